Background: an optimization exercise with open tools, aiming at small area. Do not read the settings as production practice.
Where RTL was checked, it was by simulation tests only, not by an equivalence proof against the original.
The runs stand in the order in which they began. Some may have run side by side, so a run need not build on the results above it, and the first need not be the original design.
Some runs may be left out. An edit can pass the tests and still lose a function that they never use.
Only the layout flow was run in run 11; the RTL was not checked for function there.
No activity file was given, so power comes from the tool's default toggle rates.

[flow/config.mk]
export PLATFORM = sky130hd
export DESIGN_NAME = qos_queue
export DESIGN_NICKNAME = qos_queue
export VERILOG_FILES = /design/flow/design.v
export SDC_FILE = /design/flow/constraint.sdc
export NUM_CORES = 4
export LEC_CHECK = 0
export ABC_AREA = 1
export CAP_MARGIN = 20
export CORE_MARGIN = 2
export CORE_UTILIZATION = 40
export SLEW_MARGIN = 20
[flow/constraint.sdc]
create_clock -name core_clock -period 12.0 [get_ports {clk}]
set_input_delay 2.4000 -clock core_clock [delete_from_list [all_inputs] [get_ports {clk}]]
set_output_delay 2.4000 -clock core_clock [all_outputs]
set_load 0.01 [all_outputs]
[flow/design.v]
module switch(
	input clk,
	input rst,
	input start,
	input in_0,
	input in_1,
	output reg [3:0] write,
	output reg [3:0] p_out
);
	reg [3:0] pout;
	reg [2:0] count4;
	reg stop;
	reg [3:0] write_n;			 
	reg [3:0] p_out_n;			 
	always @(posedge clk) begin
		p_out_n = p_out;
		write_n[3:0] = 0;
		if (start == 0) begin
			count4 = 3'd0;
			stop = 0;
			p_out_n[3:0] = 4'd0;
		end
		if (stop == 0) begin
			if (in_0==1) begin
				if (count4 != 3'd4) begin
					if(count4 == 0)begin
						pout[0]=0;
					end
					if(count4 == 1)begin
						pout[1]=0;
					end
					if(count4 == 2)begin
						pout[2]=0;
					end
					if(count4 == 3)begin
						pout[3]=0;
						stop = 1;
						p_out_n[3:0] = pout[3:0];
						write_n[p_out_n[3:2]]=1;
					end
					count4 = count4 + 3'd1;
				end
			end
			if (in_1 == 1) begin
				if (count4 != 3'd4) begin
					if(count4 == 0)begin
						pout[0]=1;
					end
					if(count4 == 1)begin
						pout[1]=1;
					end
					if(count4 == 2)begin
						pout[2]=1;
					end
					if(count4 == 3)begin
						pout[3]=1;
						stop = 1;
						p_out_n[3:0] = pout[3:0];
						write_n[p_out_n[3:2]]=1;
					end
					count4 = count4 + 3'd1;
				end
			end
		end
		else begin
			count4 = 3'd4;
		end
		if (rst) begin
			write_n[3:0] = 4'd0;
			p_out_n[3:0] = 4'd0;
			count4 = 3'd0;
			stop = 1;
		end
		write <= write_n;
		p_out <= p_out_n;
	end
endmodule
module buffer(
	input clk,
	input rst,
	input [3:0] p_in,
	input read, 								 
	input write, 								 
	output reg [23:0] memory,
	output reg [2:0] fullness,				 
	output reg [15:0] time_total,			 
	output reg [9:0] input_count,		   
	output reg [7:0] drop_count         
);
	integer i;
	reg [13:0] time_reg[5:0];  			 
	reg [23:0] memory_n;				 
	reg [2:0] fullness_n;				 
	reg [15:0] time_total_n;
	reg [9:0] input_count_n;
	reg [7:0] drop_count_n;
	always @(posedge clk) begin
		memory_n = memory;
		fullness_n = fullness;
		time_total_n = time_total;
		input_count_n = input_count;
		drop_count_n = drop_count;
		if (read == 1) begin                          
			if (fullness_n != 0) begin
				memory_n[4*0+3:4*0] = memory_n[4*1+3:4*1];
				memory_n[4*1+3:4*1] = memory_n[4*2+3:4*2];
				memory_n[4*2+3:4*2] = memory_n[4*3+3:4*3];
				memory_n[4*3+3:4*3] = memory_n[4*4+3:4*4];
				memory_n[4*4+3:4*4] = memory_n[4*5+3:4*5];
			   memory_n[4*5+3:4*5] = 4'd0;                             
				time_reg[0][13:0] = time_reg[1][13:0];                 
				time_reg[1][13:0] = time_reg[2][13:0];               
				time_reg[2][13:0] = time_reg[3][13:0];               
				time_reg[3][13:0] = time_reg[4][13:0];               
				time_reg[4][13:0] = time_reg[5][13:0];               
				time_reg[5][13:0] = 14'd0; 
				fullness_n = fullness_n - 1;
			end
		end
		if (write == 1) begin                            
			input_count_n = input_count_n+1;
			if (fullness_n == 6) begin
				memory_n[4*0+3:4*0] = memory_n[4*1+3:4*1];     
				memory_n[4*1+3:4*1] = memory_n[4*2+3:4*2];
				memory_n[4*2+3:4*2] = memory_n[4*3+3:4*3];
				memory_n[4*3+3:4*3] = memory_n[4*4+3:4*4];
				memory_n[4*4+3:4*4] = memory_n[4*5+3:4*5];
				memory_n[4*5+3:4*5] = p_in[3:0];
				time_reg[0][13:0] = time_reg[1][13:0];                 
				time_reg[1][13:0] = time_reg[2][13:0];               
				time_reg[2][13:0] = time_reg[3][13:0];               
				time_reg[3][13:0] = time_reg[4][13:0];               
				time_reg[4][13:0] = time_reg[5][13:0];               
				time_reg[5][13:0] = 14'd0;                           
				drop_count_n = drop_count_n+1;
			end
			if (fullness_n < 6) begin
				for (i=0;i<4;i=i+1) begin
					memory_n[fullness_n*4+i] = p_in[i];
				end
				fullness_n = fullness_n + 1;
			end
		end
		for (i=0;i<6;i=i+1) begin
			if (i < fullness_n) begin
				time_reg[i] = time_reg[i]+1;
			end
		end
		time_total_n = 16'd0;
		for(i=0;i<6;i=i+1) begin
			time_total_n = time_total_n + time_reg[i][13:0];
		end
		if (rst) begin
			memory_n = 24'd0;
			fullness_n = 3'd0;
			time_total_n = 16'd0;
			input_count_n = 10'd0;
			drop_count_n = 8'd0;
			for (i=0;i<6;i=i+1) begin
				time_reg[i][13:0] = 14'd0;
			end
		end
		memory <= memory_n;
		fullness <= fullness_n;
		time_total <= time_total_n;
		input_count <= input_count_n;
		drop_count <= drop_count_n;
	end
endmodule
module decision(
	input  clk,
	input  rst,
	input  read_clk,							 
	input [2:0] fullness_1,  				 
	input [2:0] fullness_2,  				 
	input [2:0] fullness_3,  				 
	input [2:0] fullness_4,  				 
	input [15:0] total_time_1,  			 
	input [15:0] total_time_2,  			 
	input [15:0] total_time_3,  			 
	input [15:0] total_time_4,  			 
	output reg read_1,						 
	output reg read_2,						 
	output reg read_3,						 
	output reg read_4 						 
);
	localparam [7:0] WL_1 = 8'd56;
	localparam [7:0] WL_2 = 8'd40;
	localparam [7:0] WL_3 = 8'd19;
	localparam [7:0] WL_4 = 8'd3;
	localparam [11:0] WR_1 = 12'd15;
	localparam [11:0] WR_2 = 12'd425;
	localparam [11:0] WR_3 = 12'd759;
	localparam [11:0] WR_4 = 12'd1000;
	reg [22:0] pick_fcn_1;
	reg [22:0] pick_fcn_2;
	reg [22:0] pick_fcn_3;
	reg [22:0] pick_fcn_4;
	reg [1:0] i;
	reg [22:0] max;
	reg read_1_n, read_2_n, read_3_n, read_4_n;	 
	always @(posedge clk) begin
		read_1_n = 0;
		read_2_n = 0;
		read_3_n = 0;
		read_4_n = 0;	
		if (read_clk == 1 && !rst) begin
				pick_fcn_1 = (WL_1*total_time_1)+(WR_1*fullness_1*fullness_1);
				pick_fcn_2 = (WL_2*total_time_2)+(WR_2*fullness_2*fullness_2);
				pick_fcn_3 = (WL_3*total_time_3)+(WR_3*fullness_3*fullness_3);
				pick_fcn_4 = (WL_4*total_time_4)+(WR_4*fullness_4*fullness_4);
				i	=	0;
				max = pick_fcn_1;
				if(max<pick_fcn_2) begin
					max	=	pick_fcn_2;
					i	=	1;
				end
				if (max<pick_fcn_3) begin
					max	=	pick_fcn_3;
					i	=	2;
				end
				if (max<pick_fcn_4) begin
					max	=	pick_fcn_4;
					i	=	3;
				end
				case(i)
					2'b00 : read_1_n = 1;
					2'b01 : read_2_n = 1;
					2'b10 : read_3_n = 1;
					2'b11 : read_4_n = 1;
				endcase
			end
		read_1 <= read_1_n;
		read_2 <= read_2_n;
		read_3 <= read_3_n;
		read_4 <= read_4_n;
	end
	endmodule
module qos_queue(
	input clk,
	input rst,                  
	input start,                
	input in_0,                 
	input in_1,                 
	input read_tick,            
	output [3:0]  p_in,         
	output [3:0]  read,         
	output [11:0] fullness,     
	output [95:0] memory,       
	output [31:0] drop_count,   
	output [39:0] input_count   
);
	wire [3:0] write;
	wire [15:0] total_times[3:0];
	switch switch1(clk, rst, start, in_0, in_1, write, p_in);
	genvar b;
	generate
		for (b = 0; b < 4; b = b + 1) begin : g_buf
			buffer buffer_i(clk, rst, p_in, read[b], write[b],
				memory[24*b +: 24], fullness[3*b +: 3], total_times[b],
				input_count[10*b +: 10], drop_count[8*b +: 8]);
		end
	endgenerate
	decision decision1(clk, rst, read_tick, fullness[2:0], fullness[5:3], fullness[8:6], fullness[11:9],
		total_times[0], total_times[1], total_times[2], total_times[3], read[0], read[1], read[2], read[3]);
endmodule
[flow/run.sh]
#!/bin/bash
# synth_recipe.tcl (not shown) runs the flow's synth.tcl, then flattens the netlist and writes it again
# the make line also repeats each setting of config.mk as NAME=value (left out here)
make -C /OpenROAD-flow-scripts/flow DESIGN_CONFIG=/design/flow/config.mk WORK_HOME=/design/flow/orfs CLKGATE_MAP_FILE= SYNTH_SCRIPT=/design/flow/synth_recipe.tcl finish
==> notes.md, run 1 <==
- Total number of nets in the final design: between 8,000 and 9,000
- Path category of the worst min-delay check: flop to flop
- Vias in the first global route: 48,410
- Post-synthesis cell type count: 72
- Initial antenna violation count: 11
- End of the worst register-to-register path: decision1.read_3
- Cell with the largest stage delay on the worst path: sky130_fd_sc_hd__dfxtp_1
- Yosys reg bits: 599
- Count of flip-flops with a built-in enable after synthesis: 3
- Remaining routing DRC violations: 0
- Clock network power share: 33.8%
- Maximum clock path buffer count: 3
- Buffer count from post-CTS setup fixing: 0
- Critical Path Sink Type: flop
- Number of filler instances in the final layout: 14,260
- Summed negative setup slack over all endpoints: 0 ns
- First-pass iteration count of the detailed router: 6
- H-Tree Level Count: 3
- Met1 layer wirelength in the final routing: around 75 mm
- Leftover overflow at the end of global routing: 0
- Total track usage: 22.23%
- Worst reg-to-reg setup slack: around 1.8 ns
- Cells on worst reg2reg path: between 40 and 50
- Part of the total power dissipated in sequential elements: 28.7%
- Achievable frequency: 97.82 MHz
- Worst hold path stage count: 1
- Clock period minus final worst setup slack: 10.22 ns
- Die boundary width: 377.4 um
- Total CTS buffers: 78
- DR vias: about 50,000
- Starting Density: 40.11%
- Number of nets still failing antenna checks after routing: 0
- Post-synthesis instance area: 55,760 sq um
- Source of the worst register-to-register timing path: g_buf[1].buffer_i.fullness[0]
- Buffer type at the clock tree root: sky130_fd_sc_hd__clkbuf_16
- Status: no timing/DRC/antenna violations
- # Max-Cap Violations: 0
- Die height: 377.4 um
- RSZ-0062 raised after global routing: no
- Sequential fraction of the synthesis area: around 22%
- Combinational power share: a little under two fifths
- Worst Skew: between 0.04 and 0.05 ns
- Leading register cell type out of synthesis: sky130_fd_sc_hd__dfxtp_1
- Pin count of the biggest net entering global routing: 88
- Routed Wire Length: 159.6 mm
- Full die area: 142,400 sq um
- Detail Placement HPWL: approximately 120 mm
- Fraction of registers with async set/reset: 0%
- Switching power summed over all nets: ~3.0 mW
- Number of pins with negative max-slew slack in the final report: 0
- Metal2 WL: a little over 70 mm
- Number of diodes added for antenna fixing: 0
- Critical path class: flop to flop
- # resized after CTS: 0
- Buffers added on ports: 193
- Synth Instances: 7,918
- Count of pins on the block boundary: 194
- TritonCTS clock tree: built
- Wire length of the first global-routing pass: 256.3 mm
- Cell leakage power: 30.86 nW
- Startpoint of the lowest-slack hold path: g_buf[2].buffer_i.drop_count[7]
- Destination of the worst hold path: g_buf[2].buffer_i.drop_count[7]
- Total placed cells including tap cells: 9,770
- Fraction of layout instances using a drive strength above 1: 5.289%
- Most common library cell in the layout ignoring fill and taps: sky130_fd_sc_hd__inv_1
- Top sig layer: met5
- Number of flip-flops under the largest register name: 336
- Commonest cells after routing, fill and taps aside: 1,365 x sky130_fd_sc_hd__inv_1, 1,289 x sky130_fd_sc_hd__nand2_1, 852 x sky130_fd_sc_hd__nor2_1
- 1st-iter DRT viols: 3,332
- Final clock period utilization by the worst path: 85.19%
- Data required time at the worst endpoint: ~13 ns
- Critical path arrival: between 10 and 15 ns
- Post-route non-filler standard cell count: 9,911
- Detail Route met3 WL: 9.536 mm
- Finish-stage setup viols: 0
- Number of vias per cell: 5.057
- Switching part of the total power: 39.41%
- Biggest cell delay along the critical path: 0.67 ns
- Pin slew with the least headroom to its limit: between 1 and 1.5 ns
- Placer congestion estimate: 0.9146
- Number of warnings printed during yosys synthesis: 5
- Category of the worst setup path launch point: flop
- Largest voltage drop on the vdd net: 0.1660 mV
- Wirelength per Cell: 16.11 um
- Count of final hold-check violations: 0
- Layout area overhead: 11.15%
- Int Pwr: 4.569 mW
- Core Footprint: 139,000 sq um
- Number of hold buffers added after CTS: 0
- PD cells: approximately 120 nW/um^2
- Worst skew pair latency: 0.71 ns
- Max FO, Critical Path: 42
- Number of clock sinks seen by CTS: 599
- Cell row count: 137
- Average instance area after synthesis: 7.042 sq um
- Rel. slew slack: 28.39%
- Clock-pin slew reported for the worst setup and hold paths after clock tree synthesis: 0.06 ns
[cells in the mapped netlist, types with 8 or more instances]
library cell	instances	share of area (%)
sky130_fd_sc_hd__a21boi_0	10	0.13
sky130_fd_sc_hd__a21o_1	12	0.16
sky130_fd_sc_hd__a21oi_1	397	3.6
sky130_fd_sc_hd__a31o_2	8	0.13
sky130_fd_sc_hd__buf_1	22	0.15
sky130_fd_sc_hd__buf_4	13	0.18
sky130_fd_sc_hd__nor2_1	852	5.7
sky130_fd_sc_hd__nand2_2	13	0.15
sky130_fd_sc_hd__and2_1	17	0.19
sky130_fd_sc_hd__o21ai_2	12	0.19
sky130_fd_sc_hd__o211ai_1	16	0.22
sky130_fd_sc_hd__a31oi_1	30	0.34
sky130_fd_sc_hd__mux2i_1	182	3.3
sky130_fd_sc_hd__xor2_1	308	4.8
sky130_fd_sc_hd__a22oi_1	9	0.12
sky130_fd_sc_hd__a211oi_1	20	0.27
sky130_fd_sc_hd__nor2_4	10	0.20
sky130_fd_sc_hd__and3_1	12	0.13
sky130_fd_sc_hd__dfxtp_1	596	21
sky130_fd_sc_hd__buf_2	76	0.68
sky130_fd_sc_hd__o21bai_1	41	0.55
sky130_fd_sc_hd__inv_1	1368	9.2
sky130_fd_sc_hd__xnor2_1	106	1.7
sky130_fd_sc_hd__fa_1	261	9.4
sky130_fd_sc_hd__o31ai_1	20	0.27
sky130_fd_sc_hd__o21a_1	15	0.20
sky130_fd_sc_hd__o21ai_1	19	0.17
sky130_fd_sc_hd__o21ai_0	739	6.6
sky130_fd_sc_hd__inv_2	15	0.10
sky130_fd_sc_hd__nand3b_1	9	0.12
sky130_fd_sc_hd__clkbuf_1	143	0.96
sky130_fd_sc_hd__a221oi_1	41	0.64
sky130_fd_sc_hd__nor3_2	13	0.23
sky130_fd_sc_hd__nand3_1	215	1.9
sky130_fd_sc_hd__or2_2	138	1.5
sky130_fd_sc_hd__nand2_1	1291	8.7
sky130_fd_sc_hd__nand2_4	8	0.16
sky130_fd_sc_hd__nor4_1	21	0.24
sky130_fd_sc_hd__nor3_1	143	1.3
sky130_fd_sc_hd__ha_1	499	11
sky130_fd_sc_hd__nor2_2	9	0.10
sky130_fd_sc_hd__o221ai_1	12	0.19
sky130_fd_sc_hd__o22ai_1	22	0.25
sky130_fd_sc_hd__nand4_1	93	1.0
[logic make-up (layout without fill, tap and decap cells)]
kind of cell	after synthesis	count (layout)	share of synthesized area, %
mux	183	183	3.287
flops	599	599	21.56
buf+inv	1648	1764	11.42
fa+ha+maj	760	760	20.57
simple gates	2872	2872	22.22
other cells	1	2	0.006725
compound gates	1436	1436	14.29
xor+xnor	419	419	6.649
[routing by layer]
layer	vias to the layer above	track usage [%]
li1	25520	-
met1	23320	30.20
met2	1094	36.39
met3	174	3.660
met4	6	5.879
met5	-	0
[how the worst max path moves through the flow]
stage / endpoint / slack [ns] / start
final: decision1.read_3 / 1.78 / g_buf[1].buffer_i.fullness[0]
after global routing: decision1.read_3 / 0.57 / g_buf[1].buffer_i.fullness[0]
after CTS: decision1.read_3 / 1.33 / g_buf[1].buffer_i.fullness[0]
after detailed placement: decision1.read_3 / 1.42 / g_buf[1].buffer_i.fullness[0]
after global placement: decision1.read_3 / 1.49 / g_buf[1].buffer_i.fullness[0]
after floorplan: decision1.read_3 / 2.97 / g_buf[1].buffer_i.fullness[0]
[cell type report]
| class | instances | area (sq um) | share of cell area [%] |
|---|---|---|---|
| Clock buffer | 109 | 2228 | 3.595 |
| Clock inverter | 32 | 523.0 | 0.8438 |
| Inverter | 1390 | 5229 | 8.436 |
| Multi-Input combinational cell | 5672 | 37390 | 60.33 |
| Sequential cell | 599 | 12020 | 19.40 |
| Tap cell | 1876 | 2347 | 3.787 |
| Timing Repair Buffer | 233 | 2237 | 3.609 |
[power by group through the flow]
stage / Clock (mW) / Combinational (mW) / Sequential [mW]
global placement: 0 / 2.79 / 2.21
floorplan: 0 / 2.04 / 2.18
global route: 2.69 / 3.25 / 2.18
finish: 2.55 / 2.82 / 2.17
CTS: 2.62 / 2.84 / 2.17
detailed placement: 0 / 2.82 / 2.21
[critical path, delay by kind of cell (launching register included)]
family	cells	cell delay, ns
and+or+nand+nor	21	2.75
adders and majority gates	8	2.95
xor gates and xnor gates	1	0.24
AOI/OAI and AO/OA	12	2.74
buffers and inverters	5	0.72
DFF	1	0.67
[metrics by stage]
stage                     setup slack, ns  total power, mW  util (%)  hold WS [ns]  area [sq um]
final                               1.777            7.541     44.58        0.4532         61980
after floorplan                     2.972            4.219         -        0.4725         55760
after global placement              1.486            4.998     42.60        0.4413         59230
after global routing               0.5709            8.116     44.58        0.4812         61980
after CTS                           1.325            7.629     44.58        0.4531         61980
after detailed placement            1.417            5.032     42.60        0.4452         59230
==> run 2, diff against run 1 <==
==> flow/design.v (replaced) <==
module switch(
	input clk,
	input rst,
	input start,
	input in_0,
	input in_1,
	output reg wr,              
	output reg [3:0] p,         
	output [3:0] p_out          
);
	reg run;                    
	reg [1:0] cnt;              
	reg r, done;
	reg [1:0] c;
	reg [3:0] q;
	always @(posedge clk) begin
		r = run | ~start;
		c = start ? cnt : 2'd0;
		q = start ? p : 4'd0;
		done = 1'b0;
		if (r) begin
			if (in_0) begin
				if (c == 2'd3) done = 1'b1;
				c = c + 2'd1;
			end
			if (in_1 && !done) begin
				q[c] = 1'b1;
				if (c == 2'd3) done = 1'b1;
				c = c + 2'd1;
			end
		end
		cnt <= c;
		if (rst) begin
			run <= 1'b0;
			wr <= 1'b0;
			p <= 4'd0;
		end else begin
			run <= r & ~done;
			wr <= done;
			p <= q;
		end
	end
	assign p_out = run ? 4'd0 : p;
endmodule
module buffer(
	input clk,
	input rst,
	input [3:0] p_in,
	input read,
	input write,
	output reg [23:0] memory,
	output reg [2:0] fullness,
	output reg [15:0] time_total,
	output reg [9:0] input_count,
	output reg [7:0] drop_count
);
	reg [13:0] age [0:5];
	wire rd = read & (fullness != 3'd0);
	wire drop = write & ~rd & (fullness == 3'd6);
	wire sh = rd | drop;
	wire [2:0] f1 = fullness - {2'd0, rd};
	wire [2:0] f2 = f1 + {2'd0, write & ~drop};
	integer j, k;
	reg [13:0] x;
	reg [14:0] cc;
	reg [5:0] wrap;
	reg vld;
	reg [13:0] n [0:5];
	always @(*) begin
		for (j = 0; j < 6; j = j + 1) begin
			if (rst) x = 14'd0;
			else if (sh) x = (j < 5) ? age[(j + 1) % 6] : 14'd0;
			else x = age[j];
			vld = ~rst & (j < f2);
			cc[0] = vld;
			for (k = 0; k < 14; k = k + 1) begin
				n[j][k] = x[k] ^ cc[k];
				cc[k + 1] = x[k] & cc[k];
			end
			wrap[j] = cc[14];
		end
	end
	wire s1 = wrap[0] ^ wrap[1] ^ wrap[2];
	wire k1 = (wrap[0] & wrap[1]) | (wrap[2] & (wrap[0] ^ wrap[1]));
	wire s2 = wrap[3] ^ wrap[4] ^ wrap[5];
	wire k2 = (wrap[3] & wrap[4]) | (wrap[5] & (wrap[3] ^ wrap[4]));
	wire [1:0] wc = {k1 ^ k2 ^ (s1 & s2), s1 ^ s2};
	wire [15:0] v = ~{wc, sh ? age[0] : 14'd0};
	wire [15:0] f2x = {13'd0, f2};
	reg [15:0] ps, pc;
	reg [16:0] tc;
	reg [15:0] tn;
	always @(*) begin
		for (k = 0; k < 16; k = k + 1) begin
			ps[k] = time_total[k] ^ v[k] ^ f2x[k];
			pc[k] = (time_total[k] & v[k]) | (f2x[k] & (time_total[k] ^ v[k]));
		end
		tc[0] = 1'b1;
		for (k = 0; k < 16; k = k + 1) begin
			if (k == 0) begin
				tn[k] = ps[k] ^ tc[k];
				tc[k + 1] = ps[k] & tc[k];
			end else begin
				tn[k] = ps[k] ^ pc[k - 1] ^ tc[k];
				tc[k + 1] = (ps[k] & pc[k - 1]) | (tc[k] & (ps[k] ^ pc[k - 1]));
			end
		end
	end
	reg [10:0] ic;
	reg [8:0] dc;
	reg [9:0] icn;
	reg [7:0] dcn;
	always @(*) begin
		ic[0] = write;
		for (k = 0; k < 10; k = k + 1) begin
			icn[k] = input_count[k] ^ ic[k];
			ic[k + 1] = input_count[k] & ic[k];
		end
		dc[0] = drop;
		for (k = 0; k < 8; k = k + 1) begin
			dcn[k] = drop_count[k] ^ dc[k];
			dc[k + 1] = drop_count[k] & dc[k];
		end
	end
	reg [3:0] m;
	reg [23:0] mn;
	always @(*) begin
		for (j = 0; j < 6; j = j + 1) begin
			if (sh) m = (j < 5) ? memory[4 * ((j + 1) % 6) +: 4] : 4'd0;
			else m = memory[4 * j +: 4];
			if (write && (j == 5 ? (f1 >= 3'd5) : (f1 == j))) m = p_in;
			mn[4 * j +: 4] = m;
		end
	end
	always @(posedge clk) begin
		for (j = 0; j < 6; j = j + 1) age[j] <= n[j];
		if (rst) begin
			memory <= 24'd0;
			fullness <= 3'd0;
			time_total <= 16'd0;
			input_count <= 10'd0;
			drop_count <= 8'd0;
		end else begin
			memory <= mn;
			fullness <= f2;
			time_total <= tn;
			input_count <= icn;
			drop_count <= dcn;
		end
	end
endmodule
module rca #(parameter W = 8) (
	input [W-1:0] a,
	input [W-1:0] b,
	input ci,
	output [W-1:0] s
);
	wire [W:0] cy;
	assign cy[0] = ci;
	genvar i;
	generate
		for (i = 0; i < W; i = i + 1) begin : g
			assign s[i] = a[i] ^ b[i] ^ cy[i];
			assign cy[i + 1] = (a[i] & b[i]) | (cy[i] & (a[i] ^ b[i]));
		end
	endgenerate
endmodule
module gt #(parameter W = 8) (
	input [W-1:0] a,
	input [W-1:0] b,
	output o
);
	wire [W:0] c;
	assign c[0] = 1'b0;
	genvar i;
	generate
		for (i = 0; i < W; i = i + 1) begin : g
			assign c[i + 1] = (a[i] & ~b[i]) | (c[i] & (a[i] | ~b[i]));
		end
	endgenerate
	assign o = c[W];
endmodule
module decision(
	input  clk,
	input  rst,
	input  read_clk,
	input [2:0] fullness_1,
	input [2:0] fullness_2,
	input [2:0] fullness_3,
	input [2:0] fullness_4,
	input [15:0] total_time_1,
	input [15:0] total_time_2,
	input [15:0] total_time_3,
	input [15:0] total_time_4,
	output reg read_1,
	output reg read_2,
	output reg read_3,
	output reg read_4
);
	function [15:0] sq;
		input [2:0] f;
		input [11:0] w;
		case (f)
			3'd0: sq = 16'd0;
			3'd1: sq = w;
			3'd2: sq = w * 4;
			3'd3: sq = w * 9;
			3'd4: sq = w * 16;
			3'd5: sq = w * 25;
			3'd6: sq = w * 36;
			default: sq = w * 49;
		endcase
	endfunction
	wire [15:0] k0 = sq(fullness_1, 12'd15);
	wire [15:0] k1 = sq(fullness_2, 12'd425);
	wire [15:0] k2 = sq(fullness_3, 12'd759);
	wire [15:0] k3 = sq(fullness_4, 12'd1000);
	wire [18:0] h0, g0;
	rca #(19) a0a({total_time_1, 3'd0}, ~{3'd0, total_time_1}, 1'b1, g0);
	rca #(19) a0b(g0, {12'd0, k0[9:3]}, 1'b0, h0);
	wire [21:0] p0 = {h0, k0[2:0]};
	wire [18:0] h1, g1;
	rca #(19) a1a({1'b0, total_time_2, 2'd0}, {3'd0, total_time_2}, 1'b0, g1);
	rca #(19) a1b(g1, {8'd0, k1[13:3]}, 1'b0, h1);
	wire [21:0] p1 = {h1, k1[2:0]};
	wire [20:0] g2a, g2, p2;
	rca #(21) a2a({4'd0, total_time_3, 1'b0}, {5'd0, total_time_3}, 1'b0, g2a);
	rca #(21) a2b({1'b0, total_time_3, 4'd0}, g2a, 1'b0, g2);
	rca #(21) a2c(g2, {6'd0, k2[14:0]}, 1'b0, p2);
	wire [17:0] g3, p3;
	rca #(18) a3a({1'b0, total_time_4, 1'b0}, {2'd0, total_time_4}, 1'b0, g3);
	rca #(18) a3b(g3, {2'd0, k3}, 1'b0, p3);
	wire c01, c23, cf;
	gt #(22) g01(p1, p0, c01);
	gt #(21) g23({3'd0, p3}, p2, c23);
	wire [21:0] m01 = c01 ? p1 : p0;
	wire [20:0] m23 = c23 ? {3'd0, p3} : p2;
	gt #(22) gf({1'b0, m23}, m01, cf);
	wire go = read_clk & ~rst;
	always @(posedge clk) begin
		read_1 <= go & ~cf & ~c01;
		read_2 <= go & ~cf & c01;
		read_3 <= go & cf & ~c23;
		read_4 <= go & cf & c23;
	end
endmodule
module qos_queue(
	input clk,
	input rst,                  
	input start,                
	input in_0,                 
	input in_1,                 
	input read_tick,            
	output [3:0]  p_in,         
	output [3:0]  read,         
	output [11:0] fullness,     
	output [95:0] memory,       
	output [31:0] drop_count,   
	output [39:0] input_count   
);
	wire wr;
	wire [3:0] pk;
	wire [15:0] total_times[3:0];
	switch switch1(clk, rst, start, in_0, in_1, wr, pk, p_in);
	genvar b;
	generate
		for (b = 0; b < 4; b = b + 1) begin : g_buf
			buffer buffer_i(clk, rst, pk, read[b], wr & (pk[3:2] == b),
				memory[24*b +: 24], fullness[3*b +: 3], total_times[b],
				input_count[10*b +: 10], drop_count[8*b +: 8]);
		end
	endgenerate
	decision decision1(clk, rst, read_tick, fullness[2:0], fullness[5:3], fullness[8:6], fullness[11:9],
		total_times[0], total_times[1], total_times[2], total_times[3], read[0], read[1], read[2], read[3]);
endmodule
==> run 2 against run 1 <==
Effect of this change:
- clock power down 16%
- utilization up 2.1 points
- register-to-register slack worse by 1.1 ns
- routed wire length down 56%
- sequential share of layout area up 12 points
- worst hold slack better by 0.014 ns
- final area down 38%
- synthesized cell count down 51%
- sequential cell count down 7
- critical path type unchanged
- critical endpoint is now decision1.read_2
- largest cell class unchanged
==> notes.md, run 2 <==
- Biggest cell delay along the critical path: 0.54 ns
- Die height: slightly below 300 um
- Total number of nets in the final design: 4,722
- Buffer type at the clock tree root: sky130_fd_sc_hd__clkbuf_16
- Number of warnings printed during yosys synthesis: 6
- Largest voltage drop on the vdd net: 0.1975 mV
- RSZ-0062 raised after global routing: no
- Post-synthesis cell type count: 40
- Cell with the largest stage delay on the worst path: sky130_fd_sc_hd__fa_1
- Top-area cell type share of the netlist area: about 36%
- Cell leakage power: 18.73 nW
- Remaining routing DRC violations: 0
- Pin count of the biggest net entering global routing: 145
- Placer congestion estimate: 0.8590
- PD cells: between 150 and 200 nW/um^2
- Number of pins with negative max-slew slack in the final report: 0
- Post-synthesis instance area: 33,030 sq um
- Sequential fraction of the synthesis area: 35.88%
- Final worst slack: around 0.69 ns
- Path category of the worst min-delay check: flop to flop
- Worst hold slack: roughly 0.47 ns
- Post-synthesis cell type with the largest combined area: sky130_fd_sc_hd__dfxtp_1
- Leading register cell type out of synthesis: sky130_fd_sc_hd__dfxtp_1
- Cell row count: about 110
- Total track usage: around 17%
- Synth Instances: between 3,000 and 4,000
- # Max-Cap Violations: 0
- Average instance area after synthesis: 8.500 sq um
- Wire length of the first global-routing pass: 118.9 mm
- Worst Skew: 0.02185 ns
- Most common library cell in the layout ignoring fill and taps: sky130_fd_sc_hd__nor2_1
- Pin slew with the least headroom to its limit: 1.087 ns
- Maximum clock path buffer count: 3
- Initial antenna violation count: 1
- Count of pins on the block boundary: 194
- Dpl ws: 0.1889 ns
- Number of vias per cell: 4.707
- Count of final hold-check violations: 0
- H-Tree Level Count: 3
- Achievable frequency: between 80 and 90 MHz
- Critical path arrival: 11.79 ns
- Layout area overhead: 15.92%
- Fraction of layout instances using a drive strength above 1: 4.887%
- Max FO, Critical Path: 10
- Most frequent cell after synthesis: sky130_fd_sc_hd__nor2_1
- Commonest cells post-synth: 730 x sky130_fd_sc_hd__nor2_1, 592 x sky130_fd_sc_hd__dfxtp_1, 556 x sky130_fd_sc_hd__inv_1
- Clock period minus final worst setup slack: 11.31 ns
- Core Footprint: 81,980 sq um
- Die boundary width: just under 300 um
- Buffers added on ports: ~190
- Number of nets still failing antenna checks after routing: 0
- Cell types occupying the most area after synthesis: sky130_fd_sc_hd__dfxtp_1 36%, sky130_fd_sc_hd__ha_1 19%, sky130_fd_sc_hd__fa_1 11%
- Vias in the first global route: 23,610
- Critical path class: flop to flop
- Number of diodes added for antenna fixing: 0
- 1st-iter DRT viols: around 1,300
- Cell type with the highest occurrence count on the critical path: sky130_fd_sc_hd__nand2_1
- Starting Density: 40.29%
- Commonest cells after routing, fill and taps aside: 727 x sky130_fd_sc_hd__nor2_1, 590 x sky130_fd_sc_hd__dfxtp_1, 555 x sky130_fd_sc_hd__inv_1
- TritonCTS clock tree: built
- Number of flip-flops under the largest register name: between 300 and 400
- Status: no timing/DRC/antenna violations
- Routed Wire Length: 70.85 mm
- Number of clock sinks seen by CTS: 592
- Final clock period utilization by the worst path: 94.25%
- Clock-pin slew reported for the worst setup and hold paths after clock tree synthesis: 0.06 ns
- Yosys reg bits: 592
- Number of filler instances in the final layout: 7,990
- Data required time at the worst endpoint: 12.48 ns
- Rel. slew slack: ~27%
- Wirelength per Cell: 13.78 um
- Detail Placement HPWL: 51.49 mm
- First-pass iteration count of the detailed router: 5
- Full die area: 84,890 sq um
- Total CTS buffers: 70
- Count of flip-flops with a built-in enable after synthesis: 0
- Category of the worst setup path launch point: flop
- Fraction of registers with async set/reset: 0%
- Critical Path Sink Type: flop
- Summed negative setup slack over all endpoints: 0 ns
- Finish-stage setup viols: 0
- DR vias: 24,210
- Leftover overflow at the end of global routing: 0
- Worst skew pair latency: 0.61 ns
[run 2: cell count changes after synthesis, sizes merged, moves of 144 or more]
cell	before	now
a21oi	399	112
inv	1386	575
mux2i	182	0
nand2	1312	405
nor3	156	12
o21ai	772	349
xor2	311	8
[run 2: layout make-up]
| class | count | area, sq um | share of cell area [%] |
|---|---|---|---|
| inverter | 580 | 2190 | 5.718 |
| sequential | 592 | 11850 | 30.96 |
| clock inverter | 25 | 300.3 | 0.7842 |
| timing repair buffer | 219 | 2143 | 5.597 |
| multi-input combinational | 2556 | 18430 | 48.13 |
| tap | 1070 | 1339 | 3.496 |
| clock buffer | 100 | 2037 | 5.320 |
[run 2: through the flow]
step           cell area (sq um)  utilization [%]  power, mW  std cells
2_1_floorplan              33030                -      4.513       3886
3_3_place_gp               35900            43.80      5.078       5014
3_5_place_dp               35900            43.80      5.115       5014
4_1_cts                    38240            46.65      7.319       5139
5_1_grt                    38290            46.71      7.940       5142
6_report                   38290            46.71      7.270       5142
[run 2: logic make-up (layout without fill, tap and decap cells)]
logic type | count (synthesis) | after routing | share of synthesized area [%]
adder cells (fa/ha/maj) | 697 | 697 | 30.65
flip-flops | 592 | 592 | 35.88
AND/OR/NAND/NOR | 1281 | 1282 | 15.34
AO/OA/AOI/OAI | 545 | 545 | 8.750
XOR/XNOR | 32 | 32 | 0.8485
buffers and inverters | 739 | 924 | 8.526
[run 2: repair_timing]
action	CTS	global route
endpoints found under the setup margin	0	4
hold buffers	0	0
resized for setup	0	5
endpoints found under the hold margin	0	0
buffers inserted	0	2
[run 2: layer usage]
layer | share of wire [%] | vias to the layer above | GRT usage [%]
met1 | 47 | 11170 | 22.91
met3 | 4.1 | 91 | 2.581
met4 | 2.6 | 0 | 5.557
met2 | 46 | 337 | 28.00
met5 | 0 | - | 0
li1 | - | 12610 | -
[run 2: report_power, final]
group | internal, mW | leakage [nW] | switching [mW]
Clock | 1.29 | 1.14 | 0.854
Sequential | 2.06 | 4.78 | 0.0961
Combinational | 1.20 | 12.8 | 1.76
Total | 4.56 | 18.7 | 2.71
[run 2: critical path, delay by kind of cell, from the launching register on]
family                   cells  cell delay (ns)
AO/OA/AOI/OAI                2             0.40
adder cells (fa/ha/maj)     21             8.65
buffers and inverters        4             0.38
flip-flops                   1             0.33
AND/OR/NAND/NOR             22             1.39
[run 2: final timing paths]
kind                                                      start                          end  slack [ns]  cells past startpoint
worst max register to register  g_buf[2].buffer_i.time_total[0]             decision1.read_2        0.69                     49
worst min register to register      g_buf[0].buffer_i.memory[2]  g_buf[0].buffer_i.memory[2]        0.47                      2
worst min-delay path                g_buf[0].buffer_i.memory[2]  g_buf[0].buffer_i.memory[2]        0.47                      2
worst max-delay path            g_buf[2].buffer_i.time_total[0]             decision1.read_2        0.69                     49
==> run 3, diff against run 2 <==
--- a/flow/config.mk
+++ b/flow/config.mk
@@ -9,4 +9,6 @@
 export CAP_MARGIN = 20
 export CORE_MARGIN = 2
 export CORE_UTILIZATION = 40
+export CTS_BUF_LIST = sky130_fd_sc_hd__clkbuf_4
+export CTS_CLUSTER_SIZE = 30
 export SLEW_MARGIN = 20
==> run 3 against run 2 <==
Effect of this change:
- combinational power about the same
- sequential cell count did not move
- clock skew rose by 0.033 ns
- area after synthesis unchanged
- cell count up 3.3%
- final area shrank 0.37%
- maximum frequency is essentially flat
- die area unchanged
- power is 3.2% lower
==> notes.md, run 3 <==
- Status: no timing/DRC/antenna violations
- Average instance area after synthesis: around 8.5 sq um
- Leading register cell type out of synthesis: sky130_fd_sc_hd__dfxtp_1
- Wirelength per Cell: 13.56 um
- Count of flip-flops with a built-in enable after synthesis: 0
- Clock-pin slew reported for the worst setup and hold paths after clock tree synthesis: 0.06 ns
- Core Footprint: 81,980 sq um
- Initial antenna violation count: 1
- Cell types occupying the most area after synthesis: sky130_fd_sc_hd__dfxtp_1 36%, sky130_fd_sc_hd__ha_1 19%, sky130_fd_sc_hd__fa_1 11%
- Yosys reg bits: slightly below 600
- Number of clock sinks seen by CTS: 592
- Total CTS buffers: about 170
- Total placed cells including tap cells: 5,014
- Sequential fraction of the synthesis area: between 30% and 40%
- RSZ-0062 raised after global routing: no
- Number of nets still failing antenna checks after routing: 0
- Layout area overhead: 15.50%
- Detail Placement HPWL: 51.49 mm
- Pin slew with the least headroom to its limit: 1.085 ns
- Final worst slack: 0.6963 ns
- Worst hold slack: approximately 0.47 ns
- Total number of nets in the final design: ~4,800
- TritonCTS clock tree: built
- Total track usage: 17.36%
- Worst skew pair latency: 1.02 ns
- Data required time at the worst endpoint: between 10 and 15 ns
- Count of pins on the block boundary: 194
- Final clock period utilization by the worst path: 94.20%
- Pin count of the biggest net entering global routing: 145
- Critical Path Sink Type: flop
- Number of warnings printed during yosys synthesis: 6
- Top-area cell type share of the netlist area: 35.88%
- Cell with the largest stage delay on the worst path: sky130_fd_sc_hd__fa_1
- Leftover overflow at the end of global routing: 0
- Achievable frequency: 88.47 MHz
- Number of flip-flops under the largest register name: 336
- Worst hold path stage count: 2
- # Max-Cap Violations: 0
- Post-synthesis cell type count: 40
- Max FO, Critical Path: 4
- Category of the worst setup path launch point: flop
- Post-synthesis cell type with the largest combined area: sky130_fd_sc_hd__dfxtp_1
- Buffer type at the clock tree root: sky130_fd_sc_hd__clkbuf_4
- Vias in the first global route: 24,530
- Fraction of registers with async set/reset: 0%
- Cells on worst reg2reg path: 55
- Biggest cell delay along the critical path: 0.54 ns
- Cell row count: about 110
- H-Tree Level Count: 4
- Commonest cells post-synth: 730 x sky130_fd_sc_hd__nor2_1, 592 x sky130_fd_sc_hd__dfxtp_1, 556 x sky130_fd_sc_hd__inv_1
- Maximum clock path buffer count: 3
- Worst Skew: 0.05457 ns
- 1st-iter DRT viols: 1,164
- Critical path arrival: roughly 12 ns
- Clock period minus final worst setup slack: 11.30 ns
- Rel. slew slack: between 20% and 30%
- Synth Instances: 3,886
- Finish-stage setup viols: 0
- Most common library cell in the layout ignoring fill and taps: sky130_fd_sc_hd__nor2_1
- Wire length of the first global-routing pass: 120.6 mm
- Full die area: roughly 85,000 sq um
- Critical path class: flop to flop
- First-pass iteration count of the detailed router: 5
- Remaining routing DRC violations: 0
- Buffers added on ports: 193
- Post-route non-filler standard cell count: roughly 5,300
- Largest voltage drop on the vdd net: 0.1949 mV
- Cell type with the highest occurrence count on the critical path: sky130_fd_sc_hd__nand2_1
- Most frequent cell after synthesis: sky130_fd_sc_hd__nor2_1
- Path category of the worst min-delay check: flop to flop
- Non-Filler Cell Area, Final: 38,150 sq um
- Commonest cells after routing, fill and taps aside: 727 x sky130_fd_sc_hd__nor2_1, 590 x sky130_fd_sc_hd__dfxtp_1, 555 x sky130_fd_sc_hd__inv_1
- Summed negative setup slack over all endpoints: 0 ns
- Dpl ws: around 0.19 ns
- Routed Wire Length: roughly 70 mm
- Cell leakage power: 18.91 nW
- Area after DPL: 35,900 sq um
- Die boundary width: 291.4 um
- Starting Density: 40.29%
- DR vias: 24,860
- Count of final hold-check violations: 0
- Number of vias per cell: 4.679
- Post-synthesis instance area: between 30,000 and 40,000 sq um
- Die height: 291.4 um
- Placer congestion estimate: around 0.86
- Number of pins with negative max-slew slack in the final report: 0
- Fraction of layout instances using a drive strength above 1: 8.652%
- PD cells: around 180 nW/um^2
==> run 3: cell counts after synthesis <==
No cell type changed its count.
==> run 3: routing by layer <==
layer  routed length, um  up-vias  GRT usage [%]  part of all wire (%)
met5                   0        -              0                     0
met2               33340      394          28.41                    46
met1               33890    11440          22.47                    47
met4                1805        0          6.613                   2.5
li1                    -    12900              -                     -
met3                3014      123          3.665                   4.2
==> run 3: power breakdown <==
group	internal [mW]	switching, mW	total, mW	leakage [nW]
Clock	1.03	0.884	1.92	1.32
Combinational	1.20	1.76	2.96	12.8
Sequential	2.06	0.0968	2.16	4.78
==> run 3: path summary, 6_finish.rpt <==
path | slack (ns) | endpoint | from
max | 0.70 | decision1.read_2 | g_buf[2].buffer_i.time_total[0]
min | 0.47 | g_buf[0].buffer_i.memory[2] | g_buf[0].buffer_i.memory[2]
min reg2reg | 0.47 | g_buf[0].buffer_i.memory[2] | g_buf[0].buffer_i.memory[2]
max reg2reg | 0.70 | decision1.read_2 | g_buf[2].buffer_i.time_total[0]
==> run 3: timing repair <==
action                                  in CTS  in global routing
endpoints found under the setup margin       0                  4
hold buffers                                 0                  0
setup buffers                                0                  2
gates resized for setup                      0                  6
==> run 3: worst max-delay path, delay by kind of cell (launching register included) <==
kind | cells | cell delay (ns)
simple gates | 30 | 1.71
buf+inv | 3 | 0.30
compound gates | 1 | 0.30
fa+ha+maj | 21 | 8.60
flops | 1 | 0.33
==> run 3: kinds of logic (layout without fill, tap and decap cells) <==
group	Yosys count	after routing	share of synthesized area (%)
AND/OR/NAND/NOR	1281	1282	15.34
buffers and inverters	739	1094	8.526
adder cells (fa/ha/maj)	697	697	30.65
flip-flops	592	592	35.88
AO/OA/AOI/OAI	545	545	8.750
XOR/XNOR	32	32	0.8485
other	0	1	0
==> run 3: area by class of cell <==
type / instances / area (sq um)
antenna: 1 / 2.502
sequential: 592 / 11850
fill: 8097 / 43830
timing repair buffer: 219 / 2143
inverter: 580 / 2190
tap: 1070 / 1339
multi-input combinational: 2556 / 18430
clock inverter: 34 / 232.7
clock buffer: 261 / 1959
==> run 3: per-stage QoR <==
stage	utilization, %	power, mW
finish	46.54	7.035
global route	46.54	7.749
CTS	46.47	7.109
detailed placement	43.80	5.115
global placement	43.80	5.078
floorplan	-	4.513
==> run 4, diff against run 3 <==
--- a/flow/config.mk
+++ b/flow/config.mk
@@ -9,6 +9,5 @@
 export CAP_MARGIN = 20
 export CORE_MARGIN = 2
 export CORE_UTILIZATION = 40
-export CTS_BUF_LIST = sky130_fd_sc_hd__clkbuf_4
-export CTS_CLUSTER_SIZE = 30
+export CTS_BUF_LIST = sky130_fd_sc_hd__clkbuf_8
 export SLEW_MARGIN = 20
==> run 4 against run 3 <==
Effect of this change:
- still clean
- power is 1.7% higher
- worst setup slack better by 0.038 ns
- synthesized cell count did not move
- routed wire length is 0.74% lower
- final area increased by 0.41%
- via count is 1.4% lower
- clock-buffer cell count shrank 115
- clock power increased by 6%
- highest routed layer unchanged
==> notes.md, run 4 <==
- Cell types occupying the most area after synthesis: sky130_fd_sc_hd__dfxtp_1 36%, sky130_fd_sc_hd__ha_1 19%, sky130_fd_sc_hd__fa_1 11%
- Part of the total power dissipated in sequential elements: 30.2%
- Dpl ws: 0.1889 ns
- Count of flip-flops with a built-in enable after synthesis: 0
- Post-synthesis cell type with the largest combined area: sky130_fd_sc_hd__dfxtp_1
- Sequential fraction of the synthesis area: 35.88%
- DR vias: 24,510
- Maximum clock path buffer count: 3
- Number of pins with negative max-slew slack in the final report: 0
- H-Tree Level Count: 3
- Buffer type at the clock tree root: sky130_fd_sc_hd__clkbuf_8
- Status: no timing/DRC/antenna violations
- Post-synthesis cell type count: 40
- Initial antenna violation count: 2
- Number of nets still failing antenna checks after routing: 0
- Commonest cells after routing, fill and taps aside: 727 x sky130_fd_sc_hd__nor2_1, 590 x sky130_fd_sc_hd__dfxtp_1, 584 x sky130_fd_sc_hd__inv_1
- Peak-usage layer in the global routing report: met2
- Non-Filler Cell Area, Final: approximately 38,000 sq um
- Combinational power share: 41.3%
- Layout area overhead: 15.98%
- RSZ-0062 raised after global routing: no
- TritonCTS clock tree: built
- Worst path buffer plus inverter count: 4
- Switching power summed over all nets: roughly 2.7 mW
- Dominant combinational cell family by area after synthesis: adder cells
- Cell row count: 105
- Die boundary width: slightly below 300 um
- Simple-Gate Fraction of Synth Area: 15.34%
- 1st-iter DRT viols: 1,092
- Number of clock sinks seen by CTS: between 500 and 600
- Fraction of layout instances using a drive strength above 1: 6.226%
- Data required time at the worst endpoint: 12.57 ns
- Count of pins on the block boundary: between 150 and 200
- Destination of the worst hold path: g_buf[0].buffer_i.memory[2]
- Routed Wire Length: 71.52 mm
- Die height: 291.4 um
- Final worst slack: 0.7340 ns
- Rel. slew slack: 34.42%
- Cell type with the highest occurrence count on the critical path: sky130_fd_sc_hd__nand2_1
- PD cells: 186.8 nW/um^2
- Yosys reg bits: 592
- Critical path class: flop to flop
- Count of final hold-check violations: 0
- Area after DPL: roughly 36,000 sq um
- Startpoint of the lowest-slack hold path: g_buf[0].buffer_i.memory[2]
- Remaining routing DRC violations: 0
- Core Footprint: 81,980 sq um
- Path category of the worst min-delay check: flop to flop
- Cells on worst reg2reg path: 49
- Cell with the largest stage delay on the worst path: sky130_fd_sc_hd__fa_1
- Average instance area after synthesis: 8.500 sq um
- Leading register cell type out of synthesis: sky130_fd_sc_hd__dfxtp_1
- Wire length of the first global-routing pass: 119.5 mm
- Worst skew pair latency: approximately 0.71 ns
- Largest voltage drop on the vdd net: approximately 0.20 mV
- Placer congestion estimate: 0.8590
- Biggest cell delay along the critical path: between 0.5 and 0.6 ns
- Total track usage: 17.08%
- Clock period minus final worst setup slack: 11.27 ns
- Grt met3 use: under 10%
- Number of vias per cell: 4.699
- Starting Density: between 40% and 50%
- Final clock period utilization by the worst path: 93.88%
- Commonest cells post-synth: 730 x sky130_fd_sc_hd__nor2_1, 592 x sky130_fd_sc_hd__dfxtp_1, 556 x sky130_fd_sc_hd__inv_1
- Vias in the first global route: 23,880
- Synth Instances: 3,886
- Worst reg-to-reg setup slack: about 0.73 ns
- End of the worst register-to-register path: decision1.read_2
- Number of flip-flops under the largest register name: 336
- Fraction of the mapped netlist area in adder cells: a little under a third
- Total CTS buffers: 106
- Most common library cell in the layout ignoring fill and taps: sky130_fd_sc_hd__nor2_1
- Fraction of registers with async set/reset: 0%
- Category of the worst setup path launch point: flop
- Summed negative setup slack over all endpoints: 0 ns
- Post-synthesis instance area: around 33,000 sq um
- Critical path arrival: 11.83 ns
- Worst hold path stage count: 2
- Most frequent cell after synthesis: sky130_fd_sc_hd__nor2_1
- Xor-xnor portion of the synthesized cell area: less than 1%
- Number of hold buffers added after CTS: 0
- Pin count of the biggest net entering global routing: between 100 and 150
- Wirelength per Cell: 13.71 um
- Achievable frequency: roughly 89 MHz
- Pin slew with the least headroom to its limit: 0.9747 ns
- Multiplexer share of the synthesized area: 0%
- Number of filler instances in the final layout: about 8,000
- Global routing usage on met2: 28.24%
- Max FO, Critical Path: 10
- Switching part of the total power: 38.05%
- Finish-stage setup viols: 0
- Full die area: ~85,000 sq um
- Source of the worst register-to-register timing path: g_buf[2].buffer_i.time_total[0]
- Clock-pin slew reported for the worst setup and hold paths after clock tree synthesis: about 0.060 ns
- Area fraction in compound gates after synthesis: ~8.8%
- Critical Path Sink Type: flop
- Buffers added on ports: between 150 and 200
- # Max-Cap Violations: 0
- Global Route met1 Usage: 22.67%
- First-pass iteration count of the detailed router: 5
- Clock network power share: approximately 28%
- Leftover overflow at the end of global routing: 0
- Number of warnings printed during yosys synthesis: 6
- Int Pwr: 4.433 mW
- Detail Placement HPWL: 51.49 mm
- Total number of nets in the final design: 4,758
- Worst Skew: 0.02934 ns
- Cell leakage power: 18.92 nW
- Top-area cell type share of the netlist area: 35.88%
- Category of cells accounting for the largest share of critical-path delay: adder cells
[run 4: cell counts after synthesis]
Identical to the previous run, type by type.
[run 4: area by class of cell]
class                   instances  area (sq um)  area share (%)
diodes                          1         2.502        0.006532
clock buffers                 146          2009           5.245
clock inverters                51         340.3          0.8884
inverters                     580          2190           5.716
multi-input cells            2556         18430           48.11
flip-flops and latches        592         11850           30.94
well taps                    1070          1339           3.495
repair buffers                219          2143           5.595
[run 4: logic make-up (layout without fill, tap and decap cells)]
group | Yosys count | count (layout)
simple gates | 1281 | 1282
buf+inv | 739 | 996
fa+ha+maj | 697 | 697
flops | 592 | 592
compound gates | 545 | 545
xor+xnor | 32 | 32
other cells | 0 | 1
[run 4: worst max path at each step]
stage | from | to | slack (ns) | cells past startpoint
final | g_buf[2].buffer_i.time_total[0] | decision1.read_2 | 0.73 | 49
after global routing | g_buf[2].buffer_i.time_total[0] | decision1.read_2 | 0.04 | 52
after CTS | g_buf[2].buffer_i.time_total[0] | decision1.read_2 | 0.14 | 52
after detailed placement | g_buf[2].buffer_i.time_total[0] | decision1.read_2 | 0.19 | 52
after global placement | g_buf[2].buffer_i.time_total[0] | decision1.read_2 | 0.24 | 52
after floorplan | g_buf[2].buffer_i.time_total[1] | decision1.read_2 | 0.51 | 50
[run 4: power by group through the flow]
stage          combinational, mW  sequential, mW  clock [mW]
3_5_place_dp                2.91            2.20           0
6_report                    2.96            2.16        2.04
4_1_cts                     2.93            2.16        2.11
2_1_floorplan               2.35            2.16           0
3_3_place_gp                2.87            2.20           0
5_1_grt                     3.46            2.17        2.20
[run 4: through the flow]
| stage | power, mW | util [%] | std cells | hold WS (ns) |
|---|---|---|---|---|
| floorplan | 4.513 | - | 3886 | 0.4601 |
| global placement | 5.078 | 43.80 | 5014 | 0.4549 |
| detailed placement | 5.115 | 43.80 | 5014 | 0.4541 |
| CTS | 7.209 | 46.66 | 5211 | 0.4638 |
| global route | 7.834 | 46.73 | 5215 | 0.5003 |
| finish | 7.157 | 46.73 | 5215 | 0.4674 |
[run 4: routing by layer]
metal | vias to the layer above | share of wire (%)
li1 | 12710 | -
met1 | 11300 | 48
met2 | 382 | 46
met3 | 117 | 3.8
met4 | 0 | 2.8
met5 | - | 0
[run 4: worst min-delay path, delay by kind of cell (launching register included)]
family             cells  cell delay (ns)
DFF                    1             0.31
and+or+nand+nor        1             0.06
AOI/OAI and AO/OA      1             0.05
[run 4: timing repair]
action                     4_1_cts  5_1_grt
gates resized for setup          0        6
setup endpoints to repair        0        4
buffers inserted                 0        2
==> run 5, diff against run 4 <==
--- a/flow/config.mk
+++ b/flow/config.mk
@@ -9,5 +9,6 @@
 export CAP_MARGIN = 20
 export CORE_MARGIN = 2
 export CORE_UTILIZATION = 40
-export CTS_BUF_LIST = sky130_fd_sc_hd__clkbuf_8
+export CTS_CLUSTER_DIAMETER = 70
+export CTS_CLUSTER_SIZE = 25
 export SLEW_MARGIN = 20
==> run 5 against run 4 <==
Effect of this change:
- still clean on timing, DRC and antenna
- critical path depth is 7 higher
- non-clock buffer count stayed put
- die area stayed put
- area after synthesis stayed put
- final area is 1.9% lower
- sequential cell count stayed put
- clock skew is 0.0080 ns higher
- worst hold slack better by 0.0050 ns
- register-to-register slack hardly changed
- combinational power hardly changed
- utilization is 0.88 points lower
- cell count is 2.2% lower
- critical endpoint unchanged
- largest power group unchanged
==> notes.md, run 5 <==
- Status: no timing/DRC/antenna violations
- Layout area overhead: 13.80%
- Part of the total power dissipated in sequential elements: 31.8%
- Path category of the worst min-delay check: flop to flop
- 1st-iter DRT viols: ~1,200
- Cell with the largest stage delay on the worst path: sky130_fd_sc_hd__fa_1
- Pin slew with the least headroom to its limit: 1.060 ns
- DR vias: 24,040
- Average instance area after synthesis: 8.500 sq um
- Worst path buffer plus inverter count: 3
- Leading register cell type out of synthesis: sky130_fd_sc_hd__dfxtp_1
- Int Pwr: 4.069 mW
- Core Footprint: 81,980 sq um
- Critical Path Sink Type: flop
- Non-Filler Cell Area, Final: 37,590 sq um
- Max FO, Critical Path: 4
- Finish-stage setup viols: 0
- Critical path class: flop to flop
- Startpoint of the lowest-slack hold path: g_buf[0].buffer_i.memory[2]
- Biggest cell delay along the critical path: 0.54 ns
- First-pass iteration count of the detailed router: 5
- Data required time at the worst endpoint: roughly 12 ns
- Worst Skew: 0.03733 ns
- Fraction of registers with async set/reset: 0%
- Number of diodes added for antenna fixing: 0
- Share of the core filled with cells: 45.85%
- Synth Instances: approximately 3,900
- Switching part of the total power: approximately two fifths
- TritonCTS clock tree: built
- Fraction of layout instances using a drive strength above 1: 4.244%
- Source of the worst register-to-register timing path: g_buf[2].buffer_i.time_total[0]
- Leftover overflow at the end of global routing: 0
- Category of cells accounting for the largest share of critical-path delay: adder cells
- Multiplexer share of the synthesized area: 0%
- Fraction of the mapped netlist area in adder cells: 30.65%
- Category of the worst setup path launch point: flop
- Buffer type at the clock tree root: sky130_fd_sc_hd__clkbuf_16
- Full die area: 84,890 sq um
- Maximum clock path buffer count: 3
- Cell row count: 105
- Worst skew pair latency: between 0.6 and 0.7 ns
- PD cells: 180.5 nW/um^2
- Clock network power share: 24.6%
- Post-synthesis instance area: 33,030 sq um
- Vias in the first global route: 23,290
- Number of clock sinks seen by CTS: 592
- End of the worst register-to-register path: decision1.read_2
- Remaining routing DRC violations: 0
- Total track usage: between 10% and 20%
- Top-area cell type share of the netlist area: between 30% and 40%
- Count of final hold-check violations: 0
- Buffers added on ports: 193
- Most common library cell in the layout ignoring fill and taps: sky130_fd_sc_hd__nor2_1
- Commonest cells post-synth: 730 x sky130_fd_sc_hd__nor2_1, 592 x sky130_fd_sc_hd__dfxtp_1, 556 x sky130_fd_sc_hd__inv_1
- RSZ-0062 raised after global routing: no
- Achievable frequency: 88.77 MHz
- Count of pins on the block boundary: approximately 190
- Rel. slew slack: 28.69%
- Critical path arrival: 11.74 ns
- Cells on worst reg2reg path: 56
- Cell leakage power: 18.37 nW
- Routed Wire Length: 70.35 mm
- Worst hold path stage count: 2
- Combinational power share: a little over two fifths
- Wirelength per Cell: 13.80 um
- Number of warnings printed during yosys synthesis: 6
- Area after DPL: 35,900 sq um
- Switching power summed over all nets: about 2.7 mW
- Largest voltage drop on the vdd net: 0.1988 mV
- Cell type with the highest occurrence count on the critical path: sky130_fd_sc_hd__nand2_1
- Clock-pin slew reported for the worst setup and hold paths after clock tree synthesis: 0.09 ns
- Xor-xnor portion of the synthesized cell area: less than 1%
- Die height: 291.4 um
- Die boundary width: 291.4 um
- Number of pins with negative max-slew slack in the final report: 0
- Yosys reg bits: 592
- Number of vias per cell: 4.714
- Count of flip-flops with a built-in enable after synthesis: 0
- Pin count of the biggest net entering global routing: 145
- Summed negative setup slack over all endpoints: 0 ns
- Commonest cells after routing, fill and taps aside: 727 x sky130_fd_sc_hd__nor2_1, 590 x sky130_fd_sc_hd__dfxtp_1, 555 x sky130_fd_sc_hd__inv_1
- Post-synthesis cell type with the largest combined area: sky130_fd_sc_hd__dfxtp_1
- # Max-Cap Violations: 0
- Clock period minus final worst setup slack: ~11 ns
- Worst reg-to-reg setup slack: about 0.73 ns
- Final clock period utilization by the worst path: a little over nine tenths
- Total CTS buffers: 45
- Area fraction in compound gates after synthesis: 8.750%
- H-Tree Level Count: 2
- Sequential fraction of the synthesis area: 35.88%
- Destination of the worst hold path: g_buf[0].buffer_i.memory[2]
- Wire length of the first global-routing pass: approximately 120 mm
- Number of nets still failing antenna checks after routing: 0
- Post-synthesis cell type count: 40
- Detail Placement HPWL: 51.49 mm
- Simple-Gate Fraction of Synth Area: between 10% and 20%
- Placer congestion estimate: 0.8590
- Most frequent cell after synthesis: sky130_fd_sc_hd__nor2_1
- Initial antenna violation count: 1
- Dominant combinational cell family by area after synthesis: adder cells
- Cell types occupying the most area after synthesis: sky130_fd_sc_hd__dfxtp_1 36%, sky130_fd_sc_hd__ha_1 19%, sky130_fd_sc_hd__fa_1 11%
- Number of flip-flops under the largest register name: approximately 340
- Total number of nets in the final design: 4,697
- Starting Density: 40.29%
run 5: final cells by class:
| type | instances | area [sq um] |
|---|---|---|
| fill | 8050 | 44390 |
| multi-input combinational | 2556 | 18430 |
| sequential | 592 | 11850 |
| inverter | 580 | 2190 |
| timing repair buffer | 219 | 2143 |
| tap | 1070 | 1339 |
| clock buffer | 50 | 1197 |
| clock inverter | 32 | 434.2 |
run 5: per-layer routing:
layer | routed length [um] | global-route usage, %
met1 | 33760 | 22.88
met2 | 32420 | 27.91
met3 | 2494 | 2.314
met4 | 1675 | 4.350
met5 | 0 | 0
run 5: repair_timing:
| item | 4_1_cts | 5_1_grt |
|---|---|---|
| hold buffers | 0 | 0 |
| resized for setup | 0 | 7 |
| setup buffers | 0 | 2 |
| setup endpoints to repair | 0 | 4 |
run 5: worst max-delay path by stage:
| stage | end | slack, ns | from | cells after the start |
|---|---|---|---|---|
| finish | decision1.read_2 | 0.73 | g_buf[2].buffer_i.time_total[0] | 56 |
| global placement | decision1.read_2 | 0.24 | g_buf[2].buffer_i.time_total[0] | 52 |
| detailed placement | decision1.read_2 | 0.19 | g_buf[2].buffer_i.time_total[0] | 52 |
| floorplan | decision1.read_2 | 0.51 | g_buf[2].buffer_i.time_total[1] | 50 |
| CTS | decision1.read_2 | 0.14 | g_buf[2].buffer_i.time_total[0] | 52 |
| global route | decision1.read_2 | 0.03 | g_buf[2].buffer_i.time_total[0] | 56 |
run 5: through the flow:
| stage | instances | worst slack (ns) | power, mW | hold slack [ns] |
|---|---|---|---|---|
| 6_report | 5099 | 0.7348 | 6.787 | 0.4724 |
| 3_5_place_dp | 5014 | 0.1889 | 5.115 | 0.4541 |
| 2_1_floorplan | 3886 | 0.5099 | 4.513 | 0.4601 |
| 5_1_grt | 5099 | 0.03194 | 7.449 | 0.5058 |
| 4_1_cts | 5096 | 0.1439 | 6.832 | 0.4691 |
| 3_3_place_gp | 5014 | 0.2399 | 5.078 | 0.4549 |
run 5: power by group through the flow:
stage	clock [mW]	sequential [mW]	combinational (mW)
floorplan	0	2.16	2.35
finish	1.67	2.16	2.96
global route	1.81	2.17	3.46
global placement	0	2.20	2.87
detailed placement	0	2.20	2.91
CTS	1.74	2.16	2.93
run 5: worst reg2reg max path, delay by kind of cell (launching register included):
family / cells / cell delay [ns]
compound gates: 1 / 0.30
fa+ha+maj: 21 / 8.59
buf+inv: 3 / 0.30
flops: 1 / 0.34
simple gates: 31 / 1.59
run 5: logic make-up after synthesis:
| kind of cell | count (synthesis) |
|---|---|
| compound gates | 545 |
| simple gates | 1281 |
| buf+inv | 739 |
| fa+ha+maj | 697 |
| xor+xnor | 32 |
| flops | 592 |
==> run 6, diff against run 5 <==
--- a/flow/config.mk
+++ b/flow/config.mk
@@ -9,6 +9,6 @@
 export CAP_MARGIN = 20
 export CORE_MARGIN = 2
 export CORE_UTILIZATION = 40
-export CTS_CLUSTER_DIAMETER = 70
-export CTS_CLUSTER_SIZE = 25
+export CTS_CLUSTER_DIAMETER = 50
+export CTS_CLUSTER_SIZE = 30
 export SLEW_MARGIN = 20
==> run 6 against run 5 <==
Effect of this change:
- still clean on timing, DRC and antenna
- clock power increased by 46%
- combinational power barely moved
- largest power group unchanged
- area after synthesis stayed put
- sequential share of layout area is 0.93 points lower
- routed wire length increased by 1.5%
- via count rose by 0.83%
==> notes.md, run 6 <==
- Status: no timing/DRC/antenna violations
- Summed negative setup slack over all endpoints: 0 ns
- Most common library cell in the layout ignoring fill and taps: sky130_fd_sc_hd__nor2_1
- Grt met3 use: 2.657%
- Number of clock sinks seen by CTS: 592
- Final clock period utilization by the worst path: 93.79%
- H-Tree Level Count: 3
- DR vias: 24,240
- Post-synthesis cell type with the largest combined area: sky130_fd_sc_hd__dfxtp_1
- Cell with the largest stage delay on the worst path: sky130_fd_sc_hd__fa_1
- Post-synthesis cell type count: 40
- Final worst slack: approximately 0.74 ns
- Wirelength per Cell: 13.83 um
- Max FO, Critical Path: 4
- Clock network power share: about a third
- Number of diodes added for antenna fixing: 0
- First-pass iteration count of the detailed router: 5
- Achievable frequency: around 90 MHz
- Number of pins with negative max-slew slack in the final report: 0
- Clock-pin slew reported for the worst setup and hold paths after clock tree synthesis: 0.06 ns
- Vias in the first global route: 23,700
- Number of nets still failing antenna checks after routing: 0
- Critical path arrival: 11.75 ns
- Total number of nets in the final design: ~4,700
- Remaining routing DRC violations: 0
- Largest voltage drop on the vdd net: 0.1971 mV
- Worst reg-to-reg setup slack: 0.74 ns
- Pin count of the biggest net entering global routing: 145
- Global Route met1 Usage: 22.90%
- Wire length of the first global-routing pass: 119.3 mm
- Number of flip-flops under the largest register name: 336
- Dpl ws: about 0.19 ns
- Non-Filler Cell Area, Final: 38,730 sq um
- Critical Path Sink Type: flop
- Cell type with the highest occurrence count on the critical path: sky130_fd_sc_hd__nand2_1
- Cell row count: 105
- Peak-usage layer in the global routing report: met2
- Int Pwr: between 4 and 5 mW
- Routed Wire Length: 71.40 mm
- Placer congestion estimate: between 0.8 and 0.9
- Data required time at the worst endpoint: 12.49 ns
- Buffers added on ports: 193
- Total track usage: roughly 17%
- Core Footprint: just over 80,000 sq um
- # Max-Cap Violations: 0
- Fraction of layout instances using a drive strength above 1: 5.716%
- Number of warnings printed during yosys synthesis: 6
- Switching part of the total power: 38.21%
- 1st-iter DRT viols: 1,207
- Cell leakage power: 18.93 nW
- Commonest cells post-synth: 730 x sky130_fd_sc_hd__nor2_1, 592 x sky130_fd_sc_hd__dfxtp_1, 556 x sky130_fd_sc_hd__inv_1
- Cell types occupying the most area after synthesis: sky130_fd_sc_hd__dfxtp_1 36%, sky130_fd_sc_hd__ha_1 19%, sky130_fd_sc_hd__fa_1 11%
- Count of pins on the block boundary: between 150 and 200
- Number of vias per cell: 4.694
- Starting Density: 40.29%
- Number of hold buffers added after CTS: 0
- Path category of the worst min-delay check: flop to flop
- Number of filler instances in the final layout: 7,942
- Critical path class: flop to flop
- RSZ-0062 raised after global routing: no
- Yosys reg bits: approximately 590
- Most frequent cell after synthesis: sky130_fd_sc_hd__nor2_1
- Part of the total power dissipated in sequential elements: between 20% and 30%
- Post-route non-filler standard cell count: 5,164
- Average instance area after synthesis: 8.500 sq um
- Layout area overhead: 17.25%
- Finish-stage setup viols: 0
- Top-area cell type share of the netlist area: 35.88%
- Initial antenna violation count: 0
- Total CTS buffers: 79
- Fraction of registers with async set/reset: 0%
- Pin slew with the least headroom to its limit: approximately 1.1 ns
- Combinational power share: 39.2%
- Buffer type at the clock tree root: sky130_fd_sc_hd__clkbuf_16
- Leftover overflow at the end of global routing: 0
- Total placed cells including tap cells: 5,014
- Die boundary width: 291.4 um
- Synth Instances: 3,886
- Count of final hold-check violations: 0
- Switching power summed over all nets: 2.885 mW
- Sequential fraction of the synthesis area: 35.88%
- Leading register cell type out of synthesis: sky130_fd_sc_hd__dfxtp_1
- Post-synthesis instance area: 33,030 sq um
- TritonCTS clock tree: built
- Commonest cells after routing, fill and taps aside: 727 x sky130_fd_sc_hd__nor2_1, 590 x sky130_fd_sc_hd__dfxtp_1, 555 x sky130_fd_sc_hd__inv_1
- Clock period minus final worst setup slack: 11.26 ns
- Rel. slew slack: 29.05%
- Full die area: roughly 85,000 sq um
- Global routing usage on met2: 28.25%
- Worst Skew: 0.02560 ns
- Area after DPL: approximately 36,000 sq um
- PD cells: 195.0 nW/um^2
- Die height: 291.4 um
- Category of the worst setup path launch point: flop
- Count of flip-flops with a built-in enable after synthesis: 0
- Maximum clock path buffer count: 3
- Biggest cell delay along the critical path: between 0.5 and 0.6 ns
- Worst skew pair latency: 0.63 ns
- Detail Placement HPWL: slightly above 50 mm
## run 6: cell types whose count changed in the layout (fill, tap and decap cells not counted), moves of 2 or more
cell,previous run,this run
sky130_fd_sc_hd__clkinvlp_4,5,8
sky130_fd_sc_hd__clkbuf_1,2,4
sky130_fd_sc_hd__inv_6,3,12
sky130_fd_sc_hd__bufinv_16,1,4
sky130_fd_sc_hd__clkinv_2,4,7
sky130_fd_sc_hd__clkbuf_16,47,81
sky130_fd_sc_hd__inv_12,7,1
sky130_fd_sc_hd__clkinv_4,4,13
sky130_fd_sc_hd__inv_8,4,11
## run 6: layout make-up
type                       instances  area [sq um]  share of cell area [%]
inverter                         580          2190                   5.654
sequential                       592         11850                   30.61
clock buffer                      87          2069                   5.343
clock inverter                    60         700.7                   1.809
tap                             1070          1339                   3.457
timing repair buffer             219          2143                   5.534
multi-input combinational       2556         18430                   47.60
## run 6: power groups by stage
stage	combinational, mW	sequential, mW	clock [mW]
after floorplan	2.35	2.16	0
after global placement	2.87	2.20	0
after detailed placement	2.91	2.20	0
after CTS	2.94	2.16	2.50
after global routing	3.47	2.17	2.60
final	2.96	2.16	2.43
## run 6: per-stage QoR
stage	total power [mW]	hold slack [ns]	util, %
final	7.552	0.4673	47.24
after global routing	8.235	0.5002	47.24
after CTS	7.603	0.4639	47.18
after detailed placement	5.115	0.4541	43.80
after global placement	5.078	0.4549	43.80
after floorplan	4.513	0.4601	-
## run 6: kinds of logic after synthesis
group | synth area share, %
and+or+nand+nor | 15.34
adders and majority gates | 30.65
AOI/OAI and AO/OA | 8.750
DFF | 35.88
buffers and inverters | 8.526
xor gates and xnor gates | 0.8485
## run 6: worst paths after layout
check                                                startpoint                     endpoint  cells past startpoint
worst max-delay path            g_buf[2].buffer_i.time_total[0]             decision1.read_2                     56
worst min-delay path                g_buf[0].buffer_i.memory[2]  g_buf[0].buffer_i.memory[2]                      2
worst max register to register  g_buf[2].buffer_i.time_total[0]             decision1.read_2                     56
worst min register to register      g_buf[0].buffer_i.memory[2]  g_buf[0].buffer_i.memory[2]                      2
## run 6: worst max-delay path, delay by kind of cell (launching register included)
kind | cells | cell delay, ns
buffers and inverters | 3 | 0.30
adders and majority gates | 21 | 8.59
DFF | 1 | 0.33
AOI/OAI and AO/OA | 1 | 0.30
and+or+nand+nor | 31 | 1.58
## run 6: per-layer routing
layer / up-vias / share of wire, %
met4: 0 / 2.3
li1: 12650 / -
met1: 11160 / 47
met5: - / 0
met2: 348 / 46
met3: 87 / 4.1
## run 6: repair_timing
item | in CTS | in global routing
endpoints found under the setup margin | 0 | 4
setup buffers | 0 | 2
gates resized for setup | 0 | 7
==> run 7, diff against run 6 <==
--- a/flow/design.v
+++ b/flow/design.v
@@ -81,9 +81,9 @@
 		end
 	end
 	wire s1 = wrap[0] ^ wrap[1] ^ wrap[2];
-	wire k1 = (wrap[0] & wrap[1]) | (wrap[2] & (wrap[0] ^ wrap[1]));
+	wire k1 = (wrap[0] & wrap[1]) | (wrap[0] & wrap[2]) | (wrap[1] & wrap[2]);
 	wire s2 = wrap[3] ^ wrap[4] ^ wrap[5];
-	wire k2 = (wrap[3] & wrap[4]) | (wrap[5] & (wrap[3] ^ wrap[4]));
+	wire k2 = (wrap[3] & wrap[4]) | (wrap[3] & wrap[5]) | (wrap[4] & wrap[5]);
 	wire [1:0] wc = {k1 ^ k2 ^ (s1 & s2), s1 ^ s2};
 	wire [15:0] v = ~{wc, sh ? age[0] : 14'd0};
 	wire [15:0] f2x = {13'd0, f2};
@@ -93,7 +93,7 @@
 	always @(*) begin
 		for (k = 0; k < 16; k = k + 1) begin
 			ps[k] = time_total[k] ^ v[k] ^ f2x[k];
-			pc[k] = (time_total[k] & v[k]) | (f2x[k] & (time_total[k] ^ v[k]));
+			pc[k] = (time_total[k] & v[k]) | (time_total[k] & f2x[k]) | (v[k] & f2x[k]);
 		end
 		tc[0] = 1'b1;
 		for (k = 0; k < 16; k = k + 1) begin
@@ -102,7 +102,7 @@
 				tc[k + 1] = ps[k] & tc[k];
 			end else begin
 				tn[k] = ps[k] ^ pc[k - 1] ^ tc[k];
-				tc[k + 1] = (ps[k] & pc[k - 1]) | (tc[k] & (ps[k] ^ pc[k - 1]));
+				tc[k + 1] = (ps[k] & pc[k - 1]) | (ps[k] & tc[k]) | (pc[k - 1] & tc[k]);
 			end
 		end
 	end
@@ -161,7 +161,7 @@
 	generate
 		for (i = 0; i < W; i = i + 1) begin : g
 			assign s[i] = a[i] ^ b[i] ^ cy[i];
-			assign cy[i + 1] = (a[i] & b[i]) | (cy[i] & (a[i] ^ b[i]));
+			assign cy[i + 1] = (a[i] & b[i]) | (a[i] & cy[i]) | (b[i] & cy[i]);
 		end
 	endgenerate
 endmodule
==> flow/flow/run.sh (new file) <==
#!/bin/bash
# Layout flow: the standard ORFS flow (standard.sh) with
#  - synthesis by flow/synth.tcl (area-oriented logic mapping, same registers),
#  - port buffers of the smallest buffer cell instead of clkdlybuf4s50_1.
# The make output goes to flow.log; ORFS keeps each step's log under orfs/logs.
set -euo pipefail
W=$PWD
bash standard.sh \
  "SYNTH_SCRIPT=$W/flow/synth.tcl" \
  "BUFFER_PORTS_ARGS=-buffer_cell sky130_fd_sc_hd__buf_1" \
  finish > "$W/flow.log" 2>&1
==> flow/flow/area.abc (new file) <==
strash
dch
map -a
topo
==> flow/flow/synth.tcl (new file) <==
# The standard synthesis (synth_recipe.tcl), with two changes to the
# logic mapping only: Yosys's synth runs without its internal abc pass, so
# extract_fa sees the ripple adders as the RTL writes them, and the final
# ABC mapping uses flow/area.abc, an area-only mapping without buffering or
# upsizing (placement repairs slew, capacitance and timing). Registers and
# their names are the same as in the standard synthesis.
set flow_dir [file dirname [file normalize [info script]]]
proc synth {args} { yosys synth -nofsm -noshare -noabc {*}$args }
proc abc {args} {
  set i [lsearch -exact $args -script]
  if { $i >= 0 } { lset args [expr { $i + 1 }] $::flow_dir/area.abc }
  yosys abc {*}$args
}
source $::env(SCRIPTS_DIR)/synth.tcl
# left out here: clear keep_hierarchy, flatten, clean up, hide names made inside functions, write 1_2_yosys.v
==> flow/standard.sh (new file) <==
#!/bin/bash
# synth_recipe.tcl (not shown) runs the flow's synth.tcl, then flattens the netlist and writes it again
# the make line also repeats each setting of config.mk as NAME=value (left out here)
make -C /OpenROAD-flow-scripts/flow DESIGN_CONFIG=/design/flow/config.mk WORK_HOME=/design/flow/orfs CLKGATE_MAP_FILE= SYNTH_SCRIPT=/design/flow/synth_recipe.tcl "${@:-finish}"
--- a/flow/config.mk
+++ b/flow/config.mk
@@ -9,6 +9,4 @@
 export CAP_MARGIN = 20
 export CORE_MARGIN = 2
 export CORE_UTILIZATION = 40
-export CTS_CLUSTER_DIAMETER = 50
-export CTS_CLUSTER_SIZE = 30
 export SLEW_MARGIN = 20
removed: flow/run.sh
==> run 7 against run 6 <==
Effect of this change:
- still clean on timing, DRC and antenna
- register-to-register slack got worse by 0.19 ns
- area after synthesis fell by 4.7%
- sequential cell count did not move
- global-route usage rose by 0.13 points
- clock skew barely moved
- maximum frequency fell by 1.6%
- first-iteration DRC count rose by 2.1%
- sequential share of layout area rose by 2.2 points
- cell count fell by 6.5%
- synthesized cell count fell by 11%
- power fell by 6.1%
- largest power group unchanged
==> notes.md, run 7 <==
- Remaining routing DRC violations: 0
- Worst skew pair latency: 0.61 ns
- Clock-pin slew reported for the worst setup and hold paths after clock tree synthesis: 0.06 ns
- Number of nets still failing antenna checks after routing: 0
- Critical path arrival: 11.98 ns
- Synth Instances: roughly 3,500
- Buffer type at the clock tree root: sky130_fd_sc_hd__clkbuf_16
- Cell leakage power: 16.32 nW
- Global routing usage on met2: 28.39%
- Category of the worst setup path launch point: flop
- Average instance area after synthesis: 9.125 sq um
- Worst Skew: 0.02568 ns
- Fraction of layout instances using a drive strength above 1: approximately 5.2%
- Count of pins on the block boundary: 194
- Commonest cells post-synth: 722 x sky130_fd_sc_hd__nor2_1, 592 x sky130_fd_sc_hd__dfxtp_1, 511 x sky130_fd_sc_hd__ha_1
- Post-route non-filler standard cell count: 4,826
- Rel. slew slack: 25.68%
- Path category of the worst min-delay check: flop to flop
- Count of flip-flops with a built-in enable after synthesis: 0
- Die boundary width: 284.6 um
- Fraction of registers with async set/reset: 0%
- Placer congestion estimate: between 0.9 and 1
- Leftover overflow at the end of global routing: 0
- Status: no timing/DRC/antenna violations
- Fraction of the mapped netlist area in adder cells: between 30% and 40%
- Number of warnings printed during yosys synthesis: 6
- Total placed cells including tap cells: 4,706
- Grt met3 use: 2.737%
- Wirelength per Cell: 14.15 um
- Simple-Gate Fraction of Synth Area: 12.91%
- Number of pins with negative max-slew slack in the final report: 0
- Multiplexer share of the synthesized area: 0%
- PD cells: approximately 200 nW/um^2
- Cell types occupying the most area after synthesis: sky130_fd_sc_hd__dfxtp_1 38%, sky130_fd_sc_hd__ha_1 20%, sky130_fd_sc_hd__fa_1 12%
- Category of cells accounting for the largest share of critical-path delay: adder cells
- Switching part of the total power: 36.34%
- Number of clock sinks seen by CTS: 592
- Number of flip-flops under the largest register name: between 300 and 400
- Pin count of the biggest net entering global routing: 142
- Xor-xnor portion of the synthesized cell area: 0.6675%
- Pin slew with the least headroom to its limit: 1.105 ns
- Initial antenna violation count: 0
- Number of diodes added for antenna fixing: 0
- Biggest cell delay along the critical path: around 0.57 ns
- Buffers added on ports: ~190
- Dominant combinational cell family by area after synthesis: adder cells
- Total track usage: approximately 17%
- Peak-usage layer in the global routing report: met2
- Worst path buffer plus inverter count: 2
- Routed Wire Length: 68.28 mm
- TritonCTS clock tree: built
- 1st-iter DRT viols: about 1,200
- Full die area: between 80,000 and 90,000 sq um
- Post-synthesis cell type count: 33
- Worst hold path stage count: 2
- Commonest cells after routing, fill and taps aside: 715 x sky130_fd_sc_hd__nor2_1, 590 x sky130_fd_sc_hd__dfxtp_1, 507 x sky130_fd_sc_hd__ha_1
- Leading register cell type out of synthesis: sky130_fd_sc_hd__dfxtp_1
- Detail Placement HPWL: just over 50 mm
- Starting Density: about two fifths
- DR vias: 23,590
- Top-area cell type share of the netlist area: 37.63%
- Number of vias per cell: 4.887
- Achievable frequency: ~90 MHz
- Data required time at the worst endpoint: 12.53 ns
- Part of the total power dissipated in sequential elements: 31.0%
- Worst reg-to-reg setup slack: 0.56 ns
- Maximum clock path buffer count: 3
- Share of the core filled with cells: 46.45%
- Combinational power share: 40.8%
- Total number of nets in the final design: 4,441
- Worst hold slack: 0.4614 ns
- Max FO, Critical Path: 8
- Logic depth of the worst path, buffers included: 48
- Switching power summed over all nets: 2.577 mW
- Final clock period utilization by the worst path: roughly 95%
- Largest voltage drop on the vdd net: 0.1903 mV
- Sequential fraction of the synthesis area: 37.63%
- Clock network power share: around 28%
- Die height: about 280 um
- Number of hold buffers added after CTS: 0
- Wire length of the first global-routing pass: 115.6 mm
- Cell type with the highest occurrence count on the critical path: sky130_fd_sc_hd__fa_2
- Clock period minus final worst setup slack: approximately 11 ns
- Total CTS buffers: 67
- First-pass iteration count of the detailed router: 5
- Post-synthesis cell type with the largest combined area: sky130_fd_sc_hd__dfxtp_1
- # Max-Cap Violations: 0
- Critical Path Sink Type: flop
- Finish-stage setup viols: 0
- Layout area overhead: 14.64%
- Post-synthesis instance area: 31,490 sq um
- Cells on worst reg2reg path: 48
- Core Footprint: 77,720 sq um
- Most frequent cell after synthesis: sky130_fd_sc_hd__nor2_1
- Global Route met1 Usage: 23.11%
- Count of final hold-check violations: 0
- Int Pwr: 4.515 mW
- Critical path class: flop to flop
- H-Tree Level Count: 3
- Cell row count: 102
- Vias in the first global route: around 23,000
- Cell with the largest stage delay on the worst path: sky130_fd_sc_hd__fa_2
- Yosys reg bits: 592
- Final Total Pwr: 7.093 mW
- Area fraction in compound gates after synthesis: 11.23%
- Most common library cell in the layout ignoring fill and taps: sky130_fd_sc_hd__nor2_1
run 7: final timing paths:
check,start,endpoint
setup reg to reg,g_buf[2].buffer_i.time_total[1],decision1.read_2
hold reg to reg,g_buf[0].buffer_i.memory[22],g_buf[0].buffer_i.memory[22]
setup / recovery,g_buf[2].buffer_i.time_total[1],decision1.read_2
hold / removal,g_buf[0].buffer_i.memory[22],g_buf[0].buffer_i.memory[22]
run 7: layout make-up:
cell class              count  area (sq um)
inverters                 423          1599
flip-flops and latches    592         11850
clock inverters            16         180.2
well taps                1040          1301
fillers                  7423         41620
repair buffers            227         999.7
clock buffers             102          1971
multi-input cells        2426         18200
run 7: layer usage:
layer / vias to the layer above / part of all wire (%)
met1: 10960 / 47
li1: 12070 / -
met2: 467 / 46
met4: 0 / 2.2
met5: - / 0
met3: 91 / 4.7
run 7: power by group through the flow:
stage               combinational, mW  sequential (mW)  clock (mW)
finish                           2.90             2.20        2.00
global route                     3.36             2.22        2.14
CTS                              2.82             2.20        2.07
detailed placement               2.79             2.24           0
global placement                 2.77             2.24           0
floorplan                        2.18             2.21           0
run 7: logic make-up after synthesis:
family                     count (synthesis)
buffers and inverters                    433
adders and majority gates                703
and+or+nand+nor                         1041
xor gates and xnor gates                  24
DFF                                      592
AOI/OAI and AO/OA                        658
run 7: timing repair:
item / CTS / global route
gates resized for setup: 3 / 41
buffers inserted: 0 / 2
pin swaps: 1 / 35
endpoints found under the setup margin: 2 / 4
run 7: through the flow:
stage | area [sq um] | worst slack (ns) | TNS (ns)
2_1_floorplan | 31530 | 0.04754 | 0
3_3_place_gp | 33800 | 0.08134 | 0
3_5_place_dp | 33800 | 0.004504 | 0
4_1_cts | 35960 | 0.002899 | 0
5_1_grt | 36100 | -0.01295 | -0.01363
6_report | 36100 | 0.5569 | 0
run 7: worst min-delay path, cell delays in order, from the launching register on:
cell and delay (ns):
sky130_fd_sc_hd__dfxtp_1 0.32, sky130_fd_sc_hd__nand2_1 0.07, sky130_fd_sc_hd__nor2_1 0.03
==> run 8, diff against run 7 <==
--- a/flow/config.mk
+++ b/flow/config.mk
@@ -9,4 +9,6 @@
 export CAP_MARGIN = 20
 export CORE_MARGIN = 2
 export CORE_UTILIZATION = 40
+export CTS_CLUSTER_DIAMETER = 70
+export CTS_CLUSTER_SIZE = 25
 export SLEW_MARGIN = 20
==> run 8 against run 7 <==
Effect of this change:
- cell count decreased by 1.1%
- combinational power decreased by 2%
- maximum frequency shrank 0.28%
- largest power group unchanged
- global-route usage shrank 0.28 points
- critical endpoint is now decision1.read_1
- highest routed layer unchanged
- still clean on timing, DRC and antenna
- register-to-register slack worse by 0.03 ns
- non-clock buffer count down 1
==> notes.md, run 8 <==
- Status: no timing/DRC/antenna violations
- Wire length of the first global-routing pass: 114.2 mm
- Post-synthesis instance area: 31,490 sq um
- Buffers added on ports: 193
- Leading register cell type out of synthesis: sky130_fd_sc_hd__dfxtp_1
- Largest voltage drop on the vdd net: 0.1859 mV
- Critical Path Sink Type: flop
- Cell row count: 102
- Pin count of the biggest net entering global routing: 142
- Most frequent cell after synthesis: sky130_fd_sc_hd__nor2_1
- Max FO, Critical Path: 8
- Path category of the worst min-delay check: flop to flop
- Commonest cells post-synth: 722 x sky130_fd_sc_hd__nor2_1, 592 x sky130_fd_sc_hd__dfxtp_1, 511 x sky130_fd_sc_hd__ha_1
- Core Footprint: slightly below 80,000 sq um
- Pin slew with the least headroom to its limit: ~1.1 ns
- Final worst slack: 0.5246 ns
- Routed Wire Length: 67.45 mm
- DR vias: 23,340
- # Max-Cap Violations: 0
- Number of clock sinks seen by CTS: 592
- First-pass iteration count of the detailed router: 5
- Number of warnings printed during yosys synthesis: 6
- Clock-pin slew reported for the worst setup and hold paths after clock tree synthesis: 0.09 ns
- Critical path class: flop to flop
- Layout area overhead: 11.78%
- Total track usage: between 10% and 20%
- Number of diodes added for antenna fixing: 0
- Die height: 284.6 um
- Wirelength per Cell: 14.13 um
- 1st-iter DRT viols: 1,286
- Rel. slew slack: 27.68%
- Cell leakage power: 15.92 nW
- Global routing usage on met2: between 20% and 30%
- Most common library cell in the layout ignoring fill and taps: sky130_fd_sc_hd__nor2_1
- Sequential fraction of the synthesis area: 37.63%
- Initial antenna violation count: 0
- Number of flip-flops under the largest register name: 336
- Global Route met1 Usage: 23.13%
- Starting Density: 40.52%
- Achievable frequency: 87.14 MHz
- Placer congestion estimate: 0.9032
- Peak-usage layer in the global routing report: met2
- Detail Placement HPWL: a little over 50 mm
- Buffer type at the clock tree root: sky130_fd_sc_hd__clkbuf_16
- TritonCTS clock tree: built
- Critical path arrival: about 12 ns
- Total CTS buffers: 38
- Worst skew pair latency: slightly above 0.6 ns
- Top-area cell type share of the netlist area: 37.63%
- Synth Instances: 3,451
- Post-synthesis cell type with the largest combined area: sky130_fd_sc_hd__dfxtp_1
- Final Total Pwr: 6.506 mW
- Number of pins with negative max-slew slack in the final report: 0
- Data required time at the worst endpoint: between 10 and 15 ns
- Commonest cells after routing, fill and taps aside: 716 x sky130_fd_sc_hd__nor2_1, 590 x sky130_fd_sc_hd__dfxtp_1, 511 x sky130_fd_sc_hd__ha_1
- Worst Skew: 0.04506 ns
- Full die area: 80,990 sq um
- Number of vias per cell: 4.889
- H-Tree Level Count: 2
- Fraction of layout instances using a drive strength above 1: under 10%
- Clock period minus final worst setup slack: 11.48 ns
- Die boundary width: 284.6 um
- Vias in the first global route: 22,510
- Remaining routing DRC violations: 0
- Count of pins on the block boundary: 194
- Cells on worst reg2reg path: 48
- Fraction of registers with async set/reset: 0%
- Category of the worst setup path launch point: flop
- Count of final hold-check violations: 0
- Worst reg-to-reg setup slack: 0.52 ns
- Final clock period utilization by the worst path: 95.63%
- Cell with the largest stage delay on the worst path: sky130_fd_sc_hd__fa_2
- Finish-stage setup viols: 0
- Number of nets still failing antenna checks after routing: 0
- Dpl ws: 0.004504 ns
- Post-synthesis cell type count: 33
- Count of flip-flops with a built-in enable after synthesis: 0
- Total number of nets in the final design: 4,411
- Biggest cell delay along the critical path: 0.56 ns
- Grt met3 use: 2.512%
- Number of filler instances in the final layout: 7,531
- PD cells: between 150 and 200 nW/um^2
- Worst hold path stage count: 2
- Cell types occupying the most area after synthesis: sky130_fd_sc_hd__dfxtp_1 38%, sky130_fd_sc_hd__ha_1 20%, sky130_fd_sc_hd__fa_1 12%
- Maximum clock path buffer count: 3
- Yosys reg bits: slightly below 600
- Cell type with the highest occurrence count on the critical path: sky130_fd_sc_hd__fa_2
- Number of hold buffers added after CTS: 0
- Leftover overflow at the end of global routing: 0
- Average instance area after synthesis: 9.125 sq um
-- run 8: cell counts after synthesis --
Identical to the previous run, type by type.
-- run 8: area by class of cell --
class	instances	area, sq um	share of cell area [%]
multi-input cells	2426	18130	51.49
flip-flops and latches	592	11850	33.67
inverters	423	1598	4.539
well taps	1040	1301	3.696
repair buffers	226	988.4	2.808
clock buffers	40	979.7	2.783
clock inverters	26	355.3	1.009
-- run 8: where the power goes --
group	internal, mW	switching (mW)
clock	0.667	0.798
combinational	1.23	1.61
sequential	2.07	0.125
-- run 8: final timing paths --
check                                  start                      endpoint
max reg2reg  g_buf[2].buffer_i.time_total[1]              decision1.read_1
max          g_buf[2].buffer_i.time_total[1]              decision1.read_1
min             g_buf[0].buffer_i.memory[22]  g_buf[0].buffer_i.memory[22]
min reg2reg     g_buf[0].buffer_i.memory[22]  g_buf[0].buffer_i.memory[22]
-- run 8: timing repair --
action / in CTS / in global routing
setup endpoints to repair: 2 / 4
setup buffers: 0 / 1
resized for setup: 2 / 23
pin swaps: 1 / 18
-- run 8: metrics by stage --
stage	area [sq um]	TNS, ns	instances	utilization [%]	hold slack [ns]
detailed placement	33800	0	4706	43.49	0.4529
CTS	35140	0	4772	45.21	0.4690
finish	35200	0	4773	45.29	0.4670
global route	35200	-0.04444	4773	45.29	0.4880
global placement	33800	0	4706	43.49	0.4478
floorplan	31530	0	3451	-	0.4608
-- run 8: critical path: cells and delay by family, from the launching register on --
kind                       cells  cell delay, ns
buffers and inverters          2            0.21
DFF                            1            0.34
adders and majority gates     23            8.37
AOI/OAI and AO/OA             17            2.11
and+or+nand+nor                6            0.38
-- run 8: per-layer routing --
layer / vias to the layer above / share of wire (%)
li1: 12010 / -
met1: 10870 / 48
met2: 380 / 46
met3: 83 / 4.1
met4: 0 / 2.4
met5: - / 0
-- run 8: logic make-up after synthesis --
kind of cell / after synthesis / synth area share, %
adders and majority gates: 703 / 32.35
xor gates and xnor gates: 24 / 0.6675
DFF: 592 / 37.63
buffers and inverters: 433 / 5.209
and+or+nand+nor: 1041 / 12.91
AOI/OAI and AO/OA: 658 / 11.23
==> run 9, diff against run 8 <==
--- a/flow/config.mk
+++ b/flow/config.mk
@@ -8,7 +8,7 @@
 export ABC_AREA = 1
 export CAP_MARGIN = 20
 export CORE_MARGIN = 2
-export CORE_UTILIZATION = 40
+export CORE_UTILIZATION = 60
 export CTS_CLUSTER_DIAMETER = 70
 export CTS_CLUSTER_SIZE = 25
 export SLEW_MARGIN = 20
==> run 9 against run 8 <==
Effect of this change:
- first-iteration DRC count down 1.8%
- sequential share of layout area up 0.53 points
- sequential power about the same
- largest power group unchanged
==> notes.md, run 9 <==
- Initial antenna violation count: 1
- Pin slew with the least headroom to its limit: around 1.2 ns
- Crit path from: g_buf[2].buffer_i.time_total[0]
- Die boundary width: 233.1 um
- Placer congestion estimate: 0.8918
- Core Footprint: 51,610 sq um
- Post-synthesis cell type count: 33
- Status: no timing/DRC/antenna violations
- Clock-pin slew reported for the worst setup and hold paths after clock tree synthesis: 0.09 ns
- Clock period minus final worst setup slack: 11.36 ns
- Max FO, Critical Path: 6
- PD cells: 185.6 nW/um^2
- Number of clock sinks seen by CTS: 592
- Cell types occupying the most area after synthesis: sky130_fd_sc_hd__dfxtp_1 38%, sky130_fd_sc_hd__ha_1 20%, sky130_fd_sc_hd__fa_1 12%
- Leftover overflow at the end of global routing: 0
- Fraction of layout instances using a drive strength above 1: around 4.2%
- Buffer type at the clock tree root: sky130_fd_sc_hd__clkbuf_16
- Commonest cells after routing, fill and taps aside: 716 x sky130_fd_sc_hd__nor2_1, 590 x sky130_fd_sc_hd__dfxtp_1, 509 x sky130_fd_sc_hd__ha_1
- Synth Instances: 3,451
- Count of flip-flops with a built-in enable after synthesis: 0
- End of the worst register-to-register path: decision1.read_2
- Vias in the first global route: 23,030
- Layout area overhead: 10.04%
- Total placed cells including tap cells: between 4,000 and 5,000
- Total CTS buffers: 36
- Worst Skew: 0.01973 ns
- Leading register cell type out of synthesis: sky130_fd_sc_hd__dfxtp_1
- Most common library cell in the layout ignoring fill and taps: sky130_fd_sc_hd__nor2_1
- Worst skew pair latency: 0.58 ns
- Cell leakage power: 15.85 nW
- DR vias: 23,600
- Fraction of registers with async set/reset: 0%
- Top-area cell type share of the netlist area: 37.63%
- Most frequent cell after synthesis: sky130_fd_sc_hd__nor2_1
- Post-synthesis instance area: 31,490 sq um
- Wirelength per Cell: 15.18 um
- Number of vias per cell: 5.352
- Wire length of the first global-routing pass: 112.9 mm
- Post-route non-filler standard cell count: 4,410
- Full die area: ~54,000 sq um
- # Max-Cap Violations: 0
- Post-synthesis cell type with the largest combined area: sky130_fd_sc_hd__dfxtp_1
- Number of nets still failing antenna checks after routing: 0
- Die height: 233.1 um
- Biggest cell delay along the critical path: 0.56 ns
- Number of hold buffers added after CTS: 0
- Destination of the critical timing path: decision1.read_2
- Number of pins with negative max-slew slack in the final report: 0
- Final Total Pwr: ~6.4 mW
- Finish-stage setup viols: 0
- Category of the worst setup path launch point: flop
- Sequential fraction of the synthesis area: 37.63%
- Remaining routing DRC violations: 0
- Number of warnings printed during yosys synthesis: 6
- Pin count of the biggest net entering global routing: 96
- Average instance area after synthesis: 9.125 sq um
- Critical Path Sink Type: flop
- Critical path arrival: 11.87 ns
- Cell with the largest stage delay on the worst path: sky130_fd_sc_hd__fa_1
- Routed Wire Length: 66.92 mm
- Starting Density: 61.01%
- Rel. slew slack: 23.03%
- Data required time at the worst endpoint: 12.51 ns
- H-Tree Level Count: 2
- RSZ-0062 raised after global routing: no
- Count of final hold-check violations: 0
- Source of the worst register-to-register timing path: g_buf[2].buffer_i.time_total[0]
- Detail Placement HPWL: just over 50 mm
- Worst reg-to-reg setup slack: roughly 0.64 ns
- Number of flip-flops under the largest register name: 336
- Total track usage: 25.26%
- Cells on worst reg2reg path: 49
- Critical path class: flop to flop
- 1st-iter DRT viols: 1,263
- Worst hold path stage count: 2
- Yosys reg bits: 592
- Total number of nets in the final design: 4,410
- First-pass iteration count of the detailed router: 7
- Cell row count: 83
- Cell type with the highest occurrence count on the critical path: sky130_fd_sc_hd__fa_2
- Maximum clock path buffer count: 3
- Largest voltage drop on the vdd net: 0.1666 mV
- TritonCTS clock tree: built
- Path category of the worst min-delay check: flop to flop
- Final clock period utilization by the worst path: 94.66%
- Count of pins on the block boundary: about 190
- Buffers added on ports: 193
- Achievable frequency: just under 90 MHz
- Commonest cells post-synth: 722 x sky130_fd_sc_hd__nor2_1, 592 x sky130_fd_sc_hd__dfxtp_1, 511 x sky130_fd_sc_hd__ha_1
## run 9: worst min-delay path by stage
stage | start | to | slack [ns]
after CTS | g_buf[3].buffer_i.memory[2] | g_buf[3].buffer_i.memory[2] | 0.47
after detailed placement | g_buf[0].buffer_i.memory[2] | g_buf[0].buffer_i.memory[2] | 0.46
final | g_buf[3].buffer_i.memory[2] | g_buf[3].buffer_i.memory[2] | 0.47
after global placement | g_buf[1].buffer_i.memory[23] | g_buf[1].buffer_i.memory[23] | 0.45
after floorplan | switch1.p[3] | switch1.p[3] | 0.46
after global routing | g_buf[1].buffer_i.memory[23] | g_buf[1].buffer_i.memory[23] | 0.49
## run 9: layer usage
layer  vias up  part of all wire, %  GRT usage, %
met4         0                  2.2         5.951
met5         -                    0             0
met2       380                   47         42.47
li1      12010                    -             -
met3        91                  4.3         3.687
met1     11120                   46         34.41
## run 9: per-stage QoR
stage,setup WS (ns),utilization (%),hold slack (ns),setup TNS (ns),instance area [sq um]
4_1_cts,0.03427,66.91,0.4699,0,34530
2_1_floorplan,0.04754,-,0.4608,0,31530
6_report,0.6403,67.14,0.4669,0,34650
3_5_place_dp,-0.1152,64.53,0.4574,-0.2990,33310
3_3_place_gp,0.001266,64.53,0.4482,0,33310
5_1_grt,0.03044,67.14,0.4852,0,34650
## run 9: logic make-up (layout without fill, tap and decap cells)
logic type | Yosys count | after routing | synth area share [%]
AO/OA/AOI/OAI | 658 | 658 | 11.23
XOR/XNOR | 24 | 24 | 0.6675
adder cells (fa/ha/maj) | 703 | 703 | 32.35
buffers and inverters | 433 | 711 | 5.209
flip-flops | 592 | 592 | 37.63
other | 0 | 1 | 0
AND/OR/NAND/NOR | 1041 | 1041 | 12.91
## run 9: layout make-up
class                      instances  area [sq um]
tap                              680         850.8
multi-input combinational       2426         18170
inverter                         423          1598
fill                            4327         16960
antenna                            1         2.502
clock inverter                    18         234.0
clock buffer                      43         968.4
sequential                       592         11850
timing repair buffer             227         980.9
## run 9: power by group
group | leakage [nW] | switching, mW | internal (mW)
logic | 10.5 | 1.61 | 1.27
registers | 4.78 | 0.132 | 2.07
clock network | 0.584 | 0.722 | 0.632
## run 9: what timing repair did
item / CTS / global route
gates resized for setup: 6 / 32
pin swaps: 6 / 24
setup endpoints to repair: 4 / 4
setup buffers: 1 / 4
## run 9: worst max-delay path, delay by kind of cell (launching register included)
| family | cells | cell delay [ns] |
|---|---|---|
| fa+ha+maj | 23 | 8.11 |
| compound gates | 16 | 2.03 |
| simple gates | 6 | 0.43 |
| buf+inv | 4 | 0.39 |
| flops | 1 | 0.33 |
==> run 10, diff against run 9 <==
==> flow/flow/area.abc (replaced) <==
strash
dch
amap
strash
dch
amap
topo
==> run 10 against run 9 <==
Effect of this change:
- now fails the layout checks on setup timing
- combinational power is 7% higher
- area after synthesis is 1.6% lower
- utilization is 0.32 points higher
- clock skew is 0.013 ns higher
- worst setup slack worse by 0.98 ns
- register-to-register slack worse by 0.98 ns
- maximum frequency is 8.0% lower
- worst hold slack worse by 0.0091 ns
- critical endpoint is now decision1.read_1
- largest cell class unchanged
- largest power group unchanged
==> notes.md, run 10 <==
- Startpoint of the lowest-slack hold path: g_buf[2].buffer_i.memory[22]
- Post-synthesis instance area: about 31,000 sq um
- Number of warnings printed during yosys synthesis: 6
- Initial antenna violation count: 0
- Area after DPL: 32,970 sq um
- Achievable frequency: slightly above 80 MHz
- Critical path arrival: between 10 and 15 ns
- Die boundary width: 231.3 um
- Final worst slack: -0.3420 ns
- Detail Placement HPWL: 49.72 mm
- Switching part of the total power: 38.14%
- RSZ-0062 raised after global routing: yes
- H-Tree Level Count: 2
- Switching power summed over all nets: 2.526 mW
- Number of flip-flops under the largest register name: 336
- Placer congestion estimate: 0.8631
- Share of the core filled with cells: 67.46%
- Worst skew pair latency: roughly 0.6 ns
- Post-synthesis cell type with the largest combined area: sky130_fd_sc_hd__dfxtp_1
- Yosys reg bits: a little under 600
- Rel. slew slack: 30.61%
- Total number of nets in the final design: 4,012
- Full die area: about 53,000 sq um
- Die height: 231.3 um
- Category of the worst setup path launch point: flop
- Cell row count: between 80 and 90
- Cell type with the highest occurrence count on the critical path: sky130_fd_sc_hd__buf_4
- Number of vias per cell: roughly 5.7
- Commonest cells post-synth: 592 x sky130_fd_sc_hd__dfxtp_1, 511 x sky130_fd_sc_hd__ha_1, 469 x sky130_fd_sc_hd__nor2_1
- Fraction of layout instances using a drive strength above 1: 6.055%
- Maximum clock path buffer count: 3
- Routed Wire Length: approximately 69 mm
- Layout area overhead: 11.45%
- Pin slew with the least headroom to its limit: 1.041 ns
- Leftover overflow at the end of global routing: 0
- Non-Filler Cell Area, Final: 34,540 sq um
- Core Footprint: approximately 51,000 sq um
- PD cells: 191.7 nW/um^2
- Wirelength per Cell: 17.11 um
- Average instance area after synthesis: between 10 and 15 sq um
- Number of nets still failing antenna checks after routing: 0
- Top-area cell type share of the netlist area: 38.24%
- DR vias: 22,980
- Count of final hold-check violations: 0
- Wire length of the first global-routing pass: 114.2 mm
- Max FO, Critical Path: 3
- Final Total Pwr: 6.623 mW
- Crit path from: g_buf[2].buffer_i.time_total[1]
- Worst Skew: 0.03276 ns
- Total placed cells including tap cells: 3,921
- First-pass iteration count of the detailed router: 5
- Clock-pin slew reported for the worst setup and hold paths after clock tree synthesis: around 0.09 ns
- Cell types occupying the most area after synthesis: sky130_fd_sc_hd__dfxtp_1 38%, sky130_fd_sc_hd__ha_1 21%, sky130_fd_sc_hd__fa_1 12%
- Combinational power share: 46.4%
- Cell leakage power: between 15 and 20 nW
- Remaining routing DRC violations: 0
- Largest voltage drop on the vdd net: roughly 0.20 mV
- Part of the total power dissipated in sequential elements: between 30% and 40%
- Data required time at the worst endpoint: 12.46 ns
- Buffers added on ports: 193
- Buffer type at the clock tree root: sky130_fd_sc_hd__clkbuf_16
- Critical Path Sink Type: flop
- Fraction of registers with async set/reset: 0%
- # Max-Cap Violations: 0
- Critical path class: flop to flop
- Starting Density: 60.53%
- Total track usage: 25.94%
- TritonCTS clock tree: built
- Number of clock sinks seen by CTS: between 500 and 600
- Total CTS buffers: 36
- Post-synthesis cell type count: 39
- Number of pins with negative max-slew slack in the final report: 0
- 1st-iter DRT viols: 1,327
- Path category of the worst min-delay check: flop to flop
- Most frequent cell after synthesis: sky130_fd_sc_hd__dfxtp_1
- Most common library cell in the layout ignoring fill and taps: sky130_fd_sc_hd__dfxtp_1
- Leading register cell type out of synthesis: sky130_fd_sc_hd__dfxtp_1
- Sequential fraction of the synthesis area: between 30% and 40%
- Vias in the first global route: 23,140
- Biggest cell delay along the critical path: 0.51 ns
- Clock period minus final worst setup slack: around 12 ns
- Pin count of the biggest net entering global routing: between 100 and 150
- Post-route non-filler standard cell count: approximately 4,000
- Synth Instances: 3,016
- Count of pins on the block boundary: 194
- Summed negative setup slack over all endpoints: -1.306 ns
- Status: complete, but fails checks
- Count of flip-flops with a built-in enable after synthesis: 0
- Int Pwr: 4.097 mW
- Final clock period utilization by the worst path: 102.8%
- Source of the worst register-to-register timing path: g_buf[2].buffer_i.time_total[1]
- Clock network power share: 20.7%
- Finish-stage setup viols: 4
- Number of diodes added for antenna fixing: 0
- Layout check failures: setup timing
- Number of filler instances in the final layout: just over 4,000
- Commonest cells after routing, fill and taps aside: 589 x sky130_fd_sc_hd__dfxtp_1, 507 x sky130_fd_sc_hd__ha_1, 463 x sky130_fd_sc_hd__nor2_1
- Cell with the largest stage delay on the worst path: sky130_fd_sc_hd__fa_1
## run 10: cell count changes after synthesis, moves of 25 or more
| cell | change |
|---|---|
| sky130_fd_sc_hd__and3_1 | +60 |
| sky130_fd_sc_hd__nor2_1 | -253 |
| sky130_fd_sc_hd__nor2b_1 | +135 |
| sky130_fd_sc_hd__clkinv_1 | -212 |
| sky130_fd_sc_hd__a22oi_1 | +253 |
| sky130_fd_sc_hd__nand3_1 | -36 |
| sky130_fd_sc_hd__nor3_1 | +25 |
| sky130_fd_sc_hd__o21ai_0 | -279 |
| sky130_fd_sc_hd__o22ai_1 | +32 |
| sky130_fd_sc_hd__a21oi_1 | -172 |
| sky130_fd_sc_hd__nand2_1 | -48 |
## run 10: cells by family (layout without fill, tap and decap cells)
kind of cell             count (synthesis)  count (layout)  share of synthesized area [%]
AO/OA/AOI/OAI                          569             569                          12.82
flip-flops                             592             592                          38.24
adder cells (fa/ha/maj)                698             698                          32.71
XOR/XNOR                                 4               4                         0.1130
buffers and inverters                  221             541                          2.725
AND/OR/NAND/NOR                        932             932                          13.40
## run 10: stage by stage
stage | setup WS, ns | hold slack (ns)
floorplan | 0.01105 | 0.4377
global placement | -0.2130 | 0.4342
detailed placement | -0.3719 | 0.4452
CTS | -0.1337 | 0.4589
global route | -0.7623 | 0.4749
finish | -0.3420 | 0.4578
## run 10: area by class of cell
class	instances	area, sq um	area share, %
sequential	592	11860	34.32
multi-input combinational	2203	18530	53.65
tap	680	850.8	2.463
clock inverter	23	231.5	0.6702
timing repair buffer	264	1285	3.720
clock buffer	43	988.4	2.862
inverter	211	798.3	2.311
## run 10: per-layer routing
layer | global-route usage [%] | wire [um]
met1 | 34.04 | 30160
met2 | 44.48 | 33910
met3 | 3.346 | 2723
met4 | 8.226 | 1923
met5 | 0 | 0
## run 10: power groups by stage
| stage | logic [mW] | registers (mW) | clock network, mW |
|---|---|---|---|
| 6_report | 3.07 | 2.17 | 1.37 |
| 5_1_grt | 3.49 | 2.19 | 1.48 |
| 4_1_cts | 3.01 | 2.18 | 1.42 |
| 3_5_place_dp | 2.85 | 2.22 | 0 |
| 3_3_place_gp | 2.74 | 2.22 | 0 |
| 2_1_floorplan | 2.15 | 2.18 | 0 |
## run 10: worst max-delay path, delay by kind of cell (launching register included)
kind | cells | cell delay, ns
adder cells (fa/ha/maj) | 21 | 7.57
buffers and inverters | 28 | 3.39
AND/OR/NAND/NOR | 5 | 0.47
AO/OA/AOI/OAI | 4 | 0.38
flip-flops | 1 | 0.35
## run 10: timing repair
action	CTS	global route
setup buffers	29	0
cloned	0	0
resized for setup	22	12
hold buffers	0	0
setup endpoints to repair	4	4
pin swaps	32	6
## run 10: path summary, 6_finish.rpt
path	slack, ns	to	cells past startpoint
worst max-delay path	-0.34	decision1.read_1	58
worst max register to register	-0.34	decision1.read_1	58
worst min-delay path	0.46	g_buf[2].buffer_i.memory[22]	2
worst min register to register	0.46	g_buf[2].buffer_i.memory[22]	2
==> run 11, diff against run 10 <==
--- a/flow/design.v
+++ b/flow/design.v
@@ -60,19 +60,19 @@
 	wire sh = rd | drop;
 	wire [2:0] f1 = fullness - {2'd0, rd};
 	wire [2:0] f2 = f1 + {2'd0, write & ~drop};
+	wire nr = ~rst;
+	wire s_sh = sh & nr;           
+	wire s_hold = ~sh & nr;        
 	integer j, k;
 	reg [13:0] x;
 	reg [14:0] cc;
 	reg [5:0] wrap;
-	reg vld;
 	reg [13:0] n [0:5];
 	always @(*) begin
 		for (j = 0; j < 6; j = j + 1) begin
-			if (rst) x = 14'd0;
-			else if (sh) x = (j < 5) ? age[(j + 1) % 6] : 14'd0;
-			else x = age[j];
-			vld = ~rst & (j < f2);
-			cc[0] = vld;
+			if (j < 5) x = (age[(j + 1) % 6] & {14{s_sh}}) | (age[j] & {14{s_hold}});
+			else x = age[j] & {14{s_hold}};
+			cc[0] = nr & (j < f2);
 			for (k = 0; k < 14; k = k + 1) begin
 				n[j][k] = x[k] ^ cc[k];
 				cc[k + 1] = x[k] & cc[k];
@@ -85,15 +85,21 @@
 	wire s2 = wrap[3] ^ wrap[4] ^ wrap[5];
 	wire k2 = (wrap[3] & wrap[4]) | (wrap[3] & wrap[5]) | (wrap[4] & wrap[5]);
 	wire [1:0] wc = {k1 ^ k2 ^ (s1 & s2), s1 ^ s2};
-	wire [15:0] v = ~{wc, sh ? age[0] : 14'd0};
-	wire [15:0] f2x = {13'd0, f2};
+	wire [15:0] tt = time_total & {16{nr}};
+	wire [15:0] v = ~({wc, age[0] & {14{sh}}} & {16{nr}});
+	wire [2:0] fz = f2 & {3{nr}};
 	reg [15:0] ps, pc;
 	reg [16:0] tc;
 	reg [15:0] tn;
 	always @(*) begin
 		for (k = 0; k < 16; k = k + 1) begin
-			ps[k] = time_total[k] ^ v[k] ^ f2x[k];
-			pc[k] = (time_total[k] & v[k]) | (time_total[k] & f2x[k]) | (v[k] & f2x[k]);
+			if (k < 3) begin
+				ps[k] = tt[k] ^ v[k] ^ fz[k];
+				pc[k] = (tt[k] & v[k]) | (tt[k] & fz[k]) | (v[k] & fz[k]);
+			end else begin
+				ps[k] = tt[k] ^ v[k];
+				pc[k] = tt[k] & v[k];
+			end
 		end
 		tc[0] = 1'b1;
 		for (k = 0; k < 16; k = k + 1) begin
@@ -106,47 +112,43 @@
 			end
 		end
 	end
+	wire [9:0] icq = input_count & {10{nr}};
+	wire [7:0] dcq = drop_count & {8{nr}};
 	reg [10:0] ic;
 	reg [8:0] dc;
 	reg [9:0] icn;
 	reg [7:0] dcn;
 	always @(*) begin
-		ic[0] = write;
+		ic[0] = write & nr;
 		for (k = 0; k < 10; k = k + 1) begin
-			icn[k] = input_count[k] ^ ic[k];
-			ic[k + 1] = input_count[k] & ic[k];
-		end
-		dc[0] = drop;
+			icn[k] = icq[k] ^ ic[k];
+			ic[k + 1] = icq[k] & ic[k];
+		end
+		dc[0] = drop & nr;
 		for (k = 0; k < 8; k = k + 1) begin
-			dcn[k] = drop_count[k] ^ dc[k];
-			dc[k + 1] = drop_count[k] & dc[k];
-		end
-	end
-	reg [3:0] m;
+			dcn[k] = dcq[k] ^ dc[k];
+			dc[k + 1] = dcq[k] & dc[k];
+		end
+	end
+	reg [5:0] wsel;
 	reg [23:0] mn;
 	always @(*) begin
 		for (j = 0; j < 6; j = j + 1) begin
-			if (sh) m = (j < 5) ? memory[4 * ((j + 1) % 6) +: 4] : 4'd0;
-			else m = memory[4 * j +: 4];
-			if (write && (j == 5 ? (f1 >= 3'd5) : (f1 == j))) m = p_in;
-			mn[4 * j +: 4] = m;
+			wsel[j] = write & nr & (j == 5 ? (f1 >= 3'd5) : (f1 == j));
+			if (j < 5)
+				mn[4 * j +: 4] = (memory[4 * ((j + 1) % 6) +: 4] & {4{s_sh & ~wsel[j]}}) |
+					(memory[4 * j +: 4] & {4{s_hold & ~wsel[j]}}) | (p_in & {4{wsel[j]}});
+			else
+				mn[4 * j +: 4] = (memory[4 * j +: 4] & {4{s_hold & ~wsel[j]}}) | (p_in & {4{wsel[j]}});
 		end
 	end
 	always @(posedge clk) begin
 		for (j = 0; j < 6; j = j + 1) age[j] <= n[j];
-		if (rst) begin
-			memory <= 24'd0;
-			fullness <= 3'd0;
-			time_total <= 16'd0;
-			input_count <= 10'd0;
-			drop_count <= 8'd0;
-		end else begin
-			memory <= mn;
-			fullness <= f2;
-			time_total <= tn;
-			input_count <= icn;
-			drop_count <= dcn;
-		end
+		memory <= mn;
+		fullness <= f2 & {3{nr}};
+		time_total <= tn;
+		input_count <= icn;
+		drop_count <= dcn;
 	end
 endmodule
 module rca #(parameter W = 8) (
@@ -230,12 +232,14 @@
 	wire [17:0] g3, p3;
 	rca #(18) a3a({1'b0, total_time_4, 1'b0}, {2'd0, total_time_4}, 1'b0, g3);
 	rca #(18) a3b(g3, {2'd0, k3}, 1'b0, p3);
-	wire c01, c23, cf;
+	wire c01, c23, c02, c03, c12, c13;
 	gt #(22) g01(p1, p0, c01);
 	gt #(21) g23({3'd0, p3}, p2, c23);
-	wire [21:0] m01 = c01 ? p1 : p0;
-	wire [20:0] m23 = c23 ? {3'd0, p3} : p2;
-	gt #(22) gf({1'b0, m23}, m01, cf);
+	gt #(22) g02({1'b0, p2}, p0, c02);
+	gt #(22) g03({4'd0, p3}, p0, c03);
+	gt #(22) g12({1'b0, p2}, p1, c12);
+	gt #(22) g13({4'd0, p3}, p1, c13);
+	wire cf = c23 ? (c01 ? c13 : c03) : (c01 ? c12 : c02);
 	wire go = read_clk & ~rst;
 	always @(posedge clk) begin
 		read_1 <= go & ~cf & ~c01;
==> run 11 against run 10 <==
Effect of this change:
- now clean on timing, DRC and antenna
- critical path type unchanged
- combinational power grew 23%
- largest cell class unchanged
- sequential share of layout area is 0.42 points higher
- clock-buffer cell count shrank 2
==> notes.md, run 11 <==
- Total track usage: 24.66%
- Post-synthesis cell type with the largest combined area: sky130_fd_sc_hd__dfxtp_1
- Count of flip-flops with a built-in enable after synthesis: 0
- Pin count of the biggest net entering global routing: 95
- Cell leakage power: 15.08 nW
- Initial antenna violation count: 2
- End of the worst register-to-register path: decision1.read_2
- Part of the total power dissipated in sequential elements: 30.1%
- Post-synthesis instance area: between 30,000 and 40,000 sq um
- Clock period minus final worst setup slack: around 10 ns
- PD cells: approximately 220 nW/um^2
- Rel. slew slack: approximately 29%
- Layout area overhead: 9.344%
- Critical path arrival: 10.91 ns
- Count of pins on the block boundary: 194
- Number of flip-flops under the largest register name: roughly 340
- Clock network power share: 18.7%
- Worst skew pair latency: 0.58 ns
- Die height: 232.0 um
- Non-Filler Cell Area, Final: 34,110 sq um
- TritonCTS clock tree: built
- Worst hold slack: between 0.4 and 0.5 ns
- Buffer type at the clock tree root: sky130_fd_sc_hd__clkbuf_16
- Summed negative setup slack over all endpoints: 0 ns
- Placer congestion estimate: 0.8751
- First-pass iteration count of the detailed router: 5
- Cells on worst reg2reg path: 34
- Clock-pin slew reported for the worst setup and hold paths after clock tree synthesis: 0.09 ns
- Number of hold buffers added after CTS: 0
- Combinational power share: 51.3%
- Worst path buffer plus inverter count: 1
- Sequential fraction of the synthesis area: 37.99%
- Achievable frequency: 95.45 MHz
- Cell types occupying the most area after synthesis: sky130_fd_sc_hd__dfxtp_1 38%, sky130_fd_sc_hd__ha_1 20%, sky130_fd_sc_hd__fa_1 12%
- Category of the worst setup path launch point: flop
- Total number of nets in the final design: 4,087
- Detail Placement HPWL: 50.10 mm
- Worst hold path stage count: 2
- Top sig layer: met4
- Commonest cells post-synth: 629 x sky130_fd_sc_hd__clkinv_1, 592 x sky130_fd_sc_hd__dfxtp_1, 511 x sky130_fd_sc_hd__ha_1
- Top-area cell type share of the netlist area: 37.99%
- Largest voltage drop on the vdd net: 0.2221 mV
- Cell row count: between 80 and 90
- Pin slew with the least headroom to its limit: 1.070 ns
- Final clock period utilization by the worst path: 87.31%
- Fraction of layout instances using a drive strength above 1: 2.438%
- Vias in the first global route: 22,060
- Fraction of registers with async set/reset: 0%
- Yosys reg bits: 592
- Met1 layer wirelength in the final routing: approximately 30 mm
- Status: no timing/DRC/antenna violations
- Category of cells accounting for the largest share of critical-path delay: adder cells
- Post-synthesis cell type count: 36
- Path category of the worst min-delay check: flop to flop
- Number of nets still failing antenna checks after routing: 0
- Detail Route met3 WL: 2.306 mm
- Destination of the worst hold path: g_buf[0].buffer_i.memory[22]
- Wire length of the first global-routing pass: 108.4 mm
- Routed Wire Length: between 60 and 70 mm
- Number of pins with negative max-slew slack in the final report: 0
- Commonest cells after routing, fill and taps aside: 629 x sky130_fd_sc_hd__clkinv_1, 592 x sky130_fd_sc_hd__dfxtp_1, 511 x sky130_fd_sc_hd__ha_1
- Area after DPL: 32,890 sq um
- Maximum clock path buffer count: 3
- Most frequent cell after synthesis: sky130_fd_sc_hd__clkinv_1
- Critical Path Sink Type: flop
- # resized after CTS: 0
- Buffer count from post-CTS setup fixing: 0
- Int Pwr: roughly 4.4 mW
- Remaining routing DRC violations: 0
- Buffers added on ports: 193
- Cell with the largest stage delay on the worst path: sky130_fd_sc_hd__fa_1
- Worst Skew: between 0.015 and 0.02 ns
- Switching part of the total power: approximately 40%
- # Max-Cap Violations: 0
- Source of the worst register-to-register timing path: g_buf[2].buffer_i.time_total[1]
- Die boundary width: 232.0 um
- Cell type with the highest occurrence count on the critical path: sky130_fd_sc_hd__fa_1
- Leftover overflow at the end of global routing: 0
- Number of vias per cell: 5.397
- RSZ-0062 raised after global routing: no
- Data required time at the worst endpoint: around 12 ns
- Final Total Pwr: 7.345 mW
- Synth Instances: between 3,000 and 4,000
- Leading register cell type out of synthesis: sky130_fd_sc_hd__dfxtp_1
- Wirelength per Cell: 15.88 um
- Core Footprint: 51,410 sq um
- Full die area: approximately 54,000 sq um
- Biggest cell delay along the critical path: 0.59 ns
- Number of filler instances in the final layout: approximately 4,300
- Number of warnings printed during yosys synthesis: 6
- H-Tree Level Count: 2
- Switching power summed over all nets: 2.954 mW
- Max FO, Critical Path: 4
- Startpoint of the lowest-slack hold path: g_buf[0].buffer_i.memory[22]
- Finish-stage setup viols: 0
- 1st-iter DRT viols: 1,045
- Metal2 WL: slightly above 30 mm
- Count of final hold-check violations: 0
- Number of clock sinks seen by CTS: 592
- Total CTS buffers: 35
- Average instance area after synthesis: ~9.9 sq um
- Starting Density: 60.69%
- Worst reg-to-reg setup slack: 1.52 ns
- DR vias: 22,050
- Most common library cell in the layout ignoring fill and taps: sky130_fd_sc_hd__clkinv_1
- Critical path class: flop to flop
-- run 11: cell types whose count changed in the layout (fill, tap and decap cells not counted), moves of 50 or more --
cell                       change
sky130_fd_sc_hd__clkinv_1    +425
sky130_fd_sc_hd__a22oi_1     -284
sky130_fd_sc_hd__o22ai_1     +266
sky130_fd_sc_hd__nor2_1      -216
sky130_fd_sc_hd__nand2_1      -97
sky130_fd_sc_hd__a21oi_1      +75
sky130_fd_sc_hd__and3_1       -60
sky130_fd_sc_hd__buf_4        -50
-- run 11: power by group through the flow --
stage               Sequential (mW)  Combinational (mW)  Clock, mW
global route                   2.23                4.37       1.48
floorplan                      2.22                2.93          0
detailed placement             2.26                3.74          0
finish                         2.21                3.77       1.37
global placement               2.26                3.67          0
CTS                            2.21                3.78       1.41
-- run 11: worst max path at each step --
| stage | startpoint | slack (ns) | endpoint | cells past startpoint |
|---|---|---|---|---|
| 2_1_floorplan | rst | 0.10 | g_buf[0].buffer_i.time_total[15] | 20 |
| 3_3_place_gp | rst | 1.05 | g_buf[2].buffer_i.time_total[15] | 21 |
| 3_5_place_dp | rst | 0.89 | g_buf[0].buffer_i.time_total[15] | 21 |
| 4_1_cts | g_buf[2].buffer_i.time_total[1] | 1.47 | decision1.read_2 | 34 |
| 5_1_grt | g_buf[2].buffer_i.time_total[1] | 0.92 | decision1.read_2 | 34 |
| 6_report | g_buf[2].buffer_i.time_total[1] | 1.52 | decision1.read_2 | 34 |
-- run 11: cells by family (layout without fill, tap and decap cells) --
kind of cell | after synthesis | count (layout) | synth area share [%]
flops | 592 | 592 | 37.99
other cells | 0 | 1 | 0
compound gates | 640 | 640 | 12.80
xor+xnor | 9 | 9 | 0.2527
simple gates | 567 | 567 | 8.779
buf+inv | 635 | 899 | 7.688
fa+ha+maj | 698 | 698 | 32.49
-- run 11: final cells by class --
class,count,area [sq um],share of cell area (%)
Inverter,629,2361,6.921
Clock inverter,18,270.3,0.7922
Multi-Input combinational cell,1914,16960,49.73
Clock buffer,41,950.9,2.787
Sequential cell,592,11850,34.74
Antenna cell,1,2.502,0.007335
Tap cell,680,850.8,2.494
Timing Repair Buffer,211,863.3,2.531
-- run 11: per-stage QoR --
stage          instances  util, %  worst slack (ns)
6_report            4086    66.36             1.523
3_3_place_gp        4026    63.98             1.054
4_1_cts             4085    66.36             1.468
2_1_floorplan       3141        -            0.1036
5_1_grt             4086    66.36            0.9208
3_5_place_dp        4026    63.98            0.8926
-- run 11: metal layers --
layer | global-route usage [%] | vias to the layer above
met5 | 0 | -
met4 | 5.950 | 0
met3 | 2.849 | 69
met2 | 42.60 | 341
met1 | 33.07 | 10410
li1 | - | 11230
-- run 11: worst register-to-register path: cells and delay by family (launching register included) --
kind / cells / cell delay, ns
and+or+nand+nor: 9 / 0.66
buffers and inverters: 1 / 0.11
adders and majority gates: 21 / 8.92
DFF: 1 / 0.38
AOI/OAI and AO/OA: 3 / 0.27
==> run 12, diff against run 11 <==
--- a/flow/design.v
+++ b/flow/design.v
@@ -54,7 +54,12 @@
 	output reg [9:0] input_count,
 	output reg [7:0] drop_count
 );
-	reg [13:0] age [0:5];
+	reg [13:0] nage [0:5];         
+	wire [13:0] age [0:5];
+	genvar g;
+	generate for (g = 0; g < 6; g = g + 1) begin : g_age
+		assign age[g] = ~nage[g];
+	end endgenerate
 	wire rd = read & (fullness != 3'd0);
 	wire drop = write & ~rd & (fullness == 3'd6);
 	wire sh = rd | drop;
@@ -143,7 +148,7 @@
 		end
 	end
 	always @(posedge clk) begin
-		for (j = 0; j < 6; j = j + 1) age[j] <= n[j];
+		for (j = 0; j < 6; j = j + 1) nage[j] <= ~n[j];
 		memory <= mn;
 		fullness <= f2 & {3{nr}};
 		time_total <= tn;
==> flow/flow/run.sh (replaced) <==
#!/bin/bash
# Layout flow: the standard ORFS flow (standard.sh) with
#  - synthesis by flow/synth.tcl (area-oriented logic mapping, same registers),
#  - port buffers of the smallest buffer cell instead of clkdlybuf4s50_1,
#  - clock tree synthesis with sink clusters of at most 25 sinks and 70 um
#    and without dummy loads.
# The make output goes to flow.log; ORFS keeps each step's log under orfs/logs.
set -euo pipefail
W=$PWD
bash standard.sh \
  "SYNTH_SCRIPT=$W/flow/synth.tcl" \
  "BUFFER_PORTS_ARGS=-buffer_cell sky130_fd_sc_hd__buf_1" \
  "CTS_ARGS=-sink_clustering_enable -repair_clock_nets -sink_clustering_size 25 -sink_clustering_max_diameter 70 -dont_use_dummy_load" \
  finish > "$W/flow.log" 2>&1
==> flow/flow/area.abc (replaced) <==
strash
dch -f
amap
topo
==> flow/flow/synth.tcl (replaced) <==
# The standard synthesis (synth_recipe.tcl), with three changes to the
# logic mapping only: Yosys's synth runs without its internal abc pass, so
# extract_fa sees the ripple adders as the RTL writes them; extract_fa only
# extracts full adders (half adders are left to ABC, which can then merge
# the inversions of the inverted age registers into the increment logic);
# and the final ABC mapping uses flow/area.abc, an area-only mapping without
# buffering or upsizing (placement repairs slew, capacitance and timing).
# Registers and their names are the same as in the standard synthesis.
set flow_dir [file dirname [file normalize [info script]]]
proc synth {args} { yosys synth -nofsm -noshare -noabc {*}$args }
proc abc {args} {
  set i [lsearch -exact $args -script]
  if { $i >= 0 } { lset args [expr { $i + 1 }] $::flow_dir/area.abc }
  yosys abc {*}$args
}
proc extract_fa {args} { yosys extract_fa -fa }
source $::env(SCRIPTS_DIR)/synth.tcl
# left out here: clear keep_hierarchy, flatten, clean up, hide names made inside functions, write 1_2_yosys.v
--- a/flow/config.mk
+++ b/flow/config.mk
@@ -9,6 +9,4 @@
 export CAP_MARGIN = 20
 export CORE_MARGIN = 2
 export CORE_UTILIZATION = 60
-export CTS_CLUSTER_DIAMETER = 70
-export CTS_CLUSTER_SIZE = 25
 export SLEW_MARGIN = 20
==> run 12 against run 11 <==
Effect of this change:
- routed wire length decreased by 1.6%
- non-clock buffer count decreased by 4
- maximum frequency decreased by 0.55%
- highest routed layer unchanged
- combinational power shrank 15%
- clock-buffer cell count decreased by 5
- critical path depth grew 2
- die area decreased by 7.5%
- power is 11% lower
- sequential power barely moved
- still clean on timing, DRC and antenna
==> notes.md, run 12 <==
- Share of the core filled with cells: between 60% and 70%
- Leading register cell type out of synthesis: sky130_fd_sc_hd__dfxtp_1
- Clock network power share: 17.7%
- Cell types occupying the most area after synthesis: sky130_fd_sc_hd__dfxtp_1 41%, sky130_fd_sc_hd__fa_1 13%, sky130_fd_sc_hd__clkinv_1 7.9%
- Sequential fraction of the synthesis area: 41.14%
- Clock period minus final worst setup slack: 10.53 ns
- Buffer count from post-CTS setup fixing: 0
- Final clock period utilization by the worst path: 87.79%
- Buffer type at the clock tree root: sky130_fd_sc_hd__clkbuf_16
- H-Tree Level Count: 2
- Routed Wire Length: 63.80 mm
- Die height: 223.1 um
- Cell leakage power: 10.62 nW
- Switching part of the total power: around 40%
- Status: no timing/DRC/antenna violations
- Post-synthesis cell type with the largest combined area: sky130_fd_sc_hd__dfxtp_1
- Detail Placement HPWL: 48.26 mm
- Synth Instances: around 3,600
- Die boundary width: between 200 and 250 um
- TritonCTS clock tree: built
- Worst reg-to-reg setup slack: 1.47 ns
- # resized after CTS: 0
- Maximum clock path buffer count: 3
- Total track usage: around 26%
- Part of the total power dissipated in sequential elements: 33.4%
- Fraction of layout instances using a drive strength above 1: 1.580%
- Fraction of registers with async set/reset: 0%
- Most common library cell in the layout ignoring fill and taps: sky130_fd_sc_hd__clkinv_1
- Number of nets still failing antenna checks after routing: 0
- Total placed cells including tap cells: 4,377
- Switching power summed over all nets: 2.625 mW
- Initial antenna violation count: 0
- Rel. slew slack: 26.94%
- Buffers added on ports: between 150 and 200
- Summed negative setup slack over all endpoints: 0 ns
- Critical path arrival: 11.00 ns
- First-pass iteration count of the detailed router: 5
- Worst Skew: 0.05517 ns
- Number of vias per cell: 5.522
- Top-area cell type share of the netlist area: 41.14%
- Category of the worst setup path launch point: flop
- Count of pins on the block boundary: 194
- Number of warnings printed during yosys synthesis: 6
- Largest voltage drop on the vdd net: ~0.28 mV
- Int Pwr: 3.940 mW
- Wirelength per Cell: 14.46 um
- Total number of nets in the final design: 3,993
- Top sig layer: met4
- Clock-pin slew reported for the worst setup and hold paths after clock tree synthesis: 0.08 ns
- Core Footprint: 47,550 sq um
- Worst skew pair latency: 0.59 ns
- Most frequent cell after synthesis: sky130_fd_sc_hd__clkinv_1
- Cell with the largest stage delay on the worst path: sky130_fd_sc_hd__fa_1
- Full die area: roughly 50,000 sq um
- PD cells: 209.7 nW/um^2
- Number of flip-flops under the largest register name: 336
- Layout area overhead: 8.660%
- Data required time at the worst endpoint: 12.47 ns
- Achievable frequency: 94.93 MHz
- Number of hold buffers added after CTS: 0
- Met1 layer wirelength in the final routing: 30.17 mm
- DR vias: 24,370
- Max FO, Critical Path: 4
- Vias in the first global route: 23,140
- Metal2 WL: about 30 mm
- Number of clock sinks seen by CTS: 592
- Critical Path Sink Type: flop
- Biggest cell delay along the critical path: 0.47 ns
- Remaining routing DRC violations: 0
- Pin slew with the least headroom to its limit: 1.086 ns
- Count of final hold-check violations: 0
- 1st-iter DRT viols: 1,585
- Finish-stage setup viols: 0
- Starting Density: 60.59%
- Combinational power share: 48.9%
- Number of pins with negative max-slew slack in the final report: 0
- Path category of the worst min-delay check: flop to flop
- Leftover overflow at the end of global routing: 0
- Total CTS buffers: 36
- Cell type with the highest occurrence count on the critical path: sky130_fd_sc_hd__fa_1
- Average instance area after synthesis: 8.092 sq um
- Post-route non-filler standard cell count: roughly 4,400
- Placer congestion estimate: between 0.8 and 0.9
- Count of flip-flops with a built-in enable after synthesis: 0
- Post-synthesis cell type count: 39
- # Max-Cap Violations: 0
- Final Total Pwr: 6.565 mW
- Post-synthesis instance area: 28,810 sq um
- Cell row count: 80
- Commonest cells post-synth: 604 x sky130_fd_sc_hd__clkinv_1, 592 x sky130_fd_sc_hd__dfxtp_1, 435 x sky130_fd_sc_hd__o21ai_0
- Wire length of the first global-routing pass: ~110 mm
- Detail Route met3 WL: 2.593 mm
- Commonest cells after routing, fill and taps aside: 603 x sky130_fd_sc_hd__clkinv_1, 592 x sky130_fd_sc_hd__dfxtp_1, 435 x sky130_fd_sc_hd__o21ai_0
- RSZ-0062 raised after global routing: no
- Pin count of the biggest net entering global routing: 86
- Number of diodes added for antenna fixing: 0
- Yosys reg bits: 592
- Critical path class: flop to flop
## run 12: cell count changes in the layout (fill, tap and decap cells not counted), moves of 39 or more
cell	previous run	this run
sky130_fd_sc_hd__nand3_1	9	58
sky130_fd_sc_hd__nor2b_1	117	13
sky130_fd_sc_hd__o22a_1	0	44
sky130_fd_sc_hd__ha_1	511	0
sky130_fd_sc_hd__nand2_1	61	420
sky130_fd_sc_hd__nor2_1	247	366
sky130_fd_sc_hd__nor3_1	21	60
sky130_fd_sc_hd__o21ai_0	80	435
sky130_fd_sc_hd__a21oi_1	122	282
sky130_fd_sc_hd__or3_1	54	10
## run 12: path summary, 6_finish.rpt
kind | end | cells after the start | from
setup reg to reg | decision1.read_3 | 36 | g_buf[2].buffer_i.time_total[1]
setup / recovery | decision1.read_3 | 36 | g_buf[2].buffer_i.time_total[1]
hold reg to reg | g_buf[0].buffer_i.memory[23] | 2 | g_buf[0].buffer_i.memory[23]
hold / removal | g_buf[0].buffer_i.memory[23] | 2 | g_buf[0].buffer_i.memory[23]
## run 12: area by class of cell
class,instances,area (sq um)
Tap cell,615,769.5
Inverter,604,2270
Sequential cell,592,11850
Multi-Input combinational cell,2359,14680
Clock buffer,36,900.9
Timing Repair Buffer,207,833.3
Fill cell,4127,16240
## run 12: metal layers
| metal | up-vias | track usage [%] |
|---|---|---|
| met5 | - | 0 |
| met2 | 447 | 42.86 |
| met3 | 73 | 3.161 |
| met4 | 0 | 5.802 |
| met1 | 11140 | 36.79 |
| li1 | 12710 | - |
## run 12: logic make-up (layout without fill, tap and decap cells)
family                   after synthesis  after routing  share of synthesized area (%)
adder cells (fa/ha/maj)              187            187                          12.99
AND/OR/NAND/NOR                      968            968                          13.65
buffers and inverters                609            847                          7.987
AO/OA/AOI/OAI                       1204           1204                          24.23
flip-flops                           592            592                          41.14
## run 12: stage by stage
step	cell area (sq um)	worst slack [ns]	hold slack [ns]
floorplan	28810	-0.4841	0.4513
global placement	30400	1.166	0.4268
detailed placement	30400	1.086	0.4266
CTS	31300	1.433	0.4394
global route	31300	0.8881	0.4679
finish	31300	1.465	0.4360
## run 12: power by group through the flow
stage | clock [mW] | combinational [mW] | sequential (mW)
2_1_floorplan | 0 | 2.52 | 2.21
3_3_place_gp | 0 | 3.08 | 2.24
3_5_place_dp | 0 | 3.19 | 2.24
4_1_cts | 1.20 | 3.21 | 2.20
5_1_grt | 1.27 | 3.69 | 2.21
6_report | 1.16 | 3.21 | 2.19
## run 12: critical path, delay by kind of cell, from the launching register on
kind / cells / cell delay [ns]
AND/OR/NAND/NOR: 10 / 1.07
buffers and inverters: 2 / 0.23
adder cells (fa/ha/maj): 17 / 7.60
flip-flops: 1 / 0.36
AO/OA/AOI/OAI: 7 / 1.17
==> run 13, diff against run 12 <==
==> flow/flow/run.sh (replaced) <==
#!/bin/bash
# Layout flow: the standard ORFS flow (standard.sh) with
#  - synthesis by flow/synth.tcl (area-oriented logic mapping, same registers),
#  - port buffers of the smallest buffer cell instead of clkdlybuf4s50_1.
# The make output goes to flow.log; ORFS keeps each step's log under orfs/logs.
set -euo pipefail
W=$PWD
bash standard.sh \
  "SYNTH_SCRIPT=$W/flow/synth.tcl" \
  "BUFFER_PORTS_ARGS=-buffer_cell sky130_fd_sc_hd__buf_1" \
  finish > "$W/flow.log" 2>&1
--- a/flow/config.mk
+++ b/flow/config.mk
@@ -9,4 +9,6 @@
 export CAP_MARGIN = 20
 export CORE_MARGIN = 2
 export CORE_UTILIZATION = 60
+export CTS_CLUSTER_DIAMETER = 70
+export CTS_CLUSTER_SIZE = 25
 export SLEW_MARGIN = 20
==> run 13 against run 12 <==
Effect of this change:
- final area grew 1.1%
- worst setup slack lost 0.016 ns
- sequential power is essentially flat
- largest power group unchanged
- highest routed layer unchanged
- clock skew shrank 0.031 ns
- area after synthesis is the same
- die area is the same
- clock power grew 18%
- critical path depth is the same
- still clean on timing, DRC and antenna
==> notes.md, run 13 <==
- Number of vias per cell: 5.512
- Maximum clock path buffer count: 3
- Buffers added on ports: 193
- Initial antenna violation count: 0
- Finish-stage setup viols: 0
- Max FO, Critical Path: 4
- Area after DPL: 30,400 sq um
- Wire length of the first global-routing pass: 109.5 mm
- Total number of nets in the final design: 3,993
- Layout area overhead: 9.824%
- Post-synthesis instance area: slightly below 30,000 sq um
- Vias in the first global route: 23,220
- Clock period minus final worst setup slack: 10.55 ns
- Worst Skew: 0.02412 ns
- Biggest cell delay along the critical path: 0.47 ns
- Commonest cells after routing, fill and taps aside: 603 x sky130_fd_sc_hd__clkinv_1, 592 x sky130_fd_sc_hd__dfxtp_1, 435 x sky130_fd_sc_hd__o21ai_0
- # resized after CTS: 0
- Source of the worst register-to-register timing path: g_buf[2].buffer_i.time_total[1]
- Critical Path Sink Type: flop
- Buffer count from post-CTS setup fixing: 0
- Leading register cell type out of synthesis: sky130_fd_sc_hd__dfxtp_1
- Critical path arrival: 11.06 ns
- Die boundary width: 223.1 um
- Destination of the worst hold path: g_buf[0].buffer_i.memory[23]
- Synth Instances: 3,560
- Remaining routing DRC violations: 0
- Full die area: 49,780 sq um
- Post-route non-filler standard cell count: 4,438
- Path category of the worst min-delay check: flop to flop
- Yosys reg bits: 592
- Cells on worst reg2reg path: 36
- Critical path class: flop to flop
- # Max-Cap Violations: 0
- Buffer type at the clock tree root: sky130_fd_sc_hd__clkbuf_16
- Cell types occupying the most area after synthesis: sky130_fd_sc_hd__dfxtp_1 41%, sky130_fd_sc_hd__fa_1 13%, sky130_fd_sc_hd__clkinv_1 7.9%
- Cell leakage power: 10.76 nW
- 1st-iter DRT viols: 1,663
- TritonCTS clock tree: built
- Clock-pin slew reported for the worst setup and hold paths after clock tree synthesis: 0.09 ns
- H-Tree Level Count: 2
- Final worst slack: 1.449 ns
- Count of pins on the block boundary: around 190
- Commonest cells post-synth: 604 x sky130_fd_sc_hd__clkinv_1, 592 x sky130_fd_sc_hd__dfxtp_1, 435 x sky130_fd_sc_hd__o21ai_0
- First-pass iteration count of the detailed router: 5
- Post-synthesis cell type with the largest combined area: sky130_fd_sc_hd__dfxtp_1
- Starting Density: 60.59%
- Routed Wire Length: 64.23 mm
- Number of clock sinks seen by CTS: just under 600
- Status: no timing/DRC/antenna violations
- Total placed cells including tap cells: approximately 4,400
- Count of final hold-check violations: 0
- Non-Filler Cell Area, Final: 31,640 sq um
- Number of flip-flops under the largest register name: ~340
- PD cells: approximately 210 nW/um^2
- Total track usage: 26.12%
- Number of filler instances in the final layout: about 4,000
- Wirelength per Cell: 14.47 um
- Number of warnings printed during yosys synthesis: 6
- Rel. slew slack: 27.25%
- Fraction of registers with async set/reset: 0%
- Data required time at the worst endpoint: 12.51 ns
- Count of flip-flops with a built-in enable after synthesis: 0
- Placer congestion estimate: 0.8999
- Leftover overflow at the end of global routing: 0
- DR vias: about 24,000
- Total CTS buffers: 36
- Category of the worst setup path launch point: flop
- Sequential fraction of the synthesis area: 41.14%
- Most common library cell in the layout ignoring fill and taps: sky130_fd_sc_hd__clkinv_1
- Startpoint of the lowest-slack hold path: g_buf[0].buffer_i.memory[23]
- Achievable frequency: 94.78 MHz
- RSZ-0062 raised after global routing: no
- Cell with the largest stage delay on the worst path: sky130_fd_sc_hd__fa_1
- Dpl ws: 1.086 ns
- Worst skew pair latency: 0.60 ns
- Core Footprint: 47,550 sq um
- Most frequent cell after synthesis: sky130_fd_sc_hd__clkinv_1
- Worst hold path stage count: 2
- Fraction of layout instances using a drive strength above 1: 2.198%
- Worst reg-to-reg setup slack: 1.45 ns
- Cell row count: 80
- Cell type with the highest occurrence count on the critical path: sky130_fd_sc_hd__fa_1
- Average instance area after synthesis: 8.092 sq um
- Die height: 223.1 um
- Number of pins with negative max-slew slack in the final report: 0
- Top-area cell type share of the netlist area: 41.14%
- Detail Placement HPWL: 48.26 mm
- End of the worst register-to-register path: decision1.read_3
- Final clock period utilization by the worst path: 87.93%
- Largest voltage drop on the vdd net: between 0.2 and 0.3 mV
- Pin slew with the least headroom to its limit: 1.081 ns
- Post-synthesis cell type count: 39
- Number of nets still failing antenna checks after routing: 0
- Number of hold buffers added after CTS: 0
- Pin count of the biggest net entering global routing: 86
==> run 13: worst max-delay path, delay by kind of cell (launching register included) <==
family / cells / cell delay (ns)
buffers and inverters: 2 / 0.23
AND/OR/NAND/NOR: 10 / 1.08
flip-flops: 1 / 0.37
AO/OA/AOI/OAI: 7 / 1.18
adder cells (fa/ha/maj): 17 / 7.60
==> run 13: through the flow <==
stage                     hold slack (ns)  setup TNS [ns]  utilization (%)  power (mW)
after global routing               0.4679               0            66.54       7.379
final                              0.4375               0            66.54       6.775
after floorplan                    0.4513          -3.353                -       4.725
after global placement             0.4268               0            63.94       5.315
after CTS                          0.4406               0            66.54       6.818
after detailed placement           0.4266               0            63.94       5.431
==> run 13: power breakdown <==
part           total [mW]  switching [mW]  internal [mW]
logic                3.21            1.87           1.34
clock network        1.37           0.737          0.634
registers            2.19           0.130           2.06
==> run 13: area by class of cell <==
type                    instances  area, sq um  share of cell area (%)
repair buffers                207        833.3                   2.634
clock inverters                21        280.3                  0.8858
multi-input cells            2359        14680                   46.40
inverters                     604         2270                   7.174
flip-flops and latches        592        11850                   37.46
clock buffers                  39        953.4                   3.013
well taps                     615        769.5                   2.432
diodes                          1        2.502                0.007909
==> run 13: cells by family (layout without fill, tap and decap cells) <==
logic type | count (synthesis) | count (layout) | share of synthesized area (%)
AO/OA/AOI/OAI | 1204 | 1204 | 24.23
AND/OR/NAND/NOR | 968 | 968 | 13.65
buffers and inverters | 609 | 871 | 7.987
flip-flops | 592 | 592 | 41.14
adder cells (fa/ha/maj) | 187 | 187 | 12.99
other | 0 | 1 | 0
==> run 13: worst max-delay path by stage <==
stage	start	endpoint	slack, ns	cells after the start
detailed placement	rst	g_buf[0].buffer_i.time_total[15]	1.09	22
finish	g_buf[2].buffer_i.time_total[1]	decision1.read_3	1.45	36
CTS	g_buf[2].buffer_i.time_total[1]	decision1.read_4	1.42	36
floorplan	rst	g_buf[0].buffer_i.time_total[15]	-0.48	21
global placement	rst	g_buf[0].buffer_i.time_total[15]	1.17	22
global route	g_buf[2].buffer_i.time_total[1]	decision1.read_3	0.88	36
==> run 13: per-layer routing <==
| metal | vias to the layer above | global-route usage, % | share of wire (%) |
|---|---|---|---|
| met5 | - | 0 | 0 |
| met4 | 0 | 7.101 | 1.9 |
| met3 | 74 | 2.660 | 4.0 |
| met2 | 451 | 43.05 | 47 |
| met1 | 11200 | 36.91 | 47 |
| li1 | 12730 | - | - |
==> run 14, diff against run 13 <==
==> flow/flow/run.sh (replaced) <==
#!/bin/bash
# Layout flow: the standard ORFS flow (standard.sh) with
#  - synthesis by flow/synth.tcl (area-oriented logic mapping, same registers),
#  - port buffers of the smallest buffer cell instead of clkdlybuf4s50_1,
#  - clock tree synthesis with sink clusters of at most 25 sinks and 70 um
#    and without dummy loads.
# The make output goes to flow.log; ORFS keeps each step's log under orfs/logs.
set -euo pipefail
W=$PWD
bash standard.sh \
  "SYNTH_SCRIPT=$W/flow/synth.tcl" \
  "BUFFER_PORTS_ARGS=-buffer_cell sky130_fd_sc_hd__buf_1" \
  "CTS_ARGS=-sink_clustering_enable -repair_clock_nets -sink_clustering_size 20 -sink_clustering_max_diameter 50 -dont_use_dummy_load -buf_list sky130_fd_sc_hd__clkbuf_8" \
  finish > "$W/flow.log" 2>&1
--- a/flow/config.mk
+++ b/flow/config.mk
@@ -9,6 +9,4 @@
 export CAP_MARGIN = 20
 export CORE_MARGIN = 2
 export CORE_UTILIZATION = 60
-export CTS_CLUSTER_DIAMETER = 70
-export CTS_CLUSTER_SIZE = 25
 export SLEW_MARGIN = 20
==> run 14 against run 13 <==
Effect of this change:
- still clean
- maximum frequency is essentially flat
- global-route usage shrank 0.18 points
- critical endpoint unchanged
- non-clock buffer count is the same
- largest cell class unchanged
- first-iteration DRC count shrank 13%
==> notes.md, run 14 <==
- Status: no timing/DRC/antenna violations
- Detail Placement HPWL: about 48 mm
- Cell type with the highest occurrence count on the critical path: sky130_fd_sc_hd__fa_1
- Yosys reg bits: 592
- Max FO, Critical Path: 4
- Number of nets still failing antenna checks after routing: 0
- Total number of nets in the final design: 4,007
- Rel. slew slack: just under 30%
- Buffer type at the clock tree root: sky130_fd_sc_hd__clkbuf_8
- Cell with the largest stage delay on the worst path: sky130_fd_sc_hd__fa_1
- Achievable frequency: around 95 MHz
- Synth Instances: ~3,600
- Number of flip-flops under the largest register name: 336
- Pin slew with the least headroom to its limit: 1.052 ns
- Buffers added on ports: 193
- Category of the worst setup path launch point: flop
- Number of clock sinks seen by CTS: 592
- Number of vias per cell: around 5.5
- Maximum clock path buffer count: 3
- Commonest cells post-synth: 604 x sky130_fd_sc_hd__clkinv_1, 592 x sky130_fd_sc_hd__dfxtp_1, 435 x sky130_fd_sc_hd__o21ai_0
- Dpl ws: roughly 1.1 ns
- TritonCTS clock tree: built
- Number of warnings printed during yosys synthesis: 6
- Cell leakage power: about 11 nW
- Biggest cell delay along the critical path: between 0.4 and 0.5 ns
- Clock-pin slew reported for the worst setup and hold paths after clock tree synthesis: 0.10 ns
- Buffer count from post-CTS setup fixing: 0
- Leading register cell type out of synthesis: sky130_fd_sc_hd__dfxtp_1
- Post-synthesis cell type count: 39
- Cell types occupying the most area after synthesis: sky130_fd_sc_hd__dfxtp_1 41%, sky130_fd_sc_hd__fa_1 13%, sky130_fd_sc_hd__clkinv_1 7.9%
- Number of hold buffers added after CTS: 0
- Leftover overflow at the end of global routing: 0
- Layout area overhead: 7.922%
- Core Footprint: 47,550 sq um
- Cells on worst reg2reg path: 36
- Worst hold slack: 0.4387 ns
- Count of pins on the block boundary: 194
- Largest voltage drop on the vdd net: 0.2813 mV
- Number of diodes added for antenna fixing: 0
- Fraction of registers with async set/reset: 0%
- RSZ-0062 raised after global routing: no
- Number of pins with negative max-slew slack in the final report: 0
- # Max-Cap Violations: 0
- Post-synthesis instance area: 28,810 sq um
- DR vias: 24,490
- Top-area cell type share of the netlist area: 41.14%
- Die height: 223.1 um
- Total track usage: about a quarter
- Remaining routing DRC violations: 0
- Most common library cell in the layout ignoring fill and taps: sky130_fd_sc_hd__clkinv_1
- Worst Skew: about 0.076 ns
- Cell row count: 80
- H-Tree Level Count: 2
- Starting Density: about three fifths
- End of the worst register-to-register path: decision1.read_3
- Most frequent cell after synthesis: sky130_fd_sc_hd__clkinv_1
- Final worst slack: 1.451 ns
- Critical path class: flop to flop
- Critical Path Sink Type: flop
- First-pass iteration count of the detailed router: 5
- Pin count of the biggest net entering global routing: 86
- Post-synthesis cell type with the largest combined area: sky130_fd_sc_hd__dfxtp_1
- PD cells: 205.3 nW/um^2
- Sequential fraction of the synthesis area: approximately 40%
- Path category of the worst min-delay check: flop to flop
- Full die area: 49,780 sq um
- Worst skew pair latency: 0.68 ns
- Die boundary width: 223.1 um
- Initial antenna violation count: 0
- 1st-iter DRT viols: 1,453
- Clock period minus final worst setup slack: 10.55 ns
- # resized after CTS: 0
- Count of flip-flops with a built-in enable after synthesis: 0
- Finish-stage setup viols: 0
- Source of the worst register-to-register timing path: g_buf[2].buffer_i.time_total[1]
- Data required time at the worst endpoint: 12.56 ns
- Vias in the first global route: 23,220
- Placer congestion estimate: roughly 0.90
- Routed Wire Length: between 60 and 70 mm
- Worst reg-to-reg setup slack: 1.45 ns
- Total CTS buffers: 50
- Crit path from: g_buf[2].buffer_i.time_total[1]
- Count of final hold-check violations: 0
- Average instance area after synthesis: 8.092 sq um
- Destination of the critical timing path: decision1.read_3
- Wire length of the first global-routing pass: 108.9 mm
- Commonest cells after routing, fill and taps aside: 603 x sky130_fd_sc_hd__clkinv_1, 592 x sky130_fd_sc_hd__dfxtp_1, 435 x sky130_fd_sc_hd__o21ai_0
- Critical path arrival: 11.11 ns
- Final clock period utilization by the worst path: roughly 88%
- Fraction of layout instances using a drive strength above 1: 1.941%
- Wirelength per Cell: 14.40 um
run 14: cell counts after synthesis:
Identical to the previous run, type by type.
run 14: power by group:
group / internal, mW / switching [mW] / leakage (nW)
sequential: 2.06 / 0.130 / 4.80
combinational: 1.34 / 1.86 / 5.37
clock: 0.371 / 0.614 / 0.359
run 14: cells by family (layout without fill, tap and decap cells):
group | Yosys count | in the layout | share of synthesized area, %
buf+inv | 609 | 861 | 7.987
flops | 592 | 592 | 41.14
compound gates | 1204 | 1204 | 24.23
fa+ha+maj | 187 | 187 | 12.99
simple gates | 968 | 968 | 13.65
run 14: area by class of cell:
class	count	area, sq um
multi-input cells	2359	14680
clock buffers	50	688.2
repair buffers	207	833.3
fillers	4128	16450
well taps	615	769.5
inverters	604	2270
flip-flops and latches	592	11850
run 14: per-layer routing:
| metal | wire length (um) | GRT usage (%) |
|---|---|---|
| met1 | 30010 | 36.56 |
| met2 | 29660 | 42.64 |
| met3 | 2799 | 3.358 |
| met4 | 1297 | 6.408 |
| met5 | 0 | 0 |
run 14: stage by stage:
step	power, mW	std cells	instance area, sq um	TNS [ns]	utilization (%)
finish	6.384	4427	31090	0	65.39
global route	6.988	4427	31090	0	65.39
CTS	6.428	4427	31090	0	65.39
detailed placement	5.431	4377	30400	0	63.94
global placement	5.315	4377	30400	0	63.94
floorplan	4.725	3560	28810	-3.353	-
run 14: critical path, delay by kind of cell, from the launching register on:
| kind | cells | cell delay (ns) |
|---|---|---|
| DFF | 1 | 0.37 |
| AOI/OAI and AO/OA | 7 | 1.17 |
| and+or+nand+nor | 10 | 1.06 |
| adders and majority gates | 17 | 7.60 |
| buffers and inverters | 2 | 0.23 |
run 14: how the worst min path moves through the flow:
stage / slack [ns] / startpoint / depth (start not counted) / endpoint
final: 0.44 / g_buf[0].buffer_i.memory[23] / 2 / g_buf[0].buffer_i.memory[23]
after global routing: 0.47 / g_buf[2].buffer_i.input_count[9] / 1 / g_buf[2].buffer_i.input_count[9]
after CTS: 0.44 / g_buf[0].buffer_i.memory[23] / 2 / g_buf[0].buffer_i.memory[23]
after detailed placement: 0.43 / g_buf[0].buffer_i.memory[23] / 2 / g_buf[0].buffer_i.memory[23]
after global placement: 0.43 / g_buf[0].buffer_i.memory[23] / 2 / g_buf[0].buffer_i.memory[23]
after floorplan: 0.45 / switch1.cnt[0] / 2 / switch1.cnt[0]
==> run 15, diff against run 14 <==
--- a/flow/flow/run.sh
+++ b/flow/flow/run.sh
@@ -10,5 +10,5 @@
 bash standard.sh \
   "SYNTH_SCRIPT=$W/flow/synth.tcl" \
   "BUFFER_PORTS_ARGS=-buffer_cell sky130_fd_sc_hd__buf_1" \
-  "CTS_ARGS=-sink_clustering_enable -repair_clock_nets -sink_clustering_size 20 -sink_clustering_max_diameter 50 -dont_use_dummy_load -buf_list sky130_fd_sc_hd__clkbuf_8" \
+  "CTS_ARGS=-sink_clustering_enable -repair_clock_nets -sink_clustering_size 16 -sink_clustering_max_diameter 40 -dont_use_dummy_load -buf_list sky130_fd_sc_hd__clkbuf_8" \
   finish > "$W/flow.log" 2>&1
==> run 15 against run 14 <==
Effect of this change:
- sequential power hardly changed
- final area is 1.4% higher
- routed wire length is 0.99% higher
- via count is 0.84% higher
- global-route usage is 0.28 points higher
- worst hold slack worse by 0.0052 ns
- area after synthesis stayed put
- cell count is 0.75% higher
- critical path depth stayed put
- worst setup slack worse by 0.0016 ns
==> notes.md, run 15 <==
- Sequential fraction of the synthesis area: 41.14%
- Post-synthesis cell type count: 39
- Commonest cells after routing, fill and taps aside: 603 x sky130_fd_sc_hd__clkinv_1, 592 x sky130_fd_sc_hd__dfxtp_1, 435 x sky130_fd_sc_hd__o21ai_0
- Commonest cells post-synth: 604 x sky130_fd_sc_hd__clkinv_1, 592 x sky130_fd_sc_hd__dfxtp_1, 435 x sky130_fd_sc_hd__o21ai_0
- Peak-usage layer in the global routing report: met2
- First-pass iteration count of the detailed router: 5
- Critical path arrival: 11.09 ns
- Leftover overflow at the end of global routing: 0
- Xor-xnor portion of the synthesized cell area: 0%
- Remaining routing DRC violations: 0
- Yosys reg bits: 592
- Status: no timing/DRC/antenna violations
- Worst skew pair latency: 0.66 ns
- Core Footprint: 47,550 sq um
- Multiplexer share of the synthesized area: 0%
- Initial antenna violation count: 0
- Area after DPL: 30,400 sq um
- Switching part of the total power: 39.91%
- Dpl ws: around 1.1 ns
- Count of final hold-check violations: 0
- Post-synthesis cell type with the largest combined area: sky130_fd_sc_hd__dfxtp_1
- Cell row count: 80
- Cell types occupying the most area after synthesis: sky130_fd_sc_hd__dfxtp_1 41%, sky130_fd_sc_hd__fa_1 13%, sky130_fd_sc_hd__clkinv_1 7.9%
- Total area of multi-input combinational cells: ~15,000 sq um
- Number of pins with negative max-slew slack in the final report: 0
- Leading register cell type out of synthesis: sky130_fd_sc_hd__dfxtp_1
- Achievable frequency: 94.78 MHz
- Number of nets still failing antenna checks after routing: 0
- Flip-flop and latch area: 11,850 sq um
- Largest voltage drop on the vdd net: 0.2813 mV
- Average instance area after synthesis: 8.092 sq um
- Fraction of layout instances using a drive strength above 1: under 10%
- Post-synthesis instance area: 28,810 sq um
- Rel. slew slack: a little under a third
- Combinational power share: between 40 and 50%
- Most frequent cell after synthesis: sky130_fd_sc_hd__clkinv_1
- Top-area cell type share of the netlist area: around two fifths
- Grt met3 use: 3.477%
- Buffers added on ports: between 150 and 200
- Placer congestion estimate: 0.8999
- Number of clock sinks seen by CTS: 592
- Maximum clock path buffer count: 3
- Clock-pin slew reported for the worst setup and hold paths after clock tree synthesis: roughly 0.060 ns
- Total CTS buffers: 82
- Part of the total power dissipated in sequential elements: 32.9%
- Die boundary width: 223.1 um
- Cell with the largest stage delay on the worst path: sky130_fd_sc_hd__fa_1
- Worst hold slack: around 0.43 ns
- Cell type with the highest occurrence count on the critical path: sky130_fd_sc_hd__fa_1
- Dominant combinational cell family by area after synthesis: compound AO/OA/AOI/OAI gates
- Final worst slack: 1.449 ns
- Detail Placement HPWL: 48.26 mm
- H-Tree Level Count: 3
- Worst Skew: 0.07937 ns
- Global Route met1 Usage: 36.58%
- Starting Density: between 60% and 70%
- Full die area: 49,780 sq um
- Final clock period utilization by the worst path: 87.92%
- Total track usage: 26.23%
- Share of the core filled with cells: 66.32%
- Number of hold buffers added after CTS: 0
- Global routing usage on met2: between 40% and 50%
- Pin count of the biggest net entering global routing: 86
- Routed Wire Length: around 64 mm
- Buffer count from post-CTS setup fixing: 0
- Max FO, Critical Path: 4
- Path category of the worst min-delay check: flop to flop
- Number of vias per cell: 5.536
- # Max-Cap Violations: 0
- Biggest cell delay along the critical path: 0.47 ns
- Data required time at the worst endpoint: about 13 ns
- Clock period minus final worst setup slack: 10.55 ns
- Final Total Pwr: between 6 and 7 mW
- PD cells: between 200 and 250 nW/um^2
- Vias in the first global route: 23,540
- # resized after CTS: 0
- DR vias: 24,690
- Switching power summed over all nets: 2.664 mW
- Category of the worst setup path launch point: flop
- Fraction of registers with async set/reset: 0%
- Simple-Gate Fraction of Synth Area: between 10% and 20%
- Wirelength per Cell: 14.44 um
- Area fraction in compound gates after synthesis: 24.23%
- Critical path class: flop to flop
- Total placed cells including tap cells: 4,377
- Count of flip-flops with a built-in enable after synthesis: 0
- Category of cells accounting for the largest share of critical-path delay: adder cells
- Clock network power share: 19.0%
- Die height: 223.1 um
- Pin slew with the least headroom to its limit: 1.032 ns
- Buffer type at the clock tree root: sky130_fd_sc_hd__clkbuf_8
- Synth Instances: 3,560
- Number of flip-flops under the largest register name: 336
- Int Pwr: around 4.0 mW
- 1st-iter DRT viols: between 1,500 and 2,000
- Number of filler instances in the final layout: 4,083
- Fraction of the mapped netlist area in adder cells: about an eighth
- Finish-stage setup viols: 0
- Number of warnings printed during yosys synthesis: 6
- Cell leakage power: approximately 11 nW
- Post-route non-filler standard cell count: 4,460
- Non-Filler Cell Area, Final: 31,530 sq um
- Most common library cell in the layout ignoring fill and taps: sky130_fd_sc_hd__clkinv_1
- Critical Path Sink Type: flop
- TritonCTS clock tree: built
- Wire length of the first global-routing pass: 109.6 mm
- Worst path buffer plus inverter count: 2
- Summed negative setup slack over all endpoints: 0 ns
- Count of pins on the block boundary: roughly 190
- RSZ-0062 raised after global routing: no
- Layout area overhead: 9.459%
- Total number of nets in the final design: between 4,000 and 5,000
-- run 15: cell types whose count changed in the layout (fill, tap and decap cells not counted) --
cell,before,now
sky130_fd_sc_hd__diode_2,0,1
sky130_fd_sc_hd__clkbuf_8,50,82
-- run 15: layout make-up --
class | count | share of cell area (%)
clock buffer | 82 | 3.579
multi-input combinational | 2359 | 46.55
tap | 615 | 2.440
timing repair buffer | 207 | 2.643
antenna | 1 | 0.007936
sequential | 592 | 37.58
inverter | 604 | 7.198
-- run 15: logic make-up after synthesis --
family,count (synthesis)
simple gates,968
flops,592
compound gates,1204
fa+ha+maj,187
buf+inv,609
-- run 15: worst register-to-register path, delay by kind of cell (launching register included) --
kind                     cells  cell delay, ns
adder cells (fa/ha/maj)     17            7.59
AO/OA/AOI/OAI                7            1.18
AND/OR/NAND/NOR             10            1.06
flip-flops                   1            0.36
buffers and inverters        2            0.23
-- run 15: layer usage --
layer | vias to the layer above | share of wire (%)
li1 | 12800 | -
met3 | 97 | 4.6
met4 | 0 | 2.0
met5 | - | 0
met2 | 549 | 47
met1 | 11250 | 47
-- run 15: final timing paths --
| path | cells after the start | startpoint | slack (ns) | endpoint |
|---|---|---|---|---|
| worst min register to register | 2 | g_buf[0].buffer_i.memory[23] | 0.43 | g_buf[0].buffer_i.memory[23] |
| worst max-delay path | 36 | g_buf[2].buffer_i.time_total[1] | 1.45 | decision1.read_3 |
| worst max register to register | 36 | g_buf[2].buffer_i.time_total[1] | 1.45 | decision1.read_3 |
| worst min-delay path | 2 | g_buf[0].buffer_i.memory[23] | 0.43 | g_buf[0].buffer_i.memory[23] |
-- run 15: power by group through the flow --
stage	Sequential (mW)	Clock (mW)	Combinational (mW)
2_1_floorplan	2.21	0	2.52
3_3_place_gp	2.24	0	3.08
3_5_place_dp	2.24	0	3.19
4_1_cts	2.20	1.31	3.21
5_1_grt	2.22	1.39	3.68
6_report	2.19	1.27	3.21
==> run 16, diff against run 15 <==
--- a/flow/flow/run.sh
+++ b/flow/flow/run.sh
@@ -10,5 +10,5 @@
 bash standard.sh \
   "SYNTH_SCRIPT=$W/flow/synth.tcl" \
   "BUFFER_PORTS_ARGS=-buffer_cell sky130_fd_sc_hd__buf_1" \
-  "CTS_ARGS=-sink_clustering_enable -repair_clock_nets -sink_clustering_size 16 -sink_clustering_max_diameter 40 -dont_use_dummy_load -buf_list sky130_fd_sc_hd__clkbuf_8" \
+  "CTS_ARGS=-sink_clustering_enable -repair_clock_nets -sink_clustering_size 20 -sink_clustering_max_diameter 50 -dont_use_dummy_load -buf_list {sky130_fd_sc_hd__clkbuf_8 sky130_fd_sc_hd__clkbuf_16}" \
   finish > "$W/flow.log" 2>&1
==> run 16 against run 15 <==
Effect of this change:
- still clean
- first-iteration DRC count rose by 6.7%
- clock skew fell by 0.019 ns
- die area did not move
- worst setup slack improved by 0.017 ns
- via count fell by 0.22%
- critical path depth did not move
- area after synthesis did not move
- sequential cell count did not move
- routed wire length rose by 0.32%
- sequential share of layout area fell by 0.14 points
- critical path type unchanged
- largest power group unchanged
==> notes.md, run 16 <==
- Critical path arrival: around 11 ns
- Final clock period utilization by the worst path: 87.79%
- Synth Instances: around 3,600
- Status: no timing/DRC/antenna violations
- Detail Placement HPWL: 48.26 mm
- Top-area cell type share of the netlist area: about two fifths
- Final Total Pwr: 6.811 mW
- DR vias: 24,640
- Biggest cell delay along the critical path: 0.47 ns
- Post-synthesis cell type with the largest combined area: sky130_fd_sc_hd__dfxtp_1
- Metal2 WL: 30.16 mm
- Count of flip-flops with a built-in enable after synthesis: 0
- Post-route non-filler standard cell count: ~4,400
- Clock-pin slew reported for the worst setup and hold paths after clock tree synthesis: 0.07 ns
- Number of warnings printed during yosys synthesis: 6
- Category of the worst setup path launch point: flop
- Area after DPL: 30,400 sq um
- Fraction of registers with async set/reset: 0%
- Cell type with the highest occurrence count on the critical path: sky130_fd_sc_hd__fa_1
- Pin slew with the least headroom to its limit: 1.021 ns
- RSZ-0062 raised after global routing: no
- H-Tree Level Count: 2
- Buffers added on ports: 193
- Most frequent cell after synthesis: sky130_fd_sc_hd__clkinv_1
- 1st-iter DRT viols: 1,627
- Full die area: 49,780 sq um
- Layout area overhead: 9.876%
- Cell types occupying the most area after synthesis: sky130_fd_sc_hd__dfxtp_1 41%, sky130_fd_sc_hd__fa_1 13%, sky130_fd_sc_hd__clkinv_1 7.9%
- Buffer count from post-CTS setup fixing: 0
- Data required time at the worst endpoint: 12.48 ns
- Commonest cells after routing, fill and taps aside: 603 x sky130_fd_sc_hd__clkinv_1, 592 x sky130_fd_sc_hd__dfxtp_1, 435 x sky130_fd_sc_hd__o21ai_0
- Number of clock sinks seen by CTS: 592
- Number of hold buffers added after CTS: 0
- # resized after CTS: 0
- Count of final hold-check violations: 0
- Post-synthesis cell type count: 39
- Vias in the first global route: 23,480
- Worst skew pair latency: between 0.6 and 0.7 ns
- Critical path class: flop to flop
- Number of diodes added for antenna fixing: 0
- Number of vias per cell: 5.565
- Detail Route met3 WL: 2.902 mm
- Leftover overflow at the end of global routing: 0
- Number of nets still failing antenna checks after routing: 0
- Total CTS buffers: 50
- Total placed cells including tap cells: 4,377
- Sequential fraction of the synthesis area: 41.14%
- TritonCTS clock tree: built
- Rel. slew slack: 31.31%
- Core Footprint: 47,550 sq um
- Commonest cells post-synth: 604 x sky130_fd_sc_hd__clkinv_1, 592 x sky130_fd_sc_hd__dfxtp_1, 435 x sky130_fd_sc_hd__o21ai_0
- Finish-stage setup viols: 0
- Largest voltage drop on the vdd net: about 0.28 mV
- Fraction of layout instances using a drive strength above 1: 1.941%
- First-pass iteration count of the detailed router: 5
- Post-synthesis instance area: 28,810 sq um
- Cell with the largest stage delay on the worst path: sky130_fd_sc_hd__fa_1
- Initial antenna violation count: 0
- Most common library cell in the layout ignoring fill and taps: sky130_fd_sc_hd__clkinv_1
- Number of pins with negative max-slew slack in the final report: 0
- Wire length of the first global-routing pass: 110.0 mm
- Cell leakage power: around 11 nW
- PD cells: 215.2 nW/um^2
- Maximum clock path buffer count: 3
- Starting Density: 60.59%
- Count of pins on the block boundary: roughly 190
- Wirelength per Cell: 14.59 um
- Total track usage: 26.24%
- Clock period minus final worst setup slack: 10.53 ns
- Top sig layer: met4
- Placer congestion estimate: roughly 0.9
- Pin count of the biggest net entering global routing: 86
- Number of flip-flops under the largest register name: approximately 340
- Leading register cell type out of synthesis: sky130_fd_sc_hd__dfxtp_1
- Die boundary width: approximately 220 um
- Yosys reg bits: 592
- Buffer type at the clock tree root: sky130_fd_sc_hd__clkbuf_16
- Met1 layer wirelength in the final routing: 30.18 mm
- Critical Path Sink Type: flop
- Non-Filler Cell Area, Final: between 30,000 and 40,000 sq um
- Summed negative setup slack over all endpoints: 0 ns
- Average instance area after synthesis: 8.092 sq um
- Achievable frequency: 94.93 MHz
- # Max-Cap Violations: 0
- Path category of the worst min-delay check: flop to flop
- Cell row count: 80
- Die height: 223.1 um
- Remaining routing DRC violations: 0
- Worst Skew: just over 0.06 ns
- Routed Wire Length: 64.60 mm
- Number of filler instances in the final layout: 4,077
- Total number of nets in the final design: roughly 4,000
- Max FO, Critical Path: 4
run 16: cell counts after synthesis:
No cell type changed its count.
run 16: worst paths after layout:
path                                   startpoint                      endpoint  slack (ns)  cells past startpoint
setup / recovery  g_buf[2].buffer_i.time_total[1]              decision1.read_4        1.47                     36
hold / removal       g_buf[0].buffer_i.memory[23]  g_buf[0].buffer_i.memory[23]        0.43                      2
setup reg to reg  g_buf[2].buffer_i.time_total[1]              decision1.read_4        1.47                     36
hold reg to reg      g_buf[0].buffer_i.memory[23]  g_buf[0].buffer_i.memory[23]        0.43                      2
run 16: per-layer routing:
| layer | GRT usage, % | vias to the layer above |
|---|---|---|
| li1 | - | 12760 |
| met1 | 36.52 | 11240 |
| met2 | 43.31 | 542 |
| met3 | 3.266 | 99 |
| met4 | 7.426 | 0 |
| met5 | 0 | - |
run 16: per-stage QoR:
stage / utilization (%) / setup WS, ns / hold slack (ns)
finish: 66.58 / 1.466 / 0.4341
global route: 66.58 / 0.8761 / 0.4636
CTS: 66.58 / 1.439 / 0.4376
detailed placement: 63.94 / 1.086 / 0.4266
global placement: 63.94 / 1.166 / 0.4268
floorplan: - / -0.4841 / 0.4513
run 16: final cells by class:
cell class / instances / area (sq um) / area share [%]
Multi-Input combinational cell: 2359 / 14680 / 46.37
Sequential cell: 592 / 11850 / 37.44
Inverter: 604 / 2270 / 7.170
Clock buffer: 50 / 1251 / 3.953
Timing Repair Buffer: 207 / 833.3 / 2.633
Tap cell: 615 / 769.5 / 2.431
run 16: cell families after synthesis:
| group | share of synthesized area [%] |
|---|---|
| AO/OA/AOI/OAI | 24.23 |
| buffers and inverters | 7.987 |
| flip-flops | 41.14 |
| adder cells (fa/ha/maj) | 12.99 |
| AND/OR/NAND/NOR | 13.65 |
run 16: worst max-delay path, delay by kind of cell (launching register included):
family          cells  cell delay [ns]
fa+ha+maj          17             7.59
compound gates      7             1.18
simple gates       10             1.05
flops               1             0.37
buf+inv             2             0.23
run 16: power by group:
part	internal, mW	switching [mW]	leakage (nW)	total, mW
clock	0.730	0.667	0.616	1.40
combinational	1.34	1.88	5.37	3.22
sequential	2.06	0.129	4.80	2.19
total	4.14	2.67	10.8	6.81
==> run 17, diff against run 16 <==
--- a/flow/flow/run.sh
+++ b/flow/flow/run.sh
@@ -10,5 +10,5 @@
 bash standard.sh \
   "SYNTH_SCRIPT=$W/flow/synth.tcl" \
   "BUFFER_PORTS_ARGS=-buffer_cell sky130_fd_sc_hd__buf_1" \
-  "CTS_ARGS=-sink_clustering_enable -repair_clock_nets -sink_clustering_size 20 -sink_clustering_max_diameter 50 -dont_use_dummy_load -buf_list {sky130_fd_sc_hd__clkbuf_8 sky130_fd_sc_hd__clkbuf_16}" \
+  "CTS_ARGS=-sink_clustering_enable -repair_clock_nets -sink_clustering_size 20 -sink_clustering_max_diameter 50 -dont_use_dummy_load -buf_list sky130_fd_sc_hd__clkbuf_8" \
   finish > "$W/flow.log" 2>&1
--- a/flow/config.mk
+++ b/flow/config.mk
@@ -8,5 +8,5 @@
 export ABC_AREA = 1
 export CAP_MARGIN = 20
 export CORE_MARGIN = 2
-export CORE_UTILIZATION = 60
+export CORE_UTILIZATION = 70
 export SLEW_MARGIN = 20
==> run 17 against run 16 <==
Effect of this change:
- still clean
- register-to-register slack improved by 0.07 ns
- die area decreased by 14%
- clock power decreased by 32%
- worst hold slack improved by 0.017 ns
- area after synthesis unchanged
- clock skew increased by 0.011 ns
==> notes.md, run 17 <==
- Status: no timing/DRC/antenna violations
- Layout area overhead: 7.435%
- Critical Path Sink Type: flop
- Commonest cells after routing, fill and taps aside: 603 x sky130_fd_sc_hd__clkinv_1, 592 x sky130_fd_sc_hd__dfxtp_1, 435 x sky130_fd_sc_hd__o21ai_0
- Count of flip-flops with a built-in enable after synthesis: 0
- Placer congestion estimate: 0.9229
- Category of cells accounting for the largest share of critical-path delay: adder cells
- Cell leakage power: around 11 nW
- Maximum clock path buffer count: 3
- Post-synthesis cell type with the largest combined area: sky130_fd_sc_hd__dfxtp_1
- Multiplexer share of the synthesized area: 0%
- Most common library cell in the layout ignoring fill and taps: sky130_fd_sc_hd__clkinv_1
- Cell type with the highest occurrence count on the critical path: sky130_fd_sc_hd__fa_1
- Rel. slew slack: between 30 and 40%
- Buffer type at the clock tree root: sky130_fd_sc_hd__clkbuf_8
- H-Tree Level Count: 2
- Core Footprint: 40,740 sq um
- Commonest cells post-synth: 604 x sky130_fd_sc_hd__clkinv_1, 592 x sky130_fd_sc_hd__dfxtp_1, 435 x sky130_fd_sc_hd__o21ai_0
- Final worst slack: 1.539 ns
- Fraction of registers with async set/reset: 0%
- Total number of nets in the final design: 4,003
- Most frequent cell after synthesis: sky130_fd_sc_hd__clkinv_1
- Data required time at the worst endpoint: 12.55 ns
- Buffers added on ports: 193
- Remaining routing DRC violations: 0
- Final clock period utilization by the worst path: between 80% and 90%
- Worst skew pair latency: around 0.68 ns
- Post-synthesis cell type count: 39
- Total CTS buffers: 47
- Top-area cell type share of the netlist area: 41.14%
- Dominant combinational cell family by area after synthesis: compound AO/OA/AOI/OAI gates
- Initial antenna violation count: 0
- Largest voltage drop on the vdd net: 0.2793 mV
- DR vias: 25,090
- Number of hold buffers added after CTS: 0
- Die height: 206.9 um
- Number of diodes added for antenna fixing: 0
- Cell row count: 74
- Wirelength per Cell: 14.97 um
- Number of pins with negative max-slew slack in the final report: 0
- Detail Placement HPWL: 48.55 mm
- Worst Skew: 0.07173 ns
- RSZ-0062 raised after global routing: no
- Critical path arrival: roughly 11 ns
- Finish-stage setup viols: 0
- Starting Density: 70.72%
- Clock period minus final worst setup slack: roughly 10 ns
- Fraction of layout instances using a drive strength above 1: ~1.8%
- Max FO, Critical Path: 4
- Fraction of the mapped netlist area in adder cells: 12.99%
- Number of warnings printed during yosys synthesis: 6
- Summed negative setup slack over all endpoints: 0 ns
- Cell with the largest stage delay on the worst path: sky130_fd_sc_hd__fa_1
- Area fraction in compound gates after synthesis: 24.23%
- PD cells: roughly 210 nW/um^2
- Clock-pin slew reported for the worst setup and hold paths after clock tree synthesis: 0.11 ns
- Category of the worst setup path launch point: flop
- Dpl ws: roughly 1.1 ns
- Leftover overflow at the end of global routing: 0
- Critical path class: flop to flop
- 1st-iter DRT viols: 1,740
- Full die area: 42,800 sq um
- Wire length of the first global-routing pass: ~110 mm
- Leading register cell type out of synthesis: sky130_fd_sc_hd__dfxtp_1
- Cell types occupying the most area after synthesis: sky130_fd_sc_hd__dfxtp_1 41%, sky130_fd_sc_hd__fa_1 13%, sky130_fd_sc_hd__clkinv_1 7.9%
- Yosys reg bits: 592
- Average instance area after synthesis: just over 8 sq um
- First-pass iteration count of the detailed router: 8
- Count of pins on the block boundary: around 190
- Achievable frequency: 95.59 MHz
- Count of final hold-check violations: 0
- Number of vias per cell: 5.780
- # resized after CTS: 0
- Sequential fraction of the synthesis area: 41.14%
- Pin count of the biggest net entering global routing: 87
- Number of flip-flops under the largest register name: 336
- Number of clock sinks seen by CTS: 592
- Xor-xnor portion of the synthesized cell area: 0%
- Vias in the first global route: between 20,000 and 25,000
- Die boundary width: 206.9 um
- # Max-Cap Violations: 0
- Simple-Gate Fraction of Synth Area: 13.65%
- Post-synthesis instance area: 28,810 sq um
- Pin slew with the least headroom to its limit: 1.009 ns
- Worst path buffer plus inverter count: 2
- Routed Wire Length: 64.99 mm
- Synth Instances: about 3,600
- Number of nets still failing antenna checks after routing: 0
- Total track usage: a little under a third
- Biggest cell delay along the critical path: 0.48 ns
- Path category of the worst min-delay check: flop to flop
- Buffer count from post-CTS setup fixing: 0
- TritonCTS clock tree: built
## run 17: cell counts after synthesis
Identical to the previous run, type by type.
## run 17: cells by family after synthesis
family / after synthesis
flops: 592
buf+inv: 609
compound gates: 1204
fa+ha+maj: 187
simple gates: 968
## run 17: final cells by class
cell class                 instances  area (sq um)
timing repair buffer             206         838.3
tap                              532         665.6
sequential                       592         11850
clock buffer                      47         646.9
multi-input combinational       2359         14680
inverter                         604          2270
fill                            3083          9788
## run 17: through the flow
step | instance area [sq um] | power, mW | utilization (%) | hold slack, ns | std cells
4_1_cts | 30950 | 6.421 | 75.97 | 0.4300 | 4340
6_report | 30950 | 6.437 | 75.97 | 0.4508 | 4340
2_1_floorplan | 28810 | 4.725 | - | 0.4513 | 3560
5_1_grt | 30950 | 6.991 | 75.97 | 0.4692 | 4340
3_5_place_dp | 30300 | 5.462 | 74.39 | 0.4437 | 4293
3_3_place_gp | 30300 | 5.300 | 74.39 | 0.4260 | 4293
## run 17: tightest hold or removal path: stages, from the launching register on
cell and delay [ns]:
sky130_fd_sc_hd__dfxtp_1 0.32, sky130_fd_sc_hd__clkinv_1 0.06, sky130_fd_sc_hd__o22ai_1 0.09
## run 17: routing by layer
metal,part of all wire [%],wire length [um],vias up,track usage [%]
li1,-,-,12710,-
met3,5.1,3282,102,4.035
met1,44,28910,11650,40.01
met5,0,0,-,0
met2,48,31410,627,52.89
met4,2.1,1388,0,9.119
## run 17: where the power goes
part | switching [mW] | internal [mW] | leakage, nW | total (mW)
clock | 0.604 | 0.350 | 0.338 | 0.954
sequential | 0.129 | 2.06 | 4.80 | 2.19
combinational | 1.93 | 1.36 | 5.37 | 3.29
## run 17: path summary, 6_finish.rpt
check                                        from                           end  slack (ns)  cells after the start
hold reg to reg      g_buf[1].buffer_i.memory[15]  g_buf[1].buffer_i.memory[11]        0.45                      2
setup / recovery  g_buf[2].buffer_i.time_total[1]              decision1.read_4        1.54                     36
hold / removal       g_buf[1].buffer_i.memory[15]  g_buf[1].buffer_i.memory[11]        0.45                      2
setup reg to reg  g_buf[2].buffer_i.time_total[1]              decision1.read_4        1.54                     36
==> run 18, diff against run 17 <==
--- a/flow/flow/run.sh
+++ b/flow/flow/run.sh
@@ -10,5 +10,5 @@
 bash standard.sh \
   "SYNTH_SCRIPT=$W/flow/synth.tcl" \
   "BUFFER_PORTS_ARGS=-buffer_cell sky130_fd_sc_hd__buf_1" \
-  "CTS_ARGS=-sink_clustering_enable -repair_clock_nets -sink_clustering_size 20 -sink_clustering_max_diameter 50 -dont_use_dummy_load -buf_list sky130_fd_sc_hd__clkbuf_8" \
+  "CTS_ARGS=-sink_clustering_enable -repair_clock_nets -sink_clustering_size 25 -sink_clustering_max_diameter 70 -dont_use_dummy_load" \
   finish > "$W/flow.log" 2>&1
--- a/flow/config.mk
+++ b/flow/config.mk
@@ -8,5 +8,5 @@
 export ABC_AREA = 1
 export CAP_MARGIN = 20
 export CORE_MARGIN = 2
-export CORE_UTILIZATION = 70
+export CORE_UTILIZATION = 80
 export SLEW_MARGIN = 20
==> run 18 against run 17 <==
Effect of this change:
- cell count shrank 2.0%
- register-to-register slack lost 0.28 ns
- non-clock buffer count grew 1
==> notes.md, run 18 <==
- Number of warnings printed during yosys synthesis: 6
- Cell type with the highest occurrence count on the critical path: sky130_fd_sc_hd__fa_1
- Rel. slew slack: 33.20%
- Global Route met1 Usage: 46.95%
- Post-synthesis instance area: 28,810 sq um
- Clock network power share: 16.1%
- Non-Filler Cell Area, Final: between 30,000 and 40,000 sq um
- 1st-iter DRT viols: 1,830
- Switching part of the total power: around two fifths
- Final Total Pwr: 6.648 mW
- Summed negative setup slack over all endpoints: 0 ns
- Data required time at the worst endpoint: 12.52 ns
- Worst hold slack: between 0.4 and 0.5 ns
- Flip-flop and latch area: around 12,000 sq um
- Layout area overhead: 7.579%
- Finish-stage setup viols: 0
- Path category of the worst min-delay check: flop to flop
- PD cells: 214.5 nW/um^2
- Die height: 193.8 um
- H-Tree Level Count: 1
- Full die area: 37,540 sq um
- Commonest cells after routing, fill and taps aside: 603 x sky130_fd_sc_hd__clkinv_1, 592 x sky130_fd_sc_hd__dfxtp_1, 435 x sky130_fd_sc_hd__o21ai_0
- Fraction of layout instances using a drive strength above 1: 1.476%
- Number of clock sinks seen by CTS: 592
- Total track usage: 37.49%
- Int Pwr: 3.894 mW
- Most frequent cell after synthesis: sky130_fd_sc_hd__clkinv_1
- Count of final hold-check violations: 0
- Status: no timing/DRC/antenna violations
- Vias in the first global route: 26,060
- Total CTS buffers: 31
- Cell with the largest stage delay on the worst path: sky130_fd_sc_hd__fa_1
- First-pass iteration count of the detailed router: 5
- Peak-usage layer in the global routing report: met2
- Yosys reg bits: 592
- Total placed cells including tap cells: 4,223
- Number of filler instances in the final layout: 1,890
- Worst skew pair latency: a little over 0.6 ns
- Cell types occupying the most area after synthesis: sky130_fd_sc_hd__dfxtp_1 41%, sky130_fd_sc_hd__fa_1 13%, sky130_fd_sc_hd__clkinv_1 7.9%
- Grt met3 use: 3.983%
- Starting Density: approximately four fifths
- Count of flip-flops with a built-in enable after synthesis: 0
- Cell leakage power: 10.55 nW
- Final clock period utilization by the worst path: about 90%
- Die boundary width: 193.8 um
- Post-synthesis cell type with the largest combined area: sky130_fd_sc_hd__dfxtp_1
- Cells on worst reg2reg path: 36
- Biggest cell delay along the critical path: roughly 0.5 ns
- Buffers added on ports: 193
- Wirelength per Cell: 16.82 um
- Number of flip-flops under the largest register name: 336
- Number of hold buffers added after CTS: 0
- Largest voltage drop on the vdd net: 0.3483 mV
- Count of pins on the block boundary: 194
- Worst hold path stage count: 2
- # Max-Cap Violations: 0
- Maximum clock path buffer count: 3
- Combinational power share: slightly above 50%
- Switching power summed over all nets: approximately 2.8 mW
- Clock-pin slew reported for the worst setup and hold paths after clock tree synthesis: 0.09 ns
- Worst reg-to-reg setup slack: 1.26 ns
- Wire length of the first global-routing pass: 119.7 mm
- Max FO, Critical Path: 4
- # resized after CTS: 0
- Number of nets still failing antenna checks after routing: 0
- Sequential fraction of the synthesis area: 41.14%
- Total number of nets in the final design: around 4,000
- Worst Skew: 0.04842 ns
- Destination of the worst hold path: g_buf[0].buffer_i.memory[22]
- Number of diodes added for antenna fixing: 0
- Category of the worst setup path launch point: flop
- Number of pins with negative max-slew slack in the final report: 0
- Pin slew with the least headroom to its limit: 0.9959 ns
- TritonCTS clock tree: built
- Critical path arrival: between 10 and 15 ns
- Placer congestion estimate: about 0.92
- Critical Path Sink Type: flop
- Synth Instances: 3,560
- Post-route non-filler standard cell count: 4,254
- End of the worst register-to-register path: decision1.read_3
- Source of the worst register-to-register timing path: g_buf[2].buffer_i.time_total[1]
- RSZ-0062 raised after global routing: no
- DR vias: 26,470
- Buffer count from post-CTS setup fixing: 0
- Cell row count: 69
- Pin count of the biggest net entering global routing: 86
- Leading register cell type out of synthesis: sky130_fd_sc_hd__dfxtp_1
- Most common library cell in the layout ignoring fill and taps: sky130_fd_sc_hd__clkinv_1
- Post-synthesis cell type count: 39
- Startpoint of the lowest-slack hold path: g_buf[0].buffer_i.memory[22]
- Number of vias per cell: ~6.2
- Clock period minus final worst setup slack: 10.74 ns
- Fraction of registers with async set/reset: 0%
- Area after DPL: 30,210 sq um
- Remaining routing DRC violations: 0
- Commonest cells post-synth: 604 x sky130_fd_sc_hd__clkinv_1, 592 x sky130_fd_sc_hd__dfxtp_1, 435 x sky130_fd_sc_hd__o21ai_0
- Leftover overflow at the end of global routing: 0
- Detail Placement HPWL: approximately 50 mm
- Total area of multi-input combinational cells: 14,690 sq um
- Critical path class: flop to flop
- Achievable frequency: 93.12 MHz
- Buffer type at the clock tree root: sky130_fd_sc_hd__clkbuf_16
- Part of the total power dissipated in sequential elements: between 30% and 40%
- Routed Wire Length: 71.54 mm
- Core Footprint: ~35,000 sq um
- Initial antenna violation count: 0
- Global routing usage on met2: 66.73%
- Top-area cell type share of the netlist area: 41.14%
- Average instance area after synthesis: about 8.1 sq um
- Crit path from: g_buf[2].buffer_i.time_total[1]
## run 18: power groups by stage
stage / sequential, mW / combinational, mW / clock (mW)
finish: 2.19 / 3.39 / 1.07
global route: 2.21 / 3.73 / 1.14
CTS: 2.19 / 3.29 / 1.07
detailed placement: 2.24 / 3.26 / 0
global placement: 2.23 / 3.03 / 0
floorplan: 2.21 / 2.52 / 0
## run 18: worst max path at each step
stage,slack (ns),endpoint
6_report,1.26,decision1.read_3
5_1_grt,0.82,g_buf[1].buffer_i.time_total[15]
2_1_floorplan,-0.48,g_buf[0].buffer_i.time_total[15]
4_1_cts,1.34,decision1.read_3
3_3_place_gp,1.06,g_buf[0].buffer_i.time_total[15]
3_5_place_dp,0.81,g_buf[0].buffer_i.time_total[15]
## run 18: layer usage
layer / routed length (um) / part of all wire [%] / vias to the layer above
li1: - / - / 12660
met1: 28380 / 40 / 12440
met2: 35800 / 50 / 1154
met3: 4810 / 6.7 / 219
met4: 2543 / 3.6 / 0
met5: 0 / 0 / -
## run 18: cell type report
cell class,instances,share of cell area [%]
Sequential cell,592,38.24
Multi-Input combinational cell,2359,47.38
Inverter,604,7.323
Clock buffer,31,2.503
Timing Repair Buffer,207,2.689
Tap cell,461,1.861
## run 18: metrics by stage
step                      worst slack (ns)  util (%)
after floorplan                    -0.4841         -
after global placement               1.056     85.14
after detailed placement            0.8087     85.14
after CTS                            1.338     87.33
after global routing                0.8167     87.34
final                                1.261     87.34
## run 18: worst max-delay path, delay by kind of cell, from the launching register on
kind	cells	cell delay, ns
buf+inv	2	0.24
flops	1	0.37
compound gates	7	1.19
simple gates	10	1.09
fa+ha+maj	17	7.72
## run 18: cells by family after synthesis
kind of cell,Yosys count,synth area share (%)
adder cells (fa/ha/maj),187,12.99
buffers and inverters,609,7.987
flip-flops,592,41.14
AND/OR/NAND/NOR,968,13.65
AO/OA/AOI/OAI,1204,24.23
==> run 19, diff against run 18 <==
--- a/flow/config.mk
+++ b/flow/config.mk
@@ -8,5 +8,5 @@
 export ABC_AREA = 1
 export CAP_MARGIN = 20
 export CORE_MARGIN = 2
-export CORE_UTILIZATION = 80
+export CORE_UTILIZATION = 70
 export SLEW_MARGIN = 20
==> run 19 against run 18 <==
Effect of this change:
- still clean
- sequential cell count unchanged
- die area up 14%
- critical path depth unchanged
- power down 1.3%
- sequential share of layout area down 0.11 points
==> notes.md, run 19 <==
- Status: no timing/DRC/antenna violations
- First-pass iteration count of the detailed router: 6
- Number of diodes added for antenna fixing: 0
- Routed Wire Length: 65.20 mm
- Post-synthesis instance area: 28,810 sq um
- Fraction of layout instances using a drive strength above 1: 1.424%
- Most common library cell in the layout ignoring fill and taps: sky130_fd_sc_hd__clkinv_1
- DR vias: 24,980
- Cell leakage power: 10.55 nW
- Category of the worst setup path launch point: flop
- Wirelength per Cell: 15.08 um
- Number of clock sinks seen by CTS: 592
- Worst path buffer plus inverter count: 2
- Count of pins on the block boundary: 194
- Leftover overflow at the end of global routing: 0
- # Max-Cap Violations: 0
- PD cells: 211.1 nW/um^2
- H-Tree Level Count: 1
- Buffers added on ports: 193
- Logic depth of the worst path, buffers included: 36
- Path category of the worst min-delay check: flop to flop
- Leading register cell type out of synthesis: sky130_fd_sc_hd__dfxtp_1
- Share of the core filled with cells: about three quarters
- Max FO, Critical Path: 4
- Buffer count from post-CTS setup fixing: 0
- Most frequent cell after synthesis: sky130_fd_sc_hd__clkinv_1
- Number of filler instances in the final layout: roughly 3,000
- Clock period minus final worst setup slack: 10.49 ns
- End of the worst register-to-register path: decision1.read_4
- Buffer type at the clock tree root: sky130_fd_sc_hd__clkbuf_16
- Cell with the largest stage delay on the worst path: sky130_fd_sc_hd__fa_1
- Number of nets still failing antenna checks after routing: 0
- Post-synthesis cell type with the largest combined area: sky130_fd_sc_hd__dfxtp_1
- Layout area overhead: 7.883%
- Maximum clock path buffer count: 3
- Clock-pin slew reported for the worst setup and hold paths after clock tree synthesis: 0.10 ns
- Core Footprint: 40,740 sq um
- Starting Density: 70.72%
- Fraction of registers with async set/reset: 0%
- Detail Placement HPWL: 48.55 mm
- Cell types occupying the most area after synthesis: sky130_fd_sc_hd__dfxtp_1 41%, sky130_fd_sc_hd__fa_1 13%, sky130_fd_sc_hd__clkinv_1 7.9%
- Number of hold buffers added after CTS: 0
- Count of flip-flops with a built-in enable after synthesis: 0
- Crit path from: g_buf[2].buffer_i.time_total[1]
- Total track usage: 30.43%
- Cell type with the highest occurrence count on the critical path: sky130_fd_sc_hd__fa_1
- Final clock period utilization by the worst path: 87.43%
- Critical path class: flop to flop
- TritonCTS clock tree: built
- Source of the worst register-to-register timing path: g_buf[2].buffer_i.time_total[1]
- Yosys reg bits: 592
- 1st-iter DRT viols: 1,753
- Average instance area after synthesis: 8.092 sq um
- Die boundary width: a little over 200 um
- Post-route non-filler standard cell count: 4,324
- Summed negative setup slack over all endpoints: 0 ns
- Placer congestion estimate: 0.9229
- Die height: 206.9 um
- Wire length of the first global-routing pass: 109.4 mm
- Cells on worst reg2reg path: 36
- Number of vias per cell: 5.778
- RSZ-0062 raised after global routing: no
- Worst Skew: 0.05721 ns
- Vias in the first global route: 24,000
- Critical Path Sink Type: flop
- Worst reg-to-reg setup slack: approximately 1.5 ns
- Largest voltage drop on the vdd net: 0.2799 mV
- Cell row count: 74
- Remaining routing DRC violations: 0
- Achievable frequency: about 95 MHz
- Number of pins with negative max-slew slack in the final report: 0
- Count of final hold-check violations: 0
- Critical path arrival: 10.98 ns
- Full die area: 42,800 sq um
- Pin slew with the least headroom to its limit: 1.004 ns
- Total number of nets in the final design: 3,987
- Number of flip-flops under the largest register name: ~340
- Worst hold slack: 0.4532 ns
- Commonest cells post-synth: 604 x sky130_fd_sc_hd__clkinv_1, 592 x sky130_fd_sc_hd__dfxtp_1, 435 x sky130_fd_sc_hd__o21ai_0
- Synth Instances: approximately 3,600
- Number of warnings printed during yosys synthesis: 6
- Data required time at the worst endpoint: 12.49 ns
- Finish-stage setup viols: 0
- Post-synthesis cell type count: 39
- Total placed cells including tap cells: 4,293
- Total CTS buffers: 31
- # resized after CTS: 0
- Worst skew pair latency: 0.61 ns
- Commonest cells after routing, fill and taps aside: 603 x sky130_fd_sc_hd__clkinv_1, 592 x sky130_fd_sc_hd__dfxtp_1, 435 x sky130_fd_sc_hd__o21ai_0
- Top-area cell type share of the netlist area: 41.14%
- Biggest cell delay along the critical path: roughly 0.48 ns
- Initial antenna violation count: 0
- Rel. slew slack: roughly a third
- Sequential fraction of the synthesis area: between 40% and 50%
- Destination of the critical timing path: decision1.read_4
- Category of cells accounting for the largest share of critical-path delay: adder cells
- Pin count of the biggest net entering global routing: 87
[run 19: metrics by stage]
step	setup WS, ns	total power [mW]	area (sq um)
after floorplan	-0.4841	4.725	28810
after global placement	1.324	5.300	30300
after detailed placement	1.130	5.462	30300
after CTS	1.489	6.531	31080
after global routing	0.8795	7.094	31080
final	1.508	6.559	31080
[run 19: cells by family after synthesis]
group / Yosys count / share of synthesized area [%]
AND/OR/NAND/NOR: 968 / 13.65
flip-flops: 592 / 41.14
AO/OA/AOI/OAI: 1204 / 24.23
buffers and inverters: 609 / 7.987
adder cells (fa/ha/maj): 187 / 12.99
[run 19: where the power goes]
part / leakage [nW] / switching [mW] / internal [mW]
Sequential: 4.80 / 0.130 / 2.06
Clock: 0.382 / 0.602 / 0.457
Combinational: 5.37 / 1.94 / 1.37
Total: 10.6 / 2.67 / 3.89
[run 19: layer usage]
layer / global-route usage, % / vias to the layer above / wire [um]
met2: 53.39 / 627 / 31960
met4: 7.877 / 0 / 1283
met1: 40.32 / 11580 / 28850
met5: 0 / - / 0
met3: 3.250 / 95 / 3101
li1: - / 12680 / -
[run 19: final cells by class]
class	count	area, sq um	area share (%)
multi-input cells	2359	14680	47.23
flip-flops and latches	592	11850	38.13
inverters	604	2270	7.303
repair buffers	206	838.3	2.697
clock buffers	31	775.7	2.496
well taps	532	665.6	2.142
[run 19: worst register-to-register path, delay by kind of cell (launching register included)]
family          cells  cell delay, ns
fa+ha+maj          17            7.59
compound gates      7            1.13
simple gates       10            1.05
flops               1            0.37
buf+inv             2            0.23
[run 19: how the worst min path moves through the flow]
stage | startpoint | to | slack [ns] | cells past startpoint
6_report | g_buf[1].buffer_i.memory[23] | g_buf[1].buffer_i.memory[23] | 0.45 | 2
5_1_grt | g_buf[2].buffer_i.memory[22] | g_buf[2].buffer_i.memory[22] | 0.48 | 2
4_1_cts | g_buf[1].buffer_i.memory[23] | g_buf[1].buffer_i.memory[23] | 0.46 | 2
3_5_place_dp | g_buf[1].buffer_i.memory[23] | g_buf[1].buffer_i.memory[23] | 0.44 | 2
3_3_place_gp | g_buf[0].buffer_i.memory[23] | g_buf[0].buffer_i.memory[23] | 0.43 | 2
2_1_floorplan | switch1.cnt[0] | switch1.cnt[0] | 0.45 | 2
==> run 20, diff against run 19 <==
--- a/flow/config.mk
+++ b/flow/config.mk
@@ -9,4 +9,5 @@
 export CAP_MARGIN = 20
 export CORE_MARGIN = 2
 export CORE_UTILIZATION = 70
+export GPL_TIMING_DRIVEN = 0
 export SLEW_MARGIN = 20
==> run 20 against run 19 <==
Effect of this change:
- still clean on timing, DRC and antenna
- clock skew shrank 0.010 ns
- non-clock buffer count grew 3
- cell count grew 0.14%
- critical endpoint is now g_buf[0].buffer_i.time_total[15]
- largest power group unchanged
- highest routed layer unchanged
==> notes.md, run 20 <==
- Area after DPL: 30,520 sq um
- Clock network power share: 17.0%
- Worst skew pair latency: 0.56 ns
- Number of diodes added for antenna fixing: 0
- Number of clock sinks seen by CTS: 592
- Initial antenna violation count: 0
- Starting Density: 70.72%
- Fraction of registers with async set/reset: 0%
- Total CTS buffers: 34
- Source of the worst register-to-register timing path: g_buf[1].buffer_i.fullness[0]
- TritonCTS clock tree: built
- Number of flip-flops under the largest register name: roughly 340
- Number of pins with negative max-slew slack in the final report: 0
- Clock-pin slew reported for the worst setup and hold paths after clock tree synthesis: 0.09 ns
- Post-synthesis instance area: slightly below 30,000 sq um
- Cell row count: 74
- Die boundary width: about 210 um
- Rel. slew slack: 33.15%
- Pin count of the biggest net entering global routing: 96
- Buffer count from post-CTS setup fixing: 0
- Total track usage: 30.12%
- Critical path arrival: 11.71 ns
- Status: no timing/DRC/antenna violations
- Core Footprint: roughly 41,000 sq um
- Maximum clock path buffer count: 3
- Sequential fraction of the synthesis area: 41.14%
- Layout area overhead: 8.890%
- Total placed cells including tap cells: roughly 4,300
- RSZ-0062 raised after global routing: no
- Number of warnings printed during yosys synthesis: 6
- Non-Filler Cell Area, Final: 31,370 sq um
- Worst reg-to-reg setup slack: 0.94 ns
- Post-synthesis cell type count: 39
- Leftover overflow at the end of global routing: 0
- Number of nets still failing antenna checks after routing: 0
- Destination of the worst hold path: g_buf[1].buffer_i.memory[23]
- H-Tree Level Count: 2
- Cells on worst reg2reg path: 26
- Path category of the worst min-delay check: flop to flop
- # resized after CTS: 0
- Finish-stage setup viols: 0
- Top-area cell type share of the netlist area: about two fifths
- First-pass iteration count of the detailed router: 6
- Pin slew with the least headroom to its limit: 0.9966 ns
- Remaining routing DRC violations: 0
- Buffer type at the clock tree root: sky130_fd_sc_hd__clkbuf_16
- Yosys reg bits: 592
- Detail Placement HPWL: 48.15 mm
- Placer congestion estimate: 0.9038
- Achievable frequency: between 80 and 90 MHz
- Total number of nets in the final design: 3,993
- Leading register cell type out of synthesis: sky130_fd_sc_hd__dfxtp_1
- Wire length of the first global-routing pass: 107.7 mm
- Routed Wire Length: 64.46 mm
- Most common library cell in the layout ignoring fill and taps: sky130_fd_sc_hd__clkinv_1
- Post-route non-filler standard cell count: between 4,000 and 5,000
- Startpoint of the lowest-slack hold path: g_buf[1].buffer_i.memory[23]
- Worst hold path stage count: 2
- Fraction of layout instances using a drive strength above 1: under 10%
- 1st-iter DRT viols: 1,679
- Average instance area after synthesis: 8.092 sq um
- Cell leakage power: 10.70 nW
- Buffers added on ports: about 190
- Switching part of the total power: 40.41%
- Critical Path Sink Type: flop
- Clock period minus final worst setup slack: 11.28 ns
- Most frequent cell after synthesis: sky130_fd_sc_hd__clkinv_1
- Part of the total power dissipated in sequential elements: about 33%
- Final clock period utilization by the worst path: 94.02%
- Commonest cells after routing, fill and taps aside: 603 x sky130_fd_sc_hd__clkinv_1, 592 x sky130_fd_sc_hd__dfxtp_1, 435 x sky130_fd_sc_hd__o21ai_0
- Post-synthesis cell type with the largest combined area: sky130_fd_sc_hd__dfxtp_1
- Die height: 206.9 um
- Int Pwr: 3.933 mW
- # Max-Cap Violations: 0
- Count of final hold-check violations: 0
- Cell types occupying the most area after synthesis: sky130_fd_sc_hd__dfxtp_1 41%, sky130_fd_sc_hd__fa_1 13%, sky130_fd_sc_hd__clkinv_1 7.9%
- Wirelength per Cell: 14.89 um
- Final Total Pwr: 6.599 mW
- Largest voltage drop on the vdd net: 0.2632 mV
- Critical path class: input port to flop
- Max FO, Critical Path: 95
- Count of pins on the block boundary: about 190
- Number of hold buffers added after CTS: 0
- Commonest cells post-synth: 604 x sky130_fd_sc_hd__clkinv_1, 592 x sky130_fd_sc_hd__dfxtp_1, 435 x sky130_fd_sc_hd__o21ai_0
- PD cells: 210.4 nW/um^2
- Worst Skew: 0.04674 ns
- DR vias: 25,100
- End of the worst register-to-register path: g_buf[1].buffer_i.time_total[15]
- Full die area: roughly 43,000 sq um
- Vias in the first global route: approximately 24,000
- Number of filler instances in the final layout: approximately 3,000
- Data required time at the worst endpoint: 12.43 ns
- Switching power summed over all nets: 2.667 mW
- Count of flip-flops with a built-in enable after synthesis: 0
- Summed negative setup slack over all endpoints: 0 ns
- Number of vias per cell: 5.797
- Synth Instances: 3,560
- Category of the worst setup path launch point: input port
- Combinational power share: 49.8%
- Worst hold slack: 0.4526 ns
run 20: cell counts after synthesis:
No cell type changed its count.
run 20: cell type report:
| type | instances | area [sq um] | area share (%) |
|---|---|---|---|
| buffer | 5 | 33.78 | 0.1077 |
| clock buffer | 34 | 850.8 | 2.712 |
| inverter | 604 | 2272 | 7.243 |
| multi-input combinational | 2359 | 14730 | 46.95 |
| sequential | 592 | 11850 | 37.78 |
| tap | 532 | 665.6 | 2.122 |
| timing repair buffer | 204 | 968.4 | 3.087 |
run 20: how the worst max path moves through the flow:
stage	start	end	slack [ns]	cells after the start
final	rst	g_buf[0].buffer_i.time_total[15]	0.72	24
after CTS	rst	g_buf[0].buffer_i.time_total[15]	0.72	24
after detailed placement	rst	g_buf[0].buffer_i.time_total[15]	0.17	24
after global routing	rst	g_buf[0].buffer_i.time_total[15]	0.24	24
after global placement	rst	g_buf[2].buffer_i.time_total[15]	-6.95	22
after floorplan	rst	g_buf[0].buffer_i.time_total[15]	-0.48	21
run 20: kinds of logic (layout without fill, tap and decap cells):
family / Yosys count / in the layout / synth area share [%]
fa+ha+maj: 187 / 187 / 12.99
flops: 592 / 592 / 41.14
simple gates: 968 / 968 / 13.65
compound gates: 1204 / 1204 / 24.23
buf+inv: 609 / 847 / 7.987
run 20: critical path, cell delays in order:
cell and delay, ns:
sky130_fd_sc_hd__buf_2 0.35, sky130_fd_sc_hd__clkinv_4 0.42, sky130_fd_sc_hd__buf_16 0.36, sky130_fd_sc_hd__nand2_4 0.39, sky130_fd_sc_hd__buf_12 0.27, sky130_fd_sc_hd__nor2_1 0.09
sky130_fd_sc_hd__fa_1 0.57, sky130_fd_sc_hd__clkinv_1 0.09, sky130_fd_sc_hd__fa_1 0.42, sky130_fd_sc_hd__fa_1 0.47, sky130_fd_sc_hd__fa_1 0.46, sky130_fd_sc_hd__fa_1 0.46
sky130_fd_sc_hd__fa_1 0.46, sky130_fd_sc_hd__fa_1 0.46, sky130_fd_sc_hd__fa_1 0.46, sky130_fd_sc_hd__fa_1 0.47, sky130_fd_sc_hd__fa_1 0.47, sky130_fd_sc_hd__fa_1 0.48
sky130_fd_sc_hd__fa_1 0.47, sky130_fd_sc_hd__fa_1 0.48, sky130_fd_sc_hd__fa_1 0.46, sky130_fd_sc_hd__fa_1 0.46, sky130_fd_sc_hd__nor2_1 0.16, sky130_fd_sc_hd__a21oi_1 0.06
run 20: stage by stage:
step | worst slack, ns | utilization (%)
3_5_place_dp | 0.1661 | 74.91
3_3_place_gp | -6.951 | 74.13
2_1_floorplan | -0.4841 | -
5_1_grt | 0.2388 | 77.00
4_1_cts | 0.7214 | 77.00
6_report | 0.7174 | 77.00
run 20: power by group through the flow:
stage	combinational, mW	clock [mW]	sequential (mW)
after floorplan	2.52	0	2.21
after global placement	3.08	0	2.23
after detailed placement	3.21	0	2.23
after CTS	3.24	1.14	2.19
after global routing	3.72	1.21	2.21
final	3.29	1.12	2.19
run 20: layer usage:
metal	GRT usage (%)	up-vias	routed length, um
li1	-	12680	-
met3	3.595	139	3336
met5	0	-	0
met2	51.70	649	30920
met4	9.625	0	1674
met1	39.91	11640	28530
==> run 21, diff against run 20 <==
--- a/flow/config.mk
+++ b/flow/config.mk
@@ -6,8 +6,7 @@
 export NUM_CORES = 4
 export LEC_CHECK = 0
 export ABC_AREA = 1
-export CAP_MARGIN = 20
+export CAP_MARGIN = 5
 export CORE_MARGIN = 2
 export CORE_UTILIZATION = 70
-export GPL_TIMING_DRIVEN = 0
-export SLEW_MARGIN = 20
+export SLEW_MARGIN = 5
==> run 21 against run 20 <==
Effect of this change:
- highest routed layer unchanged
- clock power down 5%
- area after synthesis unchanged
- sequential share of layout area is 0.35 points higher
- still clean
- largest power group unchanged
- critical path depth is 12 higher
- first-iteration DRC count is 4.4% higher
- worst hold slack improved by 0.00062 ns
- power shrank 0.60%
- die area unchanged
- non-clock buffer count is 3 lower
- global-route usage is 0.32 points higher
- critical path type is now flop to flop
- combinational power is essentially flat
==> notes.md, run 21 <==
- Buffers added on ports: 193
- Commonest cells after routing, fill and taps aside: 603 x sky130_fd_sc_hd__clkinv_1, 592 x sky130_fd_sc_hd__dfxtp_1, 435 x sky130_fd_sc_hd__o21ai_0
- Number of pins with negative max-slew slack in the final report: 0
- DR vias: 24,980
- Total area of multi-input combinational cells: 14,680 sq um
- Sequential fraction of the synthesis area: 41.14%
- Placer congestion estimate: 0.9229
- Average instance area after synthesis: 8.092 sq um
- Fraction of layout instances using a drive strength above 1: 1.424%
- Buffer type at the clock tree root: sky130_fd_sc_hd__clkbuf_16
- Clock-pin slew reported for the worst setup and hold paths after clock tree synthesis: 0.10 ns
- RSZ-0062 raised after global routing: no
- Number of filler instances in the final layout: ~3,100
- TritonCTS clock tree: built
- Total number of nets in the final design: 3,987
- # Max-Cap Violations: 0
- Layout area overhead: 7.883%
- Category of the worst setup path launch point: flop
- Leading register cell type out of synthesis: sky130_fd_sc_hd__dfxtp_1
- Post-route non-filler standard cell count: roughly 4,300
- Cell leakage power: 10.55 nW
- Fraction of registers with async set/reset: 0%
- Finish-stage setup viols: 0
- Largest voltage drop on the vdd net: 0.2799 mV
- Starting Density: 70.72%
- Data required time at the worst endpoint: 12.49 ns
- 1st-iter DRT viols: 1,753
- Vias in the first global route: 24,000
- Max FO, Critical Path: 4
- Path category of the worst min-delay check: flop to flop
- Pin slew with the least headroom to its limit: around 1.0 ns
- Commonest cells post-synth: 604 x sky130_fd_sc_hd__clkinv_1, 592 x sky130_fd_sc_hd__dfxtp_1, 435 x sky130_fd_sc_hd__o21ai_0
- # resized after CTS: 0
- Remaining routing DRC violations: 0
- Flip-flop and latch area: ~12,000 sq um
- Full die area: 42,800 sq um
- Count of final hold-check violations: 0
- Area fraction in compound gates after synthesis: 24.23%
- Fraction of the mapped netlist area in adder cells: 12.99%
- Achievable frequency: 95.31 MHz
- Multiplexer share of the synthesized area: 0%
- Most common library cell in the layout ignoring fill and taps: sky130_fd_sc_hd__clkinv_1
- Critical path class: flop to flop
- Number of diodes added for antenna fixing: 0
- Most frequent cell after synthesis: sky130_fd_sc_hd__clkinv_1
- Worst skew pair latency: 0.61 ns
- Routed Wire Length: between 60 and 70 mm
- Wire length of the first global-routing pass: 109.4 mm
- Total placed cells including tap cells: 4,293
- Number of hold buffers added after CTS: 0
- Dominant combinational cell family by area after synthesis: compound AO/OA/AOI/OAI gates
- Post-synthesis instance area: between 20,000 and 30,000 sq um
- Rel. slew slack: between 30 and 40%
- Leftover overflow at the end of global routing: 0
- Total track usage: 30.43%
- Number of flip-flops under the largest register name: 336
- Simple-Gate Fraction of Synth Area: 13.65%
- Cell type with the highest occurrence count on the critical path: sky130_fd_sc_hd__fa_1
- PD cells: 211.1 nW/um^2
- Count of pins on the block boundary: 194
- Number of vias per cell: 5.778
- Xor-xnor portion of the synthesized cell area: 0%
- Wirelength per Cell: 15.08 um
- Worst Skew: 0.05721 ns
- Count of flip-flops with a built-in enable after synthesis: 0
- Share of the core filled with cells: 76.29%
- Detail Placement HPWL: 48.55 mm
- Cell types occupying the most area after synthesis: sky130_fd_sc_hd__dfxtp_1 41%, sky130_fd_sc_hd__fa_1 13%, sky130_fd_sc_hd__clkinv_1 7.9%
- Critical Path Sink Type: flop
- Number of nets still failing antenna checks after routing: 0
- Synth Instances: 3,560
- Final Total Pwr: 6.559 mW
- Cell row count: 74
- Top-area cell type share of the netlist area: 41.14%
- H-Tree Level Count: 1
- First-pass iteration count of the detailed router: 6
- Clock period minus final worst setup slack: 10.49 ns
- Biggest cell delay along the critical path: 0.48 ns
- Post-synthesis cell type with the largest combined area: sky130_fd_sc_hd__dfxtp_1
- Status: no timing/DRC/antenna violations
- Critical path arrival: 10.98 ns
- Cell with the largest stage delay on the worst path: sky130_fd_sc_hd__fa_1
- Final clock period utilization by the worst path: 87.43%
- Die height: slightly above 200 um
- Maximum clock path buffer count: 3
- Number of warnings printed during yosys synthesis: 6
- Number of clock sinks seen by CTS: approximately 600
- Core Footprint: ~41,000 sq um
- Post-synthesis cell type count: 39
- Buffer count from post-CTS setup fixing: 0
- Initial antenna violation count: 0
- Yosys reg bits: 592
- Die boundary width: slightly above 200 um
- Total CTS buffers: 31
- Pin count of the biggest net entering global routing: 87
==> run 21: cell counts after synthesis <==
No cell type changed its count.
==> run 21: cell type report <==
class / instances / area share (%)
multi-input cells: 2359 / 47.23
clock buffers: 31 / 2.496
flip-flops and latches: 592 / 38.13
repair buffers: 206 / 2.697
inverters: 604 / 7.303
well taps: 532 / 2.142
==> run 21: path summary, 6_finish.rpt <==
kind                                        start                            to  slack, ns  cells after the start
hold reg to reg      g_buf[1].buffer_i.memory[23]  g_buf[1].buffer_i.memory[23]       0.45                      2
hold / removal       g_buf[1].buffer_i.memory[23]  g_buf[1].buffer_i.memory[23]       0.45                      2
setup reg to reg  g_buf[2].buffer_i.time_total[1]              decision1.read_4       1.51                     36
setup / recovery  g_buf[2].buffer_i.time_total[1]              decision1.read_4       1.51                     36
==> run 21: report_power, final <==
group	switching, mW	total (mW)	internal, mW
logic	1.94	3.31	1.37
registers	0.130	2.19	2.06
clock network	0.602	1.06	0.457
total	2.67	6.56	3.89
==> run 21: per-stage QoR <==
step / cell area, sq um / TNS, ns / hold slack (ns) / worst slack, ns
after floorplan: 28810 / -3.353 / 0.4513 / -0.4841
after global placement: 30300 / 0 / 0.4260 / 1.324
after detailed placement: 30300 / 0 / 0.4437 / 1.130
after CTS: 31080 / 0 / 0.4582 / 1.489
after global routing: 31080 / 0 / 0.4807 / 0.8795
final: 31080 / 0 / 0.4532 / 1.508
==> run 21: routing by layer <==
layer,global-route usage (%),wire (um),vias up
li1,-,-,12680
met1,40.32,28850,11580
met2,53.39,31960,627
met3,3.250,3101,95
met4,7.877,1283,0
met5,0,0,-
==> run 21: worst max-delay path: cells and delay by family, from the launching register on <==
family / cells / cell delay (ns)
compound gates: 7 / 1.13
fa+ha+maj: 17 / 7.59
buf+inv: 2 / 0.23
flops: 1 / 0.37
simple gates: 10 / 1.05
==> run 21: cells by family after synthesis <==
family,count (synthesis)
AND/OR/NAND/NOR,968
AO/OA/AOI/OAI,1204
adder cells (fa/ha/maj),187
buffers and inverters,609
flip-flops,592
==> run 22, diff against run 21 <==
==> flow/flow/run.sh (replaced) <==
#!/bin/bash
# Layout flow: the standard ORFS flow (standard.sh) with
#  - synthesis by flow/synth.tcl (area-oriented logic mapping, same registers),
#  - port buffers of the smallest buffer cell instead of clkdlybuf4s50_1,
#  - clock tree synthesis with sink clusters of at most 32 sinks and 70 um
#    and without dummy loads.
# The make output goes to flow.log; ORFS keeps each step's log under orfs/logs.
set -euo pipefail
W=$PWD
bash standard.sh \
  "SYNTH_SCRIPT=$W/flow/synth.tcl" \
  "BUFFER_PORTS_ARGS=-buffer_cell sky130_fd_sc_hd__buf_1" \
  "CTS_ARGS=-sink_clustering_enable -repair_clock_nets -sink_clustering_size 32 -sink_clustering_max_diameter 70 -dont_use_dummy_load" \
  finish > "$W/flow.log" 2>&1
--- a/flow/config.mk
+++ b/flow/config.mk
@@ -6,7 +6,7 @@
 export NUM_CORES = 4
 export LEC_CHECK = 0
 export ABC_AREA = 1
-export CAP_MARGIN = 5
+export CAP_MARGIN = 20
 export CORE_MARGIN = 2
 export CORE_UTILIZATION = 70
-export SLEW_MARGIN = 5
+export SLEW_MARGIN = 20
==> run 22 against run 21 <==
Effect of this change:
- critical endpoint unchanged
- utilization is the same
- sequential share of layout area unchanged
- clock-buffer cell count stayed put
- highest routed layer unchanged
- worst setup slack improved by 0.011 ns
- still clean on timing, DRC and antenna
- power is essentially flat
- critical path type unchanged
==> notes.md, run 22 <==
- Post-synthesis cell type with the largest combined area: sky130_fd_sc_hd__dfxtp_1
- Die height: 206.9 um
- Most frequent cell after synthesis: sky130_fd_sc_hd__clkinv_1
- Cell type with the highest occurrence count on the critical path: sky130_fd_sc_hd__fa_1
- RSZ-0062 raised after global routing: no
- Largest voltage drop on the vdd net: ~0.28 mV
- Total placed cells including tap cells: 4,293
- Number of nets still failing antenna checks after routing: 0
- Number of pins with negative max-slew slack in the final report: 0
- Biggest cell delay along the critical path: approximately 0.48 ns
- Synth Instances: 3,560
- Clock period minus final worst setup slack: 10.48 ns
- Commonest cells post-synth: 604 x sky130_fd_sc_hd__clkinv_1, 592 x sky130_fd_sc_hd__dfxtp_1, 435 x sky130_fd_sc_hd__o21ai_0
- H-Tree Level Count: 1
- Combinational power share: between 50% and 60%
- Total CTS buffers: 31
- Data required time at the worst endpoint: 12.50 ns
- Buffer count from post-CTS setup fixing: 0
- Source of the worst register-to-register timing path: g_buf[2].buffer_i.time_total[1]
- Full die area: approximately 43,000 sq um
- Dominant combinational cell family by area after synthesis: compound AO/OA/AOI/OAI gates
- TritonCTS clock tree: built
- Number of diodes added for antenna fixing: 0
- Layout area overhead: 7.883%
- Leading register cell type out of synthesis: sky130_fd_sc_hd__dfxtp_1
- Critical path arrival: between 10 and 15 ns
- Sequential fraction of the synthesis area: 41.14%
- Rel. slew slack: 31.91%
- Post-route non-filler standard cell count: 4,324
- Category of the worst setup path launch point: flop
- Top-area cell type share of the netlist area: 41.14%
- # resized after CTS: 0
- End of the worst register-to-register path: decision1.read_4
- Xor-xnor portion of the synthesized cell area: 0%
- Simple-Gate Fraction of Synth Area: around 14%
- Wirelength per Cell: 15.01 um
- Number of flip-flops under the largest register name: 336
- Post-synthesis cell type count: 39
- Startpoint of the lowest-slack hold path: g_buf[1].buffer_i.memory[23]
- Cell row count: 74
- Initial antenna violation count: 0
- Area fraction in compound gates after synthesis: 24.23%
- Commonest cells after routing, fill and taps aside: 603 x sky130_fd_sc_hd__clkinv_1, 592 x sky130_fd_sc_hd__dfxtp_1, 435 x sky130_fd_sc_hd__o21ai_0
- Total track usage: 30.42%
- Average instance area after synthesis: 8.092 sq um
- Buffers added on ports: 193
- Achievable frequency: 95.41 MHz
- Leftover overflow at the end of global routing: 0
- Number of warnings printed during yosys synthesis: 6
- Cells on worst reg2reg path: 36
- Fraction of layout instances using a drive strength above 1: about 1.4%
- Clock-pin slew reported for the worst setup and hold paths after clock tree synthesis: 0.09 ns
- Path category of the worst min-delay check: flop to flop
- Max FO, Critical Path: 4
- Number of filler instances in the final layout: 3,065
- Routed Wire Length: 64.90 mm
- Clock network power share: 16.2%
- Status: no timing/DRC/antenna violations
- Final clock period utilization by the worst path: 87.34%
- Yosys reg bits: roughly 590
- Number of hold buffers added after CTS: 0
- DR vias: 25,040
- Switching power summed over all nets: 2.673 mW
- Int Pwr: 3.885 mW
- Vias in the first global route: ~24,000
- Cell leakage power: approximately 11 nW
- Summed negative setup slack over all endpoints: 0 ns
- Switching part of the total power: 40.76%
- Destination of the worst hold path: g_buf[1].buffer_i.memory[23]
- Core Footprint: 40,740 sq um
- Critical Path Sink Type: flop
- Count of flip-flops with a built-in enable after synthesis: 0
- Critical path class: flop to flop
- Count of final hold-check violations: 0
- Fraction of the mapped netlist area in adder cells: 12.99%
- Detail Placement HPWL: 48.55 mm
- Finish-stage setup viols: 0
- Starting Density: a little over two thirds
- Total number of nets in the final design: 3,987
- Maximum clock path buffer count: 3
- Worst skew pair latency: between 0.6 and 0.7 ns
- Placer congestion estimate: slightly above 0.9
- Fraction of registers with async set/reset: 0%
- Die boundary width: 206.9 um
- Cell types occupying the most area after synthesis: sky130_fd_sc_hd__dfxtp_1 41%, sky130_fd_sc_hd__fa_1 13%, sky130_fd_sc_hd__clkinv_1 7.9%
- # Max-Cap Violations: 0
- First-pass iteration count of the detailed router: 6
- Post-synthesis instance area: 28,810 sq um
- Worst Skew: 0.07313 ns
- Multiplexer share of the synthesized area: 0%
- Most common library cell in the layout ignoring fill and taps: sky130_fd_sc_hd__clkinv_1
- Remaining routing DRC violations: 0
- Wire length of the first global-routing pass: 109.2 mm
- Pin slew with the least headroom to its limit: 1.012 ns
- Buffer type at the clock tree root: sky130_fd_sc_hd__clkbuf_16
- Cell with the largest stage delay on the worst path: sky130_fd_sc_hd__fa_1
- Pin count of the biggest net entering global routing: 87
- Worst reg-to-reg setup slack: 1.52 ns
- Worst hold path stage count: 2
- 1st-iter DRT viols: roughly 1,600
- Count of pins on the block boundary: just under 200
- Part of the total power dissipated in sequential elements: 33.4%
- Number of vias per cell: slightly below 6
- PD cells: 211.0 nW/um^2
- Number of clock sinks seen by CTS: 592
run 22: cell counts after synthesis:
No cell type changed its count.
run 22: layer usage:
layer	up-vias	GRT usage (%)	part of all wire (%)	routed length, um
met4	0	7.396	2.1	1338
met5	-	0	0	0
li1	12690	-	-	-
met2	610	53.23	49	31720
met3	96	3.579	4.5	2949
met1	11640	40.41	45	28900
run 22: cell families (layout without fill, tap and decap cells):
kind of cell / Yosys count / in the layout
adders and majority gates: 187 / 187
buffers and inverters: 609 / 841
DFF: 592 / 592
AOI/OAI and AO/OA: 1204 / 1204
and+or+nand+nor: 968 / 968
run 22: cell type report:
class	count	area (sq um)	area share (%)
Clock buffer	31	775.7	2.496
Inverter	604	2270	7.303
Multi-Input combinational cell	2359	14680	47.23
Sequential cell	592	11850	38.13
Tap cell	532	665.6	2.142
Timing Repair Buffer	206	838.3	2.697
run 22: worst max path at each step:
stage	from	to	slack, ns	cells after the start
floorplan	rst	g_buf[0].buffer_i.time_total[15]	-0.48	21
global placement	rst	g_buf[3].buffer_i.time_total[15]	1.32	22
detailed placement	rst	g_buf[3].buffer_i.time_total[15]	1.13	22
CTS	g_buf[2].buffer_i.time_total[1]	decision1.read_4	1.50	36
global route	g_buf[2].buffer_i.time_total[1]	decision1.read_3	0.89	36
finish	g_buf[2].buffer_i.time_total[1]	decision1.read_4	1.52	36
run 22: critical path: cells and delay by family, from the launching register on:
kind | cells | cell delay (ns)
adders and majority gates | 17 | 7.59
AOI/OAI and AO/OA | 7 | 1.12
and+or+nand+nor | 10 | 1.05
DFF | 1 | 0.37
buffers and inverters | 2 | 0.23
run 22: through the flow:
| stage | hold WS, ns | power, mW | utilization, % | cell area (sq um) | worst slack (ns) |
|---|---|---|---|---|---|
| CTS | 0.4574 | 6.536 | 76.29 | 31080 | 1.500 |
| detailed placement | 0.4437 | 5.462 | 74.39 | 30300 | 1.130 |
| global placement | 0.4260 | 5.300 | 74.39 | 30300 | 1.324 |
| floorplan | 0.4513 | 4.725 | - | 28810 | -0.4841 |
| finish | 0.4521 | 6.558 | 76.29 | 31080 | 1.519 |
| global route | 0.4816 | 7.098 | 76.29 | 31080 | 0.8914 |
run 22: power groups by stage:
stage	logic (mW)	registers [mW]	clock network, mW
floorplan	2.52	2.21	0
global placement	3.07	2.23	0
detailed placement	3.22	2.24	0
CTS	3.26	2.20	1.08
global route	3.74	2.21	1.15
finish	3.31	2.19	1.06
==> run 23, diff against run 22 <==
--- a/flow/design.v
+++ b/flow/design.v
@@ -141,10 +141,10 @@
 		for (j = 0; j < 6; j = j + 1) begin
 			wsel[j] = write & nr & (j == 5 ? (f1 >= 3'd5) : (f1 == j));
 			if (j < 5)
-				mn[4 * j +: 4] = (memory[4 * ((j + 1) % 6) +: 4] & {4{s_sh & ~wsel[j]}}) |
-					(memory[4 * j +: 4] & {4{s_hold & ~wsel[j]}}) | (p_in & {4{wsel[j]}});
+				mn[4 * j +: 4] = (memory[4 * ((j + 1) % 6) +: 4] & {4{s_sh}}) |
+					(memory[4 * j +: 4] & {4{s_hold}}) | (p_in & {4{wsel[j]}});
 			else
-				mn[4 * j +: 4] = (memory[4 * j +: 4] & {4{s_hold & ~wsel[j]}}) | (p_in & {4{wsel[j]}});
+				mn[4 * j +: 4] = (memory[4 * j +: 4] & {4{s_hold}}) | (p_in & {4{wsel[j]}});
 		end
 	end
 	always @(posedge clk) begin
==> flow/flow/run.sh (replaced) <==
#!/bin/bash
# Layout flow: the standard ORFS flow (standard.sh) with
#  - synthesis by flow/synth.tcl (area-oriented logic mapping, same registers),
#  - port buffers of the smallest buffer cell instead of clkdlybuf4s50_1,
#  - clock tree synthesis with sink clusters of at most 25 sinks and 70 um
#    and without dummy loads.
# The make output goes to flow.log; ORFS keeps each step's log under orfs/logs.
set -euo pipefail
W=$PWD
bash standard.sh \
  "SYNTH_SCRIPT=$W/flow/synth.tcl" \
  "BUFFER_PORTS_ARGS=-buffer_cell sky130_fd_sc_hd__buf_1" \
  "CTS_ARGS=-sink_clustering_enable -repair_clock_nets -sink_clustering_size 25 -sink_clustering_max_diameter 70 -dont_use_dummy_load" \
  finish > "$W/flow.log" 2>&1
==> run 23 against run 22 <==
Effect of this change:
- clock power barely moved
- combinational power fell by 8.2%
- power fell by 4.5%
- non-clock buffer count rose by 1
- clock skew fell by 0.020 ns
- largest power group unchanged
- die area fell by 1.2%
==> notes.md, run 23 <==
- Status: no timing/DRC/antenna violations
- Count of final hold-check violations: 0
- Number of pins with negative max-slew slack in the final report: 0
- Average instance area after synthesis: 8.187 sq um
- Buffer type at the clock tree root: sky130_fd_sc_hd__clkbuf_16
- Sequential fraction of the synthesis area: between 40% and 50%
- Area after DPL: 29,980 sq um
- Number of vias per cell: around 5.8
- Layout area overhead: 8.174%
- # resized after CTS: 0
- Pin slew with the least headroom to its limit: 1.076 ns
- Wire length of the first global-routing pass: 105.7 mm
- Achievable frequency: just under 100 MHz
- Routed Wire Length: 63.23 mm
- Number of clock sinks seen by CTS: 592
- Worst hold slack: 0.4430 ns
- Post-synthesis instance area: ~28,000 sq um
- Critical path arrival: 10.91 ns
- Cell types occupying the most area after synthesis: sky130_fd_sc_hd__dfxtp_1 42%, sky130_fd_sc_hd__fa_1 13%, sky130_fd_sc_hd__clkinv_1 7.7%
- 1st-iter DRT viols: approximately 1,700
- PD cells: 203.5 nW/um^2
- Number of nets still failing antenna checks after routing: 0
- Buffers added on ports: ~190
- Cell row count: 73
- Share of the core filled with cells: 77.12%
- Path category of the worst min-delay check: flop to flop
- Category of the worst setup path launch point: flop
- TritonCTS clock tree: built
- Post-synthesis cell type with the largest combined area: sky130_fd_sc_hd__dfxtp_1
- Buffer count from post-CTS setup fixing: 0
- Peak-usage layer in the global routing report: met2
- Global routing usage on met2: between 50% and 60%
- Post-route non-filler standard cell count: 4,234
- Grt met3 use: 4.767%
- # Max-Cap Violations: 0
- Starting Density: 71.30%
- Post-synthesis cell type count: 37
- Data required time at the worst endpoint: 12.52 ns
- Total placed cells including tap cells: 4,202
- Leading register cell type out of synthesis: sky130_fd_sc_hd__dfxtp_1
- Clock period minus final worst setup slack: 10.38 ns
- Detail Placement HPWL: 46.40 mm
- Vias in the first global route: 23,230
- Cell type with the highest occurrence count on the critical path: sky130_fd_sc_hd__fa_1
- DR vias: 24,620
- Commonest cells post-synth: 592 x sky130_fd_sc_hd__dfxtp_1, 581 x sky130_fd_sc_hd__clkinv_1, 417 x sky130_fd_sc_hd__o21ai_0
- Wirelength per Cell: 14.93 um
- H-Tree Level Count: 1
- Count of flip-flops with a built-in enable after synthesis: 0
- Finish-stage setup viols: 0
- Total track usage: 29.73%
- Final worst slack: 1.617 ns
- First-pass iteration count of the detailed router: 5
- Global Route met1 Usage: 39.89%
- Count of pins on the block boundary: 194
- Synth Instances: 3,476
- Number of flip-flops under the largest register name: roughly 340
- Cell with the largest stage delay on the worst path: sky130_fd_sc_hd__fa_1
- Critical path class: flop to flop
- Crit path from: g_buf[2].buffer_i.time_total[0]
- Fraction of registers with async set/reset: 0%
- Pin count of the biggest net entering global routing: roughly 110
- Largest voltage drop on the vdd net: ~0.27 mV
- Core Footprint: 39,910 sq um
- Biggest cell delay along the critical path: 0.49 ns
- Source of the worst register-to-register timing path: g_buf[2].buffer_i.time_total[0]
- Final clock period utilization by the worst path: slightly below 90%
- Max FO, Critical Path: 6
- Die boundary width: 205.6 um
- Startpoint of the lowest-slack hold path: g_buf[0].buffer_i.memory[22]
- Die height: between 200 and 250 um
- Remaining routing DRC violations: 0
- Number of filler instances in the final layout: 2,965
- Fraction of layout instances using a drive strength above 1: 1.483%
- Maximum clock path buffer count: 3
- Number of hold buffers added after CTS: 0
- Number of warnings printed during yosys synthesis: 6
- Non-Filler Cell Area, Final: 30,780 sq um
- Leftover overflow at the end of global routing: 0
- Worst skew pair latency: 0.61 ns
- Full die area: 42,280 sq um
- RSZ-0062 raised after global routing: no
- Clock-pin slew reported for the worst setup and hold paths after clock tree synthesis: 0.09 ns
- Yosys reg bits: 592
- Placer congestion estimate: 0.9211
- Critical Path Sink Type: flop
- Total CTS buffers: 31
- Most frequent cell after synthesis: sky130_fd_sc_hd__dfxtp_1
- Most common library cell in the layout ignoring fill and taps: sky130_fd_sc_hd__dfxtp_1
- Commonest cells after routing, fill and taps aside: 592 x sky130_fd_sc_hd__dfxtp_1, 579 x sky130_fd_sc_hd__clkinv_1, 414 x sky130_fd_sc_hd__o21ai_0
- Cell leakage power: 10.54 nW
- Dpl ws: about 1.2 ns
- Total number of nets in the final design: 3,904
- Initial antenna violation count: 0
- Worst Skew: 0.05312 ns
- Number of diodes added for antenna fixing: 0
- Rel. slew slack: 27.85%
- Top-area cell type share of the netlist area: about two fifths
run 23: layer usage:
layer	wire length, um	vias to the layer above
met5	0	-
met4	1221	0
met3	3759	87
met2	30170	663
met1	28070	11460
li1	-	12410
run 23: cell type report:
cell class,instances,area [sq um],share of cell area (%)
Clock buffer,31,775.7,2.520
Inverter,581,2183,7.093
Multi-Input combinational cell,2298,14450,46.94
Sequential cell,592,11850,38.50
Tap cell,525,656.9,2.134
Timing Repair Buffer,207,865.8,2.813
run 23: through the flow:
step / TNS [ns] / power [mW]
after floorplan: -12.00 / 4.528
after global placement: 0 / 5.053
after detailed placement: 0 / 5.207
after CTS: 0 / 6.255
after global routing: 0 / 6.761
final: 0 / 6.264
run 23: path summary, 6_finish.rpt:
check | to | slack [ns] | depth (start not counted)
worst min register to register | g_buf[0].buffer_i.memory[22] | 0.44 | 2
worst min-delay path | g_buf[0].buffer_i.memory[22] | 0.44 | 2
worst max-delay path | decision1.read_2 | 1.62 | 35
worst max register to register | decision1.read_2 | 1.62 | 35
run 23: critical path, delay by kind of cell (launching register included):
| kind | cells | cell delay [ns] |
|---|---|---|
| AOI/OAI and AO/OA | 8 | 1.33 |
| DFF | 1 | 0.32 |
| buffers and inverters | 2 | 0.25 |
| adders and majority gates | 17 | 7.58 |
| and+or+nand+nor | 8 | 0.84 |
run 23: power by group:
part,switching [mW],internal [mW]
combinational,1.80,1.24
clock,0.597,0.457
sequential,0.118,2.06
total,2.51,3.75
run 23: cell families after synthesis:
group           count (synthesis)  share of synthesized area (%)
compound gates               1212                          24.69
simple gates                  899                          12.73
flops                         592                          41.65
buf+inv                       586                          7.782
fa+ha+maj                     187                          13.16
==> run 24, diff against run 23 <==
--- a/flow/design.v
+++ b/flow/design.v
@@ -61,8 +61,8 @@
 		assign age[g] = ~nage[g];
 	end endgenerate
 	wire rd = read & (fullness != 3'd0);
-	wire drop = write & ~rd & (fullness == 3'd6);
-	wire sh = rd | drop;
+	wire drop = write & ~read & (fullness == 3'd6);
+	wire sh = read | drop;
 	wire [2:0] f1 = fullness - {2'd0, rd};
 	wire [2:0] f2 = f1 + {2'd0, write & ~drop};
 	wire nr = ~rst;
==> run 24 against run 23 <==
Effect of this change:
- first-iteration DRC count fell by 5.5%
- worst setup slack worse by 0.29 ns
- critical path depth down 13
- clock power is 7% higher
- global-route usage decreased by 0.079 points
- utilization increased by 0.18 points
- largest power group unchanged
- highest routed layer unchanged
==> notes.md, run 24 <==
- Status: no timing/DRC/antenna violations
- Maximum clock path buffer count: 3
- Buffer type at the clock tree root: sky130_fd_sc_hd__clkbuf_16
- Most common library cell in the layout ignoring fill and taps: sky130_fd_sc_hd__dfxtp_1
- Initial antenna violation count: 1
- Layout area overhead: 8.300%
- Pin count of the biggest net entering global routing: 107
- Rel. slew slack: 29.37%
- Vias in the first global route: about 23,000
- Wire length of the first global-routing pass: 104.8 mm
- Worst path buffer plus inverter count: 3
- Top-area cell type share of the netlist area: 41.60%
- Yosys reg bits: 592
- Critical path arrival: approximately 11 ns
- DR vias: 24,580
- Sequential fraction of the synthesis area: 41.60%
- Cell row count: 73
- Pin slew with the least headroom to its limit: 1.059 ns
- Global routing usage on met2: between 50 and 60%
- Remaining routing DRC violations: 0
- Routed Wire Length: 63.17 mm
- Commonest cells post-synth: 592 x sky130_fd_sc_hd__dfxtp_1, 583 x sky130_fd_sc_hd__clkinv_1, 430 x sky130_fd_sc_hd__o21ai_0
- Number of nets still failing antenna checks after routing: 0
- Total CTS buffers: 34
- Data required time at the worst endpoint: 12.40 ns
- Count of pins on the block boundary: 194
- Most frequent cell after synthesis: sky130_fd_sc_hd__dfxtp_1
- Die height: 205.7 um
- Post-route non-filler standard cell count: 4,242
- First-pass iteration count of the detailed router: 8
- Fraction of layout instances using a drive strength above 1: 1.561%
- Post-synthesis cell type with the largest combined area: sky130_fd_sc_hd__dfxtp_1
- RSZ-0062 raised after global routing: no
- Worst skew pair latency: 0.57 ns
- Placer congestion estimate: 0.9361
- # Max-Cap Violations: 0
- Total track usage: between 20% and 30%
- Total placed cells including tap cells: ~4,200
- Detail Placement HPWL: 46.46 mm
- 1st-iter DRT viols: 1,606
- Total number of nets in the final design: 3,911
- Peak-usage layer in the global routing report: met2
- Synth Instances: 3,482
- Final clock period utilization by the worst path: 88.96%
- Number of flip-flops under the largest register name: approximately 340
- Biggest cell delay along the critical path: roughly 0.74 ns
- Category of the worst setup path launch point: input port
- Leading register cell type out of synthesis: sky130_fd_sc_hd__dfxtp_1
- TritonCTS clock tree: built
- Clock-pin slew reported for the worst setup and hold paths after clock tree synthesis: 0.08 ns
- Summed negative setup slack over all endpoints: 0 ns
- Final Total Pwr: 6.447 mW
- Clock period minus final worst setup slack: 10.67 ns
- Buffers added on ports: 193
- Number of vias per cell: 5.794
- Leftover overflow at the end of global routing: 0
- Fraction of registers with async set/reset: 0%
- Cell types occupying the most area after synthesis: sky130_fd_sc_hd__dfxtp_1 42%, sky130_fd_sc_hd__fa_1 13%, sky130_fd_sc_hd__clkinv_1 7.7%
- Global Route met1 Usage: about 39%
- Number of hold buffers added after CTS: 0
- Number of pins with negative max-slew slack in the final report: 0
- Die boundary width: 205.7 um
- Full die area: 42,330 sq um
- Cell type with the highest occurrence count on the critical path: sky130_fd_sc_hd__fa_1
- Number of warnings printed during yosys synthesis: 6
- Largest voltage drop on the vdd net: 0.2829 mV
- Max FO, Critical Path: 35
- Worst Skew: 0.06111 ns
- Number of clock sinks seen by CTS: 592
- Wirelength per Cell: roughly 15 um
- Category of cells accounting for the largest share of critical-path delay: adder cells
- Post-synthesis cell type count: 42
- Count of final hold-check violations: 0
- Starting Density: 71.38%
- Commonest cells after routing, fill and taps aside: 592 x sky130_fd_sc_hd__dfxtp_1, 581 x sky130_fd_sc_hd__clkinv_1, 427 x sky130_fd_sc_hd__o21ai_0
- Buffer count from post-CTS setup fixing: 0
- Critical path class: input port to flop
- Count of flip-flops with a built-in enable after synthesis: 0
- Cell with the largest stage delay on the worst path: sky130_fd_sc_hd__nor2_2
- H-Tree Level Count: 2
- # resized after CTS: 0
- Path category of the worst min-delay check: flop to flop
- Post-synthesis instance area: 28,490 sq um
- PD cells: between 200 and 250 nW/um^2
- Finish-stage setup viols: 0
- Critical Path Sink Type: flop
- Average instance area after synthesis: 8.182 sq um
- Core Footprint: approximately 40,000 sq um
- Grt met3 use: 4.276%
- Cell-by-cell trace of the critical path: clkbuf_4, nor2_2, inv_2, nor2_1, fa_1, clkinv_1, fa_1, fa_1, fa_1, fa_1, fa_1, fa_1, fa_1, fa_1, fa_1, fa_1, fa_1, fa_1, fa_1, fa_1, nor2_1, a21oi_1
- Number of filler instances in the final layout: 2,874
- Cell leakage power: 10.59 nW
- Achievable frequency: 93.68 MHz
## run 24: layout make-up
type / instances / area [sq um] / area share, %
Tap cell: 525 / 656.9 / 2.129
Multi-Input combinational cell: 2302 / 14490 / 46.94
Timing Repair Buffer: 205 / 818.3 / 2.652
Sequential cell: 592 / 11850 / 38.41
Antenna cell: 1 / 2.502 / 0.008110
Clock buffer: 34 / 850.8 / 2.757
Inverter: 583 / 2191 / 7.100
## run 24: path summary, 6_finish.rpt
| kind | start | endpoint | slack (ns) | cells past startpoint |
|---|---|---|---|---|
| worst min register to register | g_buf[1].buffer_i.memory[23] | g_buf[1].buffer_i.memory[23] | 0.44 | 2 |
| worst max register to register | g_buf[2].buffer_i.time_total[1] | decision1.read_4 | 1.70 | 31 |
| worst min-delay path | g_buf[1].buffer_i.memory[23] | g_buf[1].buffer_i.memory[23] | 0.44 | 2 |
| worst max-delay path | rst | g_buf[3].buffer_i.time_total[15] | 1.33 | 22 |
## run 24: kinds of logic (layout without fill, tap and decap cells)
family          Yosys count  count (layout)  synth area share (%)
fa+ha+maj               187             187                 13.14
other cells               0               1                     0
buf+inv                 588             822                 7.799
flops                   592             592                 41.60
compound gates         1207            1207                 24.57
simple gates            908             908                 12.89
## run 24: metrics by stage
stage / cell area (sq um) / util (%) / hold slack, ns / setup slack [ns]
final: 30860 / 77.30 / 0.4411 / 1.325
after global routing: 30860 / 77.30 / 0.4686 / 0.9126
after CTS: 30850 / 77.28 / 0.4414 / 1.362
after detailed placement: 30000 / 75.15 / 0.4292 / 0.8240
after global placement: 29990 / 75.15 / 0.4229 / 0.5386
after floorplan: 28490 / - / 0.4358 / -1.440
## run 24: metal layers
metal	routed length, um	part of all wire [%]	vias to the layer above
li1	-	-	12440
met1	27530	44	11400
met2	30590	48	623
met3	3484	5.5	123
met4	1570	2.5	0
met5	0	0	-
## run 24: worst reg2reg max path: cells and delay by family (launching register included)
family                   cells  cell delay [ns]
adder cells (fa/ha/maj)     18             8.19
AND/OR/NAND/NOR              6             0.76
AO/OA/AOI/OAI                5             0.70
flip-flops                   1             0.38
buffers and inverters        2             0.21
## run 24: power by group
group	switching, mW	total (mW)	internal [mW]
registers	0.121	2.18	2.06
clock network	0.614	1.12	0.507
logic	1.88	3.15	1.26
==> run 25, diff against run 24 <==
--- a/flow/design.v
+++ b/flow/design.v
@@ -61,8 +61,8 @@
 		assign age[g] = ~nage[g];
 	end endgenerate
 	wire rd = read & (fullness != 3'd0);
-	wire drop = write & ~read & (fullness == 3'd6);
-	wire sh = read | drop;
+	wire drop = write & ~rd & (fullness == 3'd6);
+	wire sh = rd | drop;
 	wire [2:0] f1 = fullness - {2'd0, rd};
 	wire [2:0] f2 = f1 + {2'd0, write & ~drop};
 	wire nr = ~rst;
==> flow/flow/run.sh (replaced) <==
#!/bin/bash
# Layout flow: the standard ORFS flow (standard.sh) with
#  - synthesis by flow/synth.tcl (area-oriented logic mapping, same registers),
#  - port buffers of the smallest buffer cell instead of clkdlybuf4s50_1,
#  - clock tree synthesis with clkbuf_8 buffers, sink clusters of at most 20
#    sinks and 50 um,
#    and without dummy loads.
# The make output goes to flow.log; ORFS keeps each step's log under orfs/logs.
set -euo pipefail
W=$PWD
bash standard.sh \
  "SYNTH_SCRIPT=$W/flow/synth.tcl" \
  "BUFFER_PORTS_ARGS=-buffer_cell sky130_fd_sc_hd__buf_1" \
  "CTS_ARGS=-sink_clustering_enable -repair_clock_nets -sink_clustering_size 20 -sink_clustering_max_diameter 50 -dont_use_dummy_load -buf_list sky130_fd_sc_hd__clkbuf_8" \
  finish > "$W/flow.log" 2>&1
==> run 25 against run 24 <==
Effect of this change:
- clock power is 15% lower
- routed wire length is 0.21% lower
- sequential share of layout area is 0.24 points higher
- combinational power is 4% lower
- utilization is 0.48 points lower
- area after synthesis is 0.12% lower
- cell count is 0.21% higher
- non-clock buffer count is 3 higher
- via count is 0.26% higher
- clock skew hardly changed
==> notes.md, run 25 <==
- Multiplexer share of the synthesized area: 0%
- Placer congestion estimate: 0.9211
- Detail Route met3 WL: approximately 4.2 mm
- Fraction of registers with async set/reset: 0%
- Cell row count: 73
- Area after DPL: around 30,000 sq um
- Leading register cell type out of synthesis: sky130_fd_sc_hd__dfxtp_1
- Largest voltage drop on the vdd net: 0.2648 mV
- Worst Skew: 0.06141 ns
- Cell types occupying the most area after synthesis: sky130_fd_sc_hd__dfxtp_1 42%, sky130_fd_sc_hd__fa_1 13%, sky130_fd_sc_hd__clkinv_1 7.7%
- Top-area cell type share of the netlist area: a little over two fifths
- Count of pins on the block boundary: 194
- Layout area overhead: 7.752%
- Final clock period utilization by the worst path: 86.57%
- Wire length of the first global-routing pass: between 100 and 150 mm
- # Max-Cap Violations: 0
- Total CTS buffers: 46
- Number of nets still failing antenna checks after routing: 0
- Worst skew pair latency: 0.67 ns
- Max FO, Critical Path: 6
- Metal2 WL: about 30 mm
- Status: no timing/DRC/antenna violations
- Category of cells accounting for the largest share of critical-path delay: adder cells
- Synth Instances: ~3,500
- Data required time at the worst endpoint: 12.54 ns
- Buffers added on ports: 193
- Share of the core filled with cells: 76.82%
- Post-synthesis cell type count: 37
- Most frequent cell after synthesis: sky130_fd_sc_hd__dfxtp_1
- Cells on worst reg2reg path: 35
- Logic depth of the worst path, buffers included: 35
- Commonest cells post-synth: 592 x sky130_fd_sc_hd__dfxtp_1, 581 x sky130_fd_sc_hd__clkinv_1, 417 x sky130_fd_sc_hd__o21ai_0
- Simple-Gate Fraction of Synth Area: 12.73%
- Number of hold buffers added after CTS: 0
- Routed Wire Length: around 63 mm
- Category of the worst setup path launch point: flop
- # resized after CTS: 0
- Count of final hold-check violations: 0
- Starting Density: 71.30%
- Post-synthesis instance area: 28,460 sq um
- Wirelength per Cell: 14.83 um
- Achievable frequency: slightly below 100 MHz
- Number of filler instances in the final layout: between 2,000 and 3,000
- Critical path arrival: 10.93 ns
- Initial antenna violation count: 0
- Dominant combinational cell family by area after synthesis: compound AO/OA/AOI/OAI gates
- Pin count of the biggest net entering global routing: 107
- Count of flip-flops with a built-in enable after synthesis: 0
- H-Tree Level Count: 2
- Most common library cell in the layout ignoring fill and taps: sky130_fd_sc_hd__dfxtp_1
- Detail Placement HPWL: about 46 mm
- First-pass iteration count of the detailed router: 6
- Finish-stage setup viols: 0
- Critical Path Sink Type: flop
- Non-Filler Cell Area, Final: 30,660 sq um
- Worst path buffer plus inverter count: 2
- Sequential fraction of the synthesis area: 41.65%
- Maximum clock path buffer count: 3
- Cell type with the highest occurrence count on the critical path: sky130_fd_sc_hd__fa_1
- PD cells: about 200 nW/um^2
- Number of pins with negative max-slew slack in the final report: 0
- Yosys reg bits: about 590
- Die height: 205.6 um
- Number of vias per cell: 5.797
- 1st-iter DRT viols: about 1,700
- Vias in the first global route: 23,260
- Worst hold slack: 0.4458 ns
- Leftover overflow at the end of global routing: 0
- Cell with the largest stage delay on the worst path: sky130_fd_sc_hd__fa_1
- Biggest cell delay along the critical path: 0.49 ns
- Remaining routing DRC violations: 0
- Post-synthesis cell type with the largest combined area: sky130_fd_sc_hd__dfxtp_1
- Full die area: approximately 42,000 sq um
- Met1 layer wirelength in the final routing: 27.80 mm
- Final Total Pwr: 6.157 mW
- DR vias: 24,640
- Number of clock sinks seen by CTS: 592
- Cell leakage power: 10.49 nW
- Buffer count from post-CTS setup fixing: 0
- Die boundary width: 205.6 um
- Buffer type at the clock tree root: sky130_fd_sc_hd__clkbuf_8
- Clock period minus final worst setup slack: between 10 and 15 ns
- Path category of the worst min-delay check: flop to flop
- Worst hold path stage count: 2
- Clock-pin slew reported for the worst setup and hold paths after clock tree synthesis: 0.10 ns
- Rel. slew slack: 24.97%
- Top sig layer: met4
- Fraction of layout instances using a drive strength above 1: approximately 1.9%
- Total number of nets in the final design: 3,920
- TritonCTS clock tree: built
- Pin slew with the least headroom to its limit: 1.119 ns
- Commonest cells after routing, fill and taps aside: 592 x sky130_fd_sc_hd__dfxtp_1, 579 x sky130_fd_sc_hd__clkinv_1, 414 x sky130_fd_sc_hd__o21ai_0
- Xor-xnor portion of the synthesized cell area: 0%
- RSZ-0062 raised after global routing: no
- Summed negative setup slack over all endpoints: 0 ns
- Number of flip-flops under the largest register name: 336
- Area fraction in compound gates after synthesis: between 20% and 30%
- Total track usage: 29.96%
- Average instance area after synthesis: 8.187 sq um
- Core Footprint: 39,910 sq um
- Fraction of the mapped netlist area in adder cells: a little over an eighth
- Critical path class: flop to flop
- Number of warnings printed during yosys synthesis: 6
run 25: cell count changes after synthesis, moves of 3 or more:
cell and delta:
sky130_fd_sc_hd__o22ai_1 -4, sky130_fd_sc_hd__a21oi_1 +17, sky130_fd_sc_hd__nor3_1 +4, sky130_fd_sc_hd__nand2_1 +4, sky130_fd_sc_hd__a21o_1 +5, sky130_fd_sc_hd__nand3_1 -3, sky130_fd_sc_hd__a221oi_1 +3, sky130_fd_sc_hd__nor2b_1 -6
sky130_fd_sc_hd__or3_1 +4, sky130_fd_sc_hd__nor2_1 -9, sky130_fd_sc_hd__o21ai_0 -13, sky130_fd_sc_hd__o211ai_1 -4
run 25: tightest hold or removal path, stage by stage (launching register included):
cell and delay (ns):
sky130_fd_sc_hd__dfxtp_1 0.32, sky130_fd_sc_hd__clkinv_1 0.05, sky130_fd_sc_hd__nor2_1 0.04
run 25: where the power goes:
part | switching, mW | internal, mW
Clock | 0.603 | 0.344
Sequential | 0.119 | 2.06
Combinational | 1.79 | 1.24
run 25: area by class of cell:
cell class              count  area, sq um  share of cell area [%]
flip-flops and latches    592        11850                   38.65
diodes                      1        2.502                0.008161
repair buffers            208        885.9                   2.889
well taps                 525        656.9                   2.142
clock buffers              46        633.1                   2.065
multi-input cells        2298        14450                   47.13
inverters                 581         2183                   7.120
run 25: per-stage QoR:
step	instances	worst slack [ns]
after global routing	4250	0.9234
after CTS	4248	1.580
after floorplan	3476	-1.424
after detailed placement	4202	1.237
after global placement	4202	1.331
final	4251	1.611
run 25: routing by layer:
metal  GRT usage, %  vias to the layer above
met3          5.749                      119
met1          39.57                    11390
met4          9.738                        0
met2          49.78                      675
li1               -                    12460
met5              0                        -
run 25: path summary, 6_finish.rpt:
path / end / start / slack, ns
min reg2reg: g_buf[1].buffer_i.memory[23] / g_buf[1].buffer_i.memory[23] / 0.45
min: g_buf[1].buffer_i.memory[23] / g_buf[1].buffer_i.memory[23] / 0.45
max: decision1.read_1 / g_buf[2].buffer_i.time_total[0] / 1.61
max reg2reg: decision1.read_1 / g_buf[2].buffer_i.time_total[0] / 1.61
run 25: cell families (layout without fill, tap and decap cells):
family | count (synthesis) | count (layout)
compound gates | 1212 | 1212
fa+ha+maj | 187 | 187
buf+inv | 586 | 835
flops | 592 | 592
other cells | 0 | 1
simple gates | 899 | 899

-- port drivers added, routing unchanged --
In the flow no input, the clock included, has a driving cell. The finished layouts below were timed again as built, in two steps.
Step 1, drivers: a clkbuf_16 drives clk and a buf_2 each remaining input, both assumed.
Step 2 moves the port delays by t, midway between the first and last clock arrival at a register: inputs arrive t later, outputs are due t later. That takes back most of the time a late clock gives input paths.
Three values: no drivers, after step 1, after step 2; two values: the first two.
run | t, ns | setup WS [ns] | worst setup path at the end | slew at the worst register clock pin (ns)
run 1 | 0.766 | 1.777 / 1.777 / 1.777 | register to register | 0.06 / 0.06
run 2 | 0.665 | 0.690 / 0.690 / 0.690 | register to register | 0.06 / 0.06
run 3 | 1.050 | 0.696 / 0.696 / 0.696 | register to register | 0.07 / 0.07
run 4 | 0.761 | 0.734 / 0.734 / 0.734 | register to register | 0.07 / 0.07
run 5 | 0.661 | 0.735 / 0.735 / 0.735 | register to register | 0.10 / 0.10
run 6 | 0.687 | 0.745 / 0.745 / 0.745 | register to register | 0.07 / 0.07
run 7 | 0.657 | 0.557 / 0.557 / 0.557 | register to register | 0.06 / 0.06
run 8 | 0.653 | 0.525 / 0.525 / 0.525 | register to register | 0.10 / 0.10
run 9 | 0.625 | 0.640 / 0.640 / 0.640 | register to register | 0.10 / 0.10
run 10 | 0.635 | -0.342 / -0.342 / -0.342 | register to register | 0.10 / 0.10
run 11 | 0.629 | 1.523 / 1.523 / 0.986 | input to register | 0.10 / 0.10
run 12 | 0.619 | 1.465 / 1.465 / 1.158 | input to register | 0.10 / 0.10
run 13 | 0.641 | 1.449 / 1.449 / 1.140 | input to register | 0.10 / 0.10
run 14 | 0.700 | 1.451 / 1.451 / 1.155 | input to register | 0.12 / 0.12
run 15 | 0.677 | 1.449 / 1.449 / 1.149 | input to register | 0.09 / 0.09
run 16 | 0.638 | 1.466 / 1.466 / 1.148 | input to register | 0.08 / 0.08
run 17 | 0.694 | 1.539 / 1.539 / 1.117 | input to register | 0.12 / 0.12
run 18 | 0.657 | 1.261 / 1.261 / 0.775 | input to register | 0.10 / 0.10
run 19 | 0.635 | 1.508 / 1.508 / 1.091 | input to register | 0.10 / 0.10
run 20 | 0.603 | 0.717 / 0.751 / 0.148 | input to register | 0.10 / 0.10
run 21 | 0.635 | 1.508 / 1.508 / 1.091 | input to register | 0.10 / 0.10
run 22 | 0.653 | 1.519 / 1.519 / 1.107 | input to register | 0.12 / 0.12
run 23 | 0.643 | 1.617 / 1.617 / 1.249 | input to register | 0.10 / 0.10
run 24 | 0.604 | 1.325 / 1.361 / 0.757 | input to register | 0.09 / 0.09
run 25 | 0.681 | 1.611 / 1.611 / 1.211 | input to register | 0.12 / 0.12
For run 20, which loses most, drivers alone change the setup slack by +0.034 ns; drivers and shift together by -0.569 ns.
